This design comes from an exercise in tuning for small area on the open sky130 flow, not from production work.
RTL that was checked went through simulation tests only; none was proved equivalent to the original.
Order is by start time. A run may have started before the one above it ended, and the first run may already hold edits.
Some runs may be left out. An edit can pass the tests and still lose a function that they never use.
Function not checked in runs 2 and 3: the RTL went through the layout flow alone.
Power and IR drop assume default switching activity.

**design/flow/design.v**
```verilog
module lif_calcium ( 
    input  wire                 param_ca_en,              
    input  wire [          7:0] param_thetamem,           
    input  wire [          2:0] param_ca_theta1,          
    input  wire [          2:0] param_ca_theta2,          
    input  wire [          2:0] param_ca_theta3,          
    input  wire [          4:0] param_caleak,             
    input  wire [          2:0] state_calcium,            
    input  wire [          4:0] state_caleak_cnt,         
    input  wire [          7:0] state_core_next,          
    input  wire                 spike_out,                
    input  wire                 event_tref,               
    output wire                 v_up_next,                
    output wire                 v_down_next,              
    output reg  [          2:0] state_calcium_next,       
    output reg  [          4:0] state_caleak_cnt_next     
);
    reg    ca_leak;
    assign v_up_next   = param_ca_en && (state_core_next >= param_thetamem) && (param_ca_theta1 <= state_calcium_next) && (state_calcium_next < param_ca_theta3);
    assign v_down_next = param_ca_en && (state_core_next <  param_thetamem) && (param_ca_theta1 <= state_calcium_next) && (state_calcium_next < param_ca_theta2);
    always @(*) begin 
        if (param_ca_en)
            if (spike_out && ~ca_leak && ~&state_calcium)
                state_calcium_next = state_calcium + 3'b1;
            else if (ca_leak && ~spike_out && |state_calcium)
                state_calcium_next = state_calcium - 3'b1;
            else
                state_calcium_next = state_calcium;
        else
            state_calcium_next = state_calcium;
    end
    always @(*) begin 
        if (param_ca_en && |param_caleak && event_tref)
            if (state_caleak_cnt == (param_caleak - 5'b1)) begin
                state_caleak_cnt_next = 5'b0;
                ca_leak               = 1'b1;
            end else begin
                state_caleak_cnt_next = state_caleak_cnt + 5'b1;
                ca_leak               = 1'b0;
            end
        else begin
            state_caleak_cnt_next = state_caleak_cnt;
            ca_leak               = 1'b0;
        end
    end
endmodule
module lif_neuron_state ( 
    input  wire [          6:0] param_leak_str,          
    input  wire                 param_leak_en,           
    input  wire [          7:0] param_thr,               
    input  wire [          7:0] state_core,              
    input  wire                 event_leak,              
    input  wire                 event_inh,               
    input  wire                 event_exc,               
    input  wire [          2:0] syn_weight,              
    output wire [          7:0] state_core_next,         
    output wire [          6:0] event_out                
);
    reg  [7:0] state_core_next_i;
    wire [7:0] state_leak, state_inh, state_exc;
    wire       spike_out;
    assign spike_out       = (state_core_next_i >= param_thr);
    assign event_out       = {spike_out, 3'b000, 3'b0};
    assign state_core_next =  spike_out ? 8'd0 : state_core_next_i;
    always @(*) begin 
            if (event_leak && param_leak_en)
                if (state_core >= state_leak)
                    state_core_next_i = state_leak;
                else
                    state_core_next_i = 8'b0;
            else if (event_inh)
                if (state_core >= state_inh)
                    state_core_next_i = state_inh;
                else
                    state_core_next_i = 8'b0;
            else if (event_exc)
                if (state_core <= state_exc)
                    state_core_next_i = state_exc;
                else
                    state_core_next_i = 8'hFF;
            else 
                state_core_next_i = state_core;
    end
    assign state_leak = (state_core - {1'b0,param_leak_str});
    assign state_inh  = (state_core - {5'b0,syn_weight});
    assign state_exc  = (state_core + {5'b0,syn_weight});
endmodule 
module lif_neuron ( 
    input  wire [          6:0] param_leak_str,           
    input  wire                 param_leak_en,            
    input  wire [          7:0] param_thr,                
    input  wire                 param_ca_en,              
    input  wire [          7:0] param_thetamem,           
    input  wire [          2:0] param_ca_theta1,          
    input  wire [          2:0] param_ca_theta2,          
    input  wire [          2:0] param_ca_theta3,          
    input  wire [          4:0] param_caleak,             
    input  wire [          7:0] state_core,               
    output wire [          7:0] state_core_next,          
    input  wire [          2:0] state_calcium,            
    output wire [          2:0] state_calcium_next,       
    input  wire [          4:0] state_caleak_cnt,         
    output wire [          4:0] state_caleak_cnt_next,    
    input  wire [          2:0] syn_weight,               
    input  wire                 syn_sign,                 
    input  wire                 syn_event,                
    input  wire                 time_ref,                 
    output wire                 v_up_next,                
    output wire                 v_down_next,              
    output wire [          6:0] event_out                 
);
    wire       event_leak, event_tref;
    wire       event_inh;
    wire       event_exc;
    assign event_leak =  syn_event  & time_ref;
    assign event_tref =  event_leak;
    assign event_exc  = ~event_leak & (syn_event & ~syn_sign);
    assign event_inh  = ~event_leak & (syn_event &  syn_sign);
    lif_calcium calcium_0 ( 
        .param_ca_en(param_ca_en),
        .param_thetamem(param_thetamem),
        .param_ca_theta1(param_ca_theta1),
        .param_ca_theta2(param_ca_theta2),
        .param_ca_theta3(param_ca_theta3),
        .param_caleak(param_caleak),
        .state_calcium(state_calcium),
        .state_caleak_cnt(state_caleak_cnt),
        .state_core_next(state_core_next),
        .spike_out(event_out[6]),
        .event_tref(event_tref),
        .v_up_next(v_up_next),
        .v_down_next(v_down_next),
        .state_calcium_next(state_calcium_next),
        .state_caleak_cnt_next(state_caleak_cnt_next)
    );
    lif_neuron_state neuron_state_0 (
        .param_leak_str(param_leak_str),
        .param_leak_en(param_leak_en),
        .param_thr(param_thr),
        .state_core(state_core),
        .event_leak(event_leak),
        .event_inh(event_inh),
        .event_exc(event_exc),
        .syn_weight(syn_weight),
        .state_core_next(state_core_next),
        .event_out(event_out)
    );
endmodule
module izh_input_accumulator #(
	parameter ACC_DEPTH = 11
)( 
    input  wire [          6:0] param_leak_str,    
    input  wire                 param_leak_en,     
    input  wire [          2:0] param_fi_sel,      
    input  wire [ACC_DEPTH-1:0] state_inacc,       
    input  wire [          2:0] syn_weight,        
    input  wire                 event_leak,        
    input  wire                 event_exc,         
    input  wire                 event_inh,         
    input  wire                 state_refrac,      
    output reg  [ACC_DEPTH-1:0] state_inacc_next,  
    output wire                 ovfl_leak,         
    output wire                 ovfl_exc,          
    output wire                 ovfl_inh           
);
    reg  state_inacc_fi, state_inacc_next_fi;
    wire toggle;
    always @(*) begin 
        if (event_leak)
            state_inacc_next = param_leak_en ? (state_inacc - {{(ACC_DEPTH-7){1'b0}},param_leak_str}) : state_inacc;
        else if (event_exc)
            state_inacc_next = state_inacc + {{(ACC_DEPTH-3){1'b0}},syn_weight};
        else if (event_inh)
            state_inacc_next = state_inacc - {{(ACC_DEPTH-3){1'b0}},syn_weight};
    	else
    		state_inacc_next = state_inacc;
    end
    always @(*)
        case (param_fi_sel) 
            3'd0    : begin state_inacc_fi = state_inacc[3 ]; state_inacc_next_fi = state_inacc_next[3 ]; end
            3'd1    : begin state_inacc_fi = state_inacc[4 ]; state_inacc_next_fi = state_inacc_next[4 ]; end
            3'd2    : begin state_inacc_fi = state_inacc[5 ]; state_inacc_next_fi = state_inacc_next[5 ]; end 
            3'd3    : begin state_inacc_fi = state_inacc[6 ]; state_inacc_next_fi = state_inacc_next[6 ]; end
            3'd4    : begin state_inacc_fi = state_inacc[7 ]; state_inacc_next_fi = state_inacc_next[7 ]; end
            3'd5    : begin state_inacc_fi = state_inacc[8 ]; state_inacc_next_fi = state_inacc_next[8 ]; end 
            3'd6    : begin state_inacc_fi = state_inacc[9 ]; state_inacc_next_fi = state_inacc_next[9 ]; end 
            3'd7    : begin state_inacc_fi = state_inacc[10]; state_inacc_next_fi = state_inacc_next[10]; end
            default : begin state_inacc_fi = state_inacc[3 ]; state_inacc_next_fi = state_inacc_next[3 ]; end
        endcase 
    assign toggle = state_inacc_fi ^ state_inacc_next_fi;
    assign ovfl_leak = toggle & event_leak;
    assign ovfl_exc  = toggle & event_exc ;
    assign ovfl_inh  = toggle & event_inh ;
endmodule 
module izh_stimulation_strength ( 
    input  wire [          2:0] param_stim_thr,           
    input  wire [          3:0] state_stim_str,           
    input  wire [          3:0] state_stim_str_tmp,       
    input  wire [          1:0] state_stim0_prev,         
    input  wire [          1:0] state_inhexc_prev,        
    input  wire                 ovfl_inh,                 
    input  wire                 ovfl_exc,                 
    input  wire                 event_tref,               
    output reg  [          3:0] state_stim_str_next,      
    output reg  [          3:0] state_stim_str_tmp_next,  
    output reg  [          1:0] state_stim0_prev_next,    
    output reg  [          1:0] state_inhexc_prev_next,   
    output wire                 stim_gt_thr_exc,          
    output wire                 stim_tmp_gt_thr_exc,      
    output wire                 stim_gt_thr_inh,          
    output wire                 stim_tmp_gt_thr_inh,      
    output wire                 stim_lone_spike_exc,      
    output wire                 stim_lone_spike_inh,      
    output wire                 stim_zero                 
);
    assign stim_gt_thr_exc     = ~state_stim_str[3]     && (      state_stim_str[2:0]  >=       param_stim_thr );
    assign stim_tmp_gt_thr_exc = ~state_stim_str_tmp[3] && (  state_stim_str_tmp[2:0]  >=       param_stim_thr );
    assign stim_gt_thr_inh     =  state_stim_str[3]     && ((    -state_stim_str     ) >= {1'b0,param_stim_thr});
    assign stim_tmp_gt_thr_inh =  state_stim_str_tmp[3] && ((-state_stim_str_tmp     ) >= {1'b0,param_stim_thr});
    assign stim_lone_spike_exc =  event_tref && (state_stim_str_tmp == 4'b0) && ~state_stim0_prev[1] && state_inhexc_prev[0];
    assign stim_lone_spike_inh =  event_tref && (state_stim_str_tmp == 4'b0) && ~state_stim0_prev[1] && state_inhexc_prev[1];
    assign stim_zero           =  event_tref && (state_stim_str_tmp == 4'b0);
    always @(*) begin 
        if (event_tref)
            state_stim_str_tmp_next = 4'b0;
        else if (ovfl_exc && (state_stim_str_tmp != 4'b0111))
            state_stim_str_tmp_next = state_stim_str_tmp + 4'b1;
        else if (ovfl_inh && (state_stim_str_tmp != 4'b1001))
            state_stim_str_tmp_next = state_stim_str_tmp - 4'b1;
        else
            state_stim_str_tmp_next = state_stim_str_tmp;
    end
    always @(*) begin 
        if (event_tref)
            state_stim_str_next = state_stim_str_tmp;
        else
            state_stim_str_next = state_stim_str;
    end
    always @(*) begin 
        if (event_tref)
            state_stim0_prev_next = {state_stim0_prev[0], ~(state_stim_str_tmp == 4'b0)};
        else
            state_stim0_prev_next = state_stim0_prev;
    end
    always @(*) begin 
        if (event_tref)
            state_inhexc_prev_next = {stim_tmp_gt_thr_inh, stim_tmp_gt_thr_exc};
        else
            state_inhexc_prev_next = state_inhexc_prev;
    end
endmodule 
module izh_effective_threshold ( 
    input  wire [          2:0] param_thr,                
    input  wire                 param_thrvar_en,          
    input  wire                 param_thr_sel_of,         
    input  wire [          3:0] param_thrleak,            
    input  wire                 param_acc_en,             
    input  wire                 param_burst_incr,         
    input  wire [          3:0] state_thrmod,             
    input  wire [          3:0] state_thrleak_cnt,        
    input  wire [          3:0] state_stim_str_tmp,       
    input  wire                 ovfl_inh,                 
    input  wire                 ovfl_exc,                 
    input  wire                 event_tref,               
    input  wire [          6:0] event_out,                
    output reg  [          3:0] state_thrmod_next,        
    output reg  [          3:0] state_thrleak_cnt_next,   
    output wire [          3:0] threshold_eff             
);
    reg        thr_leak;
    wire [3:0] predicted_acc_thr;
    wire       spike_out;
    assign predicted_acc_thr = param_acc_en ? (state_stim_str_tmp + {1'b0,param_thr}): 4'b0;
    assign spike_out         = event_out[6];
    always @(*) begin 
        if (param_acc_en)
            if (event_tref)
                if (~state_stim_str_tmp[3] && predicted_acc_thr[3])
                    state_thrmod_next = 4'b0111 - {1'b0,param_thr};
                else if (state_stim_str_tmp[3] && predicted_acc_thr[3])
                    state_thrmod_next = 4'b0001 - {1'b0,param_thr};
                else
                    state_thrmod_next = state_stim_str_tmp;
            else 
                state_thrmod_next = state_thrmod;
        else if (param_thrvar_en)
            if (param_thr_sel_of ? spike_out : ovfl_exc)
                state_thrmod_next = param_burst_incr ? (((4'b0111 - threshold_eff) < {1'b0,event_out[5:3]+{2'b0,~&event_out[5:3]}}) ? 4'b0111 : (state_thrmod + {1'b0,event_out[5:3]+{2'b0,~&event_out[5:3]}})) : ((threshold_eff == 4'b0111) ? state_thrmod : (state_thrmod + 4'b1));
            else if (~param_thr_sel_of && ovfl_inh)
                state_thrmod_next = (threshold_eff == 4'b0001) ? state_thrmod : (state_thrmod - 4'b1);
            else if (thr_leak && |state_thrmod)
                state_thrmod_next = state_thrmod[3] ? (state_thrmod + 4'b1) : (state_thrmod - 4'b1);
            else 
                state_thrmod_next = state_thrmod;
        else
            state_thrmod_next = state_thrmod;
    end
    assign threshold_eff = {1'b0,param_thr} + state_thrmod;
    always @(*) begin 
        if (param_thrvar_en && |param_thrleak && event_tref)
            if (state_thrleak_cnt == (param_thrleak - 4'b1)) begin
                state_thrleak_cnt_next = 4'b0;
                thr_leak               = 1'b1;
            end else begin
                state_thrleak_cnt_next = state_thrleak_cnt + 4'b1;
                thr_leak               = 1'b0;
            end
        else begin
            state_thrleak_cnt_next = state_thrleak_cnt;
            thr_leak               = 1'b0;
        end
    end
endmodule
module izh_calcium ( 
    input  wire                 param_ca_en,              
    input  wire [          2:0] param_thetamem,           
    input  wire [          2:0] param_ca_theta1,          
    input  wire [          2:0] param_ca_theta2,          
    input  wire [          2:0] param_ca_theta3,          
    input  wire [          4:0] param_caleak,             
    input  wire                 param_burst_incr,         
    input  wire [          2:0] state_calcium,            
    input  wire [          4:0] state_caleak_cnt,         
    input  wire [          3:0] state_core_next,          
    input  wire [          6:0] event_out,                
    input  wire                 event_tref,               
    output wire                 v_up_next,                
    output wire                 v_down_next,              
    output reg  [          2:0] state_calcium_next,       
    output reg  [          4:0] state_caleak_cnt_next     
);
    reg    ca_leak;
    wire   spike_out;
    assign spike_out   = event_out[6];
    assign v_up_next   = param_ca_en && ~state_core_next[3] && (state_core_next[2:0] >= param_thetamem) && (param_ca_theta1 <= state_calcium_next) && (state_calcium_next < param_ca_theta3);
    assign v_down_next = param_ca_en && ~state_core_next[3] && (state_core_next[2:0] <  param_thetamem) && (param_ca_theta1 <= state_calcium_next) && (state_calcium_next < param_ca_theta2);
    always @(*) begin 
        if (param_ca_en) 
            if (spike_out && ~ca_leak && ~&state_calcium)
                state_calcium_next = param_burst_incr ? (((3'b111 - state_calcium) < (event_out[5:3] + {2'b0,~&event_out[5:3]})) ? 3'b111 : (state_calcium + event_out[5:3] + {2'b0,~&event_out[5:3]})) : (state_calcium + 3'b1);
            else if (ca_leak && ~spike_out && |state_calcium)
                state_calcium_next = state_calcium - 3'b1;
            else
                state_calcium_next = state_calcium;
        else
            state_calcium_next = state_calcium;
    end
    always @(*) begin 
        if (param_ca_en && |param_caleak && event_tref)
            if (state_caleak_cnt == (param_caleak - 5'b1)) begin
                state_caleak_cnt_next = 5'b0;
                ca_leak               = 1'b1;
            end else begin
                state_caleak_cnt_next = state_caleak_cnt + 5'b1;
                ca_leak               = 1'b0;
            end
        else begin
            state_caleak_cnt_next = state_caleak_cnt;
            ca_leak               = 1'b0;
        end
    end
endmodule
module izh_neuron_state (
    input  wire [          2:0] param_spk_ref,           
    input  wire [          2:0] param_isi_ref,           
    input  wire [          2:0] param_rfr,               
    input  wire [          2:0] param_dapdel,            
    input  wire                 param_spklat_en,         
    input  wire                 param_dap_en,            
    input  wire                 param_phasic_en,         
    input  wire                 param_mixed_en,          
    input  wire                 param_class2_en,         
    input  wire                 param_neg_en,            
    input  wire                 param_rebound_en,        
    input  wire                 param_inhin_en,          
    input  wire                 param_bist_en,           
    input  wire                 param_reson_en,          
    input  wire                 param_acc_en,            
    input  wire                 param_reson_sharp_en,    
    input  wire [          2:0] param_reson_sharp_amt,   
    input  wire                 state_refrac,            
    input  wire [          3:0] state_core,              
    input  wire [          2:0] state_dapdel_cnt,        
    input  wire                 state_phasic_lock,       
    input  wire                 state_mixed_lock,        
    input  wire                 state_spkout_done,       
    input  wire                 state_bist_lock,         
    input  wire                 state_inhin_lock,        
    input  wire [          1:0] state_reson_sign,        
    input  wire                 state_burst_lock,        
    input  wire [          3:0] state_stim_str_tmp,      
    input  wire                 ovfl_leak,               
    input  wire                 ovfl_inh,                
    input  wire                 ovfl_exc,                
    input  wire                 event_tref,              
    input  wire                 burst_end,               
    input  wire                 stim_gt_thr_exc,         
    input  wire                 stim_tmp_gt_thr_exc,     
    input  wire                 stim_gt_thr_inh,         
    input  wire                 stim_tmp_gt_thr_inh,     
    input  wire                 stim_lone_spike_exc,     
    input  wire                 stim_lone_spike_inh,     
    input  wire                 stim_zero,               
    input  wire [          3:0] threshold_eff,           
    output wire                 state_refrac_next,       
    output wire [          3:0] state_core_next,         
    output reg  [          2:0] state_dapdel_cnt_next,   
    output reg                  state_phasic_lock_next,  
    output reg                  state_mixed_lock_next,   
    output reg                  state_spkout_done_next,  
    output reg                  state_bist_lock_next,    
    output reg                  state_inhin_lock_next,   
    output wire [          1:0] state_reson_sign_next,   
    output reg                  state_burst_lock_next,   
    output wire [          6:0] event_out                
);
    reg [3:0] state_core_next_i;
    reg [1:0] state_reson_sign_next_i;
    reg    spike_out;
    wire   refrac_en;
    wire   dap_event, spklat_event;
    assign event_out             = state_mixed_lock ? {spike_out, 3'b000, 3'b0} : {spike_out, param_spk_ref, param_isi_ref};
    assign refrac_en             = ~param_dap_en & |param_rfr;
    always @(*) begin 
        if (param_spklat_en && |state_dapdel_cnt)
            state_core_next_i = state_core;
        else if (state_phasic_lock && ~|state_core)
            state_core_next_i = state_core;
        else
            if (event_tref)
                if      (param_reson_en)
                    state_core_next_i = (state_reson_sign == 2'd3) ? (state_core - 4'b1) : state_core;
                else if (state_refrac)
                    state_core_next_i = state_burst_lock ? state_core : (state_core + 4'b1);
                else if (param_acc_en)
                    state_core_next_i = state_spkout_done ? state_core : (state_core - state_stim_str_tmp);
                else if (param_dap_en && (state_dapdel_cnt == 3'b1) && (state_core > 4'b0))
                    state_core_next_i = 4'b0;
                else if (ovfl_leak && |state_core)
                    state_core_next_i = state_core[3] ? (state_core + 4'b1) : (state_core - 4'b1);
                else
                    state_core_next_i = state_core;
            else if (ovfl_inh)
                if (param_reson_en)
                    state_core_next_i = (((state_reson_sign == 2'd3) || (state_reson_sign == 2'd1)) && ~(state_core == 4'b0111)) ? (state_core + 4'b1) : ((((state_reson_sign == 2'd2) || (state_reson_sign == 2'd0)) && ~(state_core == 4'b0)) ? (state_core - 4'b1) : state_core);
                else
                    state_core_next_i = state_refrac ? state_core : ((param_neg_en ? (state_core == 4'b1000) : ~|state_core) ? state_core : (state_core - 1'b1)); 
            else if (ovfl_exc)
                if (param_reson_en)
                    state_core_next_i = (((state_reson_sign == 2'd3) || (state_reson_sign == 2'd1)) && ~(state_core == 4'b0)) ? (state_core - 4'b1) : ((((state_reson_sign == 2'd2) || (state_reson_sign == 2'd0)) && ~(state_core == 4'b0111)) ? (state_core + 4'b1) : state_core);
                else
                    state_core_next_i = state_refrac ? state_core : ((param_class2_en && ~stim_gt_thr_exc && ~stim_tmp_gt_thr_exc) ? state_core: ((state_core == 4'b0111) ? state_core : (state_core + 1'b1)));
            else 
                state_core_next_i = state_core;
    end
    assign spklat_event      =  param_spklat_en & (state_core_next_i == threshold_eff) & (state_core != threshold_eff);
    assign dap_event         =  param_dap_en & spike_out;
    assign state_refrac_next = (spike_out || state_inhin_lock_next) ? (refrac_en && ~param_reson_en) : ((state_core_next_i == 4'b0) ? 1'b0 : state_refrac);
    always @(*) begin 
        if (~param_reson_en)
            state_reson_sign_next_i = 2'd0;
        else
            if (event_tref)
                if (~|state_core)
                    state_reson_sign_next_i = 2'd0;
                else begin
                    case(state_reson_sign) 
                        2'd0      : state_reson_sign_next_i = 2'd3;
                        2'd1      : state_reson_sign_next_i = 2'd2;
                        2'd2: state_reson_sign_next_i = 2'd0;
                        2'd3: if (state_core_next_i == 4'b0)
                                            state_reson_sign_next_i = 2'd0;
                                        else
                                            state_reson_sign_next_i = 2'd1;
                        default:        state_reson_sign_next_i = state_reson_sign;
                    endcase
                end
            else
                state_reson_sign_next_i = state_reson_sign;
    end
    always @(*) begin 
        if (param_reson_sharp_en)
            if (event_tref && ~&state_dapdel_cnt)
                state_dapdel_cnt_next = state_dapdel_cnt + 3'b1;
            else if (ovfl_exc)
                state_dapdel_cnt_next = 3'b0;
            else 
                state_dapdel_cnt_next = state_dapdel_cnt;
        else
            if (dap_event || spklat_event)
                state_dapdel_cnt_next = param_dapdel;
            else
                if (event_tref && |state_dapdel_cnt)
                    state_dapdel_cnt_next = state_dapdel_cnt - 3'b1;
                else 
                    state_dapdel_cnt_next = state_dapdel_cnt;
    end
    always @(*) begin 
        if (spike_out && (stim_tmp_gt_thr_exc || stim_gt_thr_exc)) begin
            state_phasic_lock_next = param_phasic_en;
            state_mixed_lock_next  = param_mixed_en;
        end else if (event_tref && state_spkout_done && (~|state_core || state_refrac) && stim_tmp_gt_thr_exc) begin
            state_phasic_lock_next = param_phasic_en;
            state_mixed_lock_next  = param_mixed_en;
        end else if (~stim_gt_thr_exc) begin
            state_phasic_lock_next = 1'b0;
            state_mixed_lock_next  = 1'b0;
        end else begin
            state_phasic_lock_next = state_phasic_lock;
            state_mixed_lock_next  = state_mixed_lock;
        end
    end
    always @(*) begin 
        if (event_tref)
            state_spkout_done_next = 1'b0;
        else if (spike_out)
            state_spkout_done_next = 1'b1;
        else
            state_spkout_done_next = state_spkout_done;
    end
    always @(*) begin 
        if (event_tref && param_bist_en)
            state_bist_lock_next = stim_lone_spike_exc ? ~state_bist_lock : state_bist_lock;
        else
            state_bist_lock_next = state_bist_lock;
    end
    always @(*) begin 
        if (param_inhin_en && ~state_refrac && ((-state_core) == threshold_eff))
            state_inhin_lock_next = 1'b1;
        else if (event_tref && state_inhin_lock && (stim_zero))
            state_inhin_lock_next = 1'b0;
        else
            state_inhin_lock_next = state_inhin_lock;
    end
    always @(*) begin 
        if (param_reson_sharp_en)
            spike_out = (ovfl_exc && (state_dapdel_cnt == param_reson_sharp_amt));
        else if (param_spklat_en)
            spike_out = (event_tref && (state_dapdel_cnt == 3'b1));
        else if (param_rebound_en)
            spike_out = stim_lone_spike_inh || (state_core_next_i == threshold_eff);
        else if (param_bist_en)
            spike_out = (~state_bist_lock && stim_lone_spike_exc) || (state_bist_lock && ~|state_core_next_i) || (state_core_next_i == threshold_eff);
        else if (state_inhin_lock)
            spike_out = (state_core_next_i == 4'b0);
        else if (param_reson_en)
            spike_out = (state_reson_sign_next_i == 2'd0) && (state_core_next_i == threshold_eff);
        else
            spike_out = (state_core_next_i == threshold_eff);
    end
    always @(*) begin 
        if (event_out[6] && |event_out[5:3])
            state_burst_lock_next = 1'b1;
        else if (burst_end)
            state_burst_lock_next = 1'b0;
        else
            state_burst_lock_next = state_burst_lock;
    end
    assign state_reson_sign_next = (spike_out && param_reson_en) ?                                                                  2'd1 : state_reson_sign_next_i;
    assign state_core_next       =  spike_out                    ? ((param_dap_en || param_reson_en) ? {1'b0,param_rfr} : -{1'b0,param_rfr}) : state_core_next_i;
endmodule 
module izh_neuron #(
	parameter ACC_DEPTH = 11
)( 
    input  wire [          6:0] param_leak_str,           
    input  wire                 param_leak_en,            
    input  wire [          2:0] param_fi_sel,             
    input  wire [          2:0] param_spk_ref,            
    input  wire [          2:0] param_isi_ref,            
    input  wire                 param_reson_sharp_en,     
    input  wire [          2:0] param_thr,                
    input  wire [          2:0] param_rfr,                
    input  wire [          2:0] param_dapdel,             
    input  wire                 param_spklat_en,          
    input  wire                 param_dap_en,             
    input  wire [          2:0] param_stim_thr,           
    input  wire                 param_phasic_en,          
    input  wire                 param_mixed_en,           
    input  wire                 param_class2_en,          
    input  wire                 param_neg_en,             
    input  wire                 param_rebound_en,         
    input  wire                 param_inhin_en,           
    input  wire                 param_bist_en,            
    input  wire                 param_reson_en,           
    input  wire                 param_thrvar_en,          
    input  wire                 param_thr_sel_of,         
    input  wire [          3:0] param_thrleak,            
    input  wire                 param_acc_en,             
    input  wire                 param_ca_en,              
    input  wire [          2:0] param_thetamem,           
    input  wire [          2:0] param_ca_theta1,          
    input  wire [          2:0] param_ca_theta2,          
    input  wire [          2:0] param_ca_theta3,          
    input  wire [          4:0] param_caleak,             
    input  wire                 param_burst_incr,         
    input  wire [          2:0] param_reson_sharp_amt,    
    input  wire [ACC_DEPTH-1:0] state_inacc,              
    output wire [ACC_DEPTH-1:0] state_inacc_next,         
    input  wire                 state_refrac,             
    output wire                 state_refrac_next,        
    input  wire [          3:0] state_core,               
    output wire [          3:0] state_core_next,          
    input  wire [          2:0] state_dapdel_cnt,         
    output wire [          2:0] state_dapdel_cnt_next,    
    input  wire [          3:0] state_stim_str,           
    output wire [          3:0] state_stim_str_next,      
    input  wire [          3:0] state_stim_str_tmp,       
    output wire [          3:0] state_stim_str_tmp_next,  
    input  wire                 state_phasic_lock,        
    output wire                 state_phasic_lock_next,   
    input  wire                 state_mixed_lock,         
    output wire                 state_mixed_lock_next,    
    input  wire                 state_spkout_done,        
    output wire                 state_spkout_done_next,   
    input  wire [          1:0] state_stim0_prev,         
    output wire [          1:0] state_stim0_prev_next,    
    input  wire [          1:0] state_inhexc_prev,        
    output wire [          1:0] state_inhexc_prev_next,   
    input  wire                 state_bist_lock,          
    output wire                 state_bist_lock_next,     
    input  wire                 state_inhin_lock,         
    output wire                 state_inhin_lock_next,    
    input  wire [          1:0] state_reson_sign,         
    output wire [          1:0] state_reson_sign_next,    
    input  wire [          3:0] state_thrmod,             
    output wire [          3:0] state_thrmod_next,        
    input  wire [          3:0] state_thrleak_cnt,        
    output wire [          3:0] state_thrleak_cnt_next,   
    input  wire [          2:0] state_calcium,            
    output wire [          2:0] state_calcium_next,       
    input  wire [          4:0] state_caleak_cnt,         
    output wire [          4:0] state_caleak_cnt_next,    
    input  wire                 state_burst_lock,         
    output wire                 state_burst_lock_next,    
    input  wire [          2:0] syn_weight,               
    input  wire                 syn_sign,                 
    input  wire                 syn_event,                
    input  wire                 time_ref,                 
    input  wire                 burst_end,                
    output wire                 v_up_next,                
    output wire                 v_down_next,              
    output wire [          6:0] event_out                 
);
    wire       event_leak, event_tref;
    wire       event_inh;
    wire       event_exc;
    wire       ovfl_leak;
    wire       ovfl_exc;
    wire       ovfl_inh;
    wire       stim_gt_thr_exc, stim_gt_thr_inh;
    wire       stim_tmp_gt_thr_exc, stim_tmp_gt_thr_inh;
    wire       stim_lone_spike_exc, stim_lone_spike_inh;
    wire       stim_zero;
    wire [3:0] threshold_eff;
    assign event_leak =  syn_event  & time_ref;
    assign event_tref =  event_leak;
    assign event_exc  = ~event_leak & (syn_event & ~syn_sign);
    assign event_inh  = ~event_leak & (syn_event &  syn_sign);
    izh_input_accumulator #(
    	.ACC_DEPTH(ACC_DEPTH)
    ) input_accumulator_0 ( 
        .param_leak_str(param_leak_str),
        .param_leak_en(param_leak_en),
        .param_fi_sel(param_fi_sel),
        .state_inacc(state_inacc),
        .syn_weight(syn_weight),
        .event_leak(event_leak),
        .event_exc(event_exc),
        .event_inh(event_inh),
        .state_refrac(state_refrac),
        .state_inacc_next(state_inacc_next),
        .ovfl_leak(ovfl_leak),
        .ovfl_exc(ovfl_exc),
        .ovfl_inh(ovfl_inh)
    );
    izh_stimulation_strength stimulation_strength_0 ( 
        .param_stim_thr(param_stim_thr),
        .state_stim_str(state_stim_str),
        .state_stim_str_tmp(state_stim_str_tmp),
        .state_stim0_prev(state_stim0_prev),
        .state_inhexc_prev(state_inhexc_prev),
        .ovfl_inh(ovfl_inh),
        .ovfl_exc(ovfl_exc),
        .event_tref(event_tref),
        .state_stim_str_next(state_stim_str_next),
        .state_stim_str_tmp_next(state_stim_str_tmp_next),
        .state_stim0_prev_next(state_stim0_prev_next),
        .state_inhexc_prev_next(state_inhexc_prev_next),
        .stim_gt_thr_exc(stim_gt_thr_exc),
        .stim_tmp_gt_thr_exc(stim_tmp_gt_thr_exc),
        .stim_gt_thr_inh(stim_gt_thr_inh),
        .stim_tmp_gt_thr_inh(stim_tmp_gt_thr_inh),
        .stim_lone_spike_exc(stim_lone_spike_exc),
        .stim_lone_spike_inh(stim_lone_spike_inh),
        .stim_zero(stim_zero)
    ); 
    izh_effective_threshold effective_threshold_0 (
        .param_thr(param_thr),
        .param_thrvar_en(param_thrvar_en),
        .param_thr_sel_of(param_thr_sel_of),
        .param_thrleak(param_thrleak),
        .param_acc_en(param_acc_en),
        .param_burst_incr(param_burst_incr),
        .state_thrmod(state_thrmod),
        .state_thrleak_cnt(state_thrleak_cnt),
        .state_stim_str_tmp(state_stim_str_tmp),
        .ovfl_inh(ovfl_inh),
        .ovfl_exc(ovfl_exc),
        .event_tref(event_tref),
        .event_out(event_out),
        .state_thrmod_next(state_thrmod_next),
        .state_thrleak_cnt_next(state_thrleak_cnt_next),
        .threshold_eff(threshold_eff)
    );
    izh_calcium calcium_0 ( 
        .param_ca_en(param_ca_en),
        .param_thetamem(param_thetamem),
        .param_ca_theta1(param_ca_theta1),
        .param_ca_theta2(param_ca_theta2),
        .param_ca_theta3(param_ca_theta3),
        .param_caleak(param_caleak),
        .param_burst_incr(param_burst_incr),
        .state_calcium(state_calcium),
        .state_caleak_cnt(state_caleak_cnt),
        .state_core_next(state_core_next), 
        .event_out(event_out),
        .event_tref(event_tref),
        .v_up_next(v_up_next),
        .v_down_next(v_down_next),
        .state_calcium_next(state_calcium_next),
        .state_caleak_cnt_next(state_caleak_cnt_next)
    );
    izh_neuron_state neuron_state_0 (
        .param_spk_ref(param_spk_ref),
        .param_isi_ref(param_isi_ref),
        .param_rfr(param_rfr),
        .param_dapdel(param_dapdel),
        .param_spklat_en(param_spklat_en),
        .param_dap_en(param_dap_en),
        .param_phasic_en(param_phasic_en),
        .param_mixed_en(param_mixed_en),
        .param_class2_en(param_class2_en),
        .param_neg_en(param_neg_en),
        .param_rebound_en(param_rebound_en),
        .param_inhin_en(param_inhin_en),
        .param_bist_en(param_bist_en),
        .param_reson_en(param_reson_en),
        .param_acc_en(param_acc_en),
        .param_reson_sharp_en(param_reson_sharp_en),
        .param_reson_sharp_amt(param_reson_sharp_amt),
        .state_refrac(state_refrac),
        .state_core(state_core),
        .state_dapdel_cnt(state_dapdel_cnt),
        .state_phasic_lock(state_phasic_lock),
        .state_mixed_lock(state_mixed_lock),
        .state_spkout_done(state_spkout_done),
        .state_bist_lock(state_bist_lock),
        .state_inhin_lock(state_inhin_lock),
        .state_reson_sign(state_reson_sign),
        .state_burst_lock(state_burst_lock),
        .state_stim_str_tmp(state_stim_str_tmp),
        .ovfl_leak(ovfl_leak),
        .ovfl_inh(ovfl_inh),
        .ovfl_exc(ovfl_exc),
        .event_tref(event_tref),
        .burst_end(burst_end),
        .stim_gt_thr_exc(stim_gt_thr_exc),
        .stim_tmp_gt_thr_exc(stim_tmp_gt_thr_exc),
        .stim_gt_thr_inh(stim_gt_thr_inh),
        .stim_tmp_gt_thr_inh(stim_tmp_gt_thr_inh),
        .stim_lone_spike_exc(stim_lone_spike_exc),
        .stim_lone_spike_inh(stim_lone_spike_inh),
        .stim_zero(stim_zero),
        .threshold_eff(threshold_eff),
        .state_refrac_next(state_refrac_next),
        .state_core_next(state_core_next),
        .state_dapdel_cnt_next(state_dapdel_cnt_next),
        .state_phasic_lock_next(state_phasic_lock_next),
        .state_mixed_lock_next(state_mixed_lock_next),
        .state_spkout_done_next(state_spkout_done_next),
        .state_bist_lock_next(state_bist_lock_next),
        .state_inhin_lock_next(state_inhin_lock_next),
        .state_reson_sign_next(state_reson_sign_next),
        .state_burst_lock_next(state_burst_lock_next),
        .event_out(event_out)
    );
endmodule
module odin_neuron_update (
    input  wire          CLK,
    input  wire [127:0]  NEUR_STATE,                
    input  wire [ 31:0]  SYNARRAY_RDATA,            
    input  wire          SYN_SIGN,                  
    input  wire [  2:0]  NEUR_ADDR_LSB,             
    input  wire [  4:0]  CTRL_NEUR_VIRTS,           
    input  wire          CTRL_NEUR_EVENT,           
    input  wire          CTRL_NEUR_TREF,            
    input  wire          CTRL_NEUR_BURST_END,       
    input  wire          SPI_PROPAGATE_UNMAPPED_SYN,
    output reg  [ 57:0]  NEUR_STATE_NEXT,           
    output reg           NEUR_V_UP_NEXT,
    output reg           NEUR_V_DOWN_NEXT,
    output reg  [  6:0]  NEUR_EVENT_OUT,
    output reg  [ 14:0]  NEUR_STATE_MONITOR
);
    wire [    2:0] syn_weight;
    wire [   31:0] syn_weight_int;
    wire           syn_sign;
    wire           syn_event;
    wire           time_ref;
    wire           LIF_neuron_v_up_next,   IZH_neuron_v_up_next;
    wire           LIF_neuron_v_down_next, IZH_neuron_v_down_next;
    wire [    6:0] LIF_neuron_event_out,   IZH_neuron_event_out;
    wire [   15:0] LIF_neuron_next_NEUR_STATE;
    wire [   54:0] IZH_neuron_next_NEUR_STATE;
    wire [  127:0] neuron_data_int;
    assign syn_weight_int  = SYNARRAY_RDATA >> ({2'b0,NEUR_ADDR_LSB} << 2);
    assign syn_weight      = |CTRL_NEUR_VIRTS ? CTRL_NEUR_VIRTS[4:2] : (syn_weight_int[2:0] & {3{syn_weight_int[3] | SPI_PROPAGATE_UNMAPPED_SYN}});
    assign syn_sign        = |CTRL_NEUR_VIRTS ? CTRL_NEUR_VIRTS[1]   : SYN_SIGN;
    assign syn_event       =  CTRL_NEUR_EVENT;
    assign time_ref        = |CTRL_NEUR_VIRTS ? CTRL_NEUR_VIRTS[0]   : CTRL_NEUR_TREF;
    assign neuron_data_int = NEUR_STATE[0] ? {NEUR_STATE[127: 86], LIF_neuron_next_NEUR_STATE,NEUR_STATE[69:0]}
                                           : {NEUR_STATE[127:125], IZH_neuron_next_NEUR_STATE,NEUR_STATE[69:0]};
    always @(posedge CLK) begin
        NEUR_STATE_NEXT    <= neuron_data_int[127:70];
        NEUR_V_UP_NEXT     <= NEUR_STATE[0] ? LIF_neuron_v_up_next   : IZH_neuron_v_up_next;
        NEUR_V_DOWN_NEXT   <= NEUR_STATE[0] ? LIF_neuron_v_down_next : IZH_neuron_v_down_next;
        NEUR_EVENT_OUT     <= NEUR_STATE[127] ? 7'b0 : (NEUR_STATE[0] ? LIF_neuron_event_out : IZH_neuron_event_out);
        NEUR_STATE_MONITOR <= NEUR_STATE[0]
                            ? {LIF_neuron_v_up_next, LIF_neuron_v_down_next, LIF_neuron_next_NEUR_STATE[10:8], 2'b0, LIF_neuron_next_NEUR_STATE[7:0]}
                            : {IZH_neuron_v_up_next, IZH_neuron_v_down_next, IZH_neuron_next_NEUR_STATE[48:46], IZH_neuron_next_NEUR_STATE[37:36], {4'b0,IZH_neuron_next_NEUR_STATE[15:12]}};
    end
    lif_neuron lif_neuron_0 (
        .param_leak_str(         NEUR_STATE[0] ? NEUR_STATE[  7:  1] : 7'b0),
        .param_leak_en(          NEUR_STATE[0] ? NEUR_STATE[      8] : 1'b0),
        .param_thr(              NEUR_STATE[0] ? NEUR_STATE[ 16:  9] : 8'b0),
        .param_ca_en(            NEUR_STATE[0] ? NEUR_STATE[     17] : 1'b0),
        .param_thetamem(         NEUR_STATE[0] ? NEUR_STATE[ 25: 18] : 8'b0),
        .param_ca_theta1(        NEUR_STATE[0] ? NEUR_STATE[ 28: 26] : 3'b0),
        .param_ca_theta2(        NEUR_STATE[0] ? NEUR_STATE[ 31: 29] : 3'b0),
        .param_ca_theta3(        NEUR_STATE[0] ? NEUR_STATE[ 34: 32] : 3'b0),
        .param_caleak(           NEUR_STATE[0] ? NEUR_STATE[ 39: 35] : 5'b0),
        .state_core(             NEUR_STATE[0] ? NEUR_STATE[ 77: 70] : 8'b0),
        .state_core_next(        LIF_neuron_next_NEUR_STATE[  7:  0]       ),
        .state_calcium(          NEUR_STATE[0] ? NEUR_STATE[ 80: 78] : 3'b0),
        .state_calcium_next(     LIF_neuron_next_NEUR_STATE[ 10:  8]       ),
        .state_caleak_cnt(       NEUR_STATE[0] ? NEUR_STATE[ 85: 81] : 5'b0),
        .state_caleak_cnt_next(  LIF_neuron_next_NEUR_STATE[ 15: 11]       ),
        .syn_weight(syn_weight),
        .syn_sign(syn_sign),
        .syn_event(syn_event),
        .time_ref(time_ref),
        .v_up_next(LIF_neuron_v_up_next),
        .v_down_next(LIF_neuron_v_down_next),
        .event_out(LIF_neuron_event_out)
    );
    izh_neuron #(
        .ACC_DEPTH(11)
    ) izh_neuron_0 (
        .param_leak_str(         ~NEUR_STATE[0] ? NEUR_STATE[  7:  1] : 7'b0),
        .param_leak_en(          ~NEUR_STATE[0] ? NEUR_STATE[      8] : 1'b0),
        .param_fi_sel(           ~NEUR_STATE[0] ? NEUR_STATE[ 11:  9] : 3'b0),
        .param_spk_ref(          ~NEUR_STATE[0] ? NEUR_STATE[ 14: 12] : 3'b0),
        .param_isi_ref(          ~NEUR_STATE[0] ? NEUR_STATE[ 17: 15] : 3'b0),
        .param_reson_sharp_en(   ~NEUR_STATE[0] ? NEUR_STATE[     18] : 1'b0),
        .param_thr(              ~NEUR_STATE[0] ? NEUR_STATE[ 21: 19] : 3'b0),
        .param_rfr(              ~NEUR_STATE[0] ? NEUR_STATE[ 24: 22] : 3'b0),
        .param_dapdel(           ~NEUR_STATE[0] ? NEUR_STATE[ 27: 25] : 3'b0),
        .param_spklat_en(        ~NEUR_STATE[0] ? NEUR_STATE[     28] : 1'b0),
        .param_dap_en(           ~NEUR_STATE[0] ? NEUR_STATE[     29] : 1'b0),
        .param_stim_thr(         ~NEUR_STATE[0] ? NEUR_STATE[ 32: 30] : 3'b0),
        .param_phasic_en(        ~NEUR_STATE[0] ? NEUR_STATE[     33] : 1'b0),
        .param_mixed_en(         ~NEUR_STATE[0] ? NEUR_STATE[     34] : 1'b0),
        .param_class2_en(        ~NEUR_STATE[0] ? NEUR_STATE[     35] : 1'b0),
        .param_neg_en(           ~NEUR_STATE[0] ? NEUR_STATE[     36] : 1'b0),
        .param_rebound_en(       ~NEUR_STATE[0] ? NEUR_STATE[     37] : 1'b0),
        .param_inhin_en(         ~NEUR_STATE[0] ? NEUR_STATE[     38] : 1'b0),
        .param_bist_en(          ~NEUR_STATE[0] ? NEUR_STATE[     39] : 1'b0),
        .param_reson_en(         ~NEUR_STATE[0] ? NEUR_STATE[     40] : 1'b0),
        .param_thrvar_en(        ~NEUR_STATE[0] ? NEUR_STATE[     41] : 1'b0),
        .param_thr_sel_of(       ~NEUR_STATE[0] ? NEUR_STATE[     42] : 1'b0),
        .param_thrleak(          ~NEUR_STATE[0] ? NEUR_STATE[ 46: 43] : 4'b0),
        .param_acc_en(           ~NEUR_STATE[0] ? NEUR_STATE[     47] : 1'b0),
        .param_ca_en(            ~NEUR_STATE[0] ? NEUR_STATE[     48] : 1'b0),
        .param_thetamem(         ~NEUR_STATE[0] ? NEUR_STATE[ 51: 49] : 3'b0),
        .param_ca_theta1(        ~NEUR_STATE[0] ? NEUR_STATE[ 54: 52] : 3'b0),
        .param_ca_theta2(        ~NEUR_STATE[0] ? NEUR_STATE[ 57: 55] : 3'b0),
        .param_ca_theta3(        ~NEUR_STATE[0] ? NEUR_STATE[ 60: 58] : 3'b0),
        .param_caleak(           ~NEUR_STATE[0] ? NEUR_STATE[ 65: 61] : 5'b0),
        .param_burst_incr(       ~NEUR_STATE[0] ? NEUR_STATE[     66] : 1'b0),
        .param_reson_sharp_amt(  ~NEUR_STATE[0] ? NEUR_STATE[ 69: 67] : 3'b0),
        .state_inacc(            ~NEUR_STATE[0] ? NEUR_STATE[ 80: 70] :11'b0),
        .state_inacc_next(        IZH_neuron_next_NEUR_STATE[ 10:  0]       ),
        .state_refrac(           ~NEUR_STATE[0] ? NEUR_STATE[     81] : 1'b0),
        .state_refrac_next(       IZH_neuron_next_NEUR_STATE[     11]       ),
        .state_core(             ~NEUR_STATE[0] ? NEUR_STATE[ 85: 82] : 4'b0),
        .state_core_next(         IZH_neuron_next_NEUR_STATE[ 15: 12]       ),
        .state_dapdel_cnt(       ~NEUR_STATE[0] ? NEUR_STATE[ 88: 86] : 3'b0),
        .state_dapdel_cnt_next(   IZH_neuron_next_NEUR_STATE[ 18: 16]       ),
        .state_stim_str(         ~NEUR_STATE[0] ? NEUR_STATE[ 92: 89] : 4'b0),
        .state_stim_str_next(     IZH_neuron_next_NEUR_STATE[ 22: 19]       ),
        .state_stim_str_tmp(     ~NEUR_STATE[0] ? NEUR_STATE[ 96: 93] : 4'b0),
        .state_stim_str_tmp_next( IZH_neuron_next_NEUR_STATE[ 26: 23]       ),
        .state_phasic_lock(      ~NEUR_STATE[0] ? NEUR_STATE[     97] : 1'b0),
        .state_phasic_lock_next(  IZH_neuron_next_NEUR_STATE[     27]       ),
        .state_mixed_lock(       ~NEUR_STATE[0] ? NEUR_STATE[     98] : 1'b0),
        .state_mixed_lock_next(   IZH_neuron_next_NEUR_STATE[     28]       ),
        .state_spkout_done(      ~NEUR_STATE[0] ? NEUR_STATE[     99] : 1'b0),
        .state_spkout_done_next(  IZH_neuron_next_NEUR_STATE[     29]       ),
        .state_stim0_prev(       ~NEUR_STATE[0] ? NEUR_STATE[101:100] : 2'b0),
        .state_stim0_prev_next(   IZH_neuron_next_NEUR_STATE[ 31: 30]       ),
        .state_inhexc_prev(      ~NEUR_STATE[0] ? NEUR_STATE[103:102] : 2'b0),
        .state_inhexc_prev_next(  IZH_neuron_next_NEUR_STATE[ 33: 32]       ),
        .state_bist_lock(        ~NEUR_STATE[0] ? NEUR_STATE[    104] : 1'b0),
        .state_bist_lock_next(    IZH_neuron_next_NEUR_STATE[     34]       ),
        .state_inhin_lock(       ~NEUR_STATE[0] ? NEUR_STATE[    105] : 1'b0),
        .state_inhin_lock_next(   IZH_neuron_next_NEUR_STATE[     35]       ),
        .state_reson_sign(       ~NEUR_STATE[0] ? NEUR_STATE[107:106] : 2'b0),
        .state_reson_sign_next(   IZH_neuron_next_NEUR_STATE[ 37: 36]       ),
        .state_thrmod(           ~NEUR_STATE[0] ? NEUR_STATE[111:108] : 4'b0),
        .state_thrmod_next(       IZH_neuron_next_NEUR_STATE[ 41: 38]       ),
        .state_thrleak_cnt(      ~NEUR_STATE[0] ? NEUR_STATE[115:112] : 4'b0),
        .state_thrleak_cnt_next(  IZH_neuron_next_NEUR_STATE[ 45: 42]       ),
        .state_calcium(          ~NEUR_STATE[0] ? NEUR_STATE[118:116] : 3'b0),
        .state_calcium_next(      IZH_neuron_next_NEUR_STATE[ 48: 46]       ),
        .state_caleak_cnt(       ~NEUR_STATE[0] ? NEUR_STATE[123:119] : 5'b0),
        .state_caleak_cnt_next(   IZH_neuron_next_NEUR_STATE[ 53: 49]       ),
        .state_burst_lock(       ~NEUR_STATE[0] ? NEUR_STATE[    124] : 1'b0),
        .state_burst_lock_next(   IZH_neuron_next_NEUR_STATE[     54]       ),
        .syn_weight(syn_weight),
        .syn_sign(syn_sign),
        .syn_event(syn_event),
        .time_ref(time_ref),
        .burst_end(CTRL_NEUR_BURST_END),
        .v_up_next(IZH_neuron_v_up_next),
        .v_down_next(IZH_neuron_v_down_next),
        .event_out(IZH_neuron_event_out)
    );
endmodule
```
**design/flow/run.sh**
```bash
#!/bin/bash
# synth_recipe.tcl (not shown) runs the flow's synth.tcl, then flattens the netlist and writes it again
# the make line also repeats each setting of config.mk as NAME=value (left out here)
make -C /OpenROAD-flow-scripts/flow DESIGN_CONFIG=/design/flow/config.mk WORK_HOME=/design/flow/orfs CLKGATE_MAP_FILE= SYNTH_SCRIPT=/design/flow/synth_recipe.tcl finish
```
**design/flow/config.mk**
```make
export PLATFORM = sky130hd
export DESIGN_NAME = odin_neuron_update
export DESIGN_NICKNAME = odin_neuron_update
export VERILOG_FILES = /design/flow/design.v
export SDC_FILE = /design/flow/constraint.sdc
export NUM_CORES = 4
export LEC_CHECK = 0
export CAP_MARGIN = 20
export CORE_MARGIN = 2
export CORE_UTILIZATION = 40
export SLEW_MARGIN = 20
```
**design/flow/constraint.sdc**
```tcl
create_clock -name core_clock -period 12.0 [get_ports {CLK}]
set_input_delay 2.4000 -clock core_clock [delete_from_list [all_inputs] [get_ports {CLK}]]
set_output_delay 2.4000 -clock core_clock [all_outputs]
set_load 0.01 [all_outputs]
```
==> results of run 1 <==
-- state kept, by name, indices dropped and copies added, names as in the netlist --
register and flops:
NEUR_EVENT_OUT 7, NEUR_STATE_MONITOR 15, NEUR_STATE_NEXT 58
-- kinds of logic (layout without fill, tap and decap cells) --
group,Yosys count,after routing,synth area share
adder cells (fa/ha/maj),143,143,0.162
multiplexers,38,38,0.0437
AO/OA/AOI/OAI,476,476,0.279
flip-flops,80,80,0.139
XOR/XNOR,86,86,0.0653
buffers and inverters,172,381,0.0580
AND/OR/NAND/NOR,600,600,0.253
-- metrics by stage --
stage          hold slack, ns  setup slack, ns  area, um2  utilization
5_1_grt                  2.48            0.418      14700        0.515
4_1_cts                  2.48             1.20      14700        0.515
2_1_floorplan            2.43            0.908      11500            -
3_3_place_gp             2.86             1.05      14400        0.505
3_5_place_dp             2.86            0.840      14400        0.505
6_report                 2.49             1.11      14700        0.515
-- report_power, final --
group	switching [mW]	internal (mW)	total [mW]	leakage, nW
sequential	0.00937	0.294	0.303	0.669
combinational	0.359	0.286	0.646	5.41
clock	0.124	0.140	0.265	0.126
total	0.493	0.720	1.21	6.21
-- cells in the final DEF, fill, tap and decap left out, types with 22 or more instances in the layout --
cell type	synthesis	routed
buf_4	5	25
clkdlybuf4s50_1	0	254
xor2_1	32	32
xnor2_1	54	54
and2_1	29	29
nand2b_1	24	24
nor2b_1	46	46
a21oi_1	90	90
nor3_1	26	25
a31oi_1	25	25
a21o_1	37	37
dfxtp_1	80	80
o21ai_0	110	110
inv_1	82	81
mux2i_1	22	22
o211ai_1	22	22
ha_1	132	132
nand3_1	44	44
o22ai_1	22	22
nor2_1	125	125
nand2_1	214	214
-- cell usage after synthesis, types with 5 or more instances --
master	number	area share
nand3_1	44	0.019
nor3_1	26	0.011
buf_4	5	0.0033
nand4_1	16	0.0087
nor2_1	125	0.041
nand2_1	214	0.070
xnor2_1	54	0.041
nor4_1	10	0.0054
buf_1	12	0.0039
inv_1	82	0.027
xor2_1	32	0.024
mux4_2	9	0.018
nand2b_1	24	0.013
mux2i_1	22	0.019
or3_1	7	0.0038
clkbuf_1	66	0.021
nor3b_1	10	0.0065
ha_1	132	0.14
and2_1	29	0.016
o22ai_1	22	0.012
a211o_1	5	0.0038
a22oi_1	10	0.0065
or2_2	7	0.0038
o221ai_1	8	0.0061
a211oi_1	12	0.0078
o211ai_1	22	0.014
a311oi_1	6	0.0046
fa_1	11	0.019
o21ai_1	20	0.0087
nor2b_1	46	0.025
o21a_1	15	0.0098
o31ai_1	12	0.0078
nand3b_1	5	0.0033
and3_1	10	0.0054
o21bai_1	6	0.0039
a31oi_1	25	0.014
a21o_1	37	0.024
dfxtp_1	80	0.14
o21ai_0	110	0.048
a21oi_1	90	0.039
-- routing by layer --
metal / GRT usage / wire length, um / up-vias
met2: 0.446 / 19600 / 626
li1: - / - / 6188
met3: 0.0586 / 4200 / 96
met4: 0.0924 / 1360 / 0
met1: 0.417 / 20700 / 6037
met5: 0 / 0 / -
-- final cells by class --
cell class	count	area [um2]	area share
clock buffers	11	233	0.0158
clock inverters	5	33.8	0.00230
inverters	85	319	0.0217
multi-input cells	1343	9280	0.631
flip-flops and latches	80	1600	0.109
well taps	384	480	0.0327
repair buffers	280	2750	0.187
-- critical path: cells and delay by family --
family / cells / cell delay (ns)
compound gates: 17 / 3.15
xor+xnor: 1 / 0.24
fa+ha+maj: 4 / 1.18
buf+inv: 4 / 0.91
mux: 2 / 0.80
simple gates: 15 / 2.49
-- worst max path at each step --
stage	start	end	slack, ns	cells past startpoint
finish	NEUR_ADDR_LSB[0]	NEUR_STATE_MONITOR[13]	1.11	43
global route	NEUR_ADDR_LSB[0]	NEUR_STATE_MONITOR[14]	0.42	44
CTS	NEUR_ADDR_LSB[0]	NEUR_STATE_MONITOR[13]	1.20	41
detailed placement	NEUR_ADDR_LSB[0]	NEUR_STATE_MONITOR[13]	0.84	41
global placement	NEUR_ADDR_LSB[0]	NEUR_STATE_MONITOR[13]	1.05	43
floorplan	NEUR_STATE[0]	NEUR_STATE_MONITOR[13]	0.91	47
==> out/results.ini, run 1 <==
[timing]
setup_viol = 0
fmax_mhz = 91.8
rsz0062_at_grt = no
fin_tns_setup_ns = 0
period_needed_ns = 10.89
tightest_slew_ns = 1.03
finalMaxSlewViolations = 0
finalHoldViolCount = 0
period_share = 0.908
relSlewSlack = 0.307

[clock_tree]
root_buffer = clkbuf_16
clock-sinks = 80
clkSlewWorstSetupHoldPaths_ns = 0.08
postCtsHoldBufs = 0
cts_buffer_depth = 2
post_cts_buffers = 0
cts_max_level = 3
cts-resized-gates = 0
cts_tree = built
cts_made_buffers = 9

[grt]
grt_usage = 0.294
first_global_vias = 12200
grt_pass1_wl_mm = 69.9
antenna_found_initial = 0
grt_start_max_net_pins = 133
grt_overflow = 0

[worst_setup_path]
start_kind = primary input
cp-end-kind = flip-flop
crit_required_ns = 12.31
timing.critical_path.mode_cell = o21ai_0
cpMaxStageDelayCell = o31ai_1
cpPeakStageDelay_ns = 0.77
arrival_ns = 11.20
crit_type = primary input to flip-flop
critPathMaxFanout = 9

[status]
status = timing/DRC/antenna clean

[die]
start_util = 0.404
placeableCoreArea_um2 = 28500
fp.dieH_um = 174
die_area_um2 = 30200
core.rowCount = 62
ios = 256
die_x_um = 174

[layout]
fill_cells = 2932
final_cells = 2188
antenna_cells = 0
drive_gt1_frac = 0.0510
nNetsFinal = 2116
syn_to_final_growth_pct = 27.3

[logic_synthesis]
netlist_instances = 1595
yosysUniqueCellTypes = 102
synth.avg_cell_area_um2 = 7.24
netlist_area_um2 = 11500
synth_nets = 1912
synthArstFlopShare = 0
synth_edf_count = 0
synth_flop_cell = dfxtp_1
ys_seq_elements = 80
yosysSeqAreaShare = 0.139
yosysWarnings = 8

[power]
leakage_nw = 6.21
powerDensity_nw_per_um2 = 82.6
total_power_mw = 1.21
vdd_drop_max_uv = 78.9

[min_path]
holdPathStages = 1
hold_start = NEUR_STATE[126]
holdPathEnd = NEUR_STATE_NEXT[56]
hp-class = primary input to flip-flop

[drt]
drtAntennaViolNets = 0
drt_iter0_drc = 1327
drc = 0
firstDrtPassIters = 5
via_per_inst = 5.92
wl_mm = 45.9
wl_per_cell_um = 21.0
num_vias = 12900

[placement]
hpwl_mm = 36.3
io_buffers = 255
place_congestion = 0.961
dp.cells = 2172

[flow_run]
max_cap_violations = 0

==> run 2: changes to the inputs <==
==> design/flow/design.v (replaced) <==
module izh_stimulation_strength ( 
    input  wire [          2:0] param_stim_thr,           
    input  wire [          3:0] state_stim_str,           
    input  wire [          3:0] state_stim_str_tmp,       
    input  wire [          1:0] state_stim0_prev,         
    input  wire [          1:0] state_inhexc_prev,        
    input  wire                 ovfl_inh,                 
    input  wire                 ovfl_exc,                 
    input  wire                 event_tref,               
    output reg  [          3:0] state_stim_str_next,      
    output reg  [          3:0] state_stim_str_tmp_next,  
    output reg  [          1:0] state_stim0_prev_next,    
    output reg  [          1:0] state_inhexc_prev_next,   
    output wire                 stim_gt_thr_exc,          
    output wire                 stim_tmp_gt_thr_exc,      
    output wire                 stim_gt_thr_inh,          
    output wire                 stim_tmp_gt_thr_inh,      
    output wire                 stim_lone_spike_exc,      
    output wire                 stim_lone_spike_inh,      
    output wire                 stim_zero                 
);
    assign stim_gt_thr_exc     = ~state_stim_str[3]     && (      state_stim_str[2:0]  >=       param_stim_thr );
    assign stim_tmp_gt_thr_exc = ~state_stim_str_tmp[3] && (  state_stim_str_tmp[2:0]  >=       param_stim_thr );
    assign stim_gt_thr_inh     =  state_stim_str[3]     && ((    -state_stim_str     ) >= {1'b0,param_stim_thr});
    assign stim_tmp_gt_thr_inh =  state_stim_str_tmp[3] && ((-state_stim_str_tmp     ) >= {1'b0,param_stim_thr});
    assign stim_lone_spike_exc =  event_tref && (state_stim_str_tmp == 4'b0) && ~state_stim0_prev[1] && state_inhexc_prev[0];
    assign stim_lone_spike_inh =  event_tref && (state_stim_str_tmp == 4'b0) && ~state_stim0_prev[1] && state_inhexc_prev[1];
    assign stim_zero           =  event_tref && (state_stim_str_tmp == 4'b0);
    always @(*) begin 
        if (event_tref)
            state_stim_str_tmp_next = 4'b0;
        else if (ovfl_exc && (state_stim_str_tmp != 4'b0111))
            state_stim_str_tmp_next = state_stim_str_tmp + 4'b1;
        else if (ovfl_inh && (state_stim_str_tmp != 4'b1001))
            state_stim_str_tmp_next = state_stim_str_tmp - 4'b1;
        else
            state_stim_str_tmp_next = state_stim_str_tmp;
    end
    always @(*) begin 
        if (event_tref)
            state_stim_str_next = state_stim_str_tmp;
        else
            state_stim_str_next = state_stim_str;
    end
    always @(*) begin 
        if (event_tref)
            state_stim0_prev_next = {state_stim0_prev[0], ~(state_stim_str_tmp == 4'b0)};
        else
            state_stim0_prev_next = state_stim0_prev;
    end
    always @(*) begin 
        if (event_tref)
            state_inhexc_prev_next = {stim_tmp_gt_thr_inh, stim_tmp_gt_thr_exc};
        else
            state_inhexc_prev_next = state_inhexc_prev;
    end
endmodule 
module izh_effective_threshold ( 
    input  wire [          2:0] param_thr,                
    input  wire                 param_thrvar_en,          
    input  wire                 param_thr_sel_of,         
    input  wire [          3:0] param_thrleak,            
    input  wire                 param_acc_en,             
    input  wire                 param_burst_incr,         
    input  wire [          3:0] state_thrmod,             
    input  wire [          3:0] state_thrleak_cnt,        
    input  wire [          3:0] state_stim_str_tmp,       
    input  wire                 ovfl_inh,                 
    input  wire                 ovfl_exc,                 
    input  wire                 event_tref,               
    input  wire [          6:0] event_out,                
    output reg  [          3:0] state_thrmod_next,        
    output reg  [          3:0] state_thrleak_cnt_next,   
    output wire [          3:0] threshold_eff             
);
    reg        thr_leak;
    wire [3:0] predicted_acc_thr;
    wire       spike_out;
    assign predicted_acc_thr = param_acc_en ? (state_stim_str_tmp + {1'b0,param_thr}): 4'b0;
    assign spike_out         = event_out[6];
    always @(*) begin 
        if (param_acc_en)
            if (event_tref)
                if (~state_stim_str_tmp[3] && predicted_acc_thr[3])
                    state_thrmod_next = 4'b0111 - {1'b0,param_thr};
                else if (state_stim_str_tmp[3] && predicted_acc_thr[3])
                    state_thrmod_next = 4'b0001 - {1'b0,param_thr};
                else
                    state_thrmod_next = state_stim_str_tmp;
            else 
                state_thrmod_next = state_thrmod;
        else if (param_thrvar_en)
            if (param_thr_sel_of ? spike_out : ovfl_exc)
                state_thrmod_next = param_burst_incr ? (((4'b0111 - threshold_eff) < {1'b0,event_out[5:3]+{2'b0,~&event_out[5:3]}}) ? 4'b0111 : (state_thrmod + {1'b0,event_out[5:3]+{2'b0,~&event_out[5:3]}})) : ((threshold_eff == 4'b0111) ? state_thrmod : (state_thrmod + 4'b1));
            else if (~param_thr_sel_of && ovfl_inh)
                state_thrmod_next = (threshold_eff == 4'b0001) ? state_thrmod : (state_thrmod - 4'b1);
            else if (thr_leak && |state_thrmod)
                state_thrmod_next = state_thrmod[3] ? (state_thrmod + 4'b1) : (state_thrmod - 4'b1);
            else 
                state_thrmod_next = state_thrmod;
        else
            state_thrmod_next = state_thrmod;
    end
    assign threshold_eff = {1'b0,param_thr} + state_thrmod;
    always @(*) begin 
        if (param_thrvar_en && |param_thrleak && event_tref)
            if (state_thrleak_cnt == (param_thrleak - 4'b1)) begin
                state_thrleak_cnt_next = 4'b0;
                thr_leak               = 1'b1;
            end else begin
                state_thrleak_cnt_next = state_thrleak_cnt + 4'b1;
                thr_leak               = 1'b0;
            end
        else begin
            state_thrleak_cnt_next = state_thrleak_cnt;
            thr_leak               = 1'b0;
        end
    end
endmodule
module izh_calcium ( 
    input  wire                 param_ca_en,              
    input  wire [          2:0] param_thetamem,           
    input  wire [          2:0] param_ca_theta1,          
    input  wire [          2:0] param_ca_theta2,          
    input  wire [          2:0] param_ca_theta3,          
    input  wire [          4:0] param_caleak,             
    input  wire                 param_burst_incr,         
    input  wire [          2:0] state_calcium,            
    input  wire [          4:0] state_caleak_cnt,         
    input  wire [          3:0] state_core_next,          
    input  wire [          6:0] event_out,                
    input  wire                 event_tref,               
    output wire                 v_up_next,                
    output wire                 v_down_next,              
    output reg  [          2:0] state_calcium_next,       
    output reg  [          4:0] state_caleak_cnt_next     
);
    reg    ca_leak;
    wire   spike_out;
    assign spike_out   = event_out[6];
    assign v_up_next   = param_ca_en && ~state_core_next[3] && (state_core_next[2:0] >= param_thetamem) && (param_ca_theta1 <= state_calcium_next) && (state_calcium_next < param_ca_theta3);
    assign v_down_next = param_ca_en && ~state_core_next[3] && (state_core_next[2:0] <  param_thetamem) && (param_ca_theta1 <= state_calcium_next) && (state_calcium_next < param_ca_theta2);
    always @(*) begin 
        if (param_ca_en) 
            if (spike_out && ~ca_leak && ~&state_calcium)
                state_calcium_next = param_burst_incr ? (((3'b111 - state_calcium) < (event_out[5:3] + {2'b0,~&event_out[5:3]})) ? 3'b111 : (state_calcium + event_out[5:3] + {2'b0,~&event_out[5:3]})) : (state_calcium + 3'b1);
            else if (ca_leak && ~spike_out && |state_calcium)
                state_calcium_next = state_calcium - 3'b1;
            else
                state_calcium_next = state_calcium;
        else
            state_calcium_next = state_calcium;
    end
    always @(*) begin 
        if (param_ca_en && |param_caleak && event_tref)
            if (state_caleak_cnt == (param_caleak - 5'b1)) begin
                state_caleak_cnt_next = 5'b0;
                ca_leak               = 1'b1;
            end else begin
                state_caleak_cnt_next = state_caleak_cnt + 5'b1;
                ca_leak               = 1'b0;
            end
        else begin
            state_caleak_cnt_next = state_caleak_cnt;
            ca_leak               = 1'b0;
        end
    end
endmodule
module izh_neuron_state (
    input  wire [          2:0] param_spk_ref,           
    input  wire [          2:0] param_isi_ref,           
    input  wire [          2:0] param_rfr,               
    input  wire [          2:0] param_dapdel,            
    input  wire                 param_spklat_en,         
    input  wire                 param_dap_en,            
    input  wire                 param_phasic_en,         
    input  wire                 param_mixed_en,          
    input  wire                 param_class2_en,         
    input  wire                 param_neg_en,            
    input  wire                 param_rebound_en,        
    input  wire                 param_inhin_en,          
    input  wire                 param_bist_en,           
    input  wire                 param_reson_en,          
    input  wire                 param_acc_en,            
    input  wire                 param_reson_sharp_en,    
    input  wire [          2:0] param_reson_sharp_amt,   
    input  wire                 state_refrac,            
    input  wire [          3:0] state_core,              
    input  wire [          2:0] state_dapdel_cnt,        
    input  wire                 state_phasic_lock,       
    input  wire                 state_mixed_lock,        
    input  wire                 state_spkout_done,       
    input  wire                 state_bist_lock,         
    input  wire                 state_inhin_lock,        
    input  wire [          1:0] state_reson_sign,        
    input  wire                 state_burst_lock,        
    input  wire [          3:0] state_stim_str_tmp,      
    input  wire                 ovfl_leak,               
    input  wire                 ovfl_inh,                
    input  wire                 ovfl_exc,                
    input  wire                 event_tref,              
    input  wire                 burst_end,               
    input  wire                 stim_gt_thr_exc,         
    input  wire                 stim_tmp_gt_thr_exc,     
    input  wire                 stim_gt_thr_inh,         
    input  wire                 stim_tmp_gt_thr_inh,     
    input  wire                 stim_lone_spike_exc,     
    input  wire                 stim_lone_spike_inh,     
    input  wire                 stim_zero,               
    input  wire [          3:0] threshold_eff,           
    output wire                 state_refrac_next,       
    output wire [          3:0] state_core_next,         
    output reg  [          2:0] state_dapdel_cnt_next,   
    output reg                  state_phasic_lock_next,  
    output reg                  state_mixed_lock_next,   
    output reg                  state_spkout_done_next,  
    output reg                  state_bist_lock_next,    
    output reg                  state_inhin_lock_next,   
    output wire [          1:0] state_reson_sign_next,   
    output reg                  state_burst_lock_next,   
    output wire [          6:0] event_out                
);
    reg [3:0] state_core_next_i;
    reg [1:0] state_reson_sign_next_i;
    reg    spike_out;
    wire   refrac_en;
    wire   dap_event, spklat_event;
    assign event_out             = state_mixed_lock ? {spike_out, 3'b000, 3'b0} : {spike_out, param_spk_ref, param_isi_ref};
    assign refrac_en             = ~param_dap_en & |param_rfr;
    always @(*) begin 
        if (param_spklat_en && |state_dapdel_cnt)
            state_core_next_i = state_core;
        else if (state_phasic_lock && ~|state_core)
            state_core_next_i = state_core;
        else
            if (event_tref)
                if      (param_reson_en)
                    state_core_next_i = (state_reson_sign == 2'd3) ? (state_core - 4'b1) : state_core;
                else if (state_refrac)
                    state_core_next_i = state_burst_lock ? state_core : (state_core + 4'b1);
                else if (param_acc_en)
                    state_core_next_i = state_spkout_done ? state_core : (state_core - state_stim_str_tmp);
                else if (param_dap_en && (state_dapdel_cnt == 3'b1) && (state_core > 4'b0))
                    state_core_next_i = 4'b0;
                else if (ovfl_leak && |state_core)
                    state_core_next_i = state_core[3] ? (state_core + 4'b1) : (state_core - 4'b1);
                else
                    state_core_next_i = state_core;
            else if (ovfl_inh)
                if (param_reson_en)
                    state_core_next_i = (((state_reson_sign == 2'd3) || (state_reson_sign == 2'd1)) && ~(state_core == 4'b0111)) ? (state_core + 4'b1) : ((((state_reson_sign == 2'd2) || (state_reson_sign == 2'd0)) && ~(state_core == 4'b0)) ? (state_core - 4'b1) : state_core);
                else
                    state_core_next_i = state_refrac ? state_core : ((param_neg_en ? (state_core == 4'b1000) : ~|state_core) ? state_core : (state_core - 1'b1)); 
            else if (ovfl_exc)
                if (param_reson_en)
                    state_core_next_i = (((state_reson_sign == 2'd3) || (state_reson_sign == 2'd1)) && ~(state_core == 4'b0)) ? (state_core - 4'b1) : ((((state_reson_sign == 2'd2) || (state_reson_sign == 2'd0)) && ~(state_core == 4'b0111)) ? (state_core + 4'b1) : state_core);
                else
                    state_core_next_i = state_refrac ? state_core : ((param_class2_en && ~stim_gt_thr_exc && ~stim_tmp_gt_thr_exc) ? state_core: ((state_core == 4'b0111) ? state_core : (state_core + 1'b1)));
            else 
                state_core_next_i = state_core;
    end
    assign spklat_event      =  param_spklat_en & (state_core_next_i == threshold_eff) & (state_core != threshold_eff);
    assign dap_event         =  param_dap_en & spike_out;
    assign state_refrac_next = (spike_out || state_inhin_lock_next) ? (refrac_en && ~param_reson_en) : ((state_core_next_i == 4'b0) ? 1'b0 : state_refrac);
    always @(*) begin 
        if (~param_reson_en)
            state_reson_sign_next_i = 2'd0;
        else
            if (event_tref)
                if (~|state_core)
                    state_reson_sign_next_i = 2'd0;
                else begin
                    case(state_reson_sign) 
                        2'd0      : state_reson_sign_next_i = 2'd3;
                        2'd1      : state_reson_sign_next_i = 2'd2;
                        2'd2: state_reson_sign_next_i = 2'd0;
                        2'd3: if (state_core_next_i == 4'b0)
                                            state_reson_sign_next_i = 2'd0;
                                        else
                                            state_reson_sign_next_i = 2'd1;
                        default:        state_reson_sign_next_i = state_reson_sign;
                    endcase
                end
            else
                state_reson_sign_next_i = state_reson_sign;
    end
    always @(*) begin 
        if (param_reson_sharp_en)
            if (event_tref && ~&state_dapdel_cnt)
                state_dapdel_cnt_next = state_dapdel_cnt + 3'b1;
            else if (ovfl_exc)
                state_dapdel_cnt_next = 3'b0;
            else 
                state_dapdel_cnt_next = state_dapdel_cnt;
        else
            if (dap_event || spklat_event)
                state_dapdel_cnt_next = param_dapdel;
            else
                if (event_tref && |state_dapdel_cnt)
                    state_dapdel_cnt_next = state_dapdel_cnt - 3'b1;
                else 
                    state_dapdel_cnt_next = state_dapdel_cnt;
    end
    always @(*) begin 
        if (spike_out && (stim_tmp_gt_thr_exc || stim_gt_thr_exc)) begin
            state_phasic_lock_next = param_phasic_en;
            state_mixed_lock_next  = param_mixed_en;
        end else if (event_tref && state_spkout_done && (~|state_core || state_refrac) && stim_tmp_gt_thr_exc) begin
            state_phasic_lock_next = param_phasic_en;
            state_mixed_lock_next  = param_mixed_en;
        end else if (~stim_gt_thr_exc) begin
            state_phasic_lock_next = 1'b0;
            state_mixed_lock_next  = 1'b0;
        end else begin
            state_phasic_lock_next = state_phasic_lock;
            state_mixed_lock_next  = state_mixed_lock;
        end
    end
    always @(*) begin 
        if (event_tref)
            state_spkout_done_next = 1'b0;
        else if (spike_out)
            state_spkout_done_next = 1'b1;
        else
            state_spkout_done_next = state_spkout_done;
    end
    always @(*) begin 
        if (event_tref && param_bist_en)
            state_bist_lock_next = stim_lone_spike_exc ? ~state_bist_lock : state_bist_lock;
        else
            state_bist_lock_next = state_bist_lock;
    end
    always @(*) begin 
        if (param_inhin_en && ~state_refrac && ((-state_core) == threshold_eff))
            state_inhin_lock_next = 1'b1;
        else if (event_tref && state_inhin_lock && (stim_zero))
            state_inhin_lock_next = 1'b0;
        else
            state_inhin_lock_next = state_inhin_lock;
    end
    always @(*) begin 
        if (param_reson_sharp_en)
            spike_out = (ovfl_exc && (state_dapdel_cnt == param_reson_sharp_amt));
        else if (param_spklat_en)
            spike_out = (event_tref && (state_dapdel_cnt == 3'b1));
        else if (param_rebound_en)
            spike_out = stim_lone_spike_inh || (state_core_next_i == threshold_eff);
        else if (param_bist_en)
            spike_out = (~state_bist_lock && stim_lone_spike_exc) || (state_bist_lock && ~|state_core_next_i) || (state_core_next_i == threshold_eff);
        else if (state_inhin_lock)
            spike_out = (state_core_next_i == 4'b0);
        else if (param_reson_en)
            spike_out = (state_reson_sign_next_i == 2'd0) && (state_core_next_i == threshold_eff);
        else
            spike_out = (state_core_next_i == threshold_eff);
    end
    always @(*) begin 
        if (event_out[6] && |event_out[5:3])
            state_burst_lock_next = 1'b1;
        else if (burst_end)
            state_burst_lock_next = 1'b0;
        else
            state_burst_lock_next = state_burst_lock;
    end
    assign state_reson_sign_next = (spike_out && param_reson_en) ?                                                                  2'd1 : state_reson_sign_next_i;
    assign state_core_next       =  spike_out                    ? ((param_dap_en || param_reson_en) ? {1'b0,param_rfr} : -{1'b0,param_rfr}) : state_core_next_i;
endmodule 
module odin_neuron_update (
    input  wire          CLK,
    input  wire [127:0]  NEUR_STATE,                
    input  wire [ 31:0]  SYNARRAY_RDATA,            
    input  wire          SYN_SIGN,                  
    input  wire [  2:0]  NEUR_ADDR_LSB,             
    input  wire [  4:0]  CTRL_NEUR_VIRTS,           
    input  wire          CTRL_NEUR_EVENT,           
    input  wire          CTRL_NEUR_TREF,            
    input  wire          CTRL_NEUR_BURST_END,       
    input  wire          SPI_PROPAGATE_UNMAPPED_SYN,
    output reg  [ 57:0]  NEUR_STATE_NEXT,           
    output reg           NEUR_V_UP_NEXT,
    output reg           NEUR_V_DOWN_NEXT,
    output reg  [  6:0]  NEUR_EVENT_OUT,
    output wire [ 14:0]  NEUR_STATE_MONITOR
);
    wire [127:0] S = NEUR_STATE;
    wire         lif = S[0];
    wire [ 3:0] syn_w4     = SYNARRAY_RDATA >> {NEUR_ADDR_LSB, 2'b0};
    wire        virt       = |CTRL_NEUR_VIRTS;
    wire [ 2:0] syn_weight = virt ? CTRL_NEUR_VIRTS[4:2] : (syn_w4[2:0] & {3{syn_w4[3] | SPI_PROPAGATE_UNMAPPED_SYN}});
    wire        syn_sign   = virt ? CTRL_NEUR_VIRTS[1]   : SYN_SIGN;
    wire        time_ref   = virt ? CTRL_NEUR_VIRTS[0]   : CTRL_NEUR_TREF;
    wire event_leak = CTRL_NEUR_EVENT &  time_ref;
    wire event_exc  = CTRL_NEUR_EVENT & ~time_ref & ~syn_sign;
    wire event_inh  = CTRL_NEUR_EVENT & ~time_ref &  syn_sign;
    wire        do_leak = event_leak & S[8];
    wire        sub     = do_leak | event_inh;
    wire [ 7:0] opb     = do_leak ? {1'b0, S[7:1]} : ((event_exc | event_inh) ? {5'b0, syn_weight} : 8'b0);
    wire [ 8:0] low     = {1'b0, S[77:70]} + {1'b0, opb ^ {8{sub}}} + {8'b0, sub};
    wire [ 2:0] high    = S[80:78] + {3{sub}} + {2'b0, low[8]};
    wire [10:0] acc     = {high, low[7:0]};
    wire [7:0] lif_core_i  = sub ? (low[8] ? low[7:0] : 8'h00) : (low[8] ? 8'hFF : low[7:0]);
    wire       lif_spike   = (lif_core_i >= S[16:9]);
    wire [7:0] lif_core_n  = lif_spike ? 8'd0 : lif_core_i;
    wire       lif_ca_en   = S[17];
    wire [2:0] lif_cal     = S[80:78];
    wire [4:0] lif_cnt     = S[85:81];
    wire       lif_cnt_en  = lif_ca_en & (|S[39:35]) & event_leak;
    wire       lif_cnt_eq  = (lif_cnt == (S[39:35] - 5'b1));
    wire       lif_ca_leak = lif_cnt_en & lif_cnt_eq;
    wire [4:0] lif_cnt_n   = lif_cnt_en ? (lif_cnt_eq ? 5'b0 : lif_cnt + 5'b1) : lif_cnt;
    wire [2:0] lif_cal_n   = ~lif_ca_en ? lif_cal :
                             (lif_spike & ~lif_ca_leak & ~&lif_cal) ? lif_cal + 3'b1 :
                             (lif_ca_leak & ~lif_spike & |lif_cal) ? lif_cal - 3'b1 : lif_cal;
    wire       lif_ca_win1 = (S[28:26] <= lif_cal_n);
    wire       lif_v_up    = lif_ca_en &  (lif_core_n >= S[25:18]) & lif_ca_win1 & (lif_cal_n < S[34:32]);
    wire       lif_v_down  = lif_ca_en & ~(lif_core_n >= S[25:18]) & lif_ca_win1 & (lif_cal_n < S[31:29]);
    reg  izh_fi, izh_fi_n;
    always @(*)
        case (S[11:9])
            3'd0 : begin izh_fi = S[73]; izh_fi_n = acc[3 ]; end
            3'd1 : begin izh_fi = S[74]; izh_fi_n = acc[4 ]; end
            3'd2 : begin izh_fi = S[75]; izh_fi_n = acc[5 ]; end
            3'd3 : begin izh_fi = S[76]; izh_fi_n = acc[6 ]; end
            3'd4 : begin izh_fi = S[77]; izh_fi_n = acc[7 ]; end
            3'd5 : begin izh_fi = S[78]; izh_fi_n = acc[8 ]; end
            3'd6 : begin izh_fi = S[79]; izh_fi_n = acc[9 ]; end
            default : begin izh_fi = S[80]; izh_fi_n = acc[10]; end
        endcase
    wire toggle    = izh_fi ^ izh_fi_n;
    wire ovfl_leak = toggle & event_leak;
    wire ovfl_exc  = toggle & event_exc;
    wire ovfl_inh  = toggle & event_inh;
    wire       stim_gt_thr_exc, stim_gt_thr_inh;
    wire       stim_tmp_gt_thr_exc, stim_tmp_gt_thr_inh;
    wire       stim_lone_spike_exc, stim_lone_spike_inh;
    wire       stim_zero;
    wire [3:0] threshold_eff;
    wire [6:0] izh_event_out;
    wire [3:0] izh_core_n;
    wire [54:0] izh_n;
    assign izh_n[10:0] = acc;
    izh_stimulation_strength stimulation_strength_0 (
        .param_stim_thr(S[32:30]),
        .state_stim_str(S[92:89]),
        .state_stim_str_tmp(S[96:93]),
        .state_stim0_prev(S[101:100]),
        .state_inhexc_prev(S[103:102]),
        .ovfl_inh(ovfl_inh),
        .ovfl_exc(ovfl_exc),
        .event_tref(event_leak),
        .state_stim_str_next(izh_n[22:19]),
        .state_stim_str_tmp_next(izh_n[26:23]),
        .state_stim0_prev_next(izh_n[31:30]),
        .state_inhexc_prev_next(izh_n[33:32]),
        .stim_gt_thr_exc(stim_gt_thr_exc),
        .stim_tmp_gt_thr_exc(stim_tmp_gt_thr_exc),
        .stim_gt_thr_inh(stim_gt_thr_inh),
        .stim_tmp_gt_thr_inh(stim_tmp_gt_thr_inh),
        .stim_lone_spike_exc(stim_lone_spike_exc),
        .stim_lone_spike_inh(stim_lone_spike_inh),
        .stim_zero(stim_zero)
    );
    izh_effective_threshold effective_threshold_0 (
        .param_thr(S[21:19]),
        .param_thrvar_en(S[41]),
        .param_thr_sel_of(S[42]),
        .param_thrleak(S[46:43]),
        .param_acc_en(S[47]),
        .param_burst_incr(S[66]),
        .state_thrmod(S[111:108]),
        .state_thrleak_cnt(S[115:112]),
        .state_stim_str_tmp(S[96:93]),
        .ovfl_inh(ovfl_inh),
        .ovfl_exc(ovfl_exc),
        .event_tref(event_leak),
        .event_out(izh_event_out),
        .state_thrmod_next(izh_n[41:38]),
        .state_thrleak_cnt_next(izh_n[45:42]),
        .threshold_eff(threshold_eff)
    );
    wire izh_v_up, izh_v_down;
    izh_calcium calcium_0 (
        .param_ca_en(S[48]),
        .param_thetamem(S[51:49]),
        .param_ca_theta1(S[54:52]),
        .param_ca_theta2(S[57:55]),
        .param_ca_theta3(S[60:58]),
        .param_caleak(S[65:61]),
        .param_burst_incr(S[66]),
        .state_calcium(S[118:116]),
        .state_caleak_cnt(S[123:119]),
        .state_core_next(izh_n[15:12]),
        .event_out(izh_event_out),
        .event_tref(event_leak),
        .v_up_next(izh_v_up),
        .v_down_next(izh_v_down),
        .state_calcium_next(izh_n[48:46]),
        .state_caleak_cnt_next(izh_n[53:49])
    );
    izh_neuron_state neuron_state_0 (
        .param_spk_ref(S[14:12]),
        .param_isi_ref(S[17:15]),
        .param_rfr(S[24:22]),
        .param_dapdel(S[27:25]),
        .param_spklat_en(S[28]),
        .param_dap_en(S[29]),
        .param_phasic_en(S[33]),
        .param_mixed_en(S[34]),
        .param_class2_en(S[35]),
        .param_neg_en(S[36]),
        .param_rebound_en(S[37]),
        .param_inhin_en(S[38]),
        .param_bist_en(S[39]),
        .param_reson_en(S[40]),
        .param_acc_en(S[47]),
        .param_reson_sharp_en(S[18]),
        .param_reson_sharp_amt(S[69:67]),
        .state_refrac(S[81]),
        .state_core(S[85:82]),
        .state_dapdel_cnt(S[88:86]),
        .state_phasic_lock(S[97]),
        .state_mixed_lock(S[98]),
        .state_spkout_done(S[99]),
        .state_bist_lock(S[104]),
        .state_inhin_lock(S[105]),
        .state_reson_sign(S[107:106]),
        .state_burst_lock(S[124]),
        .state_stim_str_tmp(S[96:93]),
        .ovfl_leak(ovfl_leak),
        .ovfl_inh(ovfl_inh),
        .ovfl_exc(ovfl_exc),
        .event_tref(event_leak),
        .burst_end(CTRL_NEUR_BURST_END),
        .stim_gt_thr_exc(stim_gt_thr_exc),
        .stim_tmp_gt_thr_exc(stim_tmp_gt_thr_exc),
        .stim_gt_thr_inh(stim_gt_thr_inh),
        .stim_tmp_gt_thr_inh(stim_tmp_gt_thr_inh),
        .stim_lone_spike_exc(stim_lone_spike_exc),
        .stim_lone_spike_inh(stim_lone_spike_inh),
        .stim_zero(stim_zero),
        .threshold_eff(threshold_eff),
        .state_refrac_next(izh_n[11]),
        .state_core_next(izh_n[15:12]),
        .state_dapdel_cnt_next(izh_n[18:16]),
        .state_phasic_lock_next(izh_n[27]),
        .state_mixed_lock_next(izh_n[28]),
        .state_spkout_done_next(izh_n[29]),
        .state_bist_lock_next(izh_n[34]),
        .state_inhin_lock_next(izh_n[35]),
        .state_reson_sign_next(izh_n[37:36]),
        .state_burst_lock_next(izh_n[54]),
        .event_out(izh_event_out)
    );
    reg lif_q;
    always @(posedge CLK) begin
        lif_q            <= lif;
        NEUR_STATE_NEXT  <= lif ? {S[127:86], lif_cnt_n, lif_cal_n, lif_core_n}
                                : {S[127:125], izh_n};
        NEUR_V_UP_NEXT   <= lif ? lif_v_up   : izh_v_up;
        NEUR_V_DOWN_NEXT <= lif ? lif_v_down : izh_v_down;
        NEUR_EVENT_OUT   <= S[127] ? 7'b0 : (lif ? {lif_spike, 6'b0} : izh_event_out);
    end
    assign NEUR_STATE_MONITOR = {NEUR_V_UP_NEXT, NEUR_V_DOWN_NEXT,
                                 lif_q ? NEUR_STATE_NEXT[10:8] : NEUR_STATE_NEXT[48:46],
                                 lif_q ? 2'b0 : NEUR_STATE_NEXT[37:36],
                                 lif_q ? NEUR_STATE_NEXT[7:4] : 4'b0,
                                 lif_q ? NEUR_STATE_NEXT[3:0] : NEUR_STATE_NEXT[15:12]};
endmodule
==> design/flow/flow/run.sh (new file) <==
#!/bin/bash
# Own layout flow: the standard ORFS flow, with two changes.
#  - Synthesis (own_synth.tcl): the standard synthesis script, except that
#    arithmetic is left as plain gates for ABC (no full/half adder cell
#    extraction) and ABC uses an area-oriented script (abc_area_deep.script).
#    The registers, their names and cell types are those of the standard synthesis.
#  - Port buffers use the smallest buffer cell (buf_1) instead of the one
#    buffer_ports picks by default.
set -euo pipefail
W=$(pwd)
sed -e "s#@ABC_SCRIPT@#$W/flow/abc_area_deep.script#" -e "s#@FLOW_SYNTH@#$W/synth_recipe.tcl#" flow/own_synth.tcl > own_synth.tcl
bash standard.sh \
  SYNTH_SCRIPT=$W/own_synth.tcl \
  "BUFFER_PORTS_ARGS=-buffer_cell sky130_fd_sc_hd__buf_1" \
  finish > standard_flow.log 2>&1
==> design/flow/flow/abc_area_deep.script (new file) <==
strash
&get -n
&deepsyn -T 60
&put
dch -f
amap
topo
stime -c
==> design/flow/flow/own_synth.tcl (new file) <==
# The standard synthesis (synth_recipe.tcl) with two changes: arithmetic is
# left as plain gates for ABC (no full/half adder cell extraction), and ABC
# runs an area-oriented script instead of ORFS's speed script.
proc extract_fa {args} { puts "own flow: full/half adder extraction skipped" }
proc abc {args} {
  set i [lsearch -exact $args -script]
  if { $i >= 0 } { set args [lreplace $args $i [expr {$i + 1}] -script @ABC_SCRIPT@] }
  yosys abc {*}$args
}
source @FLOW_SYNTH@
==> design/flow/standard.sh (new file) <==
#!/bin/bash
# synth_recipe.tcl (not shown) runs the flow's synth.tcl, then flattens the netlist and writes it again
# the make line also repeats each setting of config.mk as NAME=value (left out here)
make -C /OpenROAD-flow-scripts/flow DESIGN_CONFIG=/design/flow/config.mk WORK_HOME=/design/flow/orfs CLKGATE_MAP_FILE= SYNTH_SCRIPT=/design/flow/synth_recipe.tcl "${@:-finish}"
removed: design/flow/run.sh
==> run 2 against run 1 <==
  * Global-route usage up 1.2 points
  * Cell count down 35%
  * Wire length down 46%
==> out/results.ini, run 2 <==
[grt]
antenna_found_initial = 0  ; unchanged
grtUsageMet2 = 0.475  ; +0.0289
first_global_vias = 7423  ; -39%
busiest_layer = met2
grt_overflow = 0  ; unchanged
grt_start_max_net_pins = 34  ; -74%
gr-usage-met3 = 0.0693  ; +0.0108
grt_pass1_wl_mm = 38.5  ; -45%
grt_usage = 0.305  ; +0.0116
grt_use_met1 = 0.418  ; +0.00149

[logic_synthesis]
synthMuxAreaShare = 0  ; -0.0437
synth_top_family_by_area = compound AO/OA/AOI/OAI gates
synth_top_area_share = 0.232  ; +0.0893
yosysMostFrequentCell = nor2_1
yosysUniqueCellTypes = 48  ; -53%
synthArstFlopShare = 0  ; unchanged
synth.avg_cell_area_um2 = 6.15  ; -15%
synth_nets = 1127  ; -41%
netlist_instances = 953  ; -40%
yosysWarnings = 5  ; -3
synth_compound_area_frac = 0.398  ; +0.120
yosys.area_share.adder = 0  ; -0.162
netlist_area_um2 = 5860  ; -49%
yosys-top-cells-count = 201 x nor2_1, 135 x clkinv_1, 103 x nand2_1
yosysSeqAreaShare = 0.232  ; +0.0936
yosys-top-cells-area = dfxtp_1 23%, nor2_1 13%, clkinv_1 8.7%, o21ai_0 7.2%, nand2_1 6.6%
synth_edf_count = 0  ; unchanged
synth_xor_area_frac = 0  ; -0.0653
synth_flop_cell = dfxtp_1
yosysTopAreaCell = dfxtp_1
yosys.area_share.simple = 0.280  ; +0.0269
ys_seq_elements = 68  ; -15%

[layout]
nNetsFinal = 1413  ; -33%
final_cells = 1427  ; -35%
largest_reg_flops = 58  ; unchanged
antenna_cells = 0  ; unchanged
final_area_um2 = 7580  ; -48%
regMostFlops = NEUR_STATE_NEXT
syn_to_final_growth_pct = 29.4
layout.area.seq_um2 = 1360  ; -15%
fill_cells = 1570  ; -46%
drive_gt1_frac = 0.0459  ; -0.00514
layout_common_cells = 255 x buf_1, 198 x nor2_1, 129 x clkinv_1
final_common_cell = buf_1
multi_input_area_um2 = 4080  ; -56%
reg.largest.list = NEUR_STATE_NEXT: 58 flops, NEUR_EVENT_OUT: 7 flops

[die]
fp.dieH_um = 125  ; -28%
ios = 256  ; unchanged
placeableCoreArea_um2 = 14400  ; -49%
die_area_um2 = 15600  ; -48%
core.rowCount = 44  ; -29%
start_util = 0.406  ; +0.00182
die_x_um = 125  ; -28%

[clock_tree]
cts_buffer_depth = 2  ; unchanged
root_buffer = clkbuf_16
cts_tree = built
clkSlewWorstSetupHoldPaths_ns = 0.05  ; -0.03 ns
clock-sinks = 68  ; -15%
cts_made_buffers = 9  ; unchanged
cts_max_level = 3  ; unchanged
postCtsHoldBufs = 0  ; unchanged

[timing]
finalHoldViolCount = 0  ; unchanged
relSlewSlack = 0.395  ; +0.0878
finalMaxSlewViolations = 0  ; unchanged
tightest_slew_ns = 0.907  ; -0.125 ns
setup_viol = 0  ; unchanged
period_share = 0.930  ; +0.0220
period_needed_ns = 11.16  ; +0.265 ns
fmax_mhz = 89.6  ; -2.4%
holdWs_ns = 2.15  ; -0.342 ns

[worst_setup_path]
start_kind = primary input
cpPeakStageDelay_ns = 0.35  ; -0.42 ns
crit_required_ns = 12.23  ; -0.08 ns
crit_type = primary input to flip-flop
cp-end-kind = flip-flop
timing.critical_path.mode_cell = nand2_1
arrival_ns = 11.39  ; +0.19 ns
critPathMaxFanout = 6  ; -3
startpoint = NEUR_ADDR_LSB[0]
cpMaxStageDelayCell = o41ai_2

[placement]
place_congestion = 0.980  ; +1.9%
dp.cells = 1410  ; -35%
io_buffers = 255  ; unchanged
dpl_cell_area_um2 = 7180  ; -50%
hpwl_mm = 20.2  ; -44%

[drt]
wl_mm = 24.7  ; -46%
drc = 0  ; unchanged
drt_iter0_drc = 821  ; -38%
via_per_inst = 5.85  ; -1.1%
wl_per_cell_um = 17.3  ; -17%
firstDrtPassIters = 6  ; +1
drtAntennaViolNets = 0  ; unchanged
num_vias = 8354  ; -35%

[flow_run]
max_cap_violations = 0  ; unchanged

[power]
powerDensity_nw_per_um2 = 105  ; +27%
leakage_nw = 2.60  ; -58%
vdd_drop_max_uv = 71.5  ; -9.4%

[status]
status = timing/DRC/antenna clean

[min_path]
hold_start = NEUR_STATE[126]
hp-class = primary input to flip-flop

==> run 2: changes by cell type after synthesis, moves of 26 or more <==
cell / before / now
a21o_1: 37 / 1
xor2_1: 32 / 0
nor2b_1: 46 / 11
o21ai_0: 110 / 84
inv_1: 82 / 0
clkinv_1: 3 / 135
xnor2_1: 54 / 0
nand2_1: 214 / 103
and2_1: 29 / 0
clkbuf_1: 66 / 0
nor2_1: 125 / 201
nand3_1: 44 / 13
ha_1: 132 / 0
==> run 2: worst paths after layout <==
| kind | end | cells after the start |
|---|---|---|
| worst min-delay path | NEUR_STATE_NEXT[56] | 1 |
| worst max-delay path | NEUR_V_DOWN_NEXT | 58 |
==> run 2: cell families after synthesis <==
group / Yosys count
and+or+nand+nor: 392
buffers and inverters: 137
DFF: 68
AOI/OAI and AO/OA: 356
==> run 2: area by class of cell <==
class | count | area share
clock buffer | 13 | 0.0330
clock inverter | 2 | 0.00462
inverter | 135 | 0.0668
multi-input combinational | 748 | 0.538
sequential | 68 | 0.180
tap | 184 | 0.0304
timing repair buffer | 277 | 0.148
==> run 2: through the flow <==
stage	util	setup TNS [ns]	worst slack (ns)	power, mW
2_1_floorplan	-	0	0.225	0.419
3_3_place_gp	0.498	0	0.124	0.528
3_5_place_dp	0.498	-0.598	-0.330	0.528
4_1_cts	0.518	0	0.104	0.789
5_1_grt	0.526	-0.0200	-0.0112	0.839
6_report	0.526	0	0.844	0.796
==> run 2: layer usage <==
metal  up-vias  share of wire
li1       4081              -
met1      3775           0.43
met2       447           0.45
met3        51           0.10
met4         0          0.023
met5         -              0
==> run 2: power breakdown <==
| part | internal [mW] | switching (mW) | leakage (nW) | total, mW |
|---|---|---|---|---|
| Sequential | 0.247 | 0.00896 | 0.571 | 0.256 |
| Combinational | 0.0963 | 0.184 | 1.89 | 0.280 |
| Clock | 0.165 | 0.0946 | 0.140 | 0.260 |
==> run 2: critical path, delay by kind of cell <==
kind,cells,cell delay (ns)
AOI/OAI and AO/OA,27,4.88
buffers and inverters,9,1.01
and+or+nand+nor,22,3.08
==> run 2: what timing repair did <==
item,4_1_cts,5_1_grt
buffers inserted,0,2
setup endpoints to repair,1,24
pin swaps,0,5
gates resized for setup,1,31
==> run 3: changes to the inputs <==
==> design/flow/run.sh (new file) <==
#!/bin/bash
# synth_recipe.tcl (not shown) runs the flow's synth.tcl, then flattens the netlist and writes it again
# the make line also repeats each setting of config.mk as NAME=value (left out here)
make -C /OpenROAD-flow-scripts/flow DESIGN_CONFIG=/design/flow/config.mk WORK_HOME=/design/flow/orfs CLKGATE_MAP_FILE= SYNTH_SCRIPT=/design/flow/synth_recipe.tcl finish
removed: design/flow/flow/run.sh
removed: design/flow/flow/abc_area_deep.script
removed: design/flow/flow/own_synth.tcl
removed: design/flow/standard.sh
==> run 3 against run 2 <==
  * Design area is 63% higher
  * Still clean on timing, DRC and antenna
  * Highest routed layer unchanged
  * Largest power group unchanged
  * Worst hold slack better by 0.34 ns
  * Sequential cell count stayed put
  * Setup slack got worse by 0.26 ns
  * Power is 42% higher
  * Critical path type unchanged
  * Largest cell class unchanged
==> out/results.ini, run 3 <==
[status]
status = timing/DRC/antenna clean

[clock_tree]
cts_buffer_depth = 2  ; unchanged
postCtsHoldBufs = 0  ; unchanged
root_buffer = clkbuf_16
clkSlewWorstSetupHoldPaths_ns = 0.07  ; +0.02 ns
cts_tree = built
cts_max_level = 3  ; unchanged
cts_made_buffers = 9  ; unchanged
clock-sinks = 68  ; unchanged

[layout]
antenna_cells = 0  ; unchanged
reg.largest.list = NEUR_STATE_NEXT: 58 flops, NEUR_EVENT_OUT: 7 flops
layout_common_cells = 254 x clkdlybuf4s50_1, 123 x nand2_1, 99 x nor2_1
final_area_um2 = 12400  ; +63%
largest_reg_flops = 58  ; unchanged
final_common_cell = clkdlybuf4s50_1
nNetsFinal = 1727  ; +22%
final_cells = 1740  ; +22%
drive_gt1_frac = 0.0749  ; +0.0291
syn_to_final_growth_pct = 36.1
regMostFlops = NEUR_STATE_NEXT

[worst_setup_path]
crit_required_ns = 12.27  ; +0.04 ns
start_kind = primary input
critPathMaxFanout = 10  ; +4
timing.critical_path.mode_cell = a21oi_1
cpMaxStageDelayCell = or4_4
arrival_ns = 11.69  ; +0.30 ns
cp-end-kind = flip-flop
crit_type = primary input to flip-flop
cpPeakStageDelay_ns = 0.59  ; +0.24 ns

[grt]
antenna_found_initial = 0  ; unchanged
grt_pass1_wl_mm = 53.6  ; +39%
grt_start_max_net_pins = 48  ; +41%
first_global_vias = 9645  ; +30%
grt_overflow = 0  ; unchanged
grt_usage = 0.284  ; -0.0214

[logic_synthesis]
yosysMostFrequentCell = nand2_1
netlist_area_um2 = 9090  ; +55%
synth_top_area_share = 0.150  ; -0.0826
synth.avg_cell_area_um2 = 7.51  ; +22%
synth_edf_count = 0  ; unchanged
synth_nets = 1488  ; +32%
netlist_instances = 1211  ; +27%
yosysWarnings = 5  ; unchanged
yosysTopAreaCell = dfxtp_1
synthArstFlopShare = 0  ; unchanged
yosys-top-cells-count = 123 x nand2_1, 99 x nor2_1, 95 x ha_1
yosysSeqAreaShare = 0.150  ; -0.0826
yosys-top-cells-area = dfxtp_1 15%, ha_1 13%, nand2_1 5.1%, o21ai_0 4.6%, xnor2_1 4.3%
synth_flop_cell = dfxtp_1
yosysUniqueCellTypes = 97  ; +100%
ys_seq_elements = 68  ; unchanged

[timing]
setup_viol = 0  ; unchanged
worst_slack_ns = 0.584  ; -0.260 ns
period_share = 0.951  ; +0.0217
period_needed_ns = 11.42  ; +0.260 ns
fin_tns_setup_ns = 0  ; unchanged
relSlewSlack = 0.370  ; -0.0248
fmax_mhz = 87.6  ; -2.3%
tightest_slew_ns = 0.941  ; +0.0343 ns
finalHoldViolCount = 0  ; unchanged
finalMaxSlewViolations = 0  ; unchanged

[die]
placeableCoreArea_um2 = 22500  ; +56%
start_util = 0.404  ; -0.00214
fp.dieH_um = 155  ; +24%
core.rowCount = 55  ; +25%
die_area_um2 = 24000  ; +53%
die_x_um = 155  ; +24%
ios = 256  ; unchanged

[drt]
wl_mm = 34.8  ; +41%
via_per_inst = 5.79  ; -1.0%
num_vias = 10100  ; +21%
drt_iter0_drc = 988  ; +20%
drtAntennaViolNets = 0  ; unchanged
drc = 0  ; unchanged
wl_per_cell_um = 20.0  ; +15%
firstDrtPassIters = 6  ; unchanged

[power]
leakage_nw = 5.24  ; +100%
powerDensity_nw_per_um2 = 91.2  ; -13%
vdd_drop_max_uv = 48.6  ; -32%

[placement]
dpl_worst_slack_ns = 0.0386  ; +0.369 ns
dp.cells = 1722  ; +22%
dpl_cell_area_um2 = 12000  ; +67%
io_buffers = 255  ; unchanged
hpwl_mm = 28.2  ; +40%
place_congestion = 0.988  ; +0.90%

[min_path]
holdPathEnd = NEUR_STATE_NEXT[55]
hold_start = NEUR_STATE[125]
holdPathStages = 1  ; unchanged
hp-class = primary input to flip-flop

[flow_run]
max_cap_violations = 0  ; unchanged

-- run 3: cell type report --
type                       instances  area (um2)
clock buffer                       9         225
clock inverter                     7        76.3
fill                            2174       10100
inverter                          89         334
multi-input combinational        997        7250
sequential                        68        1360
tap                              285         357
timing repair buffer             285        2770
-- run 3: how the worst max path moves through the flow --
stage | from | to | slack [ns] | depth (start not counted)
after floorplan | CTRL_NEUR_VIRTS[1] | NEUR_V_DOWN_NEXT | 0.63 | 38
after global placement | NEUR_ADDR_LSB[0] | NEUR_V_DOWN_NEXT | 0.34 | 39
after detailed placement | NEUR_ADDR_LSB[0] | NEUR_V_DOWN_NEXT | 0.04 | 40
after CTS | NEUR_ADDR_LSB[0] | NEUR_V_DOWN_NEXT | 0.36 | 40
after global routing | NEUR_ADDR_LSB[0] | NEUR_V_UP_NEXT | -0.03 | 38
final | NEUR_ADDR_LSB[0] | NEUR_V_DOWN_NEXT | 0.58 | 40
-- run 3: where the power goes --
group / total, mW / internal (mW) / switching (mW)
registers: 0.262 / 0.251 / 0.0110
clock network: 0.285 / 0.162 / 0.123
logic: 0.581 / 0.275 / 0.306
total: 1.13 / 0.689 / 0.439
-- run 3: metrics by stage --
stage | util | hold WS (ns) | total power, mW
floorplan | - | 2.43 | 0.591
global placement | 0.532 | 2.85 | 0.827
detailed placement | 0.532 | 2.86 | 0.831
CTS | 0.545 | 2.48 | 1.12
global route | 0.550 | 2.49 | 1.20
finish | 0.550 | 2.49 | 1.13
-- run 3: logic make-up after synthesis --
logic type	after synthesis	share of synthesized area
AOI/OAI and AO/OA	351	0.268
xor gates and xnor gates	77	0.0750
adders and majority gates	106	0.152
buffers and inverters	146	0.0634
DFF	68	0.150
muxes	47	0.0669
and+or+nand+nor	416	0.225
-- run 3: critical path, delay by kind of cell --
kind	cells	cell delay [ns]
buffers and inverters	3	0.84
multiplexers	1	0.37
AND/OR/NAND/NOR	10	2.49
XOR/XNOR	1	0.14
AO/OA/AOI/OAI	21	4.02
adder cells (fa/ha/maj)	4	1.41
-- run 3: routing by layer --
layer | vias up | part of all wire | GRT usage
met5 | - | 0 | 0
met4 | 0 | 0.029 | 0.100
met3 | 60 | 0.076 | 0.0493
met2 | 475 | 0.45 | 0.452
met1 | 4649 | 0.44 | 0.387
li1 | 4897 | - | -
-- run 3: timing repair --
item | 4_1_cts | 5_1_grt
buffers inserted | 0 | 2
endpoints found under the setup margin | 0 | 2
resized for setup | 0 | 16
==> run 4: changes to the inputs <==
==> design/flow/design.v (replaced) <==
module odin_neuron_update (
    input  wire          CLK,
    input  wire [127:0]  NEUR_STATE,                
    input  wire [ 31:0]  SYNARRAY_RDATA,            
    input  wire          SYN_SIGN,                  
    input  wire [  2:0]  NEUR_ADDR_LSB,             
    input  wire [  4:0]  CTRL_NEUR_VIRTS,           
    input  wire          CTRL_NEUR_EVENT,           
    input  wire          CTRL_NEUR_TREF,            
    input  wire          CTRL_NEUR_BURST_END,       
    input  wire          SPI_PROPAGATE_UNMAPPED_SYN,
    output reg  [ 57:0]  NEUR_STATE_NEXT,           
    output reg           NEUR_V_UP_NEXT,
    output reg           NEUR_V_DOWN_NEXT,
    output reg  [  6:0]  NEUR_EVENT_OUT,
    output wire [ 14:0]  NEUR_STATE_MONITOR
);
    wire [127:0] S   = NEUR_STATE;
    wire         lif = S[0];
    wire [3:0] syn_w4     = SYNARRAY_RDATA >> {NEUR_ADDR_LSB, 2'b0};
    wire       virt       = |CTRL_NEUR_VIRTS;
    wire [2:0] syn_weight = virt ? CTRL_NEUR_VIRTS[4:2] : (syn_w4[2:0] & {3{syn_w4[3] | SPI_PROPAGATE_UNMAPPED_SYN}});
    wire       syn_sign   = virt ? CTRL_NEUR_VIRTS[1]   : SYN_SIGN;
    wire       time_ref   = virt ? CTRL_NEUR_VIRTS[0]   : CTRL_NEUR_TREF;
    wire tref = CTRL_NEUR_EVENT &  time_ref;               
    wire exc  = CTRL_NEUR_EVENT & ~time_ref & ~syn_sign;   
    wire inh  = CTRL_NEUR_EVENT & ~time_ref &  syn_sign;   
    wire        do_leak = tref & S[8];
    wire        sub     = do_leak | inh;
    wire [ 7:0] opb     = do_leak ? {1'b0, S[7:1]} : ((exc | inh) ? {5'b0, syn_weight} : 8'b0);
    wire [ 8:0] low     = {1'b0, S[77:70]} + {1'b0, opb ^ {8{sub}}} + {8'b0, sub};
    wire [ 2:0] high    = S[80:78] + {3{sub}} + {2'b0, low[8]};
    wire [10:0] acc     = {high, low[7:0]};
    wire [7:0] lif_core_i  = sub ? (low[8] ? low[7:0] : 8'h00) : (low[8] ? 8'hFF : low[7:0]);
    wire       lif_spike   = (lif_core_i >= S[16:9]);
    wire [7:0] lif_core_n  = lif_spike ? 8'd0 : lif_core_i;
    wire [2:0] fi_sel          = S[11:9];
    wire [2:0] spk_ref         = S[14:12];
    wire [2:0] isi_ref         = S[17:15];
    wire       reson_sharp_en  = S[18];
    wire [2:0] thr             = S[21:19];
    wire [2:0] rfr             = S[24:22];
    wire [2:0] dapdel          = S[27:25];
    wire       spklat_en       = S[28];
    wire       dap_en          = S[29];
    wire [2:0] stim_thr        = S[32:30];
    wire       phasic_en       = S[33];
    wire       mixed_en        = S[34];
    wire       class2_en       = S[35];
    wire       neg_en          = S[36];
    wire       rebound_en      = S[37];
    wire       inhin_en        = S[38];
    wire       bist_en         = S[39];
    wire       reson_en        = S[40];
    wire       thrvar_en       = S[41];
    wire       thr_sel_of      = S[42];
    wire [3:0] thrleak         = S[46:43];
    wire       acc_en          = S[47];
    wire       ca_en           = S[48];
    wire [2:0] thetamem        = S[51:49];
    wire [2:0] ca_theta1       = S[54:52];
    wire [2:0] ca_theta2       = S[57:55];
    wire [2:0] ca_theta3       = S[60:58];
    wire [4:0] caleak          = S[65:61];
    wire       burst_incr      = S[66];
    wire [2:0] reson_sharp_amt = S[69:67];
    wire       refrac          = S[81];
    wire [3:0] core            = S[85:82];
    wire [2:0] dcnt            = S[88:86];
    wire [3:0] ss              = S[92:89];
    wire [3:0] st              = S[96:93];
    wire       phasic_lock     = S[97];
    wire       mixed_lock      = S[98];
    wire       spkout_done     = S[99];
    wire [1:0] s0p             = S[101:100];
    wire [1:0] iep             = S[103:102];
    wire       bist_lock       = S[104];
    wire       inhin_lock      = S[105];
    wire [1:0] rs              = S[107:106];
    wire [3:0] thrmod          = S[111:108];
    wire [3:0] tlcnt           = S[115:112];
    wire [2:0] cal             = S[118:116];
    wire [4:0] ccnt            = S[123:119];
    wire       burst_lock      = S[124];
    wire [7:0] acc_old = S[80:73];
    wire [7:0] acc_new = acc[10:3];
    wire       toggle   = acc_old[fi_sel] ^ acc_new[fi_sel];
    wire       ovfl_leak = toggle & tref;
    wire       ovfl_exc  = toggle & exc;
    wire       ovfl_inh  = toggle & inh;
    wire       sgte      = ~ss[3] & (ss[2:0] >= stim_thr);
    wire       stgte     = ~st[3] & (st[2:0] >= stim_thr);
    wire [3:0] ss_neg    = -ss;
    wire [3:0] st_neg    = -st;
    wire       stgti     =  st[3] & (st_neg >= {1'b0, stim_thr});
    wire       stz       = (st == 4'b0);
    wire       stim_zero = tref & stz;
    wire       lone_exc  = stim_zero & ~s0p[1] & iep[0];
    wire       lone_inh  = stim_zero & ~s0p[1] & iep[1];
    wire       st_up     = ovfl_exc & (st != 4'b0111);
    wire       st_dn     = ovfl_inh & (st != 4'b1001);
    wire [3:0] st_pm     = st + {{3{~ovfl_exc}}, 1'b1};
    wire [3:0] st_n      = tref ? 4'b0 : ((st_up | st_dn) ? st_pm : st);
    wire [3:0] ss_n      = tref ? st : ss;
    wire [1:0] s0p_n     = tref ? {s0p[0], ~stz} : s0p;
    wire [1:0] iep_n     = tref ? {stgti, stgte} : iep;
    wire [2:0] inc3      = mixed_lock ? 3'd1 : (spk_ref + {2'b0, ~&spk_ref});
    wire [3:0] teff      = {1'b0, thr} + thrmod;
    wire       core_z    = (core == 4'b0);
    wire       core_7    = (core == 4'b0111);
    wire       hold_pre  = (spklat_en & |dcnt) | (phasic_lock & core_z);
    reg        c_inc, c_dec, c_sub, c_zero;
    always @(*) begin
        c_inc = 1'b0; c_dec = 1'b0; c_sub = 1'b0; c_zero = 1'b0;
        if (hold_pre) begin
        end else if (tref) begin
            if (reson_en)
                c_dec = (rs == 2'd3);
            else if (refrac)
                c_inc = ~burst_lock;
            else if (acc_en)
                c_sub = ~spkout_done;
            else if (dap_en && (dcnt == 3'b1) && ~core_z)
                c_zero = 1'b1;
            else if (ovfl_leak && ~core_z) begin
                c_inc = core[3];
                c_dec = ~core[3];
            end
        end else if (ovfl_inh) begin
            if (reson_en) begin
                c_inc =  rs[0] & ~core_7;
                c_dec = ~rs[0] & ~core_z;
            end else
                c_dec = ~refrac & ~(neg_en ? (core == 4'b1000) : core_z);
        end else if (ovfl_exc) begin
            if (reson_en) begin
                c_inc = ~rs[0] & ~core_7;
                c_dec =  rs[0] & ~core_z;
            end else
                c_inc = ~refrac & ~(class2_en & ~sgte & ~stgte) & ~core_7;
        end
    end
    wire [3:0] core_b    = c_sub ? ~st : {4{c_dec}};
    wire [3:0] core_sum  = core + core_b + {3'b0, c_sub | c_inc};
    wire [3:0] core_i    = c_zero ? 4'b0 : core_sum;
    wire       core_i_z  = (core_i == 4'b0);
    wire       core_i_th = (core_i == teff);
    reg  [1:0] rs_i;
    always @(*) begin
        if (~reson_en)
            rs_i = 2'd0;
        else if (tref) begin
            if (core_z)
                rs_i = 2'd0;
            else case (rs)
                2'd0: rs_i = 2'd3;
                2'd1: rs_i = 2'd2;
                2'd2: rs_i = 2'd0;
                default: rs_i = core_i_z ? 2'd0 : 2'd1;
            endcase
        end else
            rs_i = rs;
    end
    reg spike;
    always @(*) begin
        if (reson_sharp_en)
            spike = ovfl_exc & (dcnt == reson_sharp_amt);
        else if (spklat_en)
            spike = tref & (dcnt == 3'b1);
        else if (rebound_en)
            spike = lone_inh | core_i_th;
        else if (bist_en)
            spike = (~bist_lock & lone_exc) | (bist_lock & core_i_z) | core_i_th;
        else if (inhin_lock)
            spike = core_i_z;
        else if (reson_en)
            spike = (rs_i == 2'd0) & core_i_th;
        else
            spike = core_i_th;
    end
    wire [6:0] izh_event = mixed_lock ? {spike, 6'b0} : {spike, spk_ref, isi_ref};
    wire       tl_en     = thrvar_en & |thrleak & tref;
    wire       tl_eq     = (tlcnt == (thrleak - 4'b1));
    wire       thr_leak  = tl_en & tl_eq;
    wire [3:0] tlcnt_n   = tl_en ? (tl_eq ? 4'b0 : tlcnt + 4'b1) : tlcnt;
    wire [3:0] pat       = st + {1'b0, thr};
    wire       tm_up     = thr_sel_of ? spike : ovfl_exc;
    wire       tm_dn     = ~thr_sel_of & ovfl_inh;
    wire [3:0] tm_b      = tm_up ? (burst_incr ? {1'b0, inc3} : 4'd1) : ((tm_dn | ~thrmod[3]) ? 4'hF : 4'd1);
    wire [3:0] tm_sum    = thrmod + tm_b;
    wire       tm_sat    = ((4'b0111 - teff) < {1'b0, inc3});
    reg  [3:0] thrmod_n;
    always @(*) begin
        if (acc_en)
            thrmod_n = ~tref ? thrmod : (~pat[3] ? st : (st[3] ? (4'b0001 - {1'b0, thr}) : (4'b0111 - {1'b0, thr})));
        else if (~thrvar_en)
            thrmod_n = thrmod;
        else if (tm_up)
            thrmod_n = burst_incr ? (tm_sat ? 4'b0111 : tm_sum) : ((teff == 4'b0111) ? thrmod : tm_sum);
        else if (tm_dn)
            thrmod_n = (teff == 4'b0001) ? thrmod : tm_sum;
        else if (thr_leak & |thrmod)
            thrmod_n = tm_sum;
        else
            thrmod_n = thrmod;
    end
    wire       inhin_n   = (inhin_en & ~refrac & ((-core) == teff)) ? 1'b1 :
                           ((stim_zero & inhin_lock) ? 1'b0 : inhin_lock);
    wire       refrac_n  = (spike | inhin_n) ? (~dap_en & |rfr & ~reson_en) : (core_i_z ? 1'b0 : refrac);
    wire [3:0] core_n    = spike ? ((dap_en | reson_en) ? {1'b0, rfr} : -{1'b0, rfr}) : core_i;
    wire [1:0] rs_n      = (spike & reson_en) ? 2'd1 : rs_i;
    wire       spklat_ev = spklat_en & core_i_th & (core != teff);
    reg  [2:0] dcnt_n;
    always @(*) begin
        if (reson_sharp_en)
            dcnt_n = (tref & ~&dcnt) ? dcnt + 3'b1 : (ovfl_exc ? 3'b0 : dcnt);
        else if ((dap_en & spike) | spklat_ev)
            dcnt_n = dapdel;
        else
            dcnt_n = (tref & |dcnt) ? dcnt - 3'b1 : dcnt;
    end
    reg phasic_n, mixed_n;
    always @(*) begin
        if ((spike & (stgte | sgte)) | (tref & spkout_done & (core_z | refrac) & stgte)) begin
            phasic_n = phasic_en;
            mixed_n  = mixed_en;
        end else if (~sgte) begin
            phasic_n = 1'b0;
            mixed_n  = 1'b0;
        end else begin
            phasic_n = phasic_lock;
            mixed_n  = mixed_lock;
        end
    end
    wire       spkdone_n = ~tref & (spike | spkout_done);
    wire       bist_n    = bist_lock ^ (bist_en & lone_exc);
    wire       burst_n   = (spike & |izh_event[5:3]) | (~CTRL_NEUR_BURST_END & burst_lock);
    wire [54:0] izh_n = {burst_n, ccnt_n, cal_n, tlcnt_n, thrmod_n, rs_n, inhin_n, bist_n,
                         iep_n, s0p_n, spkdone_n, mixed_n, phasic_n, st_n, ss_n, dcnt_n,
                         core_n, refrac_n, acc};
    wire       m_ca_en   = lif ? S[17]     : ca_en;
    wire [4:0] m_caleak  = lif ? S[39:35]  : caleak;
    wire [4:0] m_ccnt    = lif ? S[85:81]  : ccnt;
    wire [2:0] m_cal     = lif ? S[80:78]  : cal;
    wire       m_spike   = lif ? lif_spike : spike;
    wire       cc_en     = m_ca_en & |m_caleak & tref;
    wire       cc_eq     = (m_ccnt == (m_caleak - 5'b1));
    wire       ca_leak   = cc_en & cc_eq;
    wire [4:0] ccnt_n    = cc_en ? (cc_eq ? 5'b0 : m_ccnt + 5'b1) : m_ccnt;
    wire       cal_inc   = m_ca_en & m_spike & ~ca_leak & ~&m_cal;
    wire       cal_dec   = m_ca_en & ca_leak & ~m_spike & |m_cal;
    wire [3:0] cal_sum   = {1'b0, m_cal} + {1'b0, cal_inc ? ((~lif & burst_incr) ? inc3 : 3'd1) : 3'b111};
    wire [2:0] cal_n     = cal_inc ? (cal_sum[3] ? 3'b111 : cal_sum[2:0]) : (cal_dec ? cal_sum[2:0] : m_cal);
    wire [4:0] lif_cnt_n = ccnt_n;
    wire [2:0] lif_cal_n = cal_n;
    wire [2:0] m_th1      = lif ? S[28:26] : ca_theta1;
    wire [2:0] m_th2      = lif ? S[31:29] : ca_theta2;
    wire [2:0] m_th3      = lif ? S[34:32] : ca_theta3;
    wire       ca_win1    = (m_th1 <= cal_n);
    wire       lif_mem_ge = (lif_core_n >= S[25:18]);
    wire       izh_mem_ge = (core_n[2:0] >= thetamem);
    wire       mem_hi     = lif ? lif_mem_ge  : (~core_n[3] &  izh_mem_ge);
    wire       mem_lo     = lif ? ~lif_mem_ge : (~core_n[3] & ~izh_mem_ge);
    wire       v_up       = m_ca_en & mem_hi & ca_win1 & (cal_n < m_th3);
    wire       v_down     = m_ca_en & mem_lo & ca_win1 & (cal_n < m_th2);
    reg lif_q;
    always @(posedge CLK) begin
        lif_q            <= lif;
        NEUR_STATE_NEXT  <= lif ? {S[127:86], lif_cnt_n, lif_cal_n, lif_core_n}
                                : {S[127:125], izh_n};
        NEUR_V_UP_NEXT   <= v_up;
        NEUR_V_DOWN_NEXT <= v_down;
        NEUR_EVENT_OUT   <= S[127] ? 7'b0 : (lif ? {lif_spike, 6'b0} : izh_event);
    end
    assign NEUR_STATE_MONITOR = {NEUR_V_UP_NEXT, NEUR_V_DOWN_NEXT,
                                 lif_q ? NEUR_STATE_NEXT[10:8] : NEUR_STATE_NEXT[48:46],
                                 lif_q ? 2'b0 : NEUR_STATE_NEXT[37:36],
                                 lif_q ? NEUR_STATE_NEXT[7:4] : 4'b0,
                                 lif_q ? NEUR_STATE_NEXT[3:0] : NEUR_STATE_NEXT[15:12]};
endmodule
==> design/flow/flow/run.sh (new file) <==
#!/bin/bash
# Own layout flow: the standard ORFS flow, with two changes.
#  - Synthesis (own_synth.tcl): the standard synthesis script, except that
#    arithmetic is left as plain gates for ABC (no full/half adder cell
#    extraction) and ABC uses an area-oriented script (abc_area_deep.script).
#    The registers, their names and cell types are those of the standard synthesis.
#  - Port buffers use the smallest buffer cell (buf_1) instead of the one
#    buffer_ports picks by default.
set -euo pipefail
W=$(pwd)
sed -e "s#@ABC_SCRIPT@#$W/flow/abc_area_deep.script#" -e "s#@FLOW_SYNTH@#$W/synth_recipe.tcl#" flow/own_synth.tcl > own_synth.tcl
bash standard.sh \
  SYNTH_SCRIPT=$W/own_synth.tcl \
  "BUFFER_PORTS_ARGS=-buffer_cell sky130_fd_sc_hd__buf_1" \
  finish > standard_flow.log 2>&1
==> design/flow/flow/abc_area_deep.script (new file) <==
strash
&get -n
&deepsyn -T 60
&put
dch -f
amap -F 4 -A 8
topo
stime -c
==> design/flow/flow/own_synth.tcl (new file) <==
# The standard synthesis (synth_recipe.tcl) with two changes: arithmetic is
# left as plain gates for ABC (no full/half adder cell extraction), and ABC
# runs an area-oriented script instead of ORFS's speed script.
proc extract_fa {args} { puts "own flow: full/half adder extraction skipped" }
proc abc {args} {
  set i [lsearch -exact $args -script]
  if { $i >= 0 } { set args [lreplace $args $i [expr {$i + 1}] -script @ABC_SCRIPT@] }
  yosys abc {*}$args
}
source @FLOW_SYNTH@
==> design/flow/standard.sh (new file) <==
#!/bin/bash
# synth_recipe.tcl (not shown) runs the flow's synth.tcl, then flattens the netlist and writes it again
# the make line also repeats each setting of config.mk as NAME=value (left out here)
make -C /OpenROAD-flow-scripts/flow DESIGN_CONFIG=/design/flow/config.mk WORK_HOME=/design/flow/orfs CLKGATE_MAP_FILE= SYNTH_SCRIPT=/design/flow/synth_recipe.tcl "${@:-finish}"
--- a/design/flow/config.mk
+++ b/design/flow/config.mk
@@ -9,3 +9,4 @@
 export CORE_MARGIN = 2
 export CORE_UTILIZATION = 40
+export CTS_BUF_LIST = sky130_fd_sc_hd__clkbuf_4
 export SLEW_MARGIN = 20
removed: design/flow/run.sh
==> run 4 against run 3 <==
  * Sequential cell count did not move
  * First-iteration DRC count fell by 29%
  * Synthesized area fell by 41%
  * Clock-buffer cell count rose by 1
  * Clock power fell by 49%
  * Core utilization rose by 1.8 points
  * Critical endpoint unchanged
==> out/results.ini, run 4 <==
[power]
p_sw_uw = 276  ; -37%
swShare = 0.390  ; +0.000562
total_power_uw = 708  ; -37%
power_frac_seq = 0.363  ; +0.131
internal_power_uw = 432  ; -37%
vdd_drop_max_uv = 51.7  ; +6.3%
p_comb_frac = 0.434  ; -0.081
clkPwrFrac = 0.203  ; -0.050
leakage_nw = 2.67  ; -49%
powerDensity_nw_per_um2 = 94.9  ; +4.0%

[placement]
hpwl_mm = 18.5  ; -34%
io_buffers = 255  ; unchanged
dpl_worst_slack_ns = -0.449  ; -0.487 ns
place_congestion = 0.991  ; +0.30%

[clock_tree]
postCtsHoldBufs = 0  ; unchanged
cts_made_buffers = 9  ; unchanged
cts_buffer_depth = 2  ; unchanged
root_buffer = clkbuf_4
cts_max_level = 3  ; unchanged
clkSlewWorstSetupHoldPaths_ns = 0.10  ; +0.03 ns
cts_tree = built
clock-sinks = 68  ; unchanged

[layout]
nNetsFinal = 1348  ; -22%
reg.largest.list = NEUR_STATE_NEXT: 58 flops, NEUR_EVENT_OUT: 7 flops
layout_common_cells = 252 x buf_1, 144 x nor2_1, 123 x clkinv_1
largest_reg_flops = 58  ; unchanged
drive_gt1_frac = 0.127  ; +0.0517
fill_cells = 1439  ; -34%
regMostFlops = NEUR_STATE_NEXT
final_common_cell = buf_1
fin_util = 0.568  ; +0.0178
syn_to_final_growth_pct = 40.0

[logic_synthesis]
yosysUniqueCellTypes = 48  ; -51%
yosys.area_share.simple = 0.233  ; +0.00750
yosys.area_share.adder = 0  ; -0.152
synth_compound_area_frac = 0.415  ; +0.147
synthMuxAreaShare = 0  ; -0.0669
yosysTopAreaCell = dfxtp_1
synthArstFlopShare = 0  ; unchanged
synth_nets = 1004  ; -33%
netlist_instances = 830  ; -31%
synth_edf_count = 0  ; unchanged
yosys-top-cells-count = 154 x nor2_1, 128 x clkinv_1, 78 x a21oi_1
yosysMostFrequentCell = nor2_1
yosys-top-cells-area = dfxtp_1 26%, nor2_1 11%, clkinv_1 9.0%, o22ai_1 7.4%, a21oi_1 7.3%
netlist_area_um2 = 5330  ; -41%
yosysSeqAreaShare = 0.256  ; +0.106
synth_top_family_by_area = compound AO/OA/AOI/OAI gates
synth_flop_cell = dfxtp_1
ys_seq_elements = 68  ; unchanged
yosysWarnings = 1  ; -4
synth_xor_area_frac = 0.00329  ; -0.0717
synth.avg_cell_area_um2 = 6.42  ; -15%
synth_top_area_share = 0.256  ; +0.106

[drt]
num_vias = 7708  ; -24%
drtAntennaViolNets = 0  ; unchanged
drt_iter0_drc = 697  ; -29%
wl_per_cell_um = 16.9  ; -15%
wl_mm = 22.9  ; -34%
drc = 0  ; unchanged
via_per_inst = 5.69  ; -1.8%
firstDrtPassIters = 5  ; -1

[timing]
worst_slack_ns = 0.427  ; -0.157 ns
relSlewSlack = 0.455  ; +0.0848
finalHoldViolCount = 0  ; unchanged
holdWs_ns = 2.04  ; -0.453 ns
fmax_mhz = 86.4  ; -1.4%
finalMaxSlewViolations = 0  ; unchanged
period_needed_ns = 11.57  ; +0.157 ns
tightest_slew_ns = 0.809  ; -0.133 ns
period_share = 0.964  ; +0.0131
setup_viol = 0  ; unchanged

[grt]
antenna_found_initial = 2  ; +2
first_global_vias = 6783  ; -30%
grt_overflow = 0  ; unchanged
grt_pass1_wl_mm = 34.5  ; -36%
grt_start_max_net_pins = 53  ; +10%
grt_usage = 0.306  ; +0.0222

[die]
die_area_um2 = 14300  ; -40%
start_util = 0.405  ; +0.00143
placeableCoreArea_um2 = 13100  ; -42%
ios = 256  ; unchanged
fp.dieH_um = 119  ; -23%
die_x_um = 119  ; -23%
core.rowCount = 42  ; -24%

[worst_setup_path]
cpPeakStageDelay_ns = 0.40  ; -0.19 ns
cp-end-kind = flip-flop
crit_required_ns = 12.35  ; +0.08 ns
arrival_ns = 11.92  ; +0.23 ns
cpMaxStageDelayCell = a222oi_1
start_kind = primary input
critPathMaxFanout = 5  ; -5
crit_type = primary input to flip-flop

[min_path]
hp-class = primary input to flip-flop

[flow_run]
max_cap_violations = 0  ; unchanged

[status]
status = timing/DRC/antenna clean

run 4: final timing paths:
kind	start	end	slack [ns]	depth (start not counted)
worst max-delay path	NEUR_ADDR_LSB[2]	NEUR_V_DOWN_NEXT	0.43	71
worst min-delay path	NEUR_STATE[126]	NEUR_STATE_NEXT[56]	2.04	1
run 4: kinds of logic after synthesis:
| group | after synthesis |
|---|---|
| compound gates | 340 |
| xor+xnor | 2 |
| buf+inv | 130 |
| flops | 68 |
| simple gates | 290 |
run 4: layer usage:
layer	vias to the layer above	part of all wire	track usage
met5	-	0	0
met4	0	0.023	0.0831
met3	43	0.10	0.0876
met2	378	0.46	0.500
met1	3506	0.42	0.395
li1	3781	-	-
run 4: timing repair:
item                       in CTS  in global routing
setup endpoints to repair       1                 15
pin swaps                       0                 43
resized for setup               1                 74
buffers inserted                0                 13
run 4: cell type report:
class,instances,area (um2),area share
clock inverter,4,42.5,0.00570
tap,176,220,0.0295
inverter,128,480,0.0644
antenna,2,5.00,0.000671
sequential,68,1360,0.183
clock buffer,10,75.1,0.0101
multi-input combinational,632,3710,0.497
timing repair buffer,335,1570,0.210
run 4: power by group through the flow:
stage	registers (mW)	logic (mW)	clock network [mW]
finish	0.257	0.307	0.144
global route	0.259	0.335	0.157
CTS	0.257	0.279	0.148
detailed placement	0.262	0.278	0
global placement	0.262	0.278	0
floorplan	0.272	0.143	0
run 4: per-stage QoR:
step	std cells	cell area, um2	TNS, ns
finish	1355	7460	0
global route	1355	7460	-0.834
CTS	1340	7120	0
detailed placement	1326	7000	-1.21
global placement	1326	7000	-0.0483
floorplan	830	5330	0
run 4: critical path, delay by kind of cell:
family,cells,cell delay [ns]
simple gates,27,3.30
buf+inv,10,1.06
compound gates,34,5.15
==> run 5: changes to the inputs <==
--- a/design/flow/design.v
+++ b/design/flow/design.v
@@ -181,7 +181,8 @@
     wire [6:0] izh_event = mixed_lock ? {spike, 6'b0} : {spike, spk_ref, isi_ref};
     wire       tl_en     = thrvar_en & |thrleak & tref;
-    wire       tl_eq     = (tlcnt == (thrleak - 4'b1));
+    wire [3:0] tlcnt_inc = tlcnt + 4'b1;
+    wire       tl_eq     = (tlcnt_inc == thrleak);        
     wire       thr_leak  = tl_en & tl_eq;
-    wire [3:0] tlcnt_n   = tl_en ? (tl_eq ? 4'b0 : tlcnt + 4'b1) : tlcnt;
+    wire [3:0] tlcnt_n   = tl_en ? (tl_eq ? 4'b0 : tlcnt_inc) : tlcnt;
     wire [3:0] pat       = st + {1'b0, thr};
     wire       tm_up     = thr_sel_of ? spike : ovfl_exc;
@@ -211,12 +212,13 @@
     wire [1:0] rs_n      = (spike & reson_en) ? 2'd1 : rs_i;
     wire       spklat_ev = spklat_en & core_i_th & (core != teff);
+    wire [2:0] dcnt_pm   = dcnt + {{2{~reson_sharp_en}}, 1'b1};    
     reg  [2:0] dcnt_n;
     always @(*) begin
         if (reson_sharp_en)
-            dcnt_n = (tref & ~&dcnt) ? dcnt + 3'b1 : (ovfl_exc ? 3'b0 : dcnt);
+            dcnt_n = (tref & ~&dcnt) ? dcnt_pm : (ovfl_exc ? 3'b0 : dcnt);
         else if ((dap_en & spike) | spklat_ev)
             dcnt_n = dapdel;
         else
-            dcnt_n = (tref & |dcnt) ? dcnt - 3'b1 : dcnt;
+            dcnt_n = (tref & |dcnt) ? dcnt_pm : dcnt;
     end
     reg phasic_n, mixed_n;
@@ -245,7 +247,8 @@
     wire       m_spike   = lif ? lif_spike : spike;
     wire       cc_en     = m_ca_en & |m_caleak & tref;
-    wire       cc_eq     = (m_ccnt == (m_caleak - 5'b1));
+    wire [4:0] ccnt_inc  = m_ccnt + 5'b1;
+    wire       cc_eq     = (ccnt_inc == m_caleak);        
     wire       ca_leak   = cc_en & cc_eq;
-    wire [4:0] ccnt_n    = cc_en ? (cc_eq ? 5'b0 : m_ccnt + 5'b1) : m_ccnt;
+    wire [4:0] ccnt_n    = cc_en ? (cc_eq ? 5'b0 : ccnt_inc) : m_ccnt;
     wire       cal_inc   = m_ca_en & m_spike & ~ca_leak & ~&m_cal;
     wire       cal_dec   = m_ca_en & ca_leak & ~m_spike & |m_cal;
--- a/design/flow/config.mk
+++ b/design/flow/config.mk
@@ -8,5 +8,6 @@
 export CAP_MARGIN = 20
 export CORE_MARGIN = 2
-export CORE_UTILIZATION = 40
-export CTS_BUF_LIST = sky130_fd_sc_hd__clkbuf_4
+export CORE_UTILIZATION = 50
+export CTS_BUF_LIST = sky130_fd_sc_hd__clkbuf_8
+export GPL_TIMING_DRIVEN = 0
 export SLEW_MARGIN = 20
==> run 5 against run 4 <==
  * Core utilization is 14 points higher
  * Sequential share of layout area increased by 0.56 points
  * Design area decreased by 3.0%
  * Fmax increased by 0.25%
  * Sequential power barely moved
  * First-iteration DRC count is 2.6% lower
  * Worst hold slack improved by 0.10 ns
==> out/results.ini, run 5 <==
[status]
status = timing/DRC/antenna clean

[clock_tree]
clkSlewWorstSetupHoldPaths_ns = 0.08  ; -0.02 ns
clock-sinks = 68  ; unchanged
cts_tree = built
root_buffer = clkbuf_8
cts_buffer_depth = 2  ; unchanged
cts_made_buffers = 9  ; unchanged
cts_max_level = 3  ; unchanged

[grt]
grtUsageMet2 = 0.561  ; +0.0610
grt_overflow = 0  ; unchanged
antenna_found_initial = 1  ; -1
grt_pass1_wl_mm = 31.6  ; -8.4%
grt_use_met1 = 0.479  ; +0.0832
grt_usage = 0.348  ; +0.0419
gr-usage-met3 = 0.0656  ; -0.0220
grt_start_max_net_pins = 47  ; -11%
busiest_layer = met2
first_global_vias = 6335  ; -6.6%

[drt]
firstDrtPassIters = 9  ; +4
drt_iter0_drc = 679  ; -2.6%
wl_mm = 20.9  ; -8.6%
wl_per_cell_um = 16.7  ; -1.2%
drtAntennaViolNets = 0  ; unchanged
via_per_inst = 5.95  ; +4.6%
drc = 0  ; unchanged
num_vias = 7453  ; -3.3%

[timing]
period_needed_ns = 11.54  ; -0.0285 ns
setup_viol = 0  ; unchanged
finalHoldViolCount = 0  ; unchanged
fmax_mhz = 86.6  ; +0.25%
tightest_slew_ns = 0.988  ; +0.179 ns
relSlewSlack = 0.335  ; -0.121
finalMaxSlewViolations = 0  ; unchanged
fin_tns_setup_ns = 0  ; unchanged
period_share = 0.962  ; -0.00237

[placement]
dp.cells = 1203  ; -9.3%
io_buffers = 255  ; unchanged
hpwl_mm = 16.1  ; -13%
place_congestion = 0.986  ; -0.50%

[logic_synthesis]
synthArstFlopShare = 0  ; unchanged
synth_flop_cell = dfxtp_1
synth_top_area_share = 0.259  ; +0.00328
synth.avg_cell_area_um2 = 6.48  ; +1.0%
netlist_area_um2 = 5260  ; -1.3%
yosys-top-cells-count = 142 x nor2_1, 131 x clkinv_1, 76 x o21ai_0
synth_edf_count = 0  ; unchanged
yosysTopAreaCell = dfxtp_1
yosysSeqAreaShare = 0.259  ; +0.00328
yosys-top-cells-area = dfxtp_1 26%, nor2_1 10%, clkinv_1 9.4%, o22ai_1 8.1%, o21ai_0 7.2%
ys_seq_elements = 68  ; unchanged
netlist_instances = 811  ; -2.3%
yosysUniqueCellTypes = 49  ; +2.1%
synth_nets = 985  ; -1.9%
yosysWarnings = 1  ; unchanged
yosysMostFrequentCell = nor2_1

[worst_setup_path]
cpMaxStageDelayCell = o32a_1
arrival_ns = 11.78  ; -0.14 ns
critPathMaxFanout = 6  ; +1
cp-end-kind = flip-flop
start_kind = primary input
crit_required_ns = 12.24  ; -0.11 ns
cpPeakStageDelay_ns = 0.40  ; about the same
crit_type = primary input to flip-flop

[layout]
syn_to_final_growth_pct = 37.6
nNetsFinal = 1286  ; -4.6%
layout.area.seq_um2 = 1360  ; unchanged
antenna_cells = 0  ; -2
final_common_cell = buf_1
layout_common_cells = 250 x buf_1, 121 x nor2_1, 116 x clkinv_1
final_cells = 1253  ; -7.5%
fill_cells = 970  ; -33%
largest_reg_flops = 58  ; unchanged
reg.largest.list = NEUR_STATE_NEXT: 58 flops, NEUR_EVENT_OUT: 7 flops
multi_input_area_um2 = 3730  ; +0.71%
drive_gt1_frac = 0.118  ; -0.00842
regMostFlops = NEUR_STATE_NEXT

[power]
power_frac_seq = 0.348  ; -0.015
vdd_drop_max_uv = 70.2  ; +36%
leakage_nw = 2.52  ; -5.6%
clkPwrFrac = 0.260  ; +0.057
swShare = 0.391  ; +0.000968
powerDensity_nw_per_um2 = 103  ; +8.8%
internal_power_uw = 455  ; +5.4%
p_sw_uw = 292  ; +5.8%
p_comb_frac = 0.393  ; -0.041

[die]
placeableCoreArea_um2 = 10300  ; -22%
fp.dieH_um = 107  ; -11%
start_util = 0.512  ; +0.106
die_x_um = 107  ; -11%
ios = 256  ; unchanged
core.rowCount = 37  ; -12%
die_area_um2 = 11400  ; -20%

[min_path]
holdPathStages = 1  ; unchanged
hp-class = primary input to flip-flop
hold_start = NEUR_STATE[125]
holdPathEnd = NEUR_STATE_NEXT[55]

[flow_run]
max_cap_violations = 0  ; unchanged

-- run 5: how the worst max path moves through the flow --
stage / from / end / slack, ns / depth (start not counted)
detailed placement: CTRL_NEUR_VIRTS[2] / NEUR_V_DOWN_NEXT / -2.87 / 64
global route: NEUR_ADDR_LSB[2] / NEUR_V_UP_NEXT / -0.21 / 65
global placement: CTRL_NEUR_VIRTS[2] / NEUR_V_DOWN_NEXT / -2.88 / 64
CTS: CTRL_NEUR_VIRTS[4] / NEUR_V_UP_NEXT / 0.001 / 65
finish: CTRL_NEUR_VIRTS[2] / NEUR_V_UP_NEXT / 0.46 / 67
floorplan: CTRL_NEUR_VIRTS[2] / NEUR_V_UP_NEXT / 0.04 / 61
-- run 5: cells by family after synthesis --
family          synth area share
compound gates             0.430
simple gates               0.212
buf+inv                   0.0964
flops                      0.259
xor+xnor                 0.00333
-- run 5: cell type report --
class | count | area share
tap | 136 | 0.0235
clock inverter | 7 | 0.00934
clock buffer | 9 | 0.0171
timing repair buffer | 290 | 0.173
sequential | 68 | 0.188
buffer | 2 | 0.00207
multi-input combinational | 610 | 0.516
inverter | 131 | 0.0709
-- run 5: repair_timing --
action | CTS | global route
pin swaps | 16 | 53
resized for setup | 47 | 75
buffers inserted | 15 | 19
endpoints found under the setup margin | 16 | 9
hold buffers | 0 | 0
-- run 5: power by group through the flow --
stage | registers (mW) | logic, mW | clock network (mW)
after floorplan | 0.274 | 0.144 | 0
after global placement | 0.264 | 0.247 | 0
after detailed placement | 0.264 | 0.248 | 0
after CTS | 0.260 | 0.265 | 0.192
after global routing | 0.261 | 0.320 | 0.202
final | 0.260 | 0.293 | 0.194
-- run 5: per-stage QoR --
stage	setup slack [ns]	instance area (um2)	total power, mW	hold WS, ns	utilization
final	0.456	7240	0.747	2.14	0.704
after global routing	-0.206	7240	0.784	2.14	0.704
after CTS	0.00111	6880	0.716	2.14	0.669
after detailed placement	-2.87	6430	0.512	2.50	0.626
after global placement	-2.88	6410	0.511	2.49	0.623
after floorplan	0.0355	5280	0.418	2.43	-
-- run 5: per-layer routing --
metal,vias up,wire [um]
met5,-,0
met4,0,408
met3,51,2290
met2,427,9530
met1,3356,8700
li1,3619,-
-- run 5: worst max-delay path: cells and delay by family --
family	cells	cell delay (ns)
AOI/OAI and AO/OA	31	5.14
buffers and inverters	11	1.12
and+or+nand+nor	25	3.09
==> run 6: changes to the inputs <==
--- a/design/flow/design.v
+++ b/design/flow/design.v
@@ -188,7 +188,10 @@
     wire       tm_up     = thr_sel_of ? spike : ovfl_exc;
     wire       tm_dn     = ~thr_sel_of & ovfl_inh;
-    wire [3:0] tm_b      = tm_up ? (burst_incr ? {1'b0, inc3} : 4'd1) : ((tm_dn | ~thrmod[3]) ? 4'hF : 4'd1);
-    wire [3:0] tm_sum    = thrmod + tm_b;
+    wire [3:0] tm_sum_up = thrmod + (burst_incr ? {1'b0, inc3} : 4'd1);
+    wire [3:0] tm_sum_nu = thrmod + ((tm_dn | ~thrmod[3]) ? 4'hF : 4'd1);
     wire       tm_sat    = ((4'b0111 - teff) < {1'b0, inc3});
+    wire [3:0] tm_up_v   = burst_incr ? (tm_sat ? 4'b0111 : tm_sum_up) : ((teff == 4'b0111) ? thrmod : tm_sum_up);
+    wire [3:0] tm_nu_v   = tm_dn ? ((teff == 4'b0001) ? thrmod : tm_sum_nu) :
+                           ((thr_leak & |thrmod) ? tm_sum_nu : thrmod);
     reg  [3:0] thrmod_n;
     always @(*) begin
@@ -197,12 +200,6 @@
         else if (~thrvar_en)
             thrmod_n = thrmod;
-        else if (tm_up)
-            thrmod_n = burst_incr ? (tm_sat ? 4'b0111 : tm_sum) : ((teff == 4'b0111) ? thrmod : tm_sum);
-        else if (tm_dn)
-            thrmod_n = (teff == 4'b0001) ? thrmod : tm_sum;
-        else if (thr_leak & |thrmod)
-            thrmod_n = tm_sum;
         else
-            thrmod_n = thrmod;
+            thrmod_n = tm_up ? tm_up_v : tm_nu_v;
     end
     wire       inhin_n   = (inhin_en & ~refrac & ((-core) == teff)) ? 1'b1 :
@@ -251,8 +248,10 @@
     wire       ca_leak   = cc_en & cc_eq;
     wire [4:0] ccnt_n    = cc_en ? (cc_eq ? 5'b0 : ccnt_inc) : m_ccnt;
-    wire       cal_inc   = m_ca_en & m_spike & ~ca_leak & ~&m_cal;
-    wire       cal_dec   = m_ca_en & ca_leak & ~m_spike & |m_cal;
-    wire [3:0] cal_sum   = {1'b0, m_cal} + {1'b0, cal_inc ? ((~lif & burst_incr) ? inc3 : 3'd1) : 3'b111};
-    wire [2:0] cal_n     = cal_inc ? (cal_sum[3] ? 3'b111 : cal_sum[2:0]) : (cal_dec ? cal_sum[2:0] : m_cal);
+    wire       cal_inc1  = m_ca_en & ~ca_leak & ~&m_cal;           
+    wire       cal_dec0  = m_ca_en &  ca_leak &  |m_cal;           
+    wire [3:0] cal_sum1  = {1'b0, m_cal} + {1'b0, (~lif & burst_incr) ? inc3 : 3'd1};
+    wire [2:0] cal_n1    = cal_inc1 ? (cal_sum1[3] ? 3'b111 : cal_sum1[2:0]) : m_cal;
+    wire [2:0] cal_n0    = cal_dec0 ? m_cal - 3'b1 : m_cal;
+    wire [2:0] cal_n     = m_spike ? cal_n1 : cal_n0;
     wire [4:0] lif_cnt_n = ccnt_n;
     wire [2:0] lif_cal_n = cal_n;
@@ -260,11 +259,16 @@
     wire [2:0] m_th2      = lif ? S[31:29] : ca_theta2;
     wire [2:0] m_th3      = lif ? S[34:32] : ca_theta3;
-    wire       ca_win1    = (m_th1 <= cal_n);
-    wire       lif_mem_ge = (lif_core_n >= S[25:18]);
-    wire       izh_mem_ge = (core_n[2:0] >= thetamem);
-    wire       mem_hi     = lif ? lif_mem_ge  : (~core_n[3] &  izh_mem_ge);
-    wire       mem_lo     = lif ? ~lif_mem_ge : (~core_n[3] & ~izh_mem_ge);
-    wire       v_up       = m_ca_en & mem_hi & ca_win1 & (cal_n < m_th3);
-    wire       v_down     = m_ca_en & mem_lo & ca_win1 & (cal_n < m_th2);
+    wire [3:0] izh_core_s = (dap_en | reson_en) ? {1'b0, rfr} : -{1'b0, rfr};
+    wire       mem_hi1    = lif ? (S[25:18] == 8'd0) : (~izh_core_s[3] & (izh_core_s[2:0] >= thetamem));
+    wire       mem_lo1    = lif ? (S[25:18] != 8'd0) : (~izh_core_s[3] & (izh_core_s[2:0] <  thetamem));
+    wire       mem_ge0    = lif ? (lif_core_i >= S[25:18]) : (core_i[2:0] >= thetamem);
+    wire       mem_hi0    = lif ?  mem_ge0 : (~core_i[3] &  mem_ge0);
+    wire       mem_lo0    = lif ? ~mem_ge0 : (~core_i[3] & ~mem_ge0);
+    wire       v_up1      = m_ca_en & mem_hi1 & (m_th1 <= cal_n1) & (cal_n1 < m_th3);
+    wire       v_down1    = m_ca_en & mem_lo1 & (m_th1 <= cal_n1) & (cal_n1 < m_th2);
+    wire       v_up0      = m_ca_en & mem_hi0 & (m_th1 <= cal_n0) & (cal_n0 < m_th3);
+    wire       v_down0    = m_ca_en & mem_lo0 & (m_th1 <= cal_n0) & (cal_n0 < m_th2);
+    wire       v_up       = m_spike ? v_up1   : v_up0;
+    wire       v_down     = m_spike ? v_down1 : v_down0;
     reg lif_q;
     always @(posedge CLK) begin
==> run 6 against run 5 <==
  * Die area up 6.6%
  * Critical endpoint is now NEUR_STATE_NEXT[40]
  * Non-clock buffer count shrank 21
  * Still clean on timing, DRC and antenna
  * Combinational power grew 2%
  * Power is 0.95% higher
  * First-iteration DRC count increased by 25%
  * Wire length is 2.8% higher
  * Sequential power is essentially flat
  * Core utilization fell by 3.2 points
  * Setup slack improved by 0.40 ns
==> out/results.ini, run 6 <==
[status]
status = timing/DRC/antenna clean

[flow_run]
max_cap_violations = 0  ; unchanged

[die]
ios = 256  ; unchanged
placeableCoreArea_um2 = 10900  ; +5.9%
die_x_um = 110  ; +3.2%
core.rowCount = 38  ; +2.7%
fp.dieH_um = 110  ; +3.2%
die_area_um2 = 12100  ; +6.6%
start_util = 0.516  ; +0.00440

[timing]
finalHoldViolCount = 0  ; unchanged
fmax_mhz = 89.8  ; +3.6%
setup_viol = 0  ; unchanged
finalMaxSlewViolations = 0  ; unchanged
relSlewSlack = 0.280  ; -0.0541
tightest_slew_ns = 1.05  ; +0.0644 ns
holdWs_ns = 2.12  ; -0.0228 ns
worst_slack_ns = 0.861  ; +0.405 ns
period_share = 0.928  ; -0.0337
period_needed_ns = 11.14  ; -0.405 ns

[logic_synthesis]
yosys-top-cells-area = dfxtp_1 24%, nor2_1 11%, clkinv_1 9.5%, o22ai_1 7.3%, a21oi_1 6.8%
yosysMostFrequentCell = nor2_1
synth_nets = 1053  ; +6.9%
synthArstFlopShare = 0  ; unchanged
yosysSeqAreaShare = 0.242  ; -0.0166
synth_top_area_share = 0.242  ; -0.0166
netlist_instances = 879  ; +8.4%
netlist_area_um2 = 5620  ; +6.9%
ys_seq_elements = 68  ; unchanged
synth_edf_count = 0  ; unchanged
yosysWarnings = 1  ; unchanged
yosys-top-cells-count = 164 x nor2_1, 142 x clkinv_1, 76 x a21oi_1
yosysUniqueCellTypes = 49  ; unchanged
yosysTopAreaCell = dfxtp_1
synth_flop_cell = dfxtp_1
synth.avg_cell_area_um2 = 6.39  ; -1.4%

[layout]
nNetsFinal = 1333  ; +3.7%
syn_to_final_growth_pct = 30.1
drive_gt1_frac = 0.0765  ; -0.0417
antenna_cells = 0  ; unchanged
reg.largest.list = NEUR_STATE_NEXT: 58 flops, NEUR_EVENT_OUT: 7 flops
regMostFlops = NEUR_STATE_NEXT
final_common_cell = buf_1
largest_reg_flops = 58  ; unchanged
layout_common_cells = 252 x buf_1, 152 x nor2_1, 125 x clkinv_1
multi_input_area_um2 = 3930  ; +5.2%
layout.area.seq_um2 = 1360  ; unchanged
fill_cells = 1060  ; +9.3%
final_area_um2 = 7310  ; +1.1%

[grt]
antenna_found_initial = 2  ; +1
grt_start_max_net_pins = 50  ; +6.4%
grt_pass1_wl_mm = 32.6  ; +3.2%
grt_overflow = 0  ; unchanged
grt_usage = 0.347  ; -0.00135
first_global_vias = 6555  ; +3.5%

[worst_setup_path]
cpMaxStageDelayCell = or3_1
cp-end-kind = flip-flop
start_kind = primary input
cpPeakStageDelay_ns = 0.40  ; about the same
crit_required_ns = 12.27  ; +0.03 ns
critPathMaxFanout = 6  ; unchanged
arrival_ns = 11.41  ; -0.37 ns
crit_type = primary input to flip-flop
timing.critical_path.mode_cell = nor2_1

[drt]
drtAntennaViolNets = 0  ; unchanged
wl_mm = 21.5  ; +2.8%
wl_met2_mm = 9.58  ; +0.49%
drc = 0  ; unchanged
wl_met1_mm = 8.72  ; +0.20%
num_vias = 7841  ; +5.2%
drt_iter0_drc = 850  ; +25%
via_per_inst = 6.01  ; +1.1%
wl_met3_mm = 2.35  ; +2.8%
highest_layer = met4
firstDrtPassIters = 6  ; -3
wl_per_cell_um = 16.5  ; -1.2%

[clock_tree]
cts_made_buffers = 9  ; unchanged
cts_buffer_depth = 2  ; unchanged
clkSlewWorstSetupHoldPaths_ns = 0.08  ; about the same
cts_tree = built
clock-sinks = 68  ; unchanged
root_buffer = clkbuf_8
cts_max_level = 3  ; unchanged

[placement]
dpl_cell_area_um2 = 6770  ; +5.4%
io_buffers = 255  ; unchanged
dpl_worst_slack_ns = -2.48  ; +0.381 ns
place_congestion = 1.01  ; +2.0%
hpwl_mm = 17.3  ; +7.6%

[power]
total_power_uw = 754  ; +0.95%
leakage_nw = 2.49  ; -0.95%
vdd_drop_max_uv = 76.0  ; +8.4%
powerDensity_nw_per_um2 = 103  ; -0.11%

[min_path]
hp-class = primary input to flip-flop

[run 6: what timing repair did]
action / in CTS / in global routing
resized for setup: 28 / 52
hold buffers: 0 / 0
buffers inserted: 3 / 10
endpoints found under the setup margin: 27 / 27
pin swaps: 3 / 15
[run 6: stage by stage]
step | utilization | TNS (ns) | instances
after floorplan | - | 0 | 879
after global placement | 0.620 | -52.99 | 1274
after detailed placement | 0.622 | -52.93 | 1275
after CTS | 0.651 | 0 | 1294
after global routing | 0.672 | -0.0678 | 1304
final | 0.672 | 0 | 1304
[run 6: cell families (layout without fill, tap and decap cells)]
logic type / Yosys count / in the layout / share of synthesized area
simple gates: 297 / 297 / 0.225
compound gates: 368 / 368 / 0.432
buf+inv: 144 / 429 / 0.0975
flops: 68 / 68 / 0.242
xor+xnor: 2 / 2 / 0.00312
[run 6: final cells by class]
class	instances	area share
Inverter	142	0.0754
Clock inverter	7	0.0103
Sequential cell	68	0.186
Multi-Input combinational cell	667	0.537
Clock buffer	9	0.0169
Tap cell	140	0.0240
Timing Repair Buffer	269	0.148
Buffer	2	0.00205
[run 6: metal layers]
metal,GRT usage,up-vias
met2,0.546,476
met1,0.467,3444
met5,0,-
met4,0.141,0
met3,0.0635,73
li1,-,3848
[run 6: power by group]
part / internal (mW) / switching [mW] / leakage [nW]
clock network: 0.0968 / 0.0997 / 0.0923
registers: 0.249 / 0.00878 / 0.571
logic: 0.108 / 0.191 / 1.83
total: 0.454 / 0.300 / 2.49
[run 6: worst paths after layout]
check | endpoint | cells after the start | slack (ns) | start
hold / removal | NEUR_STATE_NEXT[55] | 1 | 2.12 | NEUR_STATE[125]
setup / recovery | NEUR_STATE_NEXT[40] | 66 | 0.86 | NEUR_ADDR_LSB[0]
[run 6: worst max-delay path, delay by kind of cell]
| kind | cells | cell delay, ns |
|---|---|---|
| AO/OA/AOI/OAI | 27 | 4.37 |
| buffers and inverters | 8 | 0.89 |
| AND/OR/NAND/NOR | 31 | 3.76 |
==> run 7: changes to the inputs <==
==> design/flow/design.v: back to that of run 5 <==
--- a/design/flow/flow/run.sh
+++ b/design/flow/flow/run.sh
@@ -7,4 +7,5 @@
 #  - Port buffers use the smallest buffer cell (buf_1) instead of the one
 #    buffer_ports picks by default.
+#  - Clock tree synthesis inserts no dummy loads.
 set -euo pipefail
 W=$(pwd)
@@ -13,3 +14,4 @@
   SYNTH_SCRIPT=$W/own_synth.tcl \
   "BUFFER_PORTS_ARGS=-buffer_cell sky130_fd_sc_hd__buf_1" \
+  "CTS_ARGS=-sink_clustering_enable -repair_clock_nets -dont_use_dummy_load -buf_list sky130_fd_sc_hd__clkbuf_8" \
   finish > standard_flow.log 2>&1
==> design/flow/flow/abc_area_deep.script (replaced) <==
strash
&get -n
&deepsyn -T 240
&put
dch -f
amap -F 4 -A 8
topo
stime -c
==> run 7 against run 6 <==
  * The layout now fails its checks (negative setup slack)
  * First-iteration DRC count is 19% lower
  * Die area fell by 6.8%
  * Synthesized area decreased by 7.1%
  * Critical endpoint is now NEUR_V_DOWN_NEXT
  * Critical path depth down 1
  * Cell count fell by 5.4%
==> out/results.ini, run 7 <==
[logic_synthesis]
synth_flop_cell = dfxtp_1
synth_nets = 975  ; -7.4%
yosys.area_share.adder = 0  ; unchanged
synth_top_family_by_area = compound AO/OA/AOI/OAI gates
yosys-top-cells-count = 140 x nor2_1, 124 x clkinv_1, 74 x o21ai_0
synthMuxAreaShare = 0  ; unchanged
yosysWarnings = 1  ; unchanged
yosys.area_share.simple = 0.231  ; +0.00628
synth_xor_area_frac = 0  ; -0.00312
synth.avg_cell_area_um2 = 6.52  ; +2.0%
yosysUniqueCellTypes = 46  ; -6.1%
synthArstFlopShare = 0  ; unchanged
yosysMostFrequentCell = nor2_1
yosysTopAreaCell = dfxtp_1
synth_top_area_share = 0.261  ; +0.0184
yosysSeqAreaShare = 0.261  ; +0.0184
yosys-top-cells-area = dfxtp_1 26%, nor2_1 10%, clkinv_1 8.9%, o22ai_1 8.5%, o21ai_0 7.1%
netlist_area_um2 = 5220  ; -7.1%
synth_edf_count = 0  ; unchanged
netlist_instances = 801  ; -8.9%
ys_seq_elements = 68  ; unchanged
synth_compound_area_frac = 0.416  ; -0.0160

[timing]
finalMaxSlewViolations = 0  ; unchanged
relSlewSlack = 0.407  ; +0.127
rsz0062_at_grt = yes
period_share = 1.00  ; +0.0735
period_needed_ns = 12.02  ; +0.882 ns
setup_viol = 1  ; +1
tightest_slew_ns = 0.878  ; -0.175 ns
fmax_mhz = 83.2  ; -7.3%
finalHoldViolCount = 0  ; unchanged
fin_tns_setup_ns = -0.0217  ; -0.0217 ns
holdWs_ns = 2.13  ; +0.0148 ns
worst_slack_ns = -0.0217  ; -0.882 ns

[drt]
drt_iter0_drc = 687  ; -19%
firstDrtPassIters = 8  ; +2
via_per_inst = 6.02  ; about the same
drc = 0  ; unchanged
wl_mm = 20.4  ; -5.0%
wl_per_cell_um = 16.6  ; +0.38%
num_vias = 7425  ; -5.3%
drtAntennaViolNets = 0  ; unchanged

[layout]
fin_util = 0.706  ; +0.0348
antenna_cells = 0  ; unchanged
layout_common_cells = 250 x buf_1, 122 x nor2_1, 110 x clkinv_1
final_area_um2 = 7230  ; -1.2%
final_common_cell = buf_1
final_cells = 1234  ; -5.4%
largest_reg_flops = 58  ; unchanged
regMostFlops = NEUR_STATE_NEXT
nNetsFinal = 1274  ; -4.4%
reg.largest.list = NEUR_STATE_NEXT: 58 flops, NEUR_EVENT_OUT: 7 flops
syn_to_final_growth_pct = 38.4
drive_gt1_frac = 0.119  ; +0.0428

[grt]
gr-usage-met3 = 0.0601  ; -0.00341
grtUsageMet2 = 0.533  ; -0.0121
grt_overflow = 0  ; unchanged
grt_use_met1 = 0.462  ; -0.00459
busiest_layer = met2
first_global_vias = 6395  ; -2.4%
grt_start_max_net_pins = 46  ; -8.0%
grt_pass1_wl_mm = 30.8  ; -5.6%
grt_usage = 0.341  ; -0.00597
antenna_found_initial = 0  ; -2

[worst_setup_path]
arrival_ns = 12.26  ; +0.85 ns
start_kind = primary input
crit_type = primary input to flip-flop
cpMaxStageDelayCell = a222oi_1
cpPeakStageDelay_ns = 0.41  ; about the same
cp-end-kind = flip-flop
critPathMaxFanout = 6  ; unchanged
crit_required_ns = 12.23  ; -0.04 ns
timing.critical_path.mode_cell = nor2_1

[power]
powerDensity_nw_per_um2 = 95.7  ; -7.2%
leakage_nw = 2.50  ; +0.47%
vdd_drop_max_uv = 56.1  ; -26%
total_power_uw = 692  ; -8.3%

[flow_run]
max_cap_violations = 0  ; unchanged

[min_path]
hp-class = primary input to flip-flop

[status]
status = finished with violations
violatedChecks = negative setup slack

[clock_tree]
root_buffer = clkbuf_8
cts_tree = built
postCtsHoldBufs = 0  ; unchanged
cts_made_buffers = 9  ; unchanged
cts_max_level = 3  ; unchanged
clock-sinks = 68  ; unchanged
cts_buffer_depth = 2  ; unchanged
clkSlewWorstSetupHoldPaths_ns = 0.07  ; about the same

[placement]
dp.cells = 1193  ; -6.4%
dpl_cell_area_um2 = 6400  ; -5.6%
dpl_worst_slack_ns = -3.09  ; -0.600 ns
hpwl_mm = 15.6  ; -9.8%
io_buffers = 255  ; unchanged
place_congestion = 0.987  ; -1.9%

[die]
placeableCoreArea_um2 = 10200  ; -6.0%
start_util = 0.510  ; -0.00563
core.rowCount = 37  ; -2.6%
ios = 256  ; unchanged
die_x_um = 106  ; -3.5%
die_area_um2 = 11300  ; -6.8%
fp.dieH_um = 106  ; -3.5%

[run 7: cell count changes after synthesis, moves of 6 or more]
cell / change
a31oi_1: -13
o221ai_1: -6
nor2_1: -24
nor3_1: -11
a21oi_1: -17
clkinv_1: -18
o21a_1: -6
[run 7: worst max-delay path, delay by kind of cell]
kind / cells / cell delay (ns)
AO/OA/AOI/OAI: 33 / 5.25
buffers and inverters: 8 / 0.89
AND/OR/NAND/NOR: 24 / 3.65
[run 7: layout make-up]
type                       instances  area (um2)
timing repair buffer             288        1250
inverter                         124         478
multi-input combinational        607        3830
buffer                             2        15.0
clock buffer                       9         124
sequential                        68        1360
tap                              136         170
fill                             965        3000
[run 7: layer usage]
metal	share of wire	wire, um
met1	0.41	8330
met2	0.44	9050
met3	0.11	2240
met4	0.040	815
met5	0	0
[run 7: report_power, final]
group          internal [mW]  switching [mW]
Combinational          0.108           0.181
Clock                 0.0667          0.0783
Sequential             0.249         0.00935
Total                  0.423           0.268
[run 7: worst paths after layout]
path	startpoint	to	slack [ns]	cells after the start
worst min-delay path	NEUR_STATE[125]	NEUR_STATE_NEXT[55]	2.13	1
worst max-delay path	NEUR_ADDR_LSB[2]	NEUR_V_DOWN_NEXT	-0.02	65
[run 7: repair_timing]
action	in CTS	in global routing
gates cloned	0	0
gates resized for setup	46	96
pin swaps	11	51
setup endpoints to repair	27	12
setup buffers	12	20
[run 7: cell families after synthesis]
family,count (synthesis)
AO/OA/AOI/OAI,330
AND/OR/NAND/NOR,277
flip-flops,68
buffers and inverters,126
==> run 8: changes to the inputs <==
==> design/flow/design.v: back to that of run 6 <==
==> run 8 against run 7 <==
  * The run now finishes clean
  * Setup slack better by 0.51 ns
  * Wire length is 4.3% higher
  * Clock-buffer cell count stayed put
  * Die area is 6.1% higher
  * Fmax is 4.4% higher
  * Combinational power is 2% lower
  * Global-route usage is 0.21 points lower
  * Via count is 4.4% higher
  * Sequential share of layout area hardly changed
  * Synthesized cell count is 8.4% higher
  * Critical path type unchanged
  * Critical endpoint unchanged
==> out/results.ini, run 8 <==
[logic_synthesis]
yosys-top-cells-area = dfxtp_1 25%, nor2_1 10%, clkinv_1 9.5%, o21ai_0 7.8%, o22ai_1 6.6%
yosysUniqueCellTypes = 51  ; +11%
yosysWarnings = 1  ; unchanged
ys_seq_elements = 68  ; unchanged
synth_top_family_by_area = compound AO/OA/AOI/OAI gates
yosys.area_share.adder = 0  ; unchanged
yosysTopAreaCell = dfxtp_1
synth_compound_area_frac = 0.423  ; +0.00614
synth.avg_cell_area_um2 = 6.40  ; -1.8%
synth_top_area_share = 0.245  ; -0.0156
yosysSeqAreaShare = 0.245  ; -0.0156
yosys.area_share.simple = 0.234  ; +0.00261
synth_xor_area_frac = 0.00158  ; +0.00158
yosys-top-cells-count = 155 x nor2_1, 140 x clkinv_1, 87 x o21ai_0
synth_nets = 1042  ; +6.9%
netlist_instances = 868  ; +8.4%
netlist_area_um2 = 5560  ; +6.4%
synthMuxAreaShare = 0  ; unchanged
synth_flop_cell = dfxtp_1
synthArstFlopShare = 0  ; unchanged
yosysMostFrequentCell = nor2_1
synth_edf_count = 0  ; unchanged

[power]
total_power_uw = 689  ; -0.39%
powerDensity_nw_per_um2 = 95.5  ; -0.19%
vdd_drop_max_uv = 83.6  ; +49%
leakage_nw = 2.46  ; -2.0%

[grt]
grt_start_max_net_pins = 45  ; -2.2%
antenna_found_initial = 0  ; unchanged
first_global_vias = 6494  ; +1.5%
grt_overflow = 0  ; unchanged
grt_usage = 0.339  ; -0.00208
grt_pass1_wl_mm = 31.6  ; +2.7%

[clock_tree]
postCtsHoldBufs = 0  ; unchanged
root_buffer = clkbuf_8
cts_max_level = 3  ; unchanged
cts_buffer_depth = 2  ; unchanged
cts_made_buffers = 9  ; unchanged
clock-sinks = 68  ; unchanged
cts_tree = built
clkSlewWorstSetupHoldPaths_ns = 0.06  ; about the same

[timing]
finalHoldViolCount = 0  ; unchanged
period_needed_ns = 11.51  ; -0.508 ns
setup_viol = 0  ; -1
worst_slack_ns = 0.486  ; +0.508 ns
fmax_mhz = 86.9  ; +4.4%
holdWs_ns = 2.13  ; -0.00195 ns
finalMaxSlewViolations = 0  ; unchanged
fin_tns_setup_ns = 0  ; +0.0217 ns
tightest_slew_ns = 1.02  ; +0.141 ns
period_share = 0.959  ; -0.0423
relSlewSlack = 0.319  ; -0.0888

[die]
core.rowCount = 38  ; +2.7%
start_util = 0.512  ; +0.00201
die_x_um = 109  ; +3.0%
placeableCoreArea_um2 = 10800  ; +6.0%
fp.dieH_um = 109  ; +3.0%
ios = 256  ; unchanged
die_area_um2 = 12000  ; +6.1%

[drt]
drc = 0  ; unchanged
firstDrtPassIters = 6  ; -2
num_vias = 7754  ; +4.4%
via_per_inst = 6.01  ; -0.18%
drt_iter0_drc = 700  ; +1.9%
drtAntennaViolNets = 0  ; unchanged
wl_per_cell_um = 16.5  ; -0.35%
wl_mm = 21.3  ; +4.3%

[min_path]
hp-class = primary input to flip-flop
holdPathEnd = NEUR_STATE_NEXT[55]
hold_start = NEUR_STATE[125]
holdPathStages = 1  ; unchanged

[flow_run]
max_cap_violations = 0  ; unchanged

[placement]
hpwl_mm = 16.7  ; +7.3%
place_congestion = 0.979  ; -0.81%
dpl_worst_slack_ns = -3.13  ; -0.0453 ns
io_buffers = 255  ; unchanged

[layout]
reg.largest.list = NEUR_STATE_NEXT: 58 flops, NEUR_EVENT_OUT: 7 flops
layout_common_cells = 251 x buf_1, 140 x nor2_1, 127 x clkinv_1
multi_input_area_um2 = 3870  ; +1.2%
antenna_cells = 0  ; unchanged
largest_reg_flops = 58  ; unchanged
syn_to_final_growth_pct = 29.8
drive_gt1_frac = 0.0747  ; -0.0446
nNetsFinal = 1327  ; +4.2%
layout.area.seq_um2 = 1360  ; unchanged
fill_cells = 1074  ; +11%
regMostFlops = NEUR_STATE_NEXT
final_common_cell = buf_1

[worst_setup_path]
arrival_ns = 11.75  ; -0.51 ns
crit_required_ns = 12.23  ; about the same
timing.critical_path.mode_cell = nor2_1
cp-end-kind = flip-flop
start_kind = primary input
critPathMaxFanout = 6  ; unchanged
cpMaxStageDelayCell = o32ai_1
crit_type = primary input to flip-flop
cpPeakStageDelay_ns = 0.35  ; -0.06 ns

[status]
status = timing/DRC/antenna clean

run 8: changes by cell type after synthesis, moves of 6 or more:
cell and change:
o22ai_1 -12, o21ai_0 +13, o32ai_1 +6, clkinv_1 +16
a31oi_1 +13, nor2_1 +15, a21oi_1 +9, nor3_1 +6
run 8: stage by stage:
| stage | instances | cell area [um2] | util |
|---|---|---|---|
| 6_report | 1291 | 7210 | 0.665 |
| 4_1_cts | 1278 | 6960 | 0.642 |
| 3_3_place_gp | 1263 | 6690 | 0.617 |
| 3_5_place_dp | 1264 | 6720 | 0.620 |
| 2_1_floorplan | 868 | 5560 | - |
| 5_1_grt | 1291 | 7210 | 0.665 |
run 8: final cells by class:
type / instances / share of cell area
Inverter: 140 / 0.0748
Multi-Input combinational cell: 658 / 0.537
Tap cell: 140 / 0.0243
Clock buffer: 9 / 0.0172
Buffer: 2 / 0.00208
Timing Repair Buffer: 274 / 0.156
Sequential cell: 68 / 0.189
run 8: cell families after synthesis:
logic type / after synthesis
buffers and inverters: 142
and+or+nand+nor: 298
xor gates and xnor gates: 1
DFF: 68
AOI/OAI and AO/OA: 359
run 8: critical path, delay by kind of cell:
kind	cells	cell delay, ns
AO/OA/AOI/OAI	28	4.92
buffers and inverters	9	0.88
AND/OR/NAND/NOR	30	3.50
run 8: report_power, final:
part	leakage [nW]	switching, mW	internal, mW	total (mW)
Combinational	1.82	0.180	0.103	0.282
Clock	0.0647	0.0823	0.0668	0.149
Sequential	0.570	0.00918	0.248	0.257
Total	2.46	0.271	0.418	0.689
run 8: metal layers:
metal | GRT usage | up-vias | part of all wire
met2 | 0.540 | 386 | 0.45
met4 | 0.114 | 0 | 0.022
li1 | - | 3802 | -
met5 | 0 | - | 0
met1 | 0.453 | 3522 | 0.42
met3 | 0.0735 | 44 | 0.11
run 8: what timing repair did:
action,CTS,global route
pin swaps,3,16
buffers inserted,5,13
resized for setup,22,51
setup endpoints to repair,27,27
run 8: worst max-delay path by stage:
| stage | startpoint | to | slack (ns) | cells past startpoint |
|---|---|---|---|---|
| floorplan | CTRL_NEUR_VIRTS[2] | NEUR_STATE_NEXT[27] | 0.20 | 62 |
| global placement | CTRL_NEUR_VIRTS[2] | NEUR_STATE_NEXT[27] | -3.07 | 63 |
| detailed placement | CTRL_NEUR_VIRTS[2] | NEUR_STATE_NEXT[27] | -3.13 | 63 |
| CTS | NEUR_ADDR_LSB[0] | NEUR_STATE_NEXT[27] | 0.006 | 64 |
| global route | CTRL_NEUR_VIRTS[4] | NEUR_STATE_NEXT[41] | -0.25 | 67 |
| finish | NEUR_ADDR_LSB[0] | NEUR_V_DOWN_NEXT | 0.49 | 67 |
==> run 9: changes to the inputs <==
--- a/design/flow/flow/run.sh
+++ b/design/flow/flow/run.sh
@@ -14,4 +14,4 @@
   SYNTH_SCRIPT=$W/own_synth.tcl \
   "BUFFER_PORTS_ARGS=-buffer_cell sky130_fd_sc_hd__buf_1" \
-  "CTS_ARGS=-sink_clustering_enable -repair_clock_nets -dont_use_dummy_load -buf_list sky130_fd_sc_hd__clkbuf_8" \
+  "CTS_ARGS=-sink_clustering_enable -repair_clock_nets -dont_use_dummy_load -buf_list sky130_fd_sc_hd__clkbuf_8 -sink_clustering_size 30 -sink_clustering_max_diameter 150" \
   finish > standard_flow.log 2>&1
==> run 9 against run 8 <==
  * Still clean
  * Power fell by 3.1%
  * Sequential share of layout area up 0.71 points
  * Sequential cell count unchanged
  * First-iteration DRC count is 13% lower
  * Die area is 1.4% lower
  * Clock-buffer cell count is the same
  * Combinational power down 6%
  * Design area is 3.6% lower
  * Setup slack gained 0.37 ns
  * Critical path type unchanged
==> out/results.ini, run 9 <==
[worst_setup_path]
cpPeakStageDelay_ns = 0.40  ; +0.05 ns
cp-end-kind = flip-flop
critPathMaxFanout = 5  ; -1
crit_type = primary input to flip-flop
startpoint = NEUR_ADDR_LSB[0]
timing.critical_path.mode_cell = nor2_1
start_kind = primary input
crit_required_ns = 12.23  ; about the same
cpMaxStageDelayCell = a222oi_1
arrival_ns = 11.38  ; -0.37 ns

[logic_synthesis]
yosysTopAreaCell = dfxtp_1
synth_edf_count = 0  ; unchanged
ys_seq_elements = 68  ; unchanged
netlist_area_um2 = 5480  ; -1.4%
netlist_instances = 861  ; -0.81%
synth_nets = 1035  ; -0.67%
synth_top_area_share = 0.249  ; +0.00353
synthArstFlopShare = 0  ; unchanged
yosysWarnings = 1  ; unchanged
synth.avg_cell_area_um2 = 6.36  ; -0.62%
yosysMostFrequentCell = nor2_1
yosysUniqueCellTypes = 47  ; -7.8%
yosys-top-cells-count = 157 x nor2_1, 138 x clkinv_1, 85 x o21ai_0
synth_flop_cell = dfxtp_1
yosysSeqAreaShare = 0.249  ; +0.00353
yosys-top-cells-area = dfxtp_1 25%, nor2_1 11%, clkinv_1 9.5%, o22ai_1 8.2%, o21ai_0 7.8%

[layout]
fin_util = 0.647  ; -0.0184
nNetsFinal = 1308  ; -1.4%
final_cells = 1272  ; -1.5%
syn_to_final_growth_pct = 26.9
regMostFlops = NEUR_STATE_NEXT
layout.area.seq_um2 = 1360  ; unchanged
drive_gt1_frac = 0.0424  ; -0.0323
antenna_cells = 0  ; unchanged
layout_common_cells = 254 x buf_1, 148 x nor2_1, 133 x clkinv_1
largest_reg_flops = 58  ; unchanged
reg.largest.list = NEUR_STATE_NEXT: 58 flops, NEUR_EVENT_OUT: 7 flops
multi_input_area_um2 = 3720  ; -3.9%
final_common_cell = buf_1
fill_cells = 1119  ; +4.2%

[power]
total_power_uw = 668  ; -3.1%
vdd_drop_max_uv = 76.1  ; -8.9%
powerDensity_nw_per_um2 = 96.1  ; +0.56%
leakage_nw = 2.33  ; -5.1%

[timing]
finalMaxSlewViolations = 0  ; unchanged
relSlewSlack = 0.331  ; +0.0124
fmax_mhz = 89.8  ; +3.3%
tightest_slew_ns = 1.00  ; -0.0185 ns
period_share = 0.928  ; -0.0310
period_needed_ns = 11.14  ; -0.372 ns
finalHoldViolCount = 0  ; unchanged
setup_viol = 0  ; unchanged
holdWs_ns = 2.11  ; -0.0134 ns

[placement]
place_congestion = 0.997  ; +1.9%
hpwl_mm = 16.6  ; -0.75%
io_buffers = 255  ; unchanged
dp.cells = 1256  ; -0.63%

[flow_run]
max_cap_violations = 0  ; unchanged

[drt]
firstDrtPassIters = 9  ; +3
num_vias = 7575  ; -2.3%
drc = 0  ; unchanged
via_per_inst = 5.96  ; -0.85%
wl_mm = 20.5  ; -3.8%
drtAntennaViolNets = 0  ; unchanged
drt_iter0_drc = 610  ; -13%
wl_per_cell_um = 16.1  ; -2.3%

[die]
core.rowCount = 38  ; unchanged
ios = 256  ; unchanged
placeableCoreArea_um2 = 10700  ; -0.88%
die_area_um2 = 11800  ; -1.4%
fp.dieH_um = 109  ; -0.69%
start_util = 0.510  ; -0.00280
die_x_um = 109  ; -0.69%

[grt]
antenna_found_initial = 0  ; unchanged
grt_usage = 0.335  ; -0.00333
grt_overflow = 0  ; unchanged
grt_start_max_net_pins = 40  ; -11%
first_global_vias = 6446  ; -0.74%
grt_pass1_wl_mm = 31.0  ; -1.8%

[clock_tree]
clock-sinks = 68  ; unchanged
cts_tree = built
cts_made_buffers = 9  ; unchanged
cts_buffer_depth = 2  ; unchanged
clkSlewWorstSetupHoldPaths_ns = 0.08  ; +0.02 ns
cts_max_level = 3  ; unchanged
root_buffer = clkbuf_8

[status]
status = timing/DRC/antenna clean

[min_path]
hp-class = primary input to flip-flop
hold_start = NEUR_STATE[125]

==> run 9: final timing paths <==
path	endpoint	depth (start not counted)
min	NEUR_STATE_NEXT[55]	1
max	NEUR_STATE_NEXT[18]	56
==> run 9: where the power goes <==
part | internal (mW) | switching, mW | total (mW)
Clock | 0.0667 | 0.0790 | 0.146
Sequential | 0.248 | 0.00913 | 0.257
Combinational | 0.0939 | 0.171 | 0.265
==> run 9: logic make-up (layout without fill, tap and decap cells) <==
| family | Yosys count | count (layout) | synth area share |
|---|---|---|---|
| buffers and inverters | 140 | 411 | 0.0973 |
| AND/OR/NAND/NOR | 286 | 286 | 0.220 |
| AO/OA/AOI/OAI | 367 | 367 | 0.434 |
| flip-flops | 68 | 68 | 0.249 |
==> run 9: cell type report <==
cell class,count,area share
tap,140,0.0252
buffer,2,0.00216
timing repair buffer,262,0.148
inverter,138,0.0752
clock buffer,9,0.0178
multi-input combinational,653,0.535
sequential,68,0.196
==> run 9: worst max-delay path: cells and delay by family <==
kind	cells	cell delay [ns]
simple gates	21	3.19
buf+inv	7	0.98
compound gates	28	4.76
==> run 9: metrics by stage <==
stage          TNS, ns  instance area (um2)  setup slack [ns]
2_1_floorplan        0                 5480             0.998
3_3_place_gp    -48.83                 6610             -2.27
3_5_place_dp    -47.60                 6610             -2.17
4_1_cts              0                 6780            0.0678
5_1_grt         -0.193                 6950           -0.0826
6_report             0                 6950             0.858
==> run 9: layer usage <==
layer  GRT usage  vias up  share of wire  wire length [um]
met2       0.535      440           0.45              9290
li1            -     3753              -                 -
met3      0.0777       48           0.11              2250
met4       0.139        0          0.033               667
met5           0        -              0                 0
met1       0.436     3334           0.40              8290
==> run 9: repair_timing <==
action,4_1_cts,5_1_grt
pin swaps,1,7
buffers inserted,1,5
hold buffers,0,0
resized for setup,11,30
setup endpoints to repair,27,27
==> run 10: changes to the inputs <==
--- a/design/flow/config.mk
+++ b/design/flow/config.mk
@@ -8,5 +8,5 @@
 export CAP_MARGIN = 20
 export CORE_MARGIN = 2
-export CORE_UTILIZATION = 50
+export CORE_UTILIZATION = 60
 export CTS_BUF_LIST = sky130_fd_sc_hd__clkbuf_8
 export GPL_TIMING_DRIVEN = 0
==> run 10 against run 9 <==
  * Core utilization is 14 points higher
  * Design area is 0.20% lower
  * First-iteration DRC count is 57% higher
  * Clock power is 4% higher
  * Largest cell class unchanged
  * Fmax is 1.8% lower
  * Via count is 3.6% higher
  * Highest routed layer unchanged
  * Sequential share of layout area hardly changed
  * Sequential cell count stayed put
  * Cell count is 2.4% lower
==> out/results.ini, run 10 <==
[logic_synthesis]
yosysSeqAreaShare = 0.249  ; unchanged
synth_top_area_share = 0.249  ; unchanged
netlist_instances = 861  ; unchanged
synthArstFlopShare = 0  ; unchanged
synth.avg_cell_area_um2 = 6.36  ; unchanged
synth_edf_count = 0  ; unchanged
yosys-top-cells-count = 157 x nor2_1, 138 x clkinv_1, 85 x o21ai_0
yosysWarnings = 1  ; unchanged
synth_flop_cell = dfxtp_1
ys_seq_elements = 68  ; unchanged
yosysMostFrequentCell = nor2_1
yosys-top-cells-area = dfxtp_1 25%, nor2_1 11%, clkinv_1 9.5%, o22ai_1 8.2%, o21ai_0 7.8%
yosysUniqueCellTypes = 47  ; unchanged
synth_nets = 1035  ; unchanged
yosysTopAreaCell = dfxtp_1
netlist_area_um2 = 5480  ; unchanged

[drt]
num_vias = 7848  ; +3.6%
firstDrtPassIters = 6  ; -3
drtAntennaViolNets = 0  ; unchanged
wl_per_cell_um = 16.7  ; +3.4%
drt_iter0_drc = 955  ; +57%
drc = 0  ; unchanged
via_per_inst = 6.32  ; +6.2%
wl_mm = 20.7  ; +0.90%

[min_path]
holdPathEnd = NEUR_STATE_NEXT[55]
holdPathStages = 1  ; unchanged
hold_start = NEUR_STATE[125]
hp-class = primary input to flip-flop

[die]
placeableCoreArea_um2 = 8810  ; -18%
fp.dieH_um = 99.5  ; -8.4%
die_x_um = 99.5  ; -8.4%
start_util = 0.622  ; +0.112
ios = 256  ; unchanged
core.rowCount = 34  ; -11%
die_area_um2 = 9910  ; -16%

[layout]
regMostFlops = NEUR_STATE_NEXT
final_area_um2 = 6940  ; -0.20%
syn_to_final_growth_pct = 26.7
nNetsFinal = 1309  ; +0.076%
layout_common_cells = 254 x buf_1, 147 x nor2_1, 131 x clkinv_1
antenna_cells = 0  ; unchanged
final_cells = 1241  ; -2.4%
fin_util = 0.788  ; +0.141
largest_reg_flops = 58  ; unchanged
reg.largest.list = NEUR_STATE_NEXT: 58 flops, NEUR_EVENT_OUT: 7 flops
drive_gt1_frac = 0.0468  ; +0.00438
final_common_cell = buf_1

[timing]
fin_tns_setup_ns = 0  ; unchanged
holdWs_ns = 2.12  ; +0.00991 ns
tightest_slew_ns = 0.991  ; -0.00848 ns
period_share = 0.946  ; +0.0171
rsz0062_at_grt = no
setup_viol = 0  ; unchanged
period_needed_ns = 11.35  ; +0.205 ns
fmax_mhz = 88.1  ; -1.8%
relSlewSlack = 0.337  ; +0.00567
finalMaxSlewViolations = 0  ; unchanged
finalHoldViolCount = 0  ; unchanged

[clock_tree]
cts_buffer_depth = 2  ; unchanged
root_buffer = clkbuf_8
clkSlewWorstSetupHoldPaths_ns = 0.09  ; about the same
clock-sinks = 68  ; unchanged
postCtsHoldBufs = 0  ; unchanged
cts_made_buffers = 9  ; unchanged
cts_max_level = 3  ; unchanged
cts_tree = built

[grt]
first_global_vias = 6851  ; +6.3%
grt_start_max_net_pins = 40  ; unchanged
grt_overflow = 0  ; unchanged
grt_pass1_wl_mm = 32.0  ; +3.1%
grt_usage = 0.398  ; +0.0622
antenna_found_initial = 0  ; unchanged

[power]
clkPwrFrac = 0.225  ; +0.007
power_frac_seq = 0.379  ; -0.006
leakage_nw = 2.34  ; +0.45%
vdd_drop_max_uv = 59.8  ; -21%
p_sw_uw = 269  ; +4.0%
swShare = 0.397  ; +0.00931
powerDensity_nw_per_um2 = 97.8  ; +1.8%
internal_power_uw = 409  ; about the same
p_comb_frac = 0.397  ; about the same

[worst_setup_path]
arrival_ns = 11.56  ; +0.18 ns
timing.critical_path.mode_cell = nor2_1
crit_required_ns = 12.21  ; -0.02 ns
crit_type = primary input to flip-flop
cpMaxStageDelayCell = a222oi_1
critPathMaxFanout = 5  ; unchanged
cp-end-kind = flip-flop
cpPeakStageDelay_ns = 0.44  ; +0.04 ns
start_kind = primary input

[placement]
dp.cells = 1224  ; -2.5%
dpl_cell_area_um2 = 6570  ; -0.61%
place_congestion = 1.04  ; +3.8%
hpwl_mm = 16.0  ; -3.6%
io_buffers = 255  ; unchanged

[status]
status = timing/DRC/antenna clean

[flow_run]
max_cap_violations = 0  ; unchanged

==> run 10: cell count changes in the layout (fill, tap and decap cells not counted), sizes merged <==
cell,delta
inv,+2
clkinv,-2
buf,+1
==> run 10: logic make-up after synthesis <==
| logic type | share of synthesized area |
|---|---|
| compound gates | 0.434 |
| flops | 0.249 |
| simple gates | 0.220 |
| buf+inv | 0.0973 |
==> run 10: layout make-up <==
cell class                      count  area, um2
Sequential cell                    68       1360
Tap cell                          108        135
Timing Repair Buffer              263       1040
Multi-Input combinational cell    653       3740
Fill cell                         740       1870
Clock buffer                        9        124
Buffer                              2       15.0
Inverter                          138        523
==> run 10: worst max path at each step <==
| stage | end | from | slack (ns) | depth (start not counted) |
|---|---|---|---|---|
| global route | NEUR_STATE_NEXT[18] | CTRL_NEUR_VIRTS[2] | 0.03 | 54 |
| detailed placement | NEUR_STATE_NEXT[10] | CTRL_NEUR_VIRTS[2] | -1.92 | 53 |
| CTS | NEUR_STATE_NEXT[10] | NEUR_ADDR_LSB[0] | 0.06 | 57 |
| global placement | NEUR_STATE_NEXT[9] | CTRL_NEUR_VIRTS[2] | -2.01 | 52 |
| floorplan | NEUR_STATE_NEXT[18] | CTRL_NEUR_VIRTS[2] | 1.0 | 51 |
| finish | NEUR_STATE_NEXT[18] | CTRL_NEUR_VIRTS[2] | 0.65 | 54 |
==> run 10: through the flow <==
stage          power [mW]  setup slack, ns
2_1_floorplan       0.418            0.998
3_3_place_gp        0.506            -2.01
3_5_place_dp        0.510            -1.92
4_1_cts             0.659           0.0609
5_1_grt             0.712           0.0278
6_report            0.678            0.653
==> run 10: critical path, delay by kind of cell <==
family	cells	cell delay (ns)
compound gates	26	4.87
simple gates	21	3.30
buf+inv	7	0.95
==> run 10: power groups by stage <==
stage	registers (mW)	logic, mW	clock network [mW]
3_3_place_gp	0.261	0.244	0
6_report	0.257	0.269	0.152
4_1_cts	0.257	0.251	0.151
2_1_floorplan	0.272	0.146	0
5_1_grt	0.259	0.294	0.159
3_5_place_dp	0.262	0.248	0
==> run 10: routing by layer <==
layer  up-vias  track usage  share of wire  wire [um]
li1       3766            -              -          -
met1      3438        0.507           0.38       7860
met2       545        0.655           0.46       9580
met3        99       0.0787           0.11       2350
met4         0        0.169          0.043        898
met5         -            0              0          0
==> run 10: repair_timing <==
action | CTS | global route
resized for setup | 10 | 36
setup buffers | 1 | 6
pin swaps | 1 | 5
endpoints found under the setup margin | 27 | 27
==> run 11: changes to the inputs <==
==> design/flow/flow/abc_area_deep.script (replaced) <==
strash
&get -n
&deepsyn -T 600
&put
dch -f
amap -F 4 -A 8
topo
stime -c
--- a/design/flow/config.mk
+++ b/design/flow/config.mk
@@ -8,5 +8,5 @@
 export CAP_MARGIN = 20
 export CORE_MARGIN = 2
-export CORE_UTILIZATION = 60
+export CORE_UTILIZATION = 70
 export CTS_BUF_LIST = sky130_fd_sc_hd__clkbuf_8
 export GPL_TIMING_DRIVEN = 0
==> run 11 against run 10 <==
  * The run now fails in 5_1_grt
  * Synthesized area shrank 1.2%
  * Synthesized cell count fell by 2.9%
==> out/results.ini, run 11 <==
[clock_tree]
root_buffer = clkbuf_8
cts_made_buffers = 9  ; unchanged
cts_buffer_depth = 2  ; unchanged
cts_max_level = 3  ; unchanged
postCtsHoldBufs = 0  ; unchanged
clock-sinks = 68  ; unchanged

[logic_synthesis]
yosysSeqAreaShare = 0.252  ; +0.00305
synth.avg_cell_area_um2 = 6.47  ; +1.7%
yosys-top-cells-count = 158 x nor2_1, 128 x clkinv_1, 79 x o21ai_0
synth_flop_cell = dfxtp_1
ys_seq_elements = 68  ; unchanged
yosysUniqueCellTypes = 49  ; +4.3%
synth_top_area_share = 0.252  ; +0.00305
yosysWarnings = 1  ; unchanged
yosysTopAreaCell = dfxtp_1
synthArstFlopShare = 0  ; unchanged
netlist_instances = 836  ; -2.9%
synth_edf_count = 0  ; unchanged
netlist_area_um2 = 5410  ; -1.2%
yosysMostFrequentCell = nor2_1
yosys-top-cells-area = dfxtp_1 25%, nor2_1 11%, clkinv_1 8.9%, o21ai_0 7.3%, o22ai_1 6.0%
synth_nets = 1010  ; -2.4%

[die]
fp.dieH_um = 91.9  ; -7.7%
core.rowCount = 32  ; -5.9%
start_util = 0.711  ; +0.0893
ios = 256  ; unchanged
die_x_um = 91.9  ; -7.7%

[placement]
dpl_cell_area_um2 = 6510  ; -0.93%
io_buffers = 255  ; unchanged
hpwl_mm = 17.0  ; +5.9%
place_congestion = 1.13  ; +8.7%

[status]
haltStage = 5_1_grt
status = aborted with a tool error
firstError = [ERROR GRT-0232] Routing congestion too high. Check the congestion heatmap in the GUI.

[grt]
grt_usage = 0.818
grt_overflow = 36
grt_start_max_net_pins = 44

[timing]
worst_endpoint = NEUR_STATE_NEXT[16]$_DFF_P_/D
worst-ep-kind = sequential cell input

[run 11: cell types whose count changed after synthesis, sizes merged, moves of 6 or more]
cell and change:
a21oi -12, nand3 -6, o22ai -20, clkinv -10, a22oi +6, o21a +9, o21ai -6, nor2b +6
[run 11: power groups by stage]
stage	Clock [mW]	Sequential [mW]	Combinational, mW
CTS	0.146	0.258	0.256
detailed placement	0	0.263	0.245
global placement	0	0.262	0.237
floorplan	0	0.272	0.141
[run 11: cell families after synthesis]
group,share of synthesized area
compound gates,0.419
buf+inv,0.0916
simple gates,0.238
flops,0.252
[run 11: how the worst min path moves through the flow]
stage | end | slack, ns
after detailed placement | NEUR_STATE_NEXT[56] | 2.50
after CTS | NEUR_STATE_NEXT[56] | 2.13
after floorplan | NEUR_STATE_NEXT[55] | 2.43
after global placement | NEUR_STATE_NEXT[55] | 2.49
[run 11: per-stage QoR]
stage                     std cells  setup WS, ns
after floorplan                 836         0.520
after global placement         1193         -2.02
after CTS                      1208        0.0242
after detailed placement       1194         -2.41
[run 11: timing repair]
item / in CTS
pin swaps: 6
resized for setup: 32
setup endpoints to repair: 27
setup buffers: 5
[run 11: metal layers]
metal,GRT usage,overflow
met3,0.721,3
met2,0.960,23
met5,0.385,0
met4,0.805,10
met1,0.801,0
==> run 12: changes to the inputs <==
--- a/design/flow/flow/run.sh
+++ b/design/flow/flow/run.sh
@@ -14,4 +14,4 @@
   SYNTH_SCRIPT=$W/own_synth.tcl \
   "BUFFER_PORTS_ARGS=-buffer_cell sky130_fd_sc_hd__buf_1" \
-  "CTS_ARGS=-sink_clustering_enable -repair_clock_nets -dont_use_dummy_load -buf_list sky130_fd_sc_hd__clkbuf_8 -sink_clustering_size 30 -sink_clustering_max_diameter 150" \
+  "CTS_ARGS=-sink_clustering_enable -repair_clock_nets -dont_use_dummy_load -buf_list sky130_fd_sc_hd__clkbuf_4 -root_buf sky130_fd_sc_hd__clkbuf_8" \
   finish > standard_flow.log 2>&1
--- a/design/flow/config.mk
+++ b/design/flow/config.mk
@@ -8,5 +8,5 @@
 export CAP_MARGIN = 20
 export CORE_MARGIN = 2
-export CORE_UTILIZATION = 70
+export CORE_UTILIZATION = 60
 export CTS_BUF_LIST = sky130_fd_sc_hd__clkbuf_8
 export GPL_TIMING_DRIVEN = 0
==> run 12 against run 11 <==
  * Now clean on timing, DRC and antenna
  * Synthesized cell count unchanged
  * Synthesized area did not move
==> out/results.ini, run 12 <==
[worst_setup_path]
cpMaxStageDelayCell = nor4_4
cpPeakStageDelay_ns = 0.45
arrival_ns = 11.79
timing.critical_path.mode_cell = nor2_1
crit_required_ns = 12.22
start_kind = primary input
crit_type = primary input to flip-flop
critPathMaxFanout = 5
cp-end-kind = flip-flop

[clock_tree]
postCtsHoldBufs = 0  ; unchanged
root_buffer = clkbuf_8
clkSlewWorstSetupHoldPaths_ns = 0.06
cts_tree = built
clock-sinks = 68  ; unchanged
cts_max_level = 3  ; unchanged
cts_made_buffers = 9  ; unchanged
cts_buffer_depth = 2  ; unchanged

[logic_synthesis]
yosys-top-cells-area = dfxtp_1 25%, nor2_1 11%, clkinv_1 8.9%, o21ai_0 7.3%, o22ai_1 6.0%
yosysTopAreaCell = dfxtp_1
ys_seq_elements = 68  ; unchanged
synth_top_area_share = 0.252  ; unchanged
yosysMostFrequentCell = nor2_1
synth_edf_count = 0  ; unchanged
yosysUniqueCellTypes = 49  ; unchanged
synth.avg_cell_area_um2 = 6.47  ; unchanged
yosysSeqAreaShare = 0.252  ; unchanged
synthArstFlopShare = 0  ; unchanged
synth_flop_cell = dfxtp_1
yosys-top-cells-count = 158 x nor2_1, 128 x clkinv_1, 79 x o21ai_0
yosysWarnings = 1  ; unchanged
netlist_instances = 836  ; unchanged
netlist_area_um2 = 5410  ; unchanged
synth_nets = 1010  ; unchanged

[power]
leakage_nw = 2.36
internal_power_uw = 410
vdd_drop_max_uv = 64.5
power_frac_seq = 0.382
p_sw_uw = 263
total_power_uw = 673
swShare = 0.390
powerDensity_nw_per_um2 = 97.3
clkPwrFrac = 0.217
p_comb_frac = 0.401

[flow_run]
max_cap_violations = 0

[grt]
grt_usage = 0.400
antenna_found_initial = 0
grt_start_max_net_pins = 44
first_global_vias = 6708
grt_pass1_wl_mm = 32.0
grt_overflow = 0

[placement]
io_buffers = 255  ; unchanged
dp.cells = 1200  ; +0.50%
dpl_worst_slack_ns = -2.10  ; +0.301 ns
hpwl_mm = 16.0  ; -5.7%
place_congestion = 1.04  ; -7.7%
dpl_cell_area_um2 = 6520  ; +0.15%

[timing]
worst_slack_ns = 0.426
period_share = 0.965
setup_viol = 0
period_needed_ns = 11.57
finalMaxSlewViolations = 0
tightest_slew_ns = 1.00
finalHoldViolCount = 0
fmax_mhz = 86.4
relSlewSlack = 0.326
fin_tns_setup_ns = 0

[layout]
antenna_cells = 0
drive_gt1_frac = 0.0602
syn_to_final_growth_pct = 27.9
fill_cells = 701
reg.largest.list = NEUR_STATE_NEXT: 58 flops, NEUR_EVENT_OUT: 7 flops
largest_reg_flops = 58
final_cells = 1221
final_area_um2 = 6920
regMostFlops = NEUR_STATE_NEXT
nNetsFinal = 1289
layout_common_cells = 252 x buf_1, 146 x nor2_1, 121 x clkinv_1
final_common_cell = buf_1

[status]
status = timing/DRC/antenna clean

[die]
fp.dieH_um = 99.0  ; +7.7%
start_util = 0.620  ; -0.0908
placeableCoreArea_um2 = 8720
die_area_um2 = 9790
core.rowCount = 34  ; +6.3%
ios = 256  ; unchanged
die_x_um = 99.0  ; +7.7%

[min_path]
hp-class = primary input to flip-flop
holdPathStages = 1

[drt]
drt_iter0_drc = 990
drc = 0
wl_per_cell_um = 17.2
via_per_inst = 6.41
wl_mm = 21.0
num_vias = 7823
firstDrtPassIters = 7
drtAntennaViolNets = 0

## run 12: kinds of logic after synthesis
group	synth area share
AOI/OAI and AO/OA	0.419
buffers and inverters	0.0916
DFF	0.252
and+or+nand+nor	0.238
## run 12: worst paths after layout
check / start / end / slack [ns]
min: NEUR_STATE[125] / NEUR_STATE_NEXT[55] / 2.15
max: CTRL_NEUR_VIRTS[3] / NEUR_STATE_NEXT[16] / 0.43
## run 12: metal layers
| metal | up-vias | GRT usage | wire (um) |
|---|---|---|---|
| met5 | - | 0 | 0 |
| met4 | 0 | 0.163 | 1000 |
| met3 | 104 | 0.0844 | 2720 |
| met2 | 637 | 0.639 | 9290 |
| met1 | 3423 | 0.525 | 7940 |
| li1 | 3659 | - | - |
## run 12: area by class of cell
cell class / instances / area [um2] / area share
buffer: 2 / 15.0 / 0.00217
clock buffer: 9 / 124 / 0.0179
inverter: 128 / 487 / 0.0703
multi-input combinational: 638 / 3740 / 0.540
sequential: 68 / 1360 / 0.197
tap: 108 / 135 / 0.0195
timing repair buffer: 268 / 1060 / 0.153
## run 12: metrics by stage
step,util,hold WS (ns)
after global placement,0.746,2.49
after global routing,0.794,2.16
final,0.794,2.15
after floorplan,-,2.43
after CTS,0.773,2.15
after detailed placement,0.747,2.49
## run 12: power by group through the flow
stage	registers [mW]	logic [mW]	clock network, mW
final	0.257	0.270	0.146
after global routing	0.259	0.293	0.155
after CTS	0.257	0.251	0.145
after detailed placement	0.262	0.244	0
after global placement	0.261	0.240	0
after floorplan	0.272	0.141	0
## run 12: repair_timing
item	CTS	global route
pin swaps	2	14
buffers inserted	3	9
endpoints found under the setup margin	27	27
gates resized for setup	20	35
## run 12: critical path: cells and delay by family
kind / cells / cell delay [ns]
simple gates: 23 / 3.50
buf+inv: 8 / 0.94
compound gates: 26 / 4.91
==> run 13: changes to the inputs <==
--- a/design/flow/flow/run.sh
+++ b/design/flow/flow/run.sh
@@ -14,4 +14,4 @@
   SYNTH_SCRIPT=$W/own_synth.tcl \
   "BUFFER_PORTS_ARGS=-buffer_cell sky130_fd_sc_hd__buf_1" \
-  "CTS_ARGS=-sink_clustering_enable -repair_clock_nets -dont_use_dummy_load -buf_list sky130_fd_sc_hd__clkbuf_4 -root_buf sky130_fd_sc_hd__clkbuf_8" \
+  "CTS_ARGS=-sink_clustering_enable -repair_clock_nets -dont_use_dummy_load -buf_list sky130_fd_sc_hd__clkbuf_8 -sink_clustering_size 30 -sink_clustering_max_diameter 150" \
   finish > standard_flow.log 2>&1
==> design/flow/flow/abc_area_deep.script (replaced) <==
strash
&get -n
&deepsyn -T 1200
&put
dch -f
amap -F 4 -A 8
topo
stime -c
--- a/design/flow/config.mk
+++ b/design/flow/config.mk
@@ -8,5 +8,5 @@
 export CAP_MARGIN = 20
 export CORE_MARGIN = 2
-export CORE_UTILIZATION = 60
+export CORE_UTILIZATION = 50
 export CTS_BUF_LIST = sky130_fd_sc_hd__clkbuf_8
 export GPL_TIMING_DRIVEN = 0
==> run 13 against run 12 <==
  * Core utilization fell by 13 points
  * Synthesized cell count unchanged
  * Die area increased by 19%
  * Fmax increased by 1.6%
  * Non-clock buffer count unchanged
  * Setup slack better by 0.18 ns
==> out/results.ini, run 13 <==
[layout]
multi_input_area_um2 = 3740  ; -0.10%
final_area_um2 = 6950  ; +0.42%
antenna_cells = 0  ; unchanged
largest_reg_flops = 58  ; unchanged
layout.area.seq_um2 = 1360  ; unchanged
nNetsFinal = 1289  ; unchanged
reg.largest.list = NEUR_STATE_NEXT: 58 flops, NEUR_EVENT_OUT: 7 flops
layout_common_cells = 253 x buf_1, 146 x nor2_1, 121 x clkinv_1
syn_to_final_growth_pct = 28.4
final_common_cell = buf_1
drive_gt1_frac = 0.0584  ; -0.00180
regMostFlops = NEUR_STATE_NEXT
fill_cells = 1030  ; +47%

[timing]
relSlewSlack = 0.322  ; -0.00374
finalHoldViolCount = 0  ; unchanged
finalMaxSlewViolations = 0  ; unchanged
setup_viol = 0  ; unchanged
fin_tns_setup_ns = 0  ; unchanged
period_share = 0.949  ; -0.0150
fmax_mhz = 87.8  ; +1.6%
tightest_slew_ns = 1.01  ; +0.00556 ns
period_needed_ns = 11.39  ; -0.180 ns

[logic_synthesis]
synth_edf_count = 0  ; unchanged
netlist_instances = 836  ; unchanged
synth_flop_cell = dfxtp_1
yosysWarnings = 1  ; unchanged
ys_seq_elements = 68  ; unchanged
yosysMostFrequentCell = nor2_1
yosysTopAreaCell = dfxtp_1
yosys-top-cells-count = 158 x nor2_1, 128 x clkinv_1, 79 x o21ai_0
synth.avg_cell_area_um2 = 6.47  ; unchanged
yosys-top-cells-area = dfxtp_1 25%, nor2_1 11%, clkinv_1 8.9%, o21ai_0 7.3%, o22ai_1 6.0%
synth_top_area_share = 0.252  ; unchanged
synth_nets = 1010  ; unchanged
yosysSeqAreaShare = 0.252  ; unchanged
yosysUniqueCellTypes = 49  ; unchanged
synthArstFlopShare = 0  ; unchanged
netlist_area_um2 = 5410  ; unchanged

[worst_setup_path]
arrival_ns = 11.64  ; -0.15 ns
startpoint = NEUR_ADDR_LSB[0]
cp-end-kind = flip-flop
cpPeakStageDelay_ns = 0.38  ; -0.07 ns
cpMaxStageDelayCell = o311a_1
start_kind = primary input
critPathMaxFanout = 5  ; unchanged
cpLargestDelayFamily = compound AO/OA/AOI/OAI gates
path_buf_inv = 10  ; +2
crit_type = primary input to flip-flop
timing.critical_path.mode_cell = nor2_1
crit_required_ns = 12.24  ; +0.02 ns

[clock_tree]
clock-sinks = 68  ; unchanged
clkSlewWorstSetupHoldPaths_ns = 0.07  ; about the same
postCtsHoldBufs = 0  ; unchanged
cts_made_buffers = 9  ; unchanged
root_buffer = clkbuf_8
cts_buffer_depth = 2  ; unchanged
cts_tree = built
cts_max_level = 3  ; unchanged

[die]
placeableCoreArea_um2 = 10400  ; +19%
core.rowCount = 37  ; +8.8%
start_util = 0.519  ; -0.101
die_area_um2 = 11700  ; +19%
die_x_um = 108  ; +9.2%
fp.dieH_um = 108  ; +9.2%
ios = 256  ; unchanged

[placement]
place_congestion = 0.986  ; -5.1%
io_buffers = 255  ; unchanged
dpl_cell_area_um2 = 6550  ; +0.50%
hpwl_mm = 16.6  ; +3.8%

[drt]
via_per_inst = 5.96  ; -7.0%
wl_mm = 20.8  ; -0.95%
drtAntennaViolNets = 0  ; unchanged
drc = 0  ; unchanged
wl_per_cell_um = 16.6  ; -3.2%
firstDrtPassIters = 6  ; -1
drt_iter0_drc = 699  ; -29%
num_vias = 7446  ; -4.8%

[grt]
grt_pass1_wl_mm = 31.6  ; -1.3%
grt_usage = 0.343  ; -0.0564
antenna_found_initial = 0  ; unchanged
grt_start_max_net_pins = 44  ; unchanged
first_global_vias = 6386  ; -4.8%
grt_overflow = 0  ; unchanged

[power]
vdd_drop_max_uv = 58.6  ; -9.1%
leakage_nw = 2.36  ; about the same
powerDensity_nw_per_um2 = 96.4  ; -0.93%

[status]
status = timing/DRC/antenna clean

[min_path]
hold_start = NEUR_STATE[126]
hp-class = primary input to flip-flop

[flow_run]
max_cap_violations = 0  ; unchanged

[run 13: logic make-up (layout without fill, tap and decap cells)]
logic type             after synthesis  count (layout)  synth area share
AOI/OAI and AO/OA                  343             343             0.419
buffers and inverters              130             407            0.0916
DFF                                 68              68             0.252
and+or+nand+nor                    295             295             0.238
[run 13: layout make-up]
cell class / instances / area share
Tap cell: 136 / 0.0245
Inverter: 128 / 0.0702
Timing Repair Buffer: 268 / 0.152
Sequential cell: 68 / 0.196
Buffer: 2 / 0.00216
Multi-Input combinational cell: 638 / 0.538
Clock buffer: 9 / 0.0178
[run 13: metrics by stage]
step,std cells,hold slack [ns],worst slack [ns],util,power [mW]
3_3_place_gp,1227,2.49,-2.24,0.628,0.504
6_report,1249,2.12,0.606,0.667,0.670
3_5_place_dp,1228,2.49,-2.28,0.629,0.506
2_1_floorplan,836,2.43,0.520,-,0.413
5_1_grt,1249,2.13,-0.0664,0.667,0.709
4_1_cts,1240,2.12,0.0744,0.651,0.656
[run 13: per-layer routing]
metal	track usage	routed length [um]	vias to the layer above
li1	-	-	3664
met1	0.471	8750	3282
met2	0.554	9360	459
met3	0.0434	2230	41
met4	0.121	421	0
met5	0	0	-
[run 13: report_power, final]
group / total [mW] / internal, mW / switching (mW) / leakage [nW]
clock network: 0.146 / 0.0668 / 0.0793 / 0.0647
registers: 0.257 / 0.248 / 0.00919 / 0.570
logic: 0.266 / 0.0958 / 0.171 / 1.73
total: 0.670 / 0.411 / 0.259 / 2.36
[run 13: worst paths after layout]
path | depth (start not counted) | slack, ns | to
max | 60 | 0.61 | NEUR_STATE_NEXT[16]
min | 1 | 2.12 | NEUR_STATE_NEXT[56]
[run 13: timing repair]
action / in CTS / in global routing
buffers inserted: 3 / 9
endpoints found under the setup margin: 27 / 27
pin swaps: 3 / 9
gates resized for setup: 23 / 31
gates cloned: 0 / 0
==> run 14: changes to the inputs <==
==> design/flow/flow/abc_area_deep.script (replaced) <==
strash
&get -n
&deepsyn -T 1200
&put
dch -f
amap -F 4 -A 8
strash
dch -f
amap -F 4 -A 8
topo
stime -c
--- a/design/flow/config.mk
+++ b/design/flow/config.mk
@@ -8,5 +8,5 @@
 export CAP_MARGIN = 20
 export CORE_MARGIN = 2
-export CORE_UTILIZATION = 50
+export CORE_UTILIZATION = 55
 export CTS_BUF_LIST = sky130_fd_sc_hd__clkbuf_8
 export GPL_TIMING_DRIVEN = 0
==> run 14 against run 13 <==
  * Critical path depth is 6 lower
  * Global-route usage up 1.1 points
  * Clock power about the same
  * Combinational power up 2%
  * Synthesized area fell by 0.79%
  * Via count is 2.4% higher
  * Cell count down 0.16%
  * Wire length fell by 3.2%
  * Non-clock buffer count up 4
  * Fmax shrank 1.6%
  * Die area decreased by 9.4%
  * Setup slack got worse by 0.19 ns
  * Highest routed layer unchanged
==> out/results.ini, run 14 <==
[min_path]
hold_start = NEUR_STATE[126]
hp-class = primary input to flip-flop

[clock_tree]
root_buffer = clkbuf_8
clock-sinks = 68  ; unchanged
postCtsHoldBufs = 0  ; unchanged
cts_tree = built
clkSlewWorstSetupHoldPaths_ns = 0.06  ; about the same
cts_made_buffers = 9  ; unchanged
cts_buffer_depth = 2  ; unchanged
cts_max_level = 3  ; unchanged

[worst_setup_path]
crit_required_ns = 12.22  ; -0.02 ns
critPathMaxFanout = 6  ; +1
startpoint = CTRL_NEUR_VIRTS[4]
arrival_ns = 11.80  ; +0.16 ns
cpPeakStageDelay_ns = 0.44  ; +0.06 ns
crit_type = primary input to flip-flop
cpMaxStageDelayCell = a222oi_1
start_kind = primary input
cp-end-kind = flip-flop
timing.critical_path.mode_cell = nor2_1

[logic_synthesis]
synth_edf_count = 0  ; unchanged
yosysMostFrequentCell = nor2_1
synth.avg_cell_area_um2 = 6.44  ; -0.43%
netlist_instances = 833  ; -0.36%
ys_seq_elements = 68  ; unchanged
synth_top_area_share = 0.254  ; +0.00199
synthArstFlopShare = 0  ; unchanged
yosys-top-cells-count = 147 x nor2_1, 135 x clkinv_1, 80 x o21ai_0
yosysTopAreaCell = dfxtp_1
synth_nets = 1007  ; -0.30%
yosysSeqAreaShare = 0.254  ; +0.00199
synth_flop_cell = dfxtp_1
yosysUniqueCellTypes = 49  ; unchanged
yosysWarnings = 1  ; unchanged
yosys-top-cells-area = dfxtp_1 25%, nor2_1 10%, clkinv_1 9.4%, o22ai_1 8.3%, o21ai_0 7.5%
netlist_area_um2 = 5370  ; -0.79%

[timing]
worst_slack_ns = 0.416  ; -0.190 ns
period_needed_ns = 11.58  ; +0.190 ns
finalHoldViolCount = 0  ; unchanged
period_share = 0.965  ; +0.0159
tightest_slew_ns = 1.02  ; +0.0151 ns
setup_viol = 0  ; unchanged
fmax_mhz = 86.3  ; -1.6%
relSlewSlack = 0.317  ; -0.00549
holdWs_ns = 2.15  ; +0.0243 ns
finalMaxSlewViolations = 0  ; unchanged

[die]
die_area_um2 = 10600  ; -9.4%
ios = 256  ; unchanged
core.rowCount = 36  ; -2.7%
die_x_um = 103  ; -4.8%
start_util = 0.557  ; +0.0375
fp.dieH_um = 103  ; -4.8%
placeableCoreArea_um2 = 9640  ; -7.5%

[drt]
via_per_inst = 6.11  ; +2.5%
wl_per_cell_um = 16.1  ; -3.0%
firstDrtPassIters = 6  ; unchanged
drt_iter0_drc = 748  ; +7.0%
wl_mm = 20.1  ; -3.2%
drtAntennaViolNets = 0  ; unchanged
drc = 0  ; unchanged
num_vias = 7622  ; +2.4%

[grt]
grt_pass1_wl_mm = 29.4  ; -6.8%
grt_usage = 0.354  ; +0.0106
grt_start_max_net_pins = 41  ; -6.8%
antenna_found_initial = 0  ; unchanged
first_global_vias = 6225  ; -2.5%
grt_overflow = 0  ; unchanged

[status]
status = timing/DRC/antenna clean

[placement]
hpwl_mm = 15.4  ; -7.1%
dpl_worst_slack_ns = -1.99  ; +0.282 ns
dp.cells = 1222  ; -0.49%
place_congestion = 1.00  ; +1.7%
io_buffers = 255  ; unchanged

[layout]
regMostFlops = NEUR_STATE_NEXT
syn_to_final_growth_pct = 29.9
nNetsFinal = 1290  ; +0.078%
layout_common_cells = 252 x buf_1, 133 x nor2_1, 127 x clkinv_1
largest_reg_flops = 58  ; unchanged
antenna_cells = 0  ; unchanged
drive_gt1_frac = 0.0682  ; +0.00982
fin_util = 0.723  ; +0.0562
final_cells = 1247  ; -0.16%
final_common_cell = buf_1
reg.largest.list = NEUR_STATE_NEXT: 58 flops, NEUR_EVENT_OUT: 7 flops

[power]
vdd_drop_max_uv = 56.8  ; -3.2%
leakage_nw = 2.38  ; +0.60%
powerDensity_nw_per_um2 = 96.7  ; +0.30%
total_power_uw = 674  ; +0.64%

[flow_run]
max_cap_violations = 0  ; unchanged

-- run 14: final cells by class --
class | instances | area [um2]
fill | 864 | 2670
inverter | 135 | 507
buffer | 2 | 15.0
tap | 133 | 166
sequential | 68 | 1360
timing repair buffer | 272 | 1090
multi-input combinational | 628 | 3710
clock buffer | 9 | 124
-- run 14: critical path: cells and delay by family --
kind / cells / cell delay, ns
and+or+nand+nor: 22 / 3.48
AOI/OAI and AO/OA: 26 / 4.91
buffers and inverters: 6 / 1.00
-- run 14: repair_timing --
| item | in CTS | in global routing |
|---|---|---|
| hold endpoints to repair | 0 | 0 |
| endpoints found under the setup margin | 27 | 26 |
| buffers inserted | 5 | 11 |
| pin swaps | 4 | 13 |
| resized for setup | 18 | 46 |
-- run 14: metal layers --
layer / vias up / GRT usage / share of wire / wire length, um
met2: 526 / 0.547 / 0.44 / 8940
met4: 0 / 0.154 / 0.036 / 729
met1: 3353 / 0.474 / 0.40 / 8010
li1: 3670 / - / - / -
met5: - / 0 / 0 / 0
met3: 73 / 0.0807 / 0.12 / 2410
-- run 14: cells by family (layout without fill, tap and decap cells) --
logic type | count (synthesis) | count (layout) | synth area share
compound gates | 344 | 344 | 0.421
xor+xnor | 1 | 1 | 0.00163
buf+inv | 137 | 418 | 0.0972
flops | 68 | 68 | 0.254
simple gates | 283 | 283 | 0.227
-- run 14: power breakdown --
group | internal [mW] | switching (mW) | leakage (nW)
registers | 0.248 | 0.00930 | 0.570
clock network | 0.0668 | 0.0787 | 0.0647
logic | 0.0973 | 0.174 | 1.74
total | 0.412 | 0.262 | 2.38
-- run 14: per-stage QoR --
step	area (um2)	TNS, ns
final	6970	0
after global routing	6970	-0.602
after CTS	6740	0
after detailed placement	6500	-35.78
after global placement	6490	-34.47
after floorplan	5370	0
-- run 14: worst paths after layout --
check	end	slack [ns]	cells past startpoint
worst min-delay path	NEUR_STATE_NEXT[56]	2.15	1
worst max-delay path	NEUR_V_UP_NEXT	0.42	54
==> run 15: changes to the inputs <==
--- a/design/flow/design.v
+++ b/design/flow/design.v
@@ -91,7 +91,6 @@
     wire       sgte      = ~ss[3] & (ss[2:0] >= stim_thr);
     wire       stgte     = ~st[3] & (st[2:0] >= stim_thr);
-    wire [3:0] ss_neg    = -ss;
-    wire [3:0] st_neg    = -st;
-    wire       stgti     =  st[3] & (st_neg >= {1'b0, stim_thr});
+    wire [3:0] st_thr    = {1'b0, st[2:0]} + {1'b0, stim_thr};
+    wire       stgti     =  st[3] & (~st_thr[3] | ~|st_thr[2:0]);
     wire       stz       = (st == 4'b0);
     wire       stim_zero = tref & stz;
@@ -203,5 +202,5 @@
             thrmod_n = tm_up ? tm_up_v : tm_nu_v;
     end
-    wire       inhin_n   = (inhin_en & ~refrac & ((-core) == teff)) ? 1'b1 :
+    wire       inhin_n   = (inhin_en & ~refrac & ((core + teff) == 4'b0)) ? 1'b1 :
                            ((stim_zero & inhin_lock) ? 1'b0 : inhin_lock);
     wire       refrac_n  = (spike | inhin_n) ? (~dap_en & |rfr & ~reson_en) : (core_i_z ? 1'b0 : refrac);
==> design/flow/flow/abc_area_deep.script (replaced) <==
strash
&get -n
&deepsyn -T 240
&put
dch -f
amap -F 4 -A 8
topo
stime -c
--- a/design/flow/config.mk
+++ b/design/flow/config.mk
@@ -8,5 +8,5 @@
 export CAP_MARGIN = 20
 export CORE_MARGIN = 2
-export CORE_UTILIZATION = 55
+export CORE_UTILIZATION = 50
 export CTS_BUF_LIST = sky130_fd_sc_hd__clkbuf_8
 export GPL_TIMING_DRIVEN = 0
==> run 15 against run 14 <==
  * First-iteration DRC count rose by 2.4%
  * Power increased by 0.52%
  * Non-clock buffer count down 12
  * Critical path depth fell by 4
  * Critical endpoint unchanged
  * Synthesized cell count is 3.1% higher
  * Core utilization down 7.6 points
  * Largest power group unchanged
  * Sequential power about the same
  * Cell count rose by 1.7%
  * Clock power barely moved
  * Global-route usage down 1.0 points
==> out/results.ini, run 15 <==
[die]
placeableCoreArea_um2 = 10800  ; +12%
ios = 256  ; unchanged
die_area_um2 = 11900  ; +12%
die_x_um = 109  ; +5.9%
core.rowCount = 38  ; +5.6%
fp.dieH_um = 109  ; +5.9%
start_util = 0.510  ; -0.0471

[timing]
finalHoldViolCount = 0  ; unchanged
period_share = 0.951  ; -0.0145
holdWs_ns = 2.14  ; -0.00964 ns
finalMaxSlewViolations = 0  ; unchanged
fmax_mhz = 87.6  ; +1.5%
tightest_slew_ns = 1.06  ; +0.0376 ns
period_needed_ns = 11.41  ; -0.174 ns
setup_viol = 0  ; unchanged
relSlewSlack = 0.290  ; -0.0269

[power]
vdd_drop_max_uv = 69.5  ; +22%
p_comb_frac = 0.404  ; about the same
leakage_nw = 2.36  ; -0.82%
swShare = 0.392  ; +0.00336
power_frac_seq = 0.380  ; -0.002
p_sw_uw = 266  ; +1.4%
powerDensity_nw_per_um2 = 97.0  ; +0.30%
clkPwrFrac = 0.216  ; about the same
internal_power_uw = 412  ; about the same

[layout]
final_common_cell = buf_1
antenna_cells = 0  ; unchanged
layout_common_cells = 253 x buf_1, 152 x nor2_1, 131 x clkinv_1
largest_reg_flops = 58  ; unchanged
fin_util = 0.647  ; -0.0759
regMostFlops = NEUR_STATE_NEXT
syn_to_final_growth_pct = 27.0
nNetsFinal = 1304  ; +1.1%
reg.largest.list = NEUR_STATE_NEXT: 58 flops, NEUR_EVENT_OUT: 7 flops
drive_gt1_frac = 0.0443  ; -0.0239

[worst_setup_path]
crit_type = primary input to flip-flop
cp-end-kind = flip-flop
cpMaxStageDelayCell = nor2b_1
cp.depth = 50  ; -7.4%
arrival_ns = 11.71  ; -0.09 ns
cpPeakStageDelay_ns = 0.78  ; +0.34 ns
start_kind = primary input
cpLargestDelayFamily = compound AO/OA/AOI/OAI gates
path_buf_inv = 4  ; -2
critPathMaxFanout = 10  ; +4
crit_required_ns = 12.30  ; +0.08 ns

[min_path]
holdPathEnd = NEUR_STATE_NEXT[56]
hp-class = primary input to flip-flop
holdPathStages = 1  ; unchanged
hold_start = NEUR_STATE[126]

[drt]
drc = 0  ; unchanged
highest_layer = met4
firstDrtPassIters = 8  ; +2
num_vias = 7748  ; +1.7%
wl_mm = 21.2  ; +5.5%
wl_per_cell_um = 16.7  ; +3.8%
via_per_inst = 6.11  ; about the same
wl_met2_mm = 9.19  ; +2.8%
wl_met1_mm = 8.78  ; +9.5%
wl_met3_mm = 2.49  ; +3.4%
drtAntennaViolNets = 0  ; unchanged
drt_iter0_drc = 766  ; +2.4%

[grt]
grt_overflow = 0  ; unchanged
grt_pass1_wl_mm = 31.9  ; +8.7%
antenna_found_initial = 0  ; unchanged
grt_usage = 0.344  ; -0.0103
first_global_vias = 6552  ; +5.3%
grt_start_max_net_pins = 38  ; -7.3%

[logic_synthesis]
synth_edf_count = 0  ; unchanged
synth_top_area_share = 0.247  ; -0.00617
netlist_area_um2 = 5500  ; +2.5%
yosysTopAreaCell = dfxtp_1
ys_seq_elements = 68  ; unchanged
yosys-top-cells-area = dfxtp_1 25%, nor2_1 11%, clkinv_1 9.1%, o21ai_0 7.9%, o22ai_1 7.2%
yosysMostFrequentCell = nor2_1
yosysSeqAreaShare = 0.247  ; -0.00617
yosys-top-cells-count = 156 x nor2_1, 134 x clkinv_1, 87 x o21ai_0
synthArstFlopShare = 0  ; unchanged
yosysUniqueCellTypes = 45  ; -8.2%
synth_flop_cell = dfxtp_1
netlist_instances = 859  ; +3.1%
synth.avg_cell_area_um2 = 6.40  ; -0.61%
yosysWarnings = 1  ; unchanged
synth_nets = 1033  ; +2.6%

[clock_tree]
postCtsHoldBufs = 0  ; unchanged
clock-sinks = 68  ; unchanged
cts_buffer_depth = 2  ; unchanged
cts_max_level = 3  ; unchanged
cts_tree = built
clkSlewWorstSetupHoldPaths_ns = 0.07  ; about the same
cts_made_buffers = 9  ; unchanged
root_buffer = clkbuf_8

[flow_run]
max_cap_violations = 0  ; unchanged

[placement]
io_buffers = 255  ; unchanged
place_congestion = 0.953  ; -5.0%
hpwl_mm = 16.8  ; +9.3%

[status]
status = timing/DRC/antenna clean

-- run 15: cell types whose count changed after synthesis, moves of 6 or more --
cell,before,now
nand2_1,57,65
nand3_1,18,10
a22o_1,3,9
o21ai_0,80,87
o22a_1,13,5
nor2_1,147,156
o22ai_1,71,63
-- run 15: cells by family (layout without fill, tap and decap cells) --
kind of cell           count (synthesis)  after routing  synth area share
and+or+nand+nor                      301            301             0.234
buffers and inverters                136            405            0.0942
AOI/OAI and AO/OA                    354            354             0.424
DFF                                   68             68             0.247
-- run 15: repair_timing --
| action | in CTS | in global routing |
|---|---|---|
| pin swaps | 0 | 7 |
| setup buffers | 0 | 5 |
| endpoints found under the setup margin | 27 | 26 |
| resized for setup | 16 | 35 |
-- run 15: area by class of cell --
| cell class | count | area [um2] |
|---|---|---|
| repair buffers | 260 | 997 |
| well taps | 140 | 175 |
| multi-input cells | 655 | 3810 |
| plain buffers | 2 | 15.0 |
| flip-flops and latches | 68 | 1360 |
| fillers | 1096 | 3800 |
| inverters | 134 | 503 |
| clock buffers | 9 | 124 |
-- run 15: worst max-delay path by stage --
| stage | startpoint | endpoint | slack (ns) |
|---|---|---|---|
| 5_1_grt | NEUR_ADDR_LSB[2] | NEUR_V_UP_NEXT | -0.13 |
| 3_5_place_dp | CTRL_NEUR_VIRTS[3] | NEUR_STATE_NEXT[38] | -2.03 |
| 4_1_cts | CTRL_NEUR_VIRTS[3] | NEUR_V_UP_NEXT | 0.04 |
| 6_report | CTRL_NEUR_VIRTS[3] | NEUR_V_UP_NEXT | 0.59 |
| 3_3_place_gp | CTRL_NEUR_VIRTS[3] | NEUR_STATE_NEXT[38] | -1.96 |
| 2_1_floorplan | NEUR_ADDR_LSB[0] | NEUR_STATE_NEXT[38] | 0.70 |
-- run 15: stage by stage --
step | instances | power (mW) | TNS (ns) | instance area, um2 | worst slack (ns)
3_3_place_gp | 1254 | 0.512 | -33.15 | 6630 | -1.96
2_1_floorplan | 859 | 0.419 | 0 | 5500 | 0.702
3_5_place_dp | 1254 | 0.513 | -32.83 | 6640 | -2.03
4_1_cts | 1263 | 0.663 | 0 | 6820 | 0.0442
6_report | 1268 | 0.678 | 0 | 6990 | 0.590
5_1_grt | 1268 | 0.716 | -0.134 | 6990 | -0.134
-- run 15: layer usage --
layer | track usage | vias up
met5 | 0 | -
met4 | 0.136 | 0
met3 | 0.0926 | 75
met2 | 0.538 | 513
met1 | 0.448 | 3424
li1 | - | 3736
-- run 15: power by group through the flow --
stage / sequential (mW) / combinational, mW / clock, mW
floorplan: 0.272 / 0.147 / 0
global placement: 0.262 / 0.250 / 0
detailed placement: 0.262 / 0.251 / 0
CTS: 0.257 / 0.257 / 0.149
global route: 0.259 / 0.301 / 0.156
finish: 0.257 / 0.274 / 0.146
==> run 16: changes to the inputs <==
--- a/design/flow/design.v
+++ b/design/flow/design.v
@@ -91,6 +91,7 @@
     wire       sgte      = ~ss[3] & (ss[2:0] >= stim_thr);
     wire       stgte     = ~st[3] & (st[2:0] >= stim_thr);
-    wire [3:0] st_thr    = {1'b0, st[2:0]} + {1'b0, stim_thr};
-    wire       stgti     =  st[3] & (~st_thr[3] | ~|st_thr[2:0]);
+    wire [3:0] ss_neg    = -ss;
+    wire [3:0] st_neg    = -st;
+    wire       stgti     =  st[3] & (st_neg >= {1'b0, stim_thr});
     wire       stz       = (st == 4'b0);
     wire       stim_zero = tref & stz;
@@ -202,5 +203,5 @@
             thrmod_n = tm_up ? tm_up_v : tm_nu_v;
     end
-    wire       inhin_n   = (inhin_en & ~refrac & ((core + teff) == 4'b0)) ? 1'b1 :
+    wire       inhin_n   = (inhin_en & ~refrac & ((-core) == teff)) ? 1'b1 :
                            ((stim_zero & inhin_lock) ? 1'b0 : inhin_lock);
     wire       refrac_n  = (spike | inhin_n) ? (~dap_en & |rfr & ~reson_en) : (core_i_z ? 1'b0 : refrac);
==> design/flow/flow/abc_area_deep.script (replaced) <==
strash
&get -n
&deepsyn -T 240
&put
dch -f
amap -F 4 -A 8
strash
dch -f
amap -F 4 -A 8
topo
stime -c
==> run 16 against run 15 <==
  * Critical path depth rose by 9
  * Global-route usage rose by 0.52 points
  * Via count rose by 1.1%
  * Sequential power barely moved
  * Design area rose by 3.4%
  * Die area rose by 0.73%
  * Fmax fell by 1.9%
  * Sequential cell count did not move
  * Combinational power rose by 5%
  * Wire length rose by 3.9%
  * Critical path type unchanged
  * Critical endpoint unchanged
==> out/results.ini, run 16 <==
[status]
status = timing/DRC/antenna clean

[die]
fp.dieH_um = 109  ; +0.36%
ios = 256  ; unchanged
die_x_um = 109  ; +0.36%
core.rowCount = 38  ; unchanged
start_util = 0.511  ; +0.00157
placeableCoreArea_um2 = 10800  ; +0.44%
die_area_um2 = 11900  ; +0.73%

[drt]
drt_iter0_drc = 845  ; +10%
wl_per_cell_um = 17.1  ; +2.1%
drc = 0  ; unchanged
via_per_inst = 6.07  ; -0.67%
firstDrtPassIters = 8  ; unchanged
num_vias = 7836  ; +1.1%
drtAntennaViolNets = 0  ; unchanged
wl_mm = 22.0  ; +3.9%

[clock_tree]
clkSlewWorstSetupHoldPaths_ns = 0.07  ; about the same
postCtsHoldBufs = 0  ; unchanged
cts_buffer_depth = 2  ; unchanged
cts_max_level = 3  ; unchanged
root_buffer = clkbuf_8
cts_made_buffers = 9  ; unchanged
clock-sinks = 68  ; unchanged
cts_tree = built

[power]
vdd_drop_max_uv = 69.0  ; -0.68%
powerDensity_nw_per_um2 = 96.9  ; about the same
p_sw_uw = 280  ; +5.5%
clkPwrFrac = 0.220  ; +0.004
total_power_uw = 700  ; +3.3%
leakage_nw = 2.47  ; +4.7%
internal_power_uw = 419  ; +1.8%
p_comb_frac = 0.412  ; +0.008
power_frac_seq = 0.369  ; -0.011
swShare = 0.401  ; +0.00865

[layout]
antenna_cells = 0  ; unchanged
syn_to_final_growth_pct = 30.3
largest_reg_flops = 58  ; unchanged
regMostFlops = NEUR_STATE_NEXT
reg.largest.list = NEUR_STATE_NEXT: 58 flops, NEUR_EVENT_OUT: 7 flops
drive_gt1_frac = 0.0782  ; +0.0339
fin_util = 0.666  ; +0.0189
nNetsFinal = 1327  ; +1.8%
final_area_um2 = 7220  ; +3.4%
final_common_cell = buf_1
fill_cells = 1095  ; -0.091%
multi_input_area_um2 = 3880  ; +1.8%
layout.area.seq_um2 = 1360  ; unchanged
layout_common_cells = 253 x buf_1, 141 x nor2_1, 129 x clkinv_1

[min_path]
hp-class = primary input to flip-flop
hold_start = NEUR_STATE[125]
holdPathEnd = NEUR_STATE_NEXT[55]
holdPathStages = 1  ; unchanged

[placement]
hpwl_mm = 17.3  ; +2.4%
dpl_cell_area_um2 = 6700  ; +0.90%
io_buffers = 255  ; unchanged
place_congestion = 1.01  ; +6.2%

[timing]
tightest_slew_ns = 0.922  ; -0.136 ns
finalMaxSlewViolations = 0  ; unchanged
fmax_mhz = 85.9  ; -1.9%
holdWs_ns = 2.12  ; -0.0166 ns
setup_viol = 0  ; unchanged
period_share = 0.970  ; +0.0188
relSlewSlack = 0.383  ; +0.0931
fin_tns_setup_ns = 0  ; unchanged
period_needed_ns = 11.64  ; +0.225 ns
finalHoldViolCount = 0  ; unchanged

[logic_synthesis]
synth_edf_count = 0  ; unchanged
yosysSeqAreaShare = 0.246  ; -0.00184
synth_compound_area_frac = 0.432  ; +0.00790
netlist_area_um2 = 5540  ; +0.75%
synthArstFlopShare = 0  ; unchanged
yosys.area_share.simple = 0.226  ; -0.00874
synth_top_family_by_area = compound AO/OA/AOI/OAI gates
yosysMostFrequentCell = nor2_1
synth.avg_cell_area_um2 = 6.40  ; about the same
synth_xor_area_frac = 0  ; unchanged
yosysWarnings = 1  ; unchanged
synth_top_area_share = 0.246  ; -0.00184
synthMuxAreaShare = 0  ; unchanged
yosys-top-cells-count = 156 x nor2_1, 139 x clkinv_1, 87 x o21ai_0
synth_nets = 1040  ; +0.68%
yosysTopAreaCell = dfxtp_1
ys_seq_elements = 68  ; unchanged
yosysUniqueCellTypes = 44  ; -2.2%
yosys-top-cells-area = dfxtp_1 25%, nor2_1 11%, clkinv_1 9.4%, o21ai_0 7.9%, o22ai_1 7.7%
yosys.area_share.adder = 0  ; unchanged
netlist_instances = 866  ; +0.81%
synth_flop_cell = dfxtp_1

[worst_setup_path]
crit_type = primary input to flip-flop
cpPeakStageDelay_ns = 0.56  ; -0.22 ns
critPathMaxFanout = 10  ; unchanged
crit_required_ns = 12.27  ; -0.03 ns
cp-end-kind = flip-flop
cpMaxStageDelayCell = nor2_2
timing.critical_path.mode_cell = nor2_2
start_kind = primary input
arrival_ns = 11.91  ; +0.20 ns

[grt]
grt_usage = 0.349  ; +0.00519
first_global_vias = 6559  ; +0.11%
grt_pass1_wl_mm = 32.4  ; +1.3%
grt_overflow = 0  ; unchanged
grt_start_max_net_pins = 45  ; +18%
antenna_found_initial = 0  ; unchanged

[flow_run]
max_cap_violations = 0  ; unchanged

## run 16: changes by cell type after synthesis, moves of 6 or more
cell / delta
and3_1: +7
or3_1: -6
nor4_1: -9
a222oi_1: +6
o22a_1: +9
a21oi_1: +18
a22o_1: -7
nand2_1: -17
## run 16: layout make-up
class,instances,share of cell area
Buffer,2,0.00208
Clock buffer,9,0.0171
Inverter,139,0.0741
Multi-Input combinational cell,657,0.537
Sequential cell,68,0.188
Tap cell,140,0.0243
Timing Repair Buffer,276,0.157
## run 16: power by group through the flow
stage | combinational (mW) | clock (mW) | sequential (mW)
after global placement | 0.254 | 0 | 0.262
final | 0.288 | 0.154 | 0.258
after detailed placement | 0.255 | 0 | 0.263
after global routing | 0.314 | 0.164 | 0.261
after CTS | 0.265 | 0.154 | 0.258
after floorplan | 0.147 | 0 | 0.273
## run 16: what timing repair did
action | 4_1_cts | 5_1_grt
gates resized for setup | 31 | 43
buffers inserted | 5 | 15
pin swaps | 4 | 18
setup endpoints to repair | 27 | 27
## run 16: how the worst max path moves through the flow
stage                             from              to  slack (ns)  depth (start not counted)
floorplan           CTRL_NEUR_VIRTS[2]  NEUR_V_UP_NEXT        0.17                         63
global placement    CTRL_NEUR_VIRTS[2]  NEUR_V_UP_NEXT       -3.29                         65
detailed placement  CTRL_NEUR_VIRTS[2]  NEUR_V_UP_NEXT       -3.15                         65
CTS                 CTRL_NEUR_VIRTS[2]  NEUR_V_UP_NEXT       0.008                         64
global route          NEUR_ADDR_LSB[0]  NEUR_V_UP_NEXT       -0.24                         63
finish              CTRL_NEUR_VIRTS[1]  NEUR_V_UP_NEXT        0.36                         59
## run 16: cell families (layout without fill, tap and decap cells)
| family | Yosys count | count (layout) |
|---|---|---|
| AOI/OAI and AO/OA | 371 | 371 |
| and+or+nand+nor | 286 | 286 |
| buffers and inverters | 141 | 426 |
| DFF | 68 | 68 |
## run 16: per-stage QoR
stage / setup slack (ns) / instances
after CTS: 0.00796 / 1276
after global placement: -3.29 / 1261
after detailed placement: -3.15 / 1262
final: 0.365 / 1291
after floorplan: 0.174 / 866
after global routing: -0.235 / 1291
## run 16: per-layer routing
| metal | vias to the layer above | share of wire | GRT usage |
|---|---|---|---|
| met5 | - | 0 | 0 |
| met4 | 0 | 0.043 | 0.164 |
| met3 | 71 | 0.11 | 0.0782 |
| met2 | 451 | 0.43 | 0.545 |
| met1 | 3502 | 0.42 | 0.457 |
| li1 | 3812 | - | - |
## run 16: worst max-delay path: cells and delay by family
family,cells,cell delay [ns]
and+or+nand+nor,27,4.38
buffers and inverters,7,1.01
AOI/OAI and AO/OA,25,4.12

[port drivers added, routing unchanged]
No port has a modelled driver above. Below, the same layouts with a new extraction and two added sets of constraints. Step 1 assumes that a clkbuf_16 drives the clock port and a buf_2 every other input. Step 2 times the ports against the registers' clock, not the clock port: input delays grow and output delays shrink by t, the midpoint of the rising clock arrivals with the driver on. a / b / c = ideal ports / drivers / drivers and shift; a / b = the first two.
run	t (ns)	setup slack, ns	worst hold slack (ns)	latest minus earliest clock arrival (ns)
run 1	0.405	1.109 / 1.133 / 0.728	2.488 / 2.468 / 2.873	0.020 / 0.020
run 2	0.386	0.844 / 0.860 / 0.474	2.147 / 2.129 / 2.515	0.008 / 0.008
run 3	0.390	0.584 / 0.603 / 0.213	2.489 / 2.473 / 2.863	0.006 / 0.006
run 4	0.489	0.427 / 0.443 / -0.047	2.035 / 2.023 / 2.512	0.021 / 0.021
run 5	0.386	0.456 / 0.469 / 0.084	2.138 / 2.124 / 2.510	0.016 / 0.015
run 6	0.406	0.861 / 0.873 / 0.467	2.115 / 2.106 / 2.512	0.018 / 0.018
run 7	0.385	-0.022 / -0.043 / -0.428	2.130 / 2.118 / 2.503	0.025 / 0.025
run 8	0.396	0.486 / 0.496 / 0.100	2.128 / 2.115 / 2.511	0.017 / 0.016
run 9	0.396	0.858 / 0.870 / 0.475	2.115 / 2.101 / 2.497	0.018 / 0.019
run 10	0.386	0.653 / 0.667 / 0.281	2.125 / 2.112 / 2.498	0.021 / 0.020
run 12	0.373	0.426 / 0.437 / 0.064	2.150 / 2.145 / 2.518	0.023 / 0.024
run 13	0.388	0.606 / 0.623 / 0.235	2.123 / 2.112 / 2.500	0.016 / 0.016
run 14	0.381	0.416 / 0.431 / 0.051	2.147 / 2.134 / 2.515	0.023 / 0.023
run 15	0.394	0.590 / 0.603 / 0.209	2.137 / 2.129 / 2.523	0.013 / 0.012
run 16	0.397	0.365 / 0.365 / -0.032	2.121 / 2.106 / 2.503	0.028 / 0.028
With both steps, setup timing fails in run 4 and run 16, where it was met with ideal ports. The setup slack of run 4, which loses most, moves by +0.016 ns with the drivers and by -0.474 ns with both steps.
